Context: an optimization exercise on an open-source flow, tuned for small area, a short achievable clock period and few clock cycles per item. The choices shown serve that exercise and are no tape-out recipe. At most, simulation tests tie the RTL to the original design; equivalence was not proved. Order is by start time. A run may have started before the one above it ended, and the first run may already hold edits. The series may have gaps, and a smaller design here may also do less where the tests do not look. For runs 3, 4, 11, 12 and 17, only the layout was checked, not whether the RTL still works. Power is estimated from default activity; no workload was simulated.

`flow/config.mk`:
```
export PLATFORM = sky130hd
export DESIGN_NAME = rsa_xcel_naive_RSAXcel
export DESIGN_NICKNAME = rsa_xcel_naive_RSAXcel
export VERILOG_FILES = /design/flow/design.v
export SDC_FILE = /design/flow/constraint.sdc
export NUM_CORES = 4
export LEC_CHECK = 0
export CAP_MARGIN = 20
export CORE_MARGIN = 2
export CORE_UTILIZATION = 40
export GPL_ROUTABILITY_DRIVEN = 0
export GPL_TIMING_DRIVEN = 0
export PLACE_DENSITY = 0.6
export SLEW_MARGIN = 20
```
`flow/constraint.sdc`:
```
create_clock -name core_clock -period 15.0 [get_ports {clk}]
set_input_delay 3.0000 -clock core_clock [delete_from_list [all_inputs] [get_ports {clk}]]
set_output_delay 3.0000 -clock core_clock [all_outputs]
set_load 0.01 [all_outputs]
```
`flow/design.v`:
```
module vc_Reg
#(
  parameter p_nbits = 1
)(
  input  logic               clk,  
  output logic [p_nbits-1:0] q,    
  input  logic [p_nbits-1:0] d     
);
  always_ff @( posedge clk )
    q <= d;
endmodule
module vc_ResetReg
#(
  parameter p_nbits       = 1,
  parameter p_reset_value = 0
)(
  input  logic               clk,    
  input  logic               reset,  
  output logic [p_nbits-1:0] q,      
  input  logic [p_nbits-1:0] d       
);
  always_ff @( posedge clk )
    q <= reset ? p_reset_value : d;
endmodule
module vc_EnReg
#(
  parameter p_nbits = 1
)(
  input  logic               clk,    
  input  logic               reset,  
  output logic [p_nbits-1:0] q,      
  input  logic [p_nbits-1:0] d,      
  input  logic               en      
);
  always_ff @( posedge clk )
    if ( en )
      q <= d;
endmodule
module vc_EnResetReg
#(
  parameter p_nbits       = 1,
  parameter p_reset_value = 0
)(
  input  logic               clk,    
  input  logic               reset,  
  output logic [p_nbits-1:0] q,      
  input  logic [p_nbits-1:0] d,      
  input  logic               en      
);
  always_ff @( posedge clk )
    if ( reset || en )
      q <= reset ? p_reset_value : d;
endmodule
module vc_Mux2
#(
  parameter p_nbits = 1
)(
  input  logic [p_nbits-1:0] in0, in1,
  input  logic               sel,
  output logic [p_nbits-1:0] out
);
  always_comb
  begin
    case ( sel )
      1'd0 : out = in0;
      1'd1 : out = in1;
      default : out = {p_nbits{1'bx}};
    endcase
  end
endmodule
module vc_QueueCtrl1
#(
  parameter p_type = 4'b0000
)(
  input  logic clk,
  input  logic reset,
  input  logic enq_val,         
  output logic enq_rdy,         
  output logic deq_val,         
  input  logic deq_rdy,         
  output logic write_en,        
  output logic bypass_mux_sel,  
  output logic num_free_entries  
);
  logic full;
  logic full_next;
  always_ff @(posedge clk) begin
    full <= reset ? 1'b0 : full_next;
  end
  assign num_free_entries = full ? 1'b0 : 1'b1;
  localparam c_pipe_en   = |( p_type & 4'b0001   );
  localparam c_bypass_en = |( p_type & 4'b0010 );
  logic  do_enq;
  assign do_enq = enq_rdy && enq_val;
  logic  do_deq;
  assign do_deq = deq_rdy && deq_val;
  logic  empty;
  assign empty = ~full;
  logic  do_pipe;
  assign do_pipe = c_pipe_en   && full  && do_enq && do_deq;
  logic  do_bypass;
  assign do_bypass = c_bypass_en && empty && do_enq && do_deq;
  assign write_en = do_enq && ~do_bypass;
  assign bypass_mux_sel = empty;
  assign enq_rdy  = ~full  || ( c_pipe_en   && full  && deq_rdy );
  assign deq_val  = ~empty || ( c_bypass_en && empty && enq_val );
  assign full_next = ( do_deq && ~do_pipe )   ? 1'b0
                   : ( do_enq && ~do_bypass ) ? 1'b1
                   :                            full;
endmodule
module vc_QueueDpath1
#(
  parameter p_type      = 4'b0000,
  parameter p_msg_nbits = 1
)(
  input  logic                   clk,
  input  logic                   reset,
  input  logic                   write_en,
  input  logic                   bypass_mux_sel,
  input  logic [p_msg_nbits-1:0] enq_msg,
  output logic [p_msg_nbits-1:0] deq_msg
);
  logic [p_msg_nbits-1:0] qstore;
  vc_EnReg#(p_msg_nbits) qstore_reg
  (
    .clk   (clk),
    .reset (reset),
    .en    (write_en),
    .d     (enq_msg),
    .q     (qstore)
  );
  generate
  if ( |(p_type & 4'b0010 ) )
    vc_Mux2#(p_msg_nbits) bypass_mux
    (
      .in0 (qstore),
      .in1 (enq_msg),
      .sel (bypass_mux_sel),
      .out (deq_msg)
    );
  else
    assign deq_msg = qstore;
  endgenerate
endmodule
module vc_Queue
#(
  parameter p_type      = 4'b0000,
  parameter p_msg_nbits = 1,
  parameter p_num_msgs  = 2,
  parameter c_addr_nbits = $clog2(p_num_msgs)
)(
  input  logic                   clk,
  input  logic                   reset,
  input  logic                   enq_val,
  output logic                   enq_rdy,
  input  logic [p_msg_nbits-1:0] enq_msg,
  output logic                   deq_val,
  input  logic                   deq_rdy,
  output logic [p_msg_nbits-1:0] deq_msg,
  output logic [c_addr_nbits:0]  num_free_entries
);
  logic write_en;
  logic bypass_mux_sel;
  vc_QueueCtrl1#(p_type) ctrl
  (
    .clk              (clk),
    .reset            (reset),
    .enq_val          (enq_val),
    .enq_rdy          (enq_rdy),
    .deq_val          (deq_val),
    .deq_rdy          (deq_rdy),
    .write_en         (write_en),
    .bypass_mux_sel   (bypass_mux_sel),
    .num_free_entries (num_free_entries)
  );
  vc_QueueDpath1#(p_type,p_msg_nbits) dpath
  (
    .clk            (clk),
    .reset          (reset),
    .write_en       (write_en),
    .bypass_mux_sel (bypass_mux_sel),
    .enq_msg        (enq_msg),
    .deq_msg        (deq_msg)
  );
endmodule
module div_ModDiv 
#(
  parameter nbits = 32
)(
    input  logic        clk,
    input  logic        reset,
    input  logic [( 2 * nbits):0]     istream_msg,  
    input  logic                      istream_val,
    output logic                      istream_rdy,
    output logic [nbits - 1:0]        ostream_msg,
    output logic                      ostream_val,
    input  logic                      ostream_rdy
);
    logic [nbits - 1:0] opa;
    logic [nbits - 1:0] opb;
    logic               msg_sel;  
    assign opa     = istream_msg[(2 * nbits) - 1:nbits];
    assign opb     = istream_msg[nbits - 1:0];
    assign msg_sel = istream_msg[(2 * nbits)];
    localparam IDLE      = 2'd0;
    localparam SHIFT_OPB = 2'd1;
    localparam CALC      = 2'd2;
    localparam DONE      = 2'd3;
    logic  [nbits - 1:0] opa_reg;
    logic  [nbits - 1:0] opb_reg;
    logic  [nbits - 1:0] opb_value;
    logic [nbits - 1:0] opb_reg_sl;
    assign opb_reg_sl = opb_reg << 1;
    logic  [1:0] state_curr;
    logic  [1:0] state_next;
    always @( posedge clk ) begin
        state_curr <= state_next;
    end
    always @( * ) begin
        if( reset )
            state_next = IDLE;
        else if( state_curr == IDLE ) begin
            if( istream_val ) begin
                if( opb > opa )  
                    state_next = DONE;
                else if( opb[nbits - 1] == 1 )  
                    state_next = CALC;
                else state_next = SHIFT_OPB;
            end
            else state_next = state_curr;
        end
        else if( state_curr == SHIFT_OPB ) begin
            if( opb_reg[nbits - 2] == 1'b1 )  
                state_next = CALC;
            else if( opb_reg_sl > opa_reg )  
                state_next = CALC;
            else state_next = state_curr;
        end
        else if( state_curr == CALC ) begin
            if( opb_reg == opb_value )
                state_next = DONE;
            else if( opb_reg == opa_reg )  
                state_next = DONE;
            else state_next = state_curr;
        end
        else if( state_curr == DONE ) begin
            if( ostream_rdy )
                state_next = IDLE;
            else state_next = state_curr;
        end
        else state_next = state_curr;
    end
    assign istream_rdy = ( state_curr == IDLE );
    assign ostream_val = ( state_curr == DONE );
    always @( posedge clk ) begin
        if( reset ) opa_reg <= 0;
        else if( state_curr == IDLE ) begin
            opa_reg <= opa;
        end
        else if( state_curr == CALC ) begin
            if( opb_reg <= opa_reg ) begin  
                opa_reg <= ( opa_reg - opb_reg );
            end
        end
    end
    always @( posedge clk ) begin
        if( reset ) opb_reg <= 0;
        else if( state_curr == IDLE ) begin
            opb_reg <= opb;
        end
        else if( state_curr == SHIFT_OPB ) begin
            opb_reg <= opb_reg_sl;  
        end
        else if( state_curr == CALC ) begin
            opb_reg <= ( opb_reg >> 1 );  
        end
    end
    always @( posedge clk ) begin
        if( reset ) opb_value <= 0;
        else if( state_curr == IDLE ) opb_value <= opb;
    end
    logic [nbits - 1:0] curr_quot;
    logic [nbits - 1:0] add_quot_val;
    always @( posedge clk ) begin
        if( reset ) add_quot_val <= 0;
        else if( state_curr == IDLE ) add_quot_val <= 1;
        else if( state_curr == SHIFT_OPB ) add_quot_val <= add_quot_val << 1;
        else if( state_curr == CALC ) add_quot_val <= add_quot_val >> 1;
    end
    always @( posedge clk ) begin
        if( reset ) curr_quot <= 0;
        else if( state_curr == IDLE ) curr_quot <= 0;
        else if( state_curr == CALC ) begin
            if( opb_reg <= opa_reg )  
                curr_quot <= curr_quot ^ add_quot_val;
        end
    end
    logic msg_sel_reg;
    always @( posedge clk ) begin
        if( reset ) msg_sel_reg <= 0;
        else if( state_curr == IDLE ) msg_sel_reg <= msg_sel;
    end
    assign ostream_msg = ( msg_sel_reg ) ? opa_reg : curr_quot;
endmodule
module mul_IntMulScycle
#(
  parameter nbits = 32
)
(
  input  logic        clk,
  input  logic        reset,
  input  logic        istream_val,
  output logic        istream_rdy,
  input  logic [( 2 * nbits) - 1:0] istream_msg,
  output logic        ostream_val,
  input  logic        ostream_rdy,
  output logic [nbits - 1:0] ostream_msg
);
  logic val_reg_out;
  vc_EnResetReg#(1) val_reg
  (
    .clk   (clk),
    .reset (reset),
    .d     (istream_val),
    .en    (ostream_rdy),
    .q     (val_reg_out)
  );
  logic [nbits-1:0] a_reg_out;
  vc_EnReg#(nbits) a_reg
  (
    .clk   (clk),
    .reset (reset),
    .d     (istream_msg[ (2 * nbits) - 1:nbits ]),
    .en    (ostream_rdy),
    .q     (a_reg_out)
  );
  logic [nbits-1:0] b_reg_out;
  vc_EnReg#(nbits) b_reg
  (
    .clk   (clk),
    .reset (reset),
    .d     (istream_msg[ nbits - 1 :0 ]),
    .en    (ostream_rdy),
    .q     (b_reg_out)
  );
  logic [nbits - 1:0] product;
  assign istream_rdy = ostream_rdy;
  assign ostream_val = val_reg_out;
  assign product     = a_reg_out * b_reg_out;
  assign ostream_msg = product & {nbits{ostream_val}};  
endmodule
module rsa_xcel_naive_MulRem
(
    input  logic clk,
    input  logic reset,
    input  logic [95:0] istream_msg,
    input  logic        istream_val,
    output logic        istream_rdy,
    output logic [31:0] ostream_msg,
    output logic        ostream_val,
    input  logic        ostream_rdy
);
    logic [31:0] mul_opa;
    logic [31:0] mul_opb;
    logic [31:0] n;
    assign n       = istream_msg[95:64];
    assign mul_opa = istream_msg[63:32];
    assign mul_opb = istream_msg[31:0];
    logic [31:0] n_reg_out;
    vc_EnResetReg#( 32, 0 ) n_reg
    (
        .clk   ( clk ),
        .reset ( reset ),
        .q     ( n_reg_out ),
        .d     ( n ),
        .en    ( istream_val & istream_rdy )
    );
    logic        mul_rem_val;
    logic        mul_rem_rdy;
    logic [63:0] mul_out;
    mul_IntMulScycle #( 64 ) imul
    (
      .clk         (clk),
      .reset       (reset),
      .istream_val (istream_val),
      .istream_rdy (istream_rdy),
      .istream_msg ({ 32'b0, mul_opa, 32'b0, mul_opb }),
      .ostream_val (mul_rem_val),
      .ostream_rdy (mul_rem_rdy),
      .ostream_msg (mul_out)
    );
    logic [63:0] div_out;
    div_ModDiv #( 64 ) div_rem
    (
      .clk         (clk),
      .reset       (reset),
      .istream_val (mul_rem_val),
      .istream_rdy (mul_rem_rdy),
      .istream_msg ({ 1'b1, mul_out, { 32'b0, n_reg_out } }),
      .ostream_val (ostream_val),
      .ostream_rdy (ostream_rdy),
      .ostream_msg (div_out)
    );
    assign ostream_msg = div_out[31:0];
endmodule
module rsa_xcel_naive_ModExpCtrl
(
    input  logic clk,
    input  logic reset,
    input  logic istream_val,
    output logic istream_rdy,
    output logic ostream_val,
    input  logic ostream_rdy,
    output logic e_mux_sel,
    output logic r_mux_sel,
    output logic b_mux_sel,
    output logic e_reg_en,
    output logic r_reg_en,
    output logic b_reg_en,
    output logic n_reg_en,
    output logic r_mulrem_i_val,
    output logic r_mulrem_o_rdy,
    output logic b_mulrem_i_val,
    output logic b_mulrem_o_rdy,
    input  logic [31:0] e_reg_out,
    input  logic        r_mulrem_i_rdy,
    input  logic        r_mulrem_o_val,
    input  logic        b_mulrem_i_rdy,
    input  logic        b_mulrem_o_val
);
    localparam IDLE            = 2'd0;
    localparam SEND_MULREM_MSG = 2'd1;
    localparam RECV_MULREM_MSG = 2'd2;
    localparam DONE            = 2'd3;
    logic [1:0] state_curr;
    logic [1:0] state_next;
    logic mulrems_i_rdy;
    logic mulrems_o_val;
    always @( posedge clk ) begin
        state_curr <= state_next;
    end
    always @( * ) begin
        state_next = state_curr;
        if( reset ) state_next = IDLE;
        else if( state_curr == IDLE ) begin
            if( istream_val ) state_next = SEND_MULREM_MSG;
        end
        else if( state_curr == SEND_MULREM_MSG ) begin
            if( mulrems_i_rdy ) begin
                state_next = RECV_MULREM_MSG;
            end
        end
        else if( state_curr == RECV_MULREM_MSG ) begin
            if( mulrems_o_val ) begin
                if( ( e_reg_out >> 1 ) == 0 ) state_next = DONE;
                else state_next = SEND_MULREM_MSG;
            end
        end
        else if( state_curr == DONE ) begin
            if( ostream_rdy ) state_next = IDLE;
        end
    end
    assign istream_rdy = ( state_curr == IDLE );
    assign ostream_val = ( state_curr == DONE );
    always @( * ) begin
        if( state_curr == IDLE ) begin
            e_mux_sel = 0;
            r_mux_sel = 0;
            b_mux_sel = 0;
            n_reg_en = 1;
        end
        else begin
            e_mux_sel = 1;
            r_mux_sel = 1;
            b_mux_sel = 1;
            n_reg_en = 0;
        end
    end
    logic e_lsb;
    assign e_lsb = e_reg_out[0];
    always @( * ) begin
        if( state_curr == IDLE ) begin
            e_reg_en = 1;
            b_reg_en = 1;
            r_reg_en = 1;
        end
        else if( ( ( state_curr == RECV_MULREM_MSG ) & mulrems_o_val ) ) begin
            e_reg_en = 1;
            b_reg_en = 1;
            if( e_lsb ) begin
                r_reg_en = 1;
            end else begin
                r_reg_en = 0;
            end
        end
        else begin
            e_reg_en = 0;
            b_reg_en = 0;
            r_reg_en = 0;
        end
    end
    always @( * ) begin
        if( e_lsb == 1 ) begin
            mulrems_i_rdy = ( b_mulrem_i_rdy & r_mulrem_i_rdy );
            mulrems_o_val = ( b_mulrem_o_val & r_mulrem_o_val );
        end
        else begin
            mulrems_i_rdy = b_mulrem_i_rdy;
            mulrems_o_val = b_mulrem_o_val;
        end
    end
    logic mulrems_i_val;
    logic mulrems_o_rdy;
    always @( * ) begin
        if( state_curr == SEND_MULREM_MSG ) begin
            mulrems_i_val = mulrems_i_rdy;
            mulrems_o_rdy = 0;
        end
        else if( state_curr == RECV_MULREM_MSG ) begin
            mulrems_i_val = 0;
            mulrems_o_rdy = mulrems_o_val;
        end
        else begin
            mulrems_i_val = 0;
            mulrems_o_rdy = 0;
        end
    end
    assign r_mulrem_i_val = ( e_lsb ) ? mulrems_i_val : 1'b0;
    assign b_mulrem_i_val = mulrems_i_val;
    assign r_mulrem_o_rdy = ( e_lsb ) ? mulrems_o_rdy : 1'b0;
    assign b_mulrem_o_rdy = mulrems_o_rdy;
endmodule
module rsa_xcel_naive_ModExpDpath
(
    input  logic clk,
    input  logic reset,
    input  logic [31:0] b,
    input  logic [31:0] e,
    input  logic [31:0] n,
    output logic [31:0] result,
    input  logic e_mux_sel,
    input  logic r_mux_sel,
    input  logic b_mux_sel,
    input  logic e_reg_en,
    input  logic r_reg_en,
    input  logic b_reg_en,
    input  logic n_reg_en,
    input  logic r_mulrem_i_val,
    input  logic r_mulrem_o_rdy,
    input  logic b_mulrem_i_val,
    input  logic b_mulrem_o_rdy,
    output logic [31:0] e_reg_out,
    output logic        r_mulrem_i_rdy,
    output logic        r_mulrem_o_val,
    output logic        b_mulrem_i_rdy,
    output logic        b_mulrem_o_val
);
    logic [31:0] e_mux_out;
    logic [31:0] r_mux_out;
    logic [31:0] b_mux_out;
    logic [31:0] e_shift_out;
    logic [31:0] r_mulrem_out;
    logic [31:0] b_mulrem_out;
    vc_Mux2 #( 32 ) e_mux
    (
        .in0 ( e ),
        .in1 ( e_shift_out ),
        .sel ( e_mux_sel ),
        .out ( e_mux_out )
    );
    vc_Mux2 #( 32 ) r_mux
    (
        .in0 ( 32'b1 ),
        .in1 ( r_mulrem_out ),
        .sel ( r_mux_sel ),
        .out ( r_mux_out )
    );
    vc_Mux2 #( 32 ) b_mux
    (
        .in0 ( b ),
        .in1 ( b_mulrem_out ),
        .sel ( b_mux_sel ),
        .out ( b_mux_out )
    );
    logic [31:0] n_reg_out;
    logic [31:0] b_reg_out;
    logic [31:0] r_reg_out;
    vc_EnResetReg#( 32, 0 ) e_reg
    (
        .clk   ( clk ),
        .reset ( reset ),
        .q     ( e_reg_out ),
        .d     ( e_mux_out ),
        .en    ( e_reg_en )
    );
    vc_EnResetReg#( 32, 0 ) r_reg
    (
        .clk   ( clk ),
        .reset ( reset ),
        .q     ( r_reg_out ),
        .d     ( r_mux_out ),
        .en    ( r_reg_en )
    );
    vc_EnResetReg#( 32, 0 ) b_reg
    (
        .clk   ( clk ),
        .reset ( reset ),
        .q     ( b_reg_out ),
        .d     ( b_mux_out ),
        .en    ( b_reg_en )
    );
    vc_EnResetReg#( 32, 0 ) n_reg
    (
        .clk   ( clk ),
        .reset ( reset ),
        .q     ( n_reg_out ),
        .d     ( n ),
        .en    ( n_reg_en )
    );
    assign e_shift_out = ( e_reg_out >> 1 );
    logic [95:0] r_mulrem_istream_msg;
    logic [95:0] b_mulrem_istream_msg;
    assign r_mulrem_istream_msg = { n_reg_out, r_reg_out, b_reg_out };
    assign b_mulrem_istream_msg = { n_reg_out, b_reg_out, b_reg_out };
    rsa_xcel_naive_MulRem r_mulrem
    (
        .clk         ( clk ),
        .reset       ( reset ),
        .istream_msg ( r_mulrem_istream_msg ),
        .istream_val ( r_mulrem_i_val ),
        .istream_rdy ( r_mulrem_i_rdy ),
        .ostream_msg ( r_mulrem_out ),
        .ostream_val ( r_mulrem_o_val ),
        .ostream_rdy ( r_mulrem_o_rdy )
    );
    rsa_xcel_naive_MulRem b_mulrem
    (
        .clk         ( clk ),
        .reset       ( reset ),
        .istream_msg ( b_mulrem_istream_msg ),
        .istream_val ( b_mulrem_i_val ),
        .istream_rdy ( b_mulrem_i_rdy ),
        .ostream_msg ( b_mulrem_out ),
        .ostream_val ( b_mulrem_o_val ),
        .ostream_rdy ( b_mulrem_o_rdy )
    );
    assign result = r_reg_out;
endmodule
module rsa_xcel_naive_ModExp
(
    input  logic clk,
    input  logic reset,
    input  logic [95:0] istream_msg,
    input  logic        istream_val,
    output logic        istream_rdy,
    output logic [31:0] ostream_msg,
    output logic        ostream_val,
    input  logic        ostream_rdy
);
    logic [31:0] b;
    logic [31:0] e;
    logic [31:0] n;
    assign b = istream_msg[31:0];
    assign e = istream_msg[63:32];
    assign n = istream_msg[95:64];
    logic [31:0] result;
    assign ostream_msg = result;
    logic e_mux_sel;
    logic r_mux_sel;
    logic b_mux_sel;
    logic e_reg_en;
    logic r_reg_en;
    logic b_reg_en;
    logic n_reg_en;
    logic r_mulrem_i_val;
    logic r_mulrem_o_rdy;
    logic b_mulrem_i_val;
    logic b_mulrem_o_rdy;
    logic [31:0] e_reg_out;
    logic        r_mulrem_i_rdy;
    logic        r_mulrem_o_val;
    logic        b_mulrem_i_rdy;
    logic        b_mulrem_o_val;
    rsa_xcel_naive_ModExpCtrl ctrl
    (
        .*
    );
    rsa_xcel_naive_ModExpDpath dpath
    (
        .*
    );
endmodule
module rsa_xcel_naive_XcelAdapter
(
    input  logic         clk,
    input  logic         reset,
    input  logic [37:0]  xcel_reqstream_msg,    
    input  logic         xcel_reqstream_val,
    output logic         xcel_reqstream_rdy,
    output logic [32:0]  xcel_respstream_msg,   
    output logic         xcel_respstream_val,
    input  logic         xcel_respstream_rdy,
    output logic [95:0]  modexp_istream_msg,
    output logic         modexp_istream_val,
    input  logic         modexp_istream_rdy,
    input  logic [31:0]  modexp_ostream_msg,
    input  logic         modexp_ostream_val,
    output logic         modexp_ostream_rdy
);
    logic [32:0] xcel_respstream_msg_raw;
    assign xcel_respstream_msg = xcel_respstream_msg_raw & {33{xcel_respstream_val}};
    logic      xcelreq_deq_val;
    logic      xcelreq_deq_rdy;
    logic [37:0] xcelreq_deq_msg;
    vc_Queue#(4'b0001,38,1) xcelreq_q
    (
      .clk     (clk),
      .reset   (reset),
      .num_free_entries(),
      .enq_val (xcel_reqstream_val),
      .enq_rdy (xcel_reqstream_rdy),
      .enq_msg (xcel_reqstream_msg),
      .deq_val (xcelreq_deq_val),
      .deq_rdy (xcelreq_deq_rdy),
      .deq_msg (xcelreq_deq_msg)
    );
    localparam IDLE = 2'd0;
    localparam SEND = 2'd1;
    localparam RECV = 2'd2;
    localparam DONE = 2'd3;
    logic is_write;
    assign is_write = ( xcelreq_deq_msg[37] == 1'd1 );
    logic [1:0] state_curr;
    logic [1:0] state_next;
    always @( posedge clk ) state_curr <= state_next;
    always @( * ) begin
        state_next = state_curr;
        if( reset ) state_next = IDLE;
        else if( state_curr == IDLE ) begin
            if( xcelreq_deq_val & xcelreq_deq_rdy & is_write & ( xcelreq_deq_msg[36:32] == 0 ) ) begin
                state_next = SEND;
            end
        end
        else if( state_curr == SEND ) begin
            if( modexp_istream_rdy ) begin
                state_next = RECV;
            end
        end
        else if( state_curr == RECV ) begin
            if( modexp_ostream_val ) begin
                state_next = DONE;
            end
        end
        else if( state_curr == DONE ) begin
            if( xcelreq_deq_val & xcel_respstream_rdy ) begin
                state_next = IDLE;
            end
        end
    end
    logic [31:0] base_reg;
    logic [31:0] exp_reg;
    logic [31:0] mod_reg;
    always @( posedge clk ) begin
        if( reset ) begin
            base_reg <= 32'b0;
            exp_reg  <= 32'b0;
            mod_reg  <= 32'b0;
        end
        else if( ( state_curr == IDLE ) & xcelreq_deq_val & xcelreq_deq_rdy & is_write ) begin
            if( xcelreq_deq_msg[36:32] == 1 )  
                base_reg <= xcelreq_deq_msg[31:0];
            else if( xcelreq_deq_msg[36:32] == 2 )  
                exp_reg <= xcelreq_deq_msg[31:0];
            else if( xcelreq_deq_msg[36:32] == 3 )  
                mod_reg <= xcelreq_deq_msg[31:0];
        end
    end
    logic [31:0] result;
    always @( posedge clk ) begin
        if( reset ) result <= 32'b0;
        else if( ( state_curr == RECV ) & modexp_ostream_val )  
            result <= modexp_ostream_msg;
    end
    assign modexp_istream_msg[31:0]  = base_reg;
    assign modexp_istream_msg[63:32] = exp_reg;
    assign modexp_istream_msg[95:64] = mod_reg;
    assign modexp_istream_val = ( state_curr == SEND );
    assign modexp_ostream_rdy = ( state_curr == RECV );
    always @( * ) begin
        if( state_curr == IDLE ) begin
            xcelreq_deq_rdy     = xcel_respstream_rdy;
            xcel_respstream_val = xcelreq_deq_val;
            xcel_respstream_msg_raw[31:0]  = 32'b0;
            xcel_respstream_msg_raw[32] = 1'd1;
        end
        else if( state_curr == DONE ) begin
            xcelreq_deq_rdy     = xcel_respstream_rdy;
            xcel_respstream_val = xcelreq_deq_val;
            xcel_respstream_msg_raw[31:0]   = result;
            xcel_respstream_msg_raw[32]  = 1'd0;
        end
        else begin
            xcelreq_deq_rdy     = 0;
            xcel_respstream_val = 0;
            xcel_respstream_msg_raw[31:0]   = 32'b0;
            xcel_respstream_msg_raw[32]  = 1'd0;
        end
    end
endmodule
module rsa_xcel_naive_RSAXcel
(
    input  logic clk,
    input  logic reset,
    input  logic [37:0]  xcel_reqstream_msg,    
    input  logic         xcel_reqstream_val,
    output logic         xcel_reqstream_rdy,
    output logic [32:0]  xcel_respstream_msg,   
    output logic         xcel_respstream_val,
    input  logic         xcel_respstream_rdy
);
    logic [95:0] modexp_istream_msg;
    logic        modexp_istream_val;
    logic        modexp_istream_rdy;
    logic [31:0] modexp_ostream_msg;
    logic        modexp_ostream_val;
    logic        modexp_ostream_rdy;
    rsa_xcel_naive_XcelAdapter adapter
    (
        .*
    );
    rsa_xcel_naive_ModExp modexp
    (
        .clk   ( clk ),
        .reset ( reset ),
        .istream_msg ( modexp_istream_msg ),
        .istream_val ( modexp_istream_val ),
        .istream_rdy ( modexp_istream_rdy ),
        .ostream_msg ( modexp_ostream_msg ),
        .ostream_val ( modexp_ostream_val ),
        .ostream_rdy ( modexp_ostream_rdy )
    );
endmodule
```
`flow/run.sh`:
```
#!/bin/bash
# synth_recipe.tcl (not shown) runs the flow's synth.tcl, then flattens the netlist and writes it again
# the make line also repeats each setting of config.mk as NAME=value (left out here)
make -C /OpenROAD-flow-scripts/flow DESIGN_CONFIG=/design/flow/config.mk WORK_HOME=/design/flow/orfs CLKGATE_MAP_FILE= SYNTH_SCRIPT=/design/flow/synth_recipe.tcl finish
```
==> results.yml, run 1 <==
status:
  outcome: "complete, no violations"
cells_and_area:
  filler_instances: 28700
  finalCoreUtilization: 0.435
  multi_input_comb_area_um2: 83000
  final_layout_size_suffix_gt1_frac: 0.0257
  design.final.nets: 15700
  sequential_cell_area_um2: 22900
  area_delta_synth_final_pct: 8.25
die:
  die_w_um: 544
  die_height_um: 544
  core_area_um2: 291000
  row_count: 198
  initial_core_util: 0.401
  floorplan.die_area_um2: 296000
  top_level_ports: 77
detailed_routing:
  finalWirelength_um: 418000
  vias_per_cell: 5.47
  final_antenna_net_count: 0
  drc_errors: 0
  detail_route.wl_per_cell_um: 24.4
  drtIter0Drc: 9161
  first_pass_iters: 6
  dr_total_vias: 93700
logic_synthesis:
  synth.net_count: 15500
  netlist_area_um2: 117000
  synthDominantCellAreaShare: 0.290
  yosys-top-cells-count: "2102 x sky130_fd_sc_hd__inv_1, 1688 x sky130_fd_sc_hd__fa_1, 1324 x sky130_fd_sc_hd__nand2_1"
  synth_edf_count: 328
  count_of_warnings_emitted_by_yosys: 9
  avgSynthCellArea_um2: 9.03
  synthDominantAreaCellType: "sky130_fd_sc_hd__fa_1"
  post_synth_top_flop: "sky130_fd_sc_hd__dfxtp_1"
  synth.lib_cells_used.distinct: 116
  synth.top_cells.by_area: "sky130_fd_sc_hd__fa_1 29%, sky130_fd_sc_hd__dfxtp_1 11%, sky130_fd_sc_hd__ha_1 9.6%"
  synthesis.instances: 12900
  synth_sequential_area_ratio: 0.196
  synth_most_common_cell: "sky130_fd_sc_hd__inv_1"
  synthArstFlopShare: 0
  post_synthesis_sequential_element_count: 979
clock_tree:
  worst_setup_hold_path_clk_slew_ps: 70
  numCtsBuffers: 101
  cts-root-to-sink-buffers: 3
  clock_tree.root_cell: "sky130_fd_sc_hd__clkbuf_16"
  cts_tree: "yes"
  cts-htree-levels: 3
  clock_sinks: 979
  number_of_buffers_inserted_to_repair_setup_after_cts: 0
  clk_latency_ps: 770
  cts.repair.resized: 0
  cts.hold.buffers_added: 0
grt:
  grt_pass1_wl_um: 621000
  gr-total-overflow: 0
  grt_antenna_before_repair: 20
  grt_usage: 0.283
  grt_start_max_net_pins: 42
  first_global_vias: 93300
sta:
  slew_headroom: 0.158
  final_min_period_over_clock_period: 0.797
  fin_crit_ps: 11950
  fmax_mhz: 83.7
  fin_tns_setup_ps: 0
  timing.final.max_slew_violations: 0
  finalSetupViolations: 0
  unrepaired_setup_endpoints_after_global_routing: "false"
  finClkSkew_ps: 55.9
  final_hold_viol_count: 0
  slew_of_the_pin_with_the_lowest_slew_margin_ps: 1260
setup_path:
  timing.critical_path.slowest_stage_cell: "sky130_fd_sc_hd__o21ai_0"
  cp-end-kind: "register"
  crit_path_frequent_cell: "sky130_fd_sc_hd__fa_1"
  arrival_ps: 12590
  critical_path_peak_fanout: 10
  timing.setup.critical_path_class: "reg -> reg"
  cp_slowest_stage_delay_ps: 790
  cp-start-kind: "register"
  required_ps: 15650
power:
  clkPwrFrac: 0.121
  static-leakage-power_uw: 0.0575
  pwr-share-seq: 0.170
  sw_frac_of_total: 0.542
  internal_power_uw: 10600
  p_comb_frac: 0.709
  max-vdd-ir-drop_v: 0.000214
  switching_power_uw: 12500
  power-per-cell-area_nw_per_um2: 183
flow_run:
  max_cap_viol_count: 0
placed_design:
  detailedPlacementHpwl_um: 343000
  buffer_ports.inserted: 75
min_path:
  worst_hold_path_type: "reg -> reg"
==> cell type report <==
type	count	share of cell area
Inverter	2104	0.0625
Buffer	738	0.0232
Antenna cell	20	0.000396
Sequential cell	979	0.181
Clock buffer	122	0.0212
Clock inverter	69	0.00783
Timing Repair Buffer	84	0.00744
Multi-Input combinational cell	9096	0.658
Tap cell	3900	0.0386
==> layer usage <==
layer / up-vias / part of all wire / GRT usage
met5: - / 0.00025 / 0
met4: 16 / 0.055 / 0.129
met3: 893 / 0.11 / 0.0751
met2: 4609 / 0.42 / 0.423
met1: 46400 / 0.41 / 0.383
li1: 41800 / - / -
==> cell families after synthesis <==
kind of cell,share of synthesized area
buf+inv,0.0926
other cells,0.0000644
xor+xnor,0.0285
fa+ha+maj,0.385
mux,0.0360
flops,0.196
compound gates,0.105
simple gates,0.157
==> path summary, 6_finish.rpt <==
kind                            slack (ps)                                           to                                    from  cells past startpoint
worst max register to register        3050  modexp.dpath.b_mulrem.div_rem.state_curr[1]  modexp.dpath.b_mulrem.imul.b_reg.q[25]                     30
worst min register to register         450                            adapter.result[1]                       adapter.result[1]                      2
worst max-delay path                  3050  modexp.dpath.b_mulrem.div_rem.state_curr[1]  modexp.dpath.b_mulrem.imul.b_reg.q[25]                     30
worst min-delay path                   450                            adapter.result[1]                       adapter.result[1]                      2
==> power by group through the flow <==
stage | logic [uW] | registers, uW | clock network [uW]
2_1_floorplan | 10600 | 3550 | 0
3_3_place_gp | 15800 | 3980 | 0
3_5_place_dp | 15700 | 3960 | 0
4_1_cts | 15900 | 3900 | 2850
5_1_grt | 22600 | 3910 | 2950
6_report | 16400 | 3930 | 2810
==> stage by stage <==
stage / power, uW / instance area, um2 / std cells / setup WS (ps) / hold WS, ps
5_1_grt: 29500 / 126000 / 17100 / 2610 / 469
6_report: 23200 / 126000 / 17100 / 3050 / 451
3_5_place_dp: 19700 / 123000 / 16900 / 3270 / 442
2_1_floorplan: 14100 / 117000 / 12900 / 6080 / 421
3_3_place_gp: 19700 / 122000 / 16900 / 2960 / 431
4_1_cts: 22700 / 126000 / 17100 / 3240 / 452
==> layout by cell type (no fill, tap or decap), types with 328 or more instances in the layout <==
cell                       instances
sky130_fd_sc_hd__a211oi_1        367
sky130_fd_sc_hd__nor2_1          970
sky130_fd_sc_hd__dfxtp_1         651
sky130_fd_sc_hd__ha_1            890
sky130_fd_sc_hd__and2_1          889
sky130_fd_sc_hd__clkbuf_1        644
sky130_fd_sc_hd__inv_1          2102
sky130_fd_sc_hd__edfxtp_1        328
sky130_fd_sc_hd__nand2_1        1322
sky130_fd_sc_hd__a21oi_1         675
sky130_fd_sc_hd__fa_1           1688
sky130_fd_sc_hd__mux2i_1         415
==> worst max-delay path: cells and delay by family, from the launching register on <==
kind            cells  cell delay, ps
buf+inv             5            1580
fa+ha+maj          10            5010
compound gates      5            2090
simple gates       10            2500
flops               1             640
Testbench counts, summed over its fixed seeds: cycles 297,518, items 192.
==> inputs of run 2 (changes only) <==
==> flow/design.v (replaced) <==
module rsa_xcel_naive_RSAXcel
(
    input  logic clk,
    input  logic reset,
    input  logic [37:0]  xcel_reqstream_msg,    
    input  logic         xcel_reqstream_val,
    output logic         xcel_reqstream_rdy,
    output logic [32:0]  xcel_respstream_msg,   
    output logic         xcel_respstream_val,
    input  logic         xcel_respstream_rdy
);
    localparam K     = 4;            
    localparam NSTEP = 36;           
    localparam NCYC  = NSTEP / K;    
    localparam ST_IDLE = 2'd0;
    localparam ST_DBL  = 2'd1;       
    localparam ST_MM   = 2'd2;       
    localparam OP_SQ  = 2'd0;        
    localparam OP_MUL = 2'd1;        
    localparam OP_FIN = 2'd2;        
    logic [31:0] b_r, e_r, n_r;      
    logic        busy;               
    logic        go_pend;            
    logic [1:0]  pend;               
    logic        t0, t1;             
    logic [1:0]  st;
    logic [1:0]  op;
    logic [3:0]  cyc;
    logic [6:0]  dcnt;
    logic [4:0]  idx;
    logic [32:0] r;                  
    logic [32:0] bt;                 
    logic [33:0] S, C;               
    assign xcel_reqstream_rdy = !busy & ( pend != 2'd2 );
    logic       acc, is_wr, deq, go_acc;
    logic [4:0] addr;
    assign acc    = xcel_reqstream_val & xcel_reqstream_rdy;
    assign is_wr  = xcel_reqstream_msg[37];
    assign addr   = xcel_reqstream_msg[36:32];
    assign go_acc = acc & is_wr & ( addr == 5'd0 );
    assign deq    = ( pend != 2'd0 ) & xcel_respstream_rdy;
    assign xcel_respstream_val = ( pend != 2'd0 );
    assign xcel_respstream_msg = { t0, r[31:0] & {32{~t0}} };
    always @( posedge clk ) begin
        if ( reset )
            pend <= 2'd0;
        else
            pend <= pend + {1'b0, acc} - {1'b0, deq};
        case ( {acc, deq} )
            2'b10: if ( pend == 2'd0 ) t0 <= is_wr; else t1 <= is_wr;
            2'b01: t0 <= t1;
            2'b11: if ( pend == 2'd1 ) t0 <= is_wr;
                   else begin t0 <= t1; t1 <= is_wr; end
            default: ;
        endcase
    end
    always @( posedge clk ) begin
        if ( acc & is_wr ) begin
            if ( addr == 5'd1 ) b_r <= xcel_reqstream_msg[31:0];
            if ( addr == 5'd2 ) e_r <= xcel_reqstream_msg[31:0];
            if ( addr == 5'd3 ) n_r <= xcel_reqstream_msg[31:0];
        end
    end
    logic rd_pend;
    assign rd_pend = ( ( pend != 2'd0 ) & ~t0 ) | ( ( pend == 2'd2 ) & ~t1 );
    logic start;
    assign start = go_pend & ~rd_pend & ( st == ST_IDLE );
    logic        dbl;
    logic        fast;
    logic        inbit;
    logic [32:0] v;
    assign dbl   = start | ( st == ST_DBL );
    assign fast  = n_r[31];
    assign inbit = ~dcnt[6] & ~dcnt[5] & b_r[~dcnt[4:0]];
    assign v     = start ? {1'b0, b_r & {32{fast}}} : {bt[31:0], inbit};
    logic [33:0] add_x, add_y;
    logic [35:0] add_s;
    assign add_x = S | ( {1'b0, v} & {34{dbl}} );
    assign add_y = C | ( ~{2'b0, n_r} & {34{dbl}} );
    assign add_s = {1'b0, add_x, dbl} + {1'b0, add_y, dbl};
    logic        ge;
    logic [32:0] red;                
    assign ge  = add_s[35];
    assign red = ge ? add_s[33:1] : v;
    logic [35:0] r_ext;
    logic [K-1:0] dig;
    logic [32:0] B;
    assign r_ext = {3'b0, r};
    assign dig   = r_ext[cyc*K +: K];
    assign B     = ( op == OP_SQ ) ? r : ( op == OP_MUL ) ? bt : 33'd1;
    logic [33:0] s_o, c_o;
    always @( * ) begin : csa
        logic [33:0] s, c, ab, s1;
        logic [34:0] c1, qn, s2, c2;
        logic        q;
        integer      j;
        s = S;
        c = C;
        for ( j = 0; j < K; j = j + 1 ) begin
            ab = dig[j] ? {1'b0, B} : 34'd0;
            s1 = s ^ c ^ ab;
            c1 = { ( s & c ) | ( s & ab ) | ( c & ab ), 1'b0 };
            q  = s1[0];
            qn = q ? {3'b0, n_r} : 35'd0;
            s2 = {1'b0, s1} ^ c1 ^ qn;
            c2 = ( {1'b0, s1} & c1 ) | ( {1'b0, s1} & qn ) | ( c1 & qn );
            s  = s2[34:1];
            c  = c2[33:0];
        end
        s_o = s;
        c_o = c;
    end
    logic compute;
    assign compute = ( st == ST_MM ) & ( cyc != NCYC[3:0] ) & ~reset;
    always @( posedge clk ) begin
        S <= compute ? s_o : 34'd0;
        C <= compute ? c_o : 34'd0;
    end
    logic ebit;
    assign ebit = e_r[idx];
    always @( posedge clk ) begin
        if ( reset ) begin
            st      <= ST_IDLE;
            busy    <= 1'b0;
            go_pend <= 1'b0;
        end
        else begin
            if ( go_acc ) begin
                busy    <= 1'b1;
                go_pend <= 1'b1;
            end
            case ( st )
                ST_IDLE: begin
                    if ( start ) begin
                        go_pend <= 1'b0;
                        st      <= ST_DBL;
                        bt      <= red;
                        dcnt    <= fast ? 7'd32 : 7'd0;
                        idx     <= 5'd31;
                    end
                end
                ST_DBL: begin
                    bt   <= red;
                    dcnt <= dcnt + 7'd1;
                    if ( ~ebit & ( idx != 5'd0 ) ) idx <= idx - 5'd1;
                    if ( dcnt == 7'd67 ) begin
                        cyc <= 4'd0;
                        if ( ~ebit ) begin
                            r    <= 33'd1;
                            st   <= ST_IDLE;
                            busy <= 1'b0;
                        end
                        else begin
                            r  <= red;
                            st <= ST_MM;
                            if ( idx == 5'd0 ) op <= OP_FIN;
                            else begin
                                op  <= OP_SQ;
                                idx <= idx - 5'd1;
                            end
                        end
                    end
                end
                ST_MM: begin
                    if ( cyc != NCYC[3:0] ) begin
                        cyc <= cyc + 4'd1;
                        if ( ( op == OP_FIN ) & ( cyc == NCYC[3:0] - 4'd1 ) )
                            busy <= 1'b0;
                    end
                    else begin
                        cyc <= 4'd0;
                        r   <= add_s[33:1];
                        case ( op )
                            OP_SQ: begin
                                if ( ebit ) op <= OP_MUL;
                                else if ( idx == 5'd0 ) op <= OP_FIN;
                                else idx <= idx - 5'd1;
                            end
                            OP_MUL: begin
                                if ( idx == 5'd0 ) op <= OP_FIN;
                                else begin
                                    op  <= OP_SQ;
                                    idx <= idx - 5'd1;
                                end
                            end
                            default: st <= ST_IDLE;
                        endcase
                    end
                end
                default: st <= ST_IDLE;
            endcase
        end
    end
endmodule
==> run 2 against run 1 <==
Effect of this change:
- non-clock buffer count down 635
- largest power group unchanged
- count of clock-buffer cells in the layout shrank 89
- routed wire length is 84% lower
- die area down 82%
- critical endpoint is now S[10]
- critical path type unchanged
- sequential cell count down 723
- maximum frequency increased by 10%
- register-to-register slack better by 1100 ps
- synthesized cell count fell by 85%
==> results.yml, run 2 <==
status:
  outcome: "complete, no violations"
logic_synthesis:
  count_of_warnings_emitted_by_yosys: 1
  synthesis.instances: 1883
  yosys-top-cells-count: "260 x sky130_fd_sc_hd__fa_1, 182 x sky130_fd_sc_hd__edfxtp_1, 173 x sky130_fd_sc_hd__inv_1"
  synth_most_common_cell: "sky130_fd_sc_hd__fa_1"
  synthDominantCellAreaShare: 0.263
  post_synth_top_flop: "sky130_fd_sc_hd__edfxtp_1"
  synth.top_cells.by_area: "sky130_fd_sc_hd__edfxtp_1 26%, sky130_fd_sc_hd__fa_1 25%, sky130_fd_sc_hd__dfxtp_1 7.1%"
  synth_sequential_area_ratio: 0.334
  synthDominantAreaCellType: "sky130_fd_sc_hd__edfxtp_1"
  synth_top_family_by_area: "adder cells"
  avgSynthCellArea_um2: 11.0
  synth_edf_count: 182
  synth.lib_cells_used.distinct: 73
  synthArstFlopShare: 0
  post_synthesis_compound_gate_area_fraction: 0.101
  yosys-mux-area-fraction: 0.0569
  netlist_area_um2: 20800
  synth_fa_ha_area_frac: 0.286
  synth.net_count: 2244
  synth_simple_gate_area_share: 0.154
  synth-xor-area-share: 0.0173
  post_synthesis_sequential_element_count: 256
detailed_routing:
  vias_per_cell: 5.57
  dr_total_vias: 15100
  finalWirelength_um: 65400
  drtIter0Drc: 1589
  detail_route.wl_per_cell_um: 24.2
  final_antenna_net_count: 0
  drc_errors: 0
  first_pass_iters: 6
die:
  initial_core_util: 0.405
  die_w_um: 232
  floorplan.die_area_um2: 53800
  die_height_um: 232
  row_count: 83
  core_area_um2: 51300
  top_level_ports: 77
sta:
  unrepaired_setup_endpoints_after_global_routing: "false"
  finalSetupViolations: 0
  slew_headroom: 0.205
  setup_slack_after_layout_ps: 4180
  final_hold_viol_count: 0
  slew_of_the_pin_with_the_lowest_slew_margin_ps: 1190
  fin_tns_setup_ps: 0
  fmax_mhz: 92.5
  finClkSkew_ps: 15.2
  fin_crit_ps: 10820
  final_min_period_over_clock_period: 0.721
  timing.final.max_slew_violations: 0
  hold-worst-slack_ps: 524
grt:
  gr-total-overflow: 0
  grt_start_max_net_pins: 21
  grt_antenna_before_repair: 2
  grt_pass1_wl_um: 99600
  grt_usage: 0.250
  first_global_vias: 15600
cells_and_area:
  antenna_cells: 0
  finalCoreUtilization: 0.460
  most-common-layout-cells: "260 x sky130_fd_sc_hd__fa_1, 182 x sky130_fd_sc_hd__edfxtp_1, 173 x sky130_fd_sc_hd__inv_1, 146 x sky130_fd_sc_hd__nand2_1, 101 x sky130_fd_sc_hd__nand2b_1"
  area_delta_synth_final_pct: 13.5
  filler_instances: 4790
  final_common_cell: "sky130_fd_sc_hd__fa_1"
  design.final.nets: 2367
  largest_registers: "C (34), S (34)"
  final_layout_size_suffix_gt1_frac: 0.0675
  postLayoutCellArea_um2: 23600
power:
  static-leakage-power_uw: 0.00880
  switching_power_uw: 1160
  sw_frac_of_total: 0.400
  max-vdd-ir-drop_v: 0.0000984
  power-per-cell-area_nw_per_um2: 123
  pwr-share-seq: 0.287
  p_comb_frac: 0.449
  clkPwrFrac: 0.264
  internal_power_uw: 1730
setup_path:
  cp-end-kind: "register"
  arrival_ps: 11290
  critical_path_peak_fanout: 10
  required_ps: 15470
  cp-start-kind: "register"
  worst_r2r_path_depth: 21
  timing.setup.critical_path_class: "reg -> reg"
clock_tree:
  cts-htree-levels: 1
  worst_setup_hold_path_clk_slew_ps: 60
  numCtsBuffers: 30
  cts.hold.buffers_added: 0
  cts-root-to-sink-buffers: 3
  cts.repair.resized: 0
  number_of_buffers_inserted_to_repair_setup_after_cts: 0
  cts_tree: "yes"
  clk_latency_ps: 580
  clock_tree.root_cell: "sky130_fd_sc_hd__clkbuf_16"
  clock_sinks: 256
flow_run:
  max_cap_viol_count: 0
min_path:
  worst_hold_path_type: "reg -> reg"
  hold_path_depth: 2
placed_design:
  post_dp_cell_area_um2: 22600
  detailedPlacementHpwl_um: 52300
  pre_cts_slack_ps: 4530
  buffer_ports.inserted: 76
## run 2: cell count changes after synthesis, moves of 605 or more
cell                      previous run  this run
sky130_fd_sc_hd__nor2_1            972        87
sky130_fd_sc_hd__ha_1              892        59
sky130_fd_sc_hd__fa_1             1688       260
sky130_fd_sc_hd__and2_1            890        72
sky130_fd_sc_hd__nand2_1          1324       146
sky130_fd_sc_hd__a21oi_1           675        70
sky130_fd_sc_hd__inv_1            2102       173
## run 2: cell families after synthesis
family | Yosys count
xor gates and xnor gates | 41
and+or+nand+nor | 614
buffers and inverters | 271
muxes | 82
AOI/OAI and AO/OA | 300
adders and majority gates | 319
DFF | 256
## run 2: routing by layer
metal	vias up	wire, um	GRT usage
met5	-	0	0
met4	0	3180	0.101
met3	127	5240	0.0320
met2	692	29100	0.384
met1	7680	27900	0.359
li1	6602	-	-
## run 2: metrics by stage
step	power [uW]	std cells
floorplan	1660	1883
global placement	2100	2639
detailed placement	2130	2654
CTS	2900	2709
global route	3080	2709
finish	2890	2709
## run 2: cell type report
| cell class | count | area [um2] | share of cell area |
|---|---|---|---|
| multi-input cells | 1356 | 12800 | 0.543 |
| repair buffers | 91 | 913 | 0.0387 |
| inverters | 175 | 657 | 0.0278 |
| clock buffers | 33 | 783 | 0.0332 |
| plain buffers | 96 | 403 | 0.0171 |
| well taps | 680 | 851 | 0.0361 |
| flip-flops and latches | 256 | 6950 | 0.294 |
| clock inverters | 22 | 223 | 0.00944 |
## run 2: final timing paths
check,start,to,slack [ps]
max,cyc[0],S[10],4180
min,busy,busy,520
max reg2reg,cyc[0],S[10],4180
min reg2reg,busy,busy,520
## run 2: critical path, stage by stage, from the launching register on
cell and delay, ps:
sky130_fd_sc_hd__edfxtp_1 420, sky130_fd_sc_hd__buf_1 630, sky130_fd_sc_hd__mux4_2 600, sky130_fd_sc_hd__a31oi_1 700, sky130_fd_sc_hd__clkbuf_1 740, sky130_fd_sc_hd__nor2_1 150
sky130_fd_sc_hd__fa_1 500, sky130_fd_sc_hd__fa_1 490, sky130_fd_sc_hd__inv_1 50, sky130_fd_sc_hd__fa_1 960, sky130_fd_sc_hd__nor2b_1 160, sky130_fd_sc_hd__fa_1 560
sky130_fd_sc_hd__inv_1 50, sky130_fd_sc_hd__fa_1 1070, sky130_fd_sc_hd__clkbuf_1 610, sky130_fd_sc_hd__nand2b_1 220, sky130_fd_sc_hd__fa_1 440, sky130_fd_sc_hd__fa_1 710
sky130_fd_sc_hd__clkbuf_1 800, sky130_fd_sc_hd__nor2b_1 190, sky130_fd_sc_hd__fa_1 520, sky130_fd_sc_hd__and2_1 150
## run 2: power groups by stage
stage / clock network (uW) / logic [uW] / registers, uW
final: 763 / 1300 / 831
after global routing: 792 / 1460 / 832
after CTS: 768 / 1300 / 829
after detailed placement: 0 / 1290 / 844
after global placement: 0 / 1250 / 847
after floorplan: 0 / 833 / 826
Testbench counts for the RTL of run 2, summed over its fixed seeds: cycles 70,710, items 192.
==> inputs of run 3 (changes only) <==
--- a/flow/design.v
+++ b/flow/design.v
@@ -10,8 +10,8 @@
     input  logic         xcel_respstream_rdy
 );
     localparam K     = 4;            
-    localparam NSTEP = 36;           
-    localparam NCYC  = NSTEP / K;    
+    localparam NSLOT = 36;           
+    localparam NCYC  = NSLOT / K;    
     localparam ST_IDLE = 2'd0;
     localparam ST_DBL  = 2'd1;       
     localparam ST_MM   = 2'd2;       
@@ -30,7 +30,8 @@
     logic [4:0]  idx;
     logic [32:0] r;                  
     logic [32:0] bt;                 
-    logic [33:0] S, C;               
+    logic [34:0] S, C;               
+    logic [K-1:0] dig_r;             
     assign xcel_reqstream_rdy = !busy & ( pend != 2'd2 );
     logic       acc, is_wr, deq, go_acc;
     logic [4:0] addr;
@@ -75,37 +76,35 @@
     assign v     = start ? {1'b0, b_r & {32{fast}}} : {bt[31:0], inbit};
     logic [33:0] add_x, add_y;
     logic [35:0] add_s;
-    assign add_x = S | ( {1'b0, v} & {34{dbl}} );
-    assign add_y = C | ( ~{2'b0, n_r} & {34{dbl}} );
+    assign add_x = S[33:0] | ( {1'b0, v} & {34{dbl}} );
+    assign add_y = C[33:0] | ( ~{2'b0, n_r} & {34{dbl}} );
     assign add_s = {1'b0, add_x, dbl} + {1'b0, add_y, dbl};
     logic        ge;
     logic [32:0] red;                
     assign ge  = add_s[35];
     assign red = ge ? add_s[33:1] : v;
-    logic [35:0] r_ext;
-    logic [K-1:0] dig;
-    logic [32:0] B;
+    logic [35:0]  r_ext;
+    logic [32:0]  B;
     assign r_ext = {3'b0, r};
-    assign dig   = r_ext[cyc*K +: K];
     assign B     = ( op == OP_SQ ) ? r : ( op == OP_MUL ) ? bt : 33'd1;
-    logic [33:0] s_o, c_o;
+    logic [34:0] s_o, c_o;
     always @( * ) begin : csa
-        logic [33:0] s, c, ab, s1;
-        logic [34:0] c1, qn, s2, c2;
+        logic [34:0] s, c, qn, s1, c1, ab, s2, c2;
         logic        q;
         integer      j;
         s = S;
         c = C;
         for ( j = 0; j < K; j = j + 1 ) begin
-            ab = dig[j] ? {1'b0, B} : 34'd0;
-            s1 = s ^ c ^ ab;
-            c1 = { ( s & c ) | ( s & ab ) | ( c & ab ), 1'b0 };
-            q  = s1[0];
+            q  = s[0];
             qn = q ? {3'b0, n_r} : 35'd0;
-            s2 = {1'b0, s1} ^ c1 ^ qn;
-            c2 = ( {1'b0, s1} & c1 ) | ( {1'b0, s1} & qn ) | ( c1 & qn );
-            s  = s2[34:1];
-            c  = c2[33:0];
+            s1 = s ^ c ^ qn;
+            c1 = ( s & c ) | ( s & qn ) | ( c & qn );
+            s1 = s1 >> 1;
+            ab = dig_r[j] ? {2'b0, B} : 35'd0;
+            s2 = s1 ^ c1 ^ ab;
+            c2 = ( s1 & c1 ) | ( s1 & ab ) | ( c1 & ab );
+            s  = s2;
+            c  = {c2[33:0], 1'b0};
         end
         s_o = s;
         c_o = c;
@@ -113,8 +112,8 @@
     logic compute;
     assign compute = ( st == ST_MM ) & ( cyc != NCYC[3:0] ) & ~reset;
     always @( posedge clk ) begin
-        S <= compute ? s_o : 34'd0;
-        C <= compute ? c_o : 34'd0;
+        S <= compute ? s_o : 35'd0;
+        C <= compute ? c_o : 35'd0;
     end
     logic ebit;
     assign ebit = e_r[idx];
@@ -143,7 +142,7 @@
                     bt   <= red;
                     dcnt <= dcnt + 7'd1;
                     if ( ~ebit & ( idx != 5'd0 ) ) idx <= idx - 5'd1;
-                    if ( dcnt == 7'd67 ) begin
+                    if ( dcnt == 7'd66 ) begin
                         cyc <= 4'd0;
                         if ( ~ebit ) begin
                             r    <= 33'd1;
@@ -151,8 +150,9 @@
                             busy <= 1'b0;
                         end
                         else begin
-                            r  <= red;
-                            st <= ST_MM;
+                            r     <= red;
+                            dig_r <= red[K-1:0];
+                            st    <= ST_MM;
                             if ( idx == 5'd0 ) op <= OP_FIN;
                             else begin
                                 op  <= OP_SQ;
@@ -163,13 +163,15 @@
                 end
                 ST_MM: begin
                     if ( cyc != NCYC[3:0] ) begin
-                        cyc <= cyc + 4'd1;
+                        cyc   <= cyc + 4'd1;
+                        dig_r <= r_ext[(cyc+4'd1)*K +: K];
                         if ( ( op == OP_FIN ) & ( cyc == NCYC[3:0] - 4'd1 ) )
                             busy <= 1'b0;
                     end
                     else begin
-                        cyc <= 4'd0;
-                        r   <= add_s[33:1];
+                        cyc   <= 4'd0;
+                        r     <= add_s[33:1];
+                        dig_r <= add_s[K:1];
                         case ( op )
                             OP_SQ: begin
                                 if ( ebit ) op <= OP_MUL;
--- a/flow/config.mk
+++ b/flow/config.mk
@@ -11,4 +11,5 @@
 export GPL_ROUTABILITY_DRIVEN = 0
 export GPL_TIMING_DRIVEN = 0
 export PLACE_DENSITY = 0.6
+export SETUP_SLACK_MARGIN = 5
 export SLEW_MARGIN = 20
==> run 3 against run 2 <==
Effect of this change:
- routed wire length increased by 0.96%
- sequential cell count increased by 5
- critical path depth decreased by 3
- worst hold slack got worse by 19 ps
- worst setup slack improved by 2300 ps
- clock power increased by 1%
- critical endpoint is now S[21]
- highest routed layer unchanged
==> results.yml, run 3 <==
sta:
  unrepaired_setup_endpoints_after_global_routing: "false"
  slew_headroom: 0.215
  final_hold_viol_count: 0
  fin_crit_ps: 8560
  final_min_period_over_clock_period: 0.571
  hold-worst-slack_ps: 506
  finClkSkew_ps: 35.4
  fmax_mhz: 117
  finalSetupViolations: 0
  timing.final.max_slew_violations: 0
  fin_tns_setup_ps: 0
  slew_of_the_pin_with_the_lowest_slew_margin_ps: 1180
logic_synthesis:
  synthDominantCellAreaShare: 0.267
  synthArstFlopShare: 0
  avgSynthCellArea_um2: 11.0
  synthDominantAreaCellType: "sky130_fd_sc_hd__edfxtp_1"
  synth_most_common_cell: "sky130_fd_sc_hd__fa_1"
  synth.top_cells.by_area: "sky130_fd_sc_hd__edfxtp_1 27%, sky130_fd_sc_hd__fa_1 25%, sky130_fd_sc_hd__dfxtp_1 7.2%"
  synth.net_count: 2265
  synth_edf_count: 186
  post_synth_top_flop: "sky130_fd_sc_hd__edfxtp_1"
  netlist_area_um2: 20900
  synthesis.instances: 1899
  yosys-top-cells-count: "260 x sky130_fd_sc_hd__fa_1, 186 x sky130_fd_sc_hd__edfxtp_1, 170 x sky130_fd_sc_hd__inv_1"
  synth_sequential_area_ratio: 0.339
  count_of_warnings_emitted_by_yosys: 1
  synth.lib_cells_used.distinct: 73
  post_synthesis_sequential_element_count: 261
detailed_routing:
  finalWirelength_um: 66100
  drtIter0Drc: 1549
  vias_per_cell: 5.61
  drc_errors: 0
  first_pass_iters: 5
  detail_route.wl_per_cell_um: 24.3
  dr_total_vias: 15300
  final_antenna_net_count: 0
die:
  core_area_um2: 51500
  row_count: 83
  initial_core_util: 0.406
  die_w_um: 233
  die_height_um: 233
  floorplan.die_area_um2: 54200
  top_level_ports: 77
setup_path:
  timing.setup.critical_path_class: "reg -> reg"
  cp-end-kind: "register"
  cp-start-kind: "register"
  arrival_ps: 9040
  critical_path_peak_fanout: 10
  required_ps: 15480
power:
  internal_power_uw: 1590
  p_comb_frac: 0.337
  power-per-cell-area_nw_per_um2: 103
  pwr-share-seq: 0.346
  clkPwrFrac: 0.317
  sw_frac_of_total: 0.351
  max-vdd-ir-drop_v: 0.0000959
  switching_power_uw: 857
  static-leakage-power_uw: 0.00899
  total_power_uw: 2440
cells_and_area:
  final_layout_size_suffix_gt1_frac: 0.0569
  design.final.nets: 2380
  final_common_cell: "sky130_fd_sc_hd__fa_1"
  postLayoutCellArea_um2: 23800
  most-common-layout-cells: "260 x sky130_fd_sc_hd__fa_1, 186 x sky130_fd_sc_hd__edfxtp_1, 170 x sky130_fd_sc_hd__inv_1, 162 x sky130_fd_sc_hd__nand2_1, 138 x sky130_fd_sc_hd__and2_1"
  largest_registers: "S (35), C (34)"
  filler_instances: 4928
  area_delta_synth_final_pct: 13.5
  largest_register_ffs: 35
  largest_reg_by_ff_count: "S"
clock_tree:
  clock_tree.root_cell: "sky130_fd_sc_hd__clkbuf_16"
  numCtsBuffers: 31
  worst_setup_hold_path_clk_slew_ps: 60
  cts_tree: "yes"
  cts-htree-levels: 1
  clock_sinks: 261
  clk_latency_ps: 620
  cts-root-to-sink-buffers: 3
  cts.repair.resized: 0
  number_of_buffers_inserted_to_repair_setup_after_cts: 0
  cts.hold.buffers_added: 0
grt:
  grt_pass1_wl_um: 99600
  gr-total-overflow: 0
  first_global_vias: 16100
  grt_usage: 0.250
  grt_antenna_before_repair: 2
  grt_start_max_net_pins: 21
placed_design:
  detailedPlacementHpwl_um: 51500
  post_dp_cell_area_um2: 22700
  buffer_ports.inserted: 76
flow_run:
  max_cap_viol_count: 0
status:
  outcome: "complete, no violations"
min_path:
  worst_hold_path_type: "reg -> reg"
run 3: final timing paths:
kind | slack, ps | end | from | cells after the start
hold / removal | 510 | go_pend | go_pend | 2
setup reg to reg | 6440 | S[21] | op[0] | 18
setup / recovery | 6440 | S[21] | op[0] | 18
hold reg to reg | 510 | go_pend | go_pend | 2
run 3: worst max-delay path: stages, from the launching register on:
cell,delay [ps]
sky130_fd_sc_hd__edfxtp_1,320
sky130_fd_sc_hd__clkbuf_1,600
sky130_fd_sc_hd__clkbuf_1,700
sky130_fd_sc_hd__a211o_1,330
sky130_fd_sc_hd__nand2_1,120
sky130_fd_sc_hd__fa_1,950
sky130_fd_sc_hd__nor2b_1,140
sky130_fd_sc_hd__fa_1,550
sky130_fd_sc_hd__inv_1,50
sky130_fd_sc_hd__fa_1,1070
sky130_fd_sc_hd__nor2b_1,160
sky130_fd_sc_hd__fa_1,570
sky130_fd_sc_hd__inv_1,50
sky130_fd_sc_hd__fa_1,660
sky130_fd_sc_hd__clkbuf_1,800
sky130_fd_sc_hd__nor2b_1,160
sky130_fd_sc_hd__fa_1,600
sky130_fd_sc_hd__fa_1,420
sky130_fd_sc_hd__and2_1,150
run 3: final cells by class:
type | instances | area (um2) | area share
tap | 680 | 851 | 0.0358
sequential | 261 | 7090 | 0.298
clock buffer | 43 | 851 | 0.0358
antenna | 2 | 5.00 | 0.000211
timing repair buffer | 82 | 906 | 0.0381
clock inverter | 15 | 171 | 0.00722
inverter | 173 | 652 | 0.0274
multi-input combinational | 1373 | 12900 | 0.541
buffer | 92 | 372 | 0.0156
run 3: through the flow:
| stage | cells | util | worst slack [ps] |
|---|---|---|---|
| global placement | 2655 | 0.438 | 5330 |
| CTS | 2719 | 0.461 | 6430 |
| detailed placement | 2661 | 0.441 | 6490 |
| floorplan | 1899 | - | 8210 |
| finish | 2721 | 0.461 | 6440 |
| global route | 2719 | 0.461 | 6150 |
run 3: kinds of logic (layout without fill, tap and decap cells):
kind of cell / Yosys count / count (layout) / share of synthesized area
other: 0 / 2 / 0
AOI/OAI and AO/OA: 314 / 314 / 0.100
adders and majority gates: 324 / 324 / 0.287
buffers and inverters: 265 / 405 / 0.0488
and+or+nand+nor: 616 / 616 / 0.156
xor gates and xnor gates: 43 / 43 / 0.0180
DFF: 261 / 261 / 0.339
muxes: 76 / 76 / 0.0513
run 3: power by group through the flow:
stage / clock, uW / sequential (uW) / combinational [uW]
CTS: 784 / 845 / 823
detailed placement: 0 / 860 / 814
global route: 808 / 847 / 916
floorplan: 0 / 843 / 522
finish: 774 / 846 / 823
global placement: 0 / 864 / 791
run 3: layer usage:
layer	GRT usage	vias to the layer above	share of wire
li1	-	6625	-
met1	0.330	7829	0.41
met5	0	-	0
met4	0.108	0	0.050
met3	0.0430	144	0.080
met2	0.407	658	0.46
==> inputs of run 4 (changes only) <==
==> flow/flow/run.sh (new file) <==
#!/bin/bash
# Standard ORFS layout, with timing repair aiming well below the clock period.
set -euo pipefail
bash standard.sh SETUP_SLACK_MARGIN=10 finish > standard_flow.log 2>&1
==> flow/standard.sh (new file) <==
#!/bin/bash
# synth_recipe.tcl (not shown) runs the flow's synth.tcl, then flattens the netlist and writes it again
# the make line also repeats each setting of config.mk as NAME=value (left out here)
make -C /OpenROAD-flow-scripts/flow DESIGN_CONFIG=/design/flow/config.mk WORK_HOME=/design/flow/orfs CLKGATE_MAP_FILE= SYNTH_SCRIPT=/design/flow/synth_recipe.tcl "${@:-finish}"
--- a/flow/config.mk
+++ b/flow/config.mk
@@ -11,5 +11,4 @@
 export GPL_ROUTABILITY_DRIVEN = 0
 export GPL_TIMING_DRIVEN = 0
 export PLACE_DENSITY = 0.6
-export SETUP_SLACK_MARGIN = 5
 export SLEW_MARGIN = 20
removed: flow/run.sh
==> run 4 against run 3 <==
Effect of this change:
- first-iteration DRC count is 6.1% lower
- area after synthesis is the same
- sequential power shrank 0.7%
- still clean
- via count is 1.5% higher
==> results.yml, run 4 <==
status:
  outcome: "complete, no violations"
grt:
  first_global_vias: 16400
  gr-total-overflow: 0
  grt_usage: 0.258
  grt_antenna_before_repair: 2
  grt_pass1_wl_um: 103000
  grt_start_max_net_pins: 21
setup_path:
  timing.critical_path.slowest_stage_cell: "sky130_fd_sc_hd__fa_2"
  cp-start-kind: "register"
  crit_path_frequent_cell: "sky130_fd_sc_hd__fa_2"
  required_ps: 15430
  path_cells: "clkbuf_16 -> and2_4 -> fa_1 -> inv_2 -> fa_2 -> nor2b_2 -> fa_1 -> inv_2 -> fa_2 -> nor2b_2 -> fa_1 -> inv_2 -> fa_2 -> buf_12 -> clkbuf_16 -> nor2b_4 -> fa_2 -> fa_2 -> and2_1"
  cp-end-kind: "register"
  path_delay_family: "adder cells"
  cp_slowest_stage_delay_ps: 620
  critical_path_peak_fanout: 5
  arrival_ps: 6250
  timing.setup.critical_path_class: "reg -> reg"
  cp_num_buf_inv: 6
cells_and_area:
  antenna_cells: 0
  finalCoreUtilization: 0.483
  largest_register_ffs: 35
  largest_registers: "S (35), C (34)"
  most-common-layout-cells: "212 x sky130_fd_sc_hd__fa_1, 186 x sky130_fd_sc_hd__edfxtp_1, 166 x sky130_fd_sc_hd__inv_1, 161 x sky130_fd_sc_hd__nand2_1, 127 x sky130_fd_sc_hd__and2_1"
  final_layout_size_suffix_gt1_frac: 0.142
  largest_reg_by_ff_count: "S"
  filler_instances: 4769
  design.final.nets: 2407
  area_delta_synth_final_pct: 18.8
  final_common_cell: "sky130_fd_sc_hd__fa_1"
logic_synthesis:
  yosys-mux-area-fraction: 0.0513
  post_synthesis_sequential_element_count: 261
  synthesis.instances: 1899
  synth_most_common_cell: "sky130_fd_sc_hd__fa_1"
  synth.lib_cells_used.distinct: 73
  synth_simple_gate_area_share: 0.156
  synthDominantAreaCellType: "sky130_fd_sc_hd__edfxtp_1"
  synth-xor-area-share: 0.0180
  synth.top_cells.by_area: "sky130_fd_sc_hd__edfxtp_1 27%, sky130_fd_sc_hd__fa_1 25%, sky130_fd_sc_hd__dfxtp_1 7.2%"
  synthArstFlopShare: 0
  synth_edf_count: 186
  synth_sequential_area_ratio: 0.339
  avgSynthCellArea_um2: 11.0
  synth.net_count: 2265
  synthDominantCellAreaShare: 0.267
  yosys-top-cells-count: "260 x sky130_fd_sc_hd__fa_1, 186 x sky130_fd_sc_hd__edfxtp_1, 170 x sky130_fd_sc_hd__inv_1"
  netlist_area_um2: 20900
  post_synth_top_flop: "sky130_fd_sc_hd__edfxtp_1"
  synth_top_family_by_area: "adder cells"
  count_of_warnings_emitted_by_yosys: 1
  synth_fa_ha_area_frac: 0.287
  post_synthesis_compound_gate_area_fraction: 0.100
sta:
  slew_headroom: 0.420
  fmax_mhz: 172
  fin_crit_ps: 5820
  final_hold_viol_count: 0
  slew_of_the_pin_with_the_lowest_slew_margin_ps: 871
  finClkSkew_ps: 24.7
  finalSetupViolations: 0
  timing.final.max_slew_violations: 0
  final_min_period_over_clock_period: 0.388
  fin_tns_setup_ps: 0
  unrepaired_setup_endpoints_after_global_routing: "true"
power:
  power-per-cell-area_nw_per_um2: 105
  static-leakage-power_uw: 0.00971
  max-vdd-ir-drop_v: 0.0000777
detailed_routing:
  dr_total_vias: 15500
  vias_per_cell: 5.64
  finalWirelength_um: 68600
  first_pass_iters: 9
  drc_errors: 0
  detail_route.wl_per_cell_um: 25.0
  drtIter0Drc: 1454
  final_antenna_net_count: 0
die:
  die_w_um: 233
  floorplan.die_area_um2: 54200
  initial_core_util: 0.406
  die_height_um: 233
  top_level_ports: 77
  row_count: 83
  core_area_um2: 51500
min_path:
  worst_hold_path_type: "reg -> reg"
flow_run:
  max_cap_viol_count: 0
clock_tree:
  cts.hold.buffers_added: 0
  cts-htree-levels: 2
  numCtsBuffers: 34
  clock_tree.root_cell: "sky130_fd_sc_hd__clkbuf_16"
  cts-root-to-sink-buffers: 3
  worst_setup_hold_path_clk_slew_ps: 60
  clk_latency_ps: 540
  cts_tree: "yes"
  clock_sinks: 261
placed_design:
  detailedPlacementHpwl_um: 52400
  buffer_ports.inserted: 76
## run 4: cell families after synthesis
| group | Yosys count |
|---|---|
| adders and majority gates | 324 |
| buffers and inverters | 265 |
| muxes | 76 |
| xor gates and xnor gates | 43 |
| DFF | 261 |
| and+or+nand+nor | 616 |
| AOI/OAI and AO/OA | 314 |
## run 4: worst register-to-register path: cells and delay by family (launching register included)
| kind | cells | cell delay [ps] |
|---|---|---|
| simple gates | 5 | 480 |
| flops | 1 | 350 |
| fa+ha+maj | 8 | 4270 |
| buf+inv | 6 | 630 |
## run 4: worst paths after layout
path	from	to	slack, ps	depth (start not counted)
max reg2reg	S[0]	S[10]	9180	19
max	S[0]	S[10]	9180	19
min reg2reg	go_pend	go_pend	510	2
min	go_pend	go_pend	510	2
## run 4: metal layers
metal,vias to the layer above,global-route usage,wire (um)
li1,6678,-,-
met1,7945,0.344,27800
met2,708,0.423,32100
met3,155,0.0379,5510
met4,0,0.106,3140
met5,-,0,0
## run 4: final cells by class
type	count	area, um2	share of cell area
buffer	92	616	0.0248
clock buffer	44	930	0.0374
clock inverter	17	160	0.00644
inverter	173	652	0.0262
multi-input combinational	1373	13300	0.536
sequential	261	7090	0.285
tap	680	851	0.0342
timing repair buffer	106	1230	0.0496
## run 4: what timing repair did
item | in CTS | in global routing
endpoints found under the setup margin | 167 | 157
resized for setup | 118 | 113
gates cloned | 1 | 3
pin swaps | 13 | 23
buffers inserted | 17 | 1
## run 4: power breakdown
group / leakage, uW / total, uW / switching [uW] / internal [uW]
combinational: 0.00689 / 957 / 558 / 399
sequential: 0.00229 / 840 / 27.7 / 812
clock: 0.000529 / 825 / 336 / 489
total: 0.00971 / 2620 / 922 / 1700
## run 4: metrics by stage
step	area, um2	worst slack (ps)	power, uW	std cells	hold slack, ps
2_1_floorplan	21100	9550	1390	1899	476
3_5_place_dp	22900	7580	1710	2663	501
5_1_grt	24900	9070	2750	2746	551
6_report	24900	9180	2620	2746	514
4_1_cts	24500	9200	2590	2742	513
3_3_place_gp	22700	7670	1680	2655	496
==> inputs of run 5 (changes only) <==
==> flow/design.v (replaced) <==
module rsa_xcel_naive_RSAXcel
(
    input  logic clk,
    input  logic reset,
    input  logic [37:0]  xcel_reqstream_msg,    
    input  logic         xcel_reqstream_val,
    output logic         xcel_reqstream_rdy,
    output logic [32:0]  xcel_respstream_msg,   
    output logic         xcel_respstream_val,
    input  logic         xcel_respstream_rdy
);
    localparam K     = 4;            
    localparam NSLOT = 36;           
    localparam NCYC  = NSLOT / K;    
    localparam ST_IDLE = 2'd0;
    localparam ST_DBL  = 2'd1;       
    localparam ST_MM   = 2'd2;       
    localparam OP_SQ  = 2'd0;        
    localparam OP_MUL = 2'd1;        
    localparam OP_FIN = 2'd2;        
    logic [31:0]  b_r, e_r, n_r;     
    logic         busy;              
    logic         go_pend;           
    logic [1:0]   pend;              
    logic         t0, t1;            
    logic [1:0]   st;
    logic [1:0]   op;
    logic [3:0]   cyc;
    logic [6:0]   dcnt;
    logic [4:0]   idx;
    logic         inbit;             
    logic [32:0]  r;                 
    logic [31:0]  bt;                
    logic [34:0]  S;                 
    logic [34:1]  C;
    logic [K-1:0] dsq, dmul, dfin;   
    logic rdy_r, val_r;              
    assign xcel_reqstream_rdy = rdy_r;
    logic       acc, is_wr, deq, go_acc;
    logic [4:0] addr;
    assign acc    = xcel_reqstream_val & xcel_reqstream_rdy;
    assign is_wr  = xcel_reqstream_msg[37];
    assign addr   = xcel_reqstream_msg[36:32];
    assign go_acc = acc & is_wr & ( addr == 5'd0 );
    assign deq    = val_r & xcel_respstream_rdy;
    assign xcel_respstream_val = val_r;
    assign xcel_respstream_msg = { t0, r[31:0] & {32{~t0}} };
    logic [1:0] pend_nxt;
    logic       busy_nxt;
    assign pend_nxt = reset ? 2'd0 : pend + {1'b0, acc} - {1'b0, deq};
    always @( posedge clk ) begin
        pend  <= pend_nxt;
        busy  <= busy_nxt;
        val_r <= ( pend_nxt != 2'd0 );
        rdy_r <= ~busy_nxt & ( pend_nxt != 2'd2 );
        case ( {acc, deq} )
            2'b10: if ( pend == 2'd0 ) t0 <= is_wr; else t1 <= is_wr;
            2'b01: t0 <= t1;
            2'b11: if ( pend == 2'd1 ) t0 <= is_wr;
                   else begin t0 <= t1; t1 <= is_wr; end
            default: ;
        endcase
    end
    always @( posedge clk ) begin
        if ( acc & is_wr ) begin
            if ( addr == 5'd1 ) b_r <= xcel_reqstream_msg[31:0];
            if ( addr == 5'd2 ) e_r <= xcel_reqstream_msg[31:0];
            if ( addr == 5'd3 ) n_r <= xcel_reqstream_msg[31:0];
        end
    end
    logic rd_pend;
    assign rd_pend = ( ( pend != 2'd0 ) & ~t0 ) | ( ( pend == 2'd2 ) & ~t1 );
    logic start;
    assign start = go_pend & ~rd_pend & ( st == ST_IDLE );
    logic        dbl;
    logic        fast;
    logic [32:0] v;
    assign dbl  = start | ( st == ST_DBL );
    assign fast = n_r[31];
    assign v    = start ? {1'b0, b_r & {32{fast}}} : {bt, inbit};
    logic [34:0] add_x, add_y;
    logic [35:0] add_s;
    assign add_x = S | ( {2'b0, v} & {35{dbl}} );
    assign add_y = {C, 1'b0} | ( ~{3'b0, n_r} & {35{dbl}} );
    always @( * ) begin : bk
        logic [35:0] g, p, G, P;
        integer      d, i;
        g = {add_x & add_y, dbl};
        p = {add_x ^ add_y, 1'b0};
        G = g;
        P = p;
        for ( d = 1; d < 36; d = d * 2 )
            for ( i = 2 * d - 1; i < 36; i = i + 2 * d ) begin
                G[i] = G[i] | ( P[i] & G[i-d] );
                P[i] = P[i] & P[i-d];
            end
        for ( d = 8; d >= 1; d = d / 2 )
            for ( i = 3 * d - 1; i < 36; i = i + 2 * d ) begin
                G[i] = G[i] | ( P[i] & G[i-d] );
                P[i] = P[i] & P[i-d];
            end
        add_s = {G[35], p[35:1] ^ G[34:0]};
    end
    logic        ge;
    logic [31:0] red;                
    logic [32:0] sum;                
    assign ge  = add_s[35];
    assign red = ge ? add_s[31:0] : v[31:0];
    assign sum = add_s[32:0];
    logic [34:0] s_o, c_o;
    always @( * ) begin : csa
        logic [34:0] s, c, qn, s1, c1, ab, s2, c2;
        logic        q, qa;
        integer      j;
        s = S;
        c = {C, 1'b0};
        q = S[0];
        for ( j = 0; j < K; j = j + 1 ) begin
            ab = {2'b0, ( r & {33{dsq[j]}} ) | ( {1'b0, bt} & {33{dmul[j]}} ) | {32'd0, dfin[j]}};
            qa = s[1] ^ c[1] ^ ab[0] ^ ( q & ~n_r[1] );
            qn = q ? {3'b0, n_r} : 35'd0;
            s1 = s ^ c ^ qn;
            c1 = ( s & c ) | ( s & qn ) | ( c & qn );
            s1 = s1 >> 1;
            s2 = s1 ^ c1 ^ ab;
            c2 = ( s1 & c1 ) | ( s1 & ab ) | ( c1 & ab );
            s  = s2;
            c  = {c2[33:0], 1'b0};
            q  = qa;
        end
        s_o = s;
        c_o = c;
    end
    logic ebit;
    assign ebit = e_r[idx];
    logic cpa;                       
    assign cpa = ( st == ST_MM ) & ( cyc == NCYC[3:0] );
    logic lead;                      
    assign lead = ( st == ST_DBL ) & ( dcnt == 7'd66 );
    logic       nxt_done;
    logic [1:0] nxt_op;
    logic       nxt_dec;
    always @( * ) begin
        nxt_done = 1'b0;
        nxt_op   = op;
        nxt_dec  = 1'b0;
        if ( lead ) begin
            if ( ~ebit ) nxt_done = 1'b1;                
            else if ( idx == 5'd0 ) nxt_op = OP_FIN;
            else begin nxt_op = OP_SQ; nxt_dec = 1'b1; end
        end
        else case ( op )
            OP_SQ: begin
                if ( ebit ) nxt_op = OP_MUL;
                else if ( idx == 5'd0 ) nxt_op = OP_FIN;
                else nxt_dec = 1'b1;
            end
            OP_MUL: begin
                if ( idx == 5'd0 ) nxt_op = OP_FIN;
                else begin nxt_op = OP_SQ; nxt_dec = 1'b1; end
            end
            default: nxt_done = 1'b1;
        endcase
    end
    always @( * ) begin
        busy_nxt = busy;
        if ( go_acc ) busy_nxt = 1'b1;
        if ( lead & nxt_done ) busy_nxt = 1'b0;
        if ( ( st == ST_MM ) & ( op == OP_FIN ) & ( cyc == NCYC[3:0] - 4'd1 ) )
            busy_nxt = 1'b0;
        if ( reset ) busy_nxt = 1'b0;
    end
    always @( posedge clk ) begin
        if ( reset ) begin
            st      <= ST_IDLE;
            go_pend <= 1'b0;
        end
        else begin
            if ( go_acc ) go_pend <= 1'b1;
            if ( start ) begin
                go_pend <= 1'b0;
                st      <= ST_DBL;
            end
            if ( lead ) st <= nxt_done ? ST_IDLE : ST_MM;
            if ( cpa & nxt_done ) st <= ST_IDLE;
        end
    end
    logic [32:0]    r_nxt;           
    logic [NSLOT+K-1:0] r_ext;
    assign r_nxt = lead ? {1'b0, red} : sum;
    assign r_ext = {{(NSLOT+K-33){1'b0}}, r};
    always @( posedge clk ) begin
        S <= ( ( st == ST_MM ) & ~cpa ) ? s_o      : 35'd0;
        C <= ( ( st == ST_MM ) & ~cpa ) ? c_o[34:1] : 34'd0;
    end
    always @( posedge clk ) begin
        if ( start ) begin
            bt   <= red;
            dcnt <= fast ? 7'd32 : 7'd0;
            idx  <= 5'd31;
        end
        if ( st == ST_DBL ) begin
            bt   <= red;
            dcnt <= dcnt + 7'd1;
            if ( ~ebit & ( idx != 5'd0 ) ) idx <= idx - 5'd1;
        end
        if ( start )
            inbit <= ~fast & b_r[31];
        else
            inbit <= ~( dcnt[6] | dcnt[5] | ( dcnt[4:0] == 5'd31 ) ) & b_r[~( dcnt[4:0] + 5'd1 )];
        if ( lead | cpa ) begin
            cyc  <= 4'd0;
            op   <= nxt_op;
            if ( nxt_dec ) idx <= idx - 5'd1;
            r    <= nxt_done & lead ? 33'd1 : r_nxt;
            dsq  <= r_nxt[K-1:0] & {K{nxt_op == OP_SQ}};
            dmul <= r_nxt[K-1:0] & {K{nxt_op == OP_MUL}};
            dfin <= r_nxt[K-1:0] & {K{nxt_op == OP_FIN}};
        end
        else if ( st == ST_MM ) begin
            cyc  <= cyc + 4'd1;
            dsq  <= r_ext[(cyc+4'd1)*K +: K] & {K{op == OP_SQ}};
            dmul <= r_ext[(cyc+4'd1)*K +: K] & {K{op == OP_MUL}};
            dfin <= r_ext[(cyc+4'd1)*K +: K] & {K{op == OP_FIN}};
        end
    end
endmodule
==> flow/flow/run.sh (replaced) <==
#!/bin/bash
# Standard ORFS layout, with timing repair aiming below the clock period.
set -euo pipefail
bash standard.sh SETUP_SLACK_MARGIN=10.8 finish > standard_flow.log 2>&1
==> run 5 against run 4 <==
Effect of this change:
- sequential share of layout area down 2.5 points
- via count up 5.6%
- clock skew down 7.0 ps
- final cell count up 0.98%
- non-clock buffer count up 142
- routed wire length up 11%
- still clean on timing, DRC and antenna
- sequential cell count up 10
- register-to-register slack better by 680 ps
- maximum frequency up 13%
- global-route usage up 2.8 points
==> results.yml, run 5 <==
status:
  outcome: "complete, no violations"
cells_and_area:
  design.final.nets: 2450
  largest_registers: "S (35), C (34), r (33)"
  postLayoutCellArea_um2: 28000
  final_common_cell: "sky130_fd_sc_hd__fa_1"
  largest_register_ffs: 35
  most-common-layout-cells: "221 x sky130_fd_sc_hd__fa_1, 184 x sky130_fd_sc_hd__edfxtp_1, 160 x sky130_fd_sc_hd__inv_1, 105 x sky130_fd_sc_hd__a22oi_1, 89 x sky130_fd_sc_hd__buf_4"
  largest_reg_by_ff_count: "S"
  final_layout_size_suffix_gt1_frac: 0.334
  area_delta_synth_final_pct: 35.2
detailed_routing:
  wl_met2_um: 35200
  final_antenna_net_count: 0
  finalWirelength_um: 76400
  drtIter0Drc: 1802
  detail_route.wl_per_cell_um: 27.5
  met3_wirelength_um: 7670
  dr_total_vias: 16400
  highest_layer: "met4"
  wirelength_met1_um: 28700
  first_pass_iters: 9
  drc_errors: 0
  vias_per_cell: 5.90
logic_synthesis:
  netlist_area_um2: 20700
  count_of_warnings_emitted_by_yosys: 1
  synthArstFlopShare: 0
  synthDominantCellAreaShare: 0.267
  post_synth_top_flop: "sky130_fd_sc_hd__edfxtp_1"
  synth.net_count: 2163
  synth.lib_cells_used.distinct: 65
  yosys-top-cells-count: "275 x sky130_fd_sc_hd__fa_1, 190 x sky130_fd_sc_hd__inv_1, 184 x sky130_fd_sc_hd__edfxtp_1"
  synth_most_common_cell: "sky130_fd_sc_hd__fa_1"
  synth.top_cells.by_area: "sky130_fd_sc_hd__edfxtp_1 27%, sky130_fd_sc_hd__fa_1 27%, sky130_fd_sc_hd__dfxtp_1 8.4%"
  synthDominantAreaCellType: "sky130_fd_sc_hd__edfxtp_1"
  synth_edf_count: 184
  post_synthesis_sequential_element_count: 271
  synthesis.instances: 1780
  avgSynthCellArea_um2: 11.6
  synth_sequential_area_ratio: 0.351
setup_path:
  worst_setup_path_startpoint: "S[0]"
  cp-start-kind: "register"
  critical_register_to_register_path_startpoint: "S[0]"
  path_cells: "clkbuf_16 -> and2_4 -> fa_1 -> inv_1 -> fa_1 -> fa_1 -> fa_2 -> inv_2 -> ha_4 -> xor2_4 -> xnor2_4 -> buf_12 -> clkbuf_16 -> nand2_4 -> fa_1 -> inv_2 -> fa_2 -> and2_1"
  cp-end-kind: "register"
  arrival_ps: 5630
  cp_slowest_stage_delay_ps: 570
  timing.critical_path.slowest_stage_cell: "sky130_fd_sc_hd__fa_2"
  required_ps: 15490
  critical_path_peak_fanout: 7
  crit_path_frequent_cell: "sky130_fd_sc_hd__fa_1"
  timing.setup.critical_path_class: "reg -> reg"
placed_design:
  post_dp_cell_area_um2: 23000
  pre_cts_slack_ps: 8350
  detailedPlacementHpwl_um: 52600
  buffer_ports.inserted: 76
clock_tree:
  cts-htree-levels: 2
  worst_setup_hold_path_clk_slew_ps: 60
  clock_tree.root_cell: "sky130_fd_sc_hd__clkbuf_16"
  cts_tree: "yes"
  cts-root-to-sink-buffers: 3
  cts.hold.buffers_added: 0
  clk_latency_ps: 550
  numCtsBuffers: 34
  clock_sinks: 271
grt:
  gr-total-overflow: 0
  grt_pass1_wl_um: 111000
  first_global_vias: 17000
  grt_antenna_before_repair: 1
  grt_start_max_net_pins: 33
  grt_usage: 0.286
sta:
  finalSetupViolations: 0
  fin_crit_ps: 5140
  fmax_mhz: 195
  finClkSkew_ps: 17.7
  slew_of_the_pin_with_the_lowest_slew_margin_ps: 1200
  unrepaired_setup_endpoints_after_global_routing: "true"
  fin_tns_setup_ps: 0
  slew_headroom: 0.198
  final_hold_viol_count: 0
  setup_slack_after_layout_ps: 9860
  final_min_period_over_clock_period: 0.343
  timing.final.max_slew_violations: 0
die:
  die_height_um: 231
  initial_core_util: 0.404
  die_w_um: 231
  floorplan.die_area_um2: 53500
  core_area_um2: 51200
  row_count: 83
  top_level_ports: 77
power:
  power-per-cell-area_nw_per_um2: 77.2
  max-vdd-ir-drop_v: 0.0000885
  static-leakage-power_uw: 0.0110
flow_run:
  max_cap_viol_count: 0
min_path:
  worst_hold_path_type: "reg -> reg"
  worst_hold_startpoint: "idx[3]"
[run 5: changes by cell type after synthesis, moves of 26 or more]
cell                       change
sky130_fd_sc_hd__nor2_1       -35
sky130_fd_sc_hd__and2_1       -33
sky130_fd_sc_hd__o21bai_1     -27
sky130_fd_sc_hd__nor2b_1      -32
sky130_fd_sc_hd__a22o_1       +26
sky130_fd_sc_hd__a22oi_1     +109
sky130_fd_sc_hd__nand2b_1     -51
[run 5: cell families (layout without fill, tap and decap cells)]
kind of cell,count (synthesis),after routing,synth area share
compound gates,354,354,0.124
xor+xnor,32,32,0.0136
fa+ha+maj,341,341,0.306
buf+inv,283,594,0.0534
flops,271,271,0.351
mux,66,66,0.0435
other cells,0,1,0
simple gates,433,434,0.107
[run 5: metal layers]
layer,global-route usage,vias to the layer above
met4,0.152,0
li1,-,6758
met2,0.455,937
met5,0,-
met1,0.365,8419
met3,0.0625,243
[run 5: repair_timing]
| item | in CTS | in global routing |
|---|---|---|
| pin swaps | 143 | 69 |
| cloned | 17 | 2 |
| buffers inserted | 110 | 42 |
| gates resized for setup | 524 | 175 |
| endpoints found under the setup margin | 277 | 183 |
[run 5: worst paths after layout]
| path | endpoint | slack [ps] | cells after the start |
|---|---|---|---|
| worst max-delay path | S[15] | 9860 | 18 |
| worst min-delay path | idx[3] | 540 | 1 |
| worst max register to register | S[15] | 9860 | 18 |
| worst min register to register | idx[3] | 540 | 1 |
[run 5: final cells by class]
cell class	count	area, um2
Clock inverter	18	168
Sequential cell	271	7270
Timing Repair inverter	2	12.5
Fill cell	4194	23200
Multi-Input combinational cell	1227	14200
Inverter	191	721
Tap cell	680	851
Buffer	92	1040
Timing Repair Buffer	248	2740
Clock buffer	43	916
Antenna cell	1	2.50
[run 5: metrics by stage]
stage | hold WS (ps) | util | total power [uW] | cells
6_report | 535 | 0.546 | 2160 | 2773
5_1_grt | 568 | 0.546 | 2220 | 2772
4_1_cts | 529 | 0.525 | 2110 | 2728
3_5_place_dp | 525 | 0.449 | 1210 | 2540
3_3_place_gp | 496 | 0.447 | 1210 | 2536
2_1_floorplan | 472 | - | 1070 | 1780
[run 5: worst max-delay path, delay by kind of cell, from the launching register on]
kind	cells	cell delay, ps
buffers and inverters	6	710
adder cells (fa/ha/maj)	7	3330
AND/OR/NAND/NOR	3	300
flip-flops	1	370
XOR/XNOR	2	360
[run 5: report_power, final]
part / switching [uW] / internal, uW
clock network: 347 / 485
registers: 23.0 / 815
logic: 252 / 238
Testbench counts for the RTL of run 5, summed over its fixed seeds: cycles 70,518, items 192.
==> inputs of run 6 (changes only) <==
==> flow/flow/run.sh (replaced) <==
#!/bin/bash
# Standard ORFS layout, with timing repair aiming below the clock period.
set -euo pipefail
bash standard.sh SETUP_SLACK_MARGIN=10 finish > standard_flow.log 2>&1
==> run 6 against run 5 <==
Effect of this change:
- worst hold slack worse by 4.1 ps
- clock power is 3.0% higher
- non-clock buffer count shrank 133
- utilization fell by 6.4 points
==> results.yml, run 6 <==
setup_path:
  timing.critical_path.slowest_stage_cell: "sky130_fd_sc_hd__fa_1"
  cp-start-kind: "register"
  required_ps: 15440
  crit_path_frequent_cell: "sky130_fd_sc_hd__fa_1"
  timing.setup.critical_path_class: "reg -> reg"
  path_cells: "clkbuf_8 -> and2_1 -> fa_1 -> inv_1 -> fa_1 -> fa_1 -> fa_1 -> fa_1 -> fa_1 -> fa_1 -> inv_1 -> fa_1 -> and2_1"
  critical_path_peak_fanout: 10
  arrival_ps: 5610
  cp-end-kind: "register"
  cp_slowest_stage_delay_ps: 550
sta:
  slew_headroom: 0.201
  setup_slack_after_layout_ps: 9830
  fin_crit_ps: 5170
  unrepaired_setup_endpoints_after_global_routing: "true"
  finClkSkew_ps: 19.9
  fin_tns_setup_ps: 0
  timing.final.max_slew_violations: 0
  slew_of_the_pin_with_the_lowest_slew_margin_ps: 1200
  fmax_mhz: 194
  final_min_period_over_clock_period: 0.345
  finalSetupViolations: 0
  final_hold_viol_count: 0
logic_synthesis:
  synth_edf_count: 184
  synthesis.instances: 1780
  post_synthesis_sequential_element_count: 271
  post_synth_top_flop: "sky130_fd_sc_hd__edfxtp_1"
  synth.lib_cells_used.distinct: 65
  synth_most_common_cell: "sky130_fd_sc_hd__fa_1"
  yosys-top-cells-count: "275 x sky130_fd_sc_hd__fa_1, 190 x sky130_fd_sc_hd__inv_1, 184 x sky130_fd_sc_hd__edfxtp_1"
  synthDominantAreaCellType: "sky130_fd_sc_hd__edfxtp_1"
  netlist_area_um2: 20700
  synth_sequential_area_ratio: 0.351
  synthDominantCellAreaShare: 0.267
  synth.net_count: 2163
  avgSynthCellArea_um2: 11.6
  synth.top_cells.by_area: "sky130_fd_sc_hd__edfxtp_1 27%, sky130_fd_sc_hd__fa_1 27%, sky130_fd_sc_hd__dfxtp_1 8.4%"
  synthArstFlopShare: 0
  count_of_warnings_emitted_by_yosys: 1
grt:
  first_global_vias: 15800
  gr-total-overflow: 0
  grt_start_max_net_pins: 26
  grt_usage: 0.263
  grt_pass1_wl_um: 102000
  grt_antenna_before_repair: 1
power:
  static-leakage-power_uw: 0.00967
  max-vdd-ir-drop_v: 0.0000587
  p_comb_frac: 0.181
  internal_power_uw: 1480
  switching_power_uw: 584
  power-per-cell-area_nw_per_um2: 83.7
  sw_frac_of_total: 0.283
  clkPwrFrac: 0.415
  pwr-share-seq: 0.404
clock_tree:
  clk_latency_ps: 560
  cts_tree: "yes"
  cts-htree-levels: 2
  cts.hold.buffers_added: 0
  worst_setup_hold_path_clk_slew_ps: 60
  clock_sinks: 271
  numCtsBuffers: 36
  cts-root-to-sink-buffers: 3
  clock_tree.root_cell: "sky130_fd_sc_hd__clkbuf_16"
die:
  top_level_ports: 77
  core_area_um2: 51200
  floorplan.die_area_um2: 53500
  die_height_um: 231
  initial_core_util: 0.404
  row_count: 83
  die_w_um: 231
detailed_routing:
  vias_per_cell: 5.76
  detail_route.wl_per_cell_um: 26.3
  first_pass_iters: 6
  drtIter0Drc: 1551
  final_antenna_net_count: 0
  finalWirelength_um: 69300
  dr_total_vias: 15200
  drc_errors: 0
cells_and_area:
  largest_register_ffs: 35
  design.final.nets: 2316
  antenna_cells: 0
  largest_registers: "S (35), C (34), r (33)"
  final_common_cell: "sky130_fd_sc_hd__fa_1"
  final_layout_size_suffix_gt1_frac: 0.153
  finish.cell_count_without_fillers: 2637
  most-common-layout-cells: "245 x sky130_fd_sc_hd__fa_1, 184 x sky130_fd_sc_hd__edfxtp_1, 179 x sky130_fd_sc_hd__inv_1, 109 x sky130_fd_sc_hd__nand2_1, 109 x sky130_fd_sc_hd__a22oi_1"
  largest_reg_by_ff_count: "S"
  area_delta_synth_final_pct: 19.4
placed_design:
  detailedPlacementHpwl_um: 52400
  pre_cts_slack_ps: 7520
  buffer_ports.inserted: 76
  post-place-cells: 2542
flow_run:
  max_cap_viol_count: 0
status:
  outcome: "complete, no violations"
min_path:
  worst_hold_path_type: "reg -> reg"
## run 6: final timing paths
path	from	to	slack [ps]	cells past startpoint
worst min-delay path	idx[2]	idx[2]	530	1
worst min register to register	idx[2]	idx[2]	530	1
worst max-delay path	n_r[31]	S[28]	9830	13
worst max register to register	n_r[31]	S[28]	9830	13
## run 6: what timing repair did
action	4_1_cts	5_1_grt
endpoints found under the hold margin	0	0
cloned	4	0
endpoints found under the setup margin	174	138
buffers inserted	22	7
pin swaps	53	39
gates resized for setup	226	66
## run 6: stage by stage
step                power [uW]   util  cell area (um2)  hold WS, ps
floorplan                 1060      -            20700          472
global placement          1190  0.436            22300          499
detailed placement        1200  0.438            22400          512
CTS                       2060  0.478            24500          517
global route              2130  0.482            24700          545
finish                    2070  0.482            24700          531
## run 6: per-layer routing
layer / vias up / wire length (um) / part of all wire / global-route usage
li1: 6459 / - / - / -
met1: 7761 / 27000 / 0.39 / 0.343
met2: 821 / 32400 / 0.47 / 0.424
met3: 153 / 6530 / 0.094 / 0.0524
met4: 2 / 3420 / 0.049 / 0.119
met5: - / 13 / 0.00019 / 0
## run 6: critical path: cells and delay by family, from the launching register on
family,cells,cell delay (ps)
AND/OR/NAND/NOR,2,320
adder cells (fa/ha/maj),8,3890
flip-flops,1,500
buffers and inverters,3,340
## run 6: cell families after synthesis
kind of cell / after synthesis / synth area share
muxes: 66 / 0.0435
buffers and inverters: 283 / 0.0534
and+or+nand+nor: 433 / 0.107
AOI/OAI and AO/OA: 354 / 0.124
adders and majority gates: 341 / 0.306
DFF: 271 / 0.351
xor gates and xnor gates: 32 / 0.0136
## run 6: final cells by class
cell class,instances,area (um2)
Buffer,92,668
Timing Repair Buffer,115,1200
Fill cell,4569,26500
Clock buffer,44,952
Sequential cell,271,7270
Tap cell,680,851
Clock inverter,18,181
Inverter,191,719
Multi-Input combinational cell,1226,12800
## run 6: power groups by stage
| stage | sequential [uW] | clock, uW | combinational (uW) |
|---|---|---|---|
| after floorplan | 845 | 0 | 216 |
| final | 835 | 857 | 375 |
| after detailed placement | 851 | 0 | 350 |
| after global routing | 836 | 889 | 407 |
| after CTS | 833 | 861 | 368 |
| after global placement | 852 | 0 | 343 |
==> inputs of run 7 (changes only) <==
==> flow/flow/run.sh (replaced) <==
#!/bin/bash
# Standard ORFS layout, with timing repair aiming below the clock period.
set -euo pipefail
bash standard.sh SETUP_SLACK_MARGIN=10 GPL_TIMING_DRIVEN=1 finish > standard_flow.log 2>&1
==> run 7 against run 6 <==
Effect of this change:
- still clean on timing, DRC and antenna
- worst hold slack worse by 4.0 ps
- critical path depth is 6 higher
- worst setup slack hardly changed
- register-to-register slack hardly changed
- synthesized cell count stayed put
- global-route usage is 2.8 points lower
- clock skew is 4.4 ps lower
- non-clock buffer count is 62 lower
- clock power is 8.5% higher
- sequential cell count stayed put
- critical path type unchanged
- largest power group unchanged
==> results.yml, run 7 <==
status:
  outcome: "complete, no violations"
sta:
  fmax_mhz: 193
  fin_tns_setup_ps: 0
  fin_crit_ps: 5170
  finalSetupViolations: 0
  final_min_period_over_clock_period: 0.345
  slew_headroom: 0.269
  unrepaired_setup_endpoints_after_global_routing: "true"
  timing.final.max_slew_violations: 0
  finClkSkew_ps: 15.4
  slew_of_the_pin_with_the_lowest_slew_margin_ps: 1090
  setup_slack_after_layout_ps: 9830
  final_hold_viol_count: 0
power:
  static-leakage-power_uw: 0.00962
  power-per-cell-area_nw_per_um2: 87.2
  max-vdd-ir-drop_v: 0.0000573
clock_tree:
  clock_sinks: 271
  clk_latency_ps: 540
  cts-htree-levels: 2
  clock_tree.root_cell: "sky130_fd_sc_hd__clkbuf_16"
  cts-root-to-sink-buffers: 3
  worst_setup_hold_path_clk_slew_ps: 60
  numCtsBuffers: 34
  cts_tree: "yes"
  cts.hold.buffers_added: 0
logic_synthesis:
  synth_sequential_area_ratio: 0.351
  synthDominantCellAreaShare: 0.267
  post_synth_top_flop: "sky130_fd_sc_hd__edfxtp_1"
  synth.net_count: 2163
  yosys-top-cells-count: "275 x sky130_fd_sc_hd__fa_1, 190 x sky130_fd_sc_hd__inv_1, 184 x sky130_fd_sc_hd__edfxtp_1"
  post_synthesis_sequential_element_count: 271
  synth.lib_cells_used.distinct: 65
  synthDominantAreaCellType: "sky130_fd_sc_hd__edfxtp_1"
  synth_most_common_cell: "sky130_fd_sc_hd__fa_1"
  avgSynthCellArea_um2: 11.6
  synth.top_cells.by_area: "sky130_fd_sc_hd__edfxtp_1 27%, sky130_fd_sc_hd__fa_1 27%, sky130_fd_sc_hd__dfxtp_1 8.4%"
  netlist_area_um2: 20700
  synthArstFlopShare: 0
  synthesis.instances: 1780
  count_of_warnings_emitted_by_yosys: 1
  synth_edf_count: 184
placed_design:
  post-place-cells: 2466
  pre_cts_slack_ps: 7720
  detailedPlacementHpwl_um: 42500
  buffer_ports.inserted: 76
cells_and_area:
  finish.cell_count_without_fillers: 2576
  largest_registers: "S (35), C (34), r (33)"
  antenna_cells: 0
  final_layout_size_suffix_gt1_frac: 0.133
  final_common_cell: "sky130_fd_sc_hd__fa_1"
  largest_reg_by_ff_count: "S"
  area_delta_synth_final_pct: 18.9
  design.final.nets: 2255
  largest_register_ffs: 35
  most-common-layout-cells: "253 x sky130_fd_sc_hd__fa_1, 184 x sky130_fd_sc_hd__edfxtp_1, 181 x sky130_fd_sc_hd__inv_1, 115 x sky130_fd_sc_hd__nand2_1, 109 x sky130_fd_sc_hd__a22oi_1"
detailed_routing:
  detail_route.wl_per_cell_um: 24.4
  vias_per_cell: 5.71
  drc_errors: 0
  finalWirelength_um: 62900
  final_antenna_net_count: 0
  first_pass_iters: 5
  dr_total_vias: 14700
  drtIter0Drc: 1293
die:
  row_count: 83
  core_area_um2: 51200
  die_height_um: 231
  floorplan.die_area_um2: 53500
  die_w_um: 231
  initial_core_util: 0.404
  top_level_ports: 77
grt:
  gr-total-overflow: 0
  grt_usage: 0.235
  grt_antenna_before_repair: 1
  grt_start_max_net_pins: 70
  grt_pass1_wl_um: 94300
  first_global_vias: 15400
setup_path:
  critical_path_peak_fanout: 6
  required_ps: 15480
  cp-end-kind: "register"
  cp-start-kind: "register"
  timing.setup.critical_path_class: "reg -> reg"
  arrival_ps: 5650
flow_run:
  max_cap_viol_count: 0
min_path:
  worst_hold_path_type: "reg -> reg"
run 7: worst paths after layout:
check | start | to | slack [ps] | cells past startpoint
max reg2reg | S[0] | S[23] | 9830 | 19
min reg2reg | idx[3] | idx[3] | 530 | 1
max | S[0] | S[23] | 9830 | 19
min | idx[3] | idx[3] | 530 | 1
run 7: critical path: stages (launching register included):
cell and delay [ps]:
sky130_fd_sc_hd__dfxtp_4 350, sky130_fd_sc_hd__buf_12 120, sky130_fd_sc_hd__and2_4 130, sky130_fd_sc_hd__fa_1 480, sky130_fd_sc_hd__inv_1 50, sky130_fd_sc_hd__fa_1 510, sky130_fd_sc_hd__fa_1 440, sky130_fd_sc_hd__fa_1 540
sky130_fd_sc_hd__inv_2 60, sky130_fd_sc_hd__ha_4 280, sky130_fd_sc_hd__xor2_4 230, sky130_fd_sc_hd__xnor2_4 160, sky130_fd_sc_hd__buf_12 150, sky130_fd_sc_hd__buf_12 130, sky130_fd_sc_hd__buf_12 140, sky130_fd_sc_hd__nand2_2 70
sky130_fd_sc_hd__fa_1 570, sky130_fd_sc_hd__inv_2 40, sky130_fd_sc_hd__fa_2 520, sky130_fd_sc_hd__and2_1 110
run 7: timing repair:
item	4_1_cts	5_1_grt
cloned	7	5
pin swaps	22	25
buffers inserted	27	11
endpoints found under the setup margin	174	120
resized for setup	86	67
run 7: kinds of logic (layout without fill, tap and decap cells):
kind of cell / Yosys count / count (layout) / synth area share
multiplexers: 66 / 66 / 0.0435
AND/OR/NAND/NOR: 433 / 435 / 0.107
flip-flops: 271 / 271 / 0.351
buffers and inverters: 283 / 396 / 0.0534
XOR/XNOR: 32 / 32 / 0.0136
adder cells (fa/ha/maj): 341 / 341 / 0.306
AO/OA/AOI/OAI: 354 / 355 / 0.124
run 7: metal layers:
metal  part of all wire  GRT usage
met1               0.42      0.314
met2               0.49      0.400
met3              0.063     0.0314
met4              0.026     0.0643
met5            0.00021          0
run 7: final cells by class:
| cell class | instances | area [um2] |
|---|---|---|
| inverters | 191 | 722 |
| fillers | 4557 | 26600 |
| clock buffers | 38 | 897 |
| multi-input cells | 1229 | 12800 |
| well taps | 680 | 851 |
| repair buffers | 145 | 1680 |
| clock inverters | 22 | 339 |
| flip-flops and latches | 271 | 7270 |
run 7: through the flow:
stage | power, uW | hold slack (ps) | instance area, um2 | util
global route | 2210 | 543 | 24600 | 0.480
detailed placement | 1180 | 509 | 22100 | 0.432
global placement | 1170 | 494 | 22100 | 0.432
finish | 2150 | 527 | 24600 | 0.480
CTS | 2130 | 522 | 24200 | 0.472
floorplan | 1060 | 472 | 20700 | -
run 7: report_power, final:
part           internal [uW]  total (uW)  leakage [uW]  switching [uW]
combinational            163         361       0.00664             197
clock                    585         930      0.000603             345
sequential               815         854       0.00237            39.7
total                   1560        2150       0.00962             582
==> inputs of run 8 (changes only) <==
==> flow/flow/run.sh (replaced) <==
#!/bin/bash
# Standard ORFS layout, with timing repair aiming below the clock period.
set -euo pipefail
bash standard.sh SETUP_SLACK_MARGIN=10 PLACE_DENSITY=0.75 finish > standard_flow.log 2>&1
==> run 8 against run 7 <==
Effect of this change:
- worst setup slack got worse by 71 ps
- sequential share of layout area fell by 0.18 points
- sequential cell count unchanged
==> results.yml, run 8 <==
status:
  outcome: "complete, no violations"
sta:
  slew_of_the_pin_with_the_lowest_slew_margin_ps: 1130
  unrepaired_setup_endpoints_after_global_routing: "true"
  finClkSkew_ps: 33.2
  fmax_mhz: 191
  finalSetupViolations: 0
  slew_headroom: 0.244
  final_min_period_over_clock_period: 0.349
  timing.final.max_slew_violations: 0
  fin_tns_setup_ps: 0
  final_hold_viol_count: 0
  fin_crit_ps: 5240
placed_design:
  buffer_ports.inserted: 76
  post-place-cells: 2542
  detailedPlacementHpwl_um: 50300
clock_tree:
  cts_tree: "yes"
  numCtsBuffers: 31
  clk_latency_ps: 600
  clock_sinks: 271
  cts-htree-levels: 1
  cts-root-to-sink-buffers: 3
  cts.hold.buffers_added: 0
  worst_setup_hold_path_clk_slew_ps: 60
  clock_tree.root_cell: "sky130_fd_sc_hd__clkbuf_16"
setup_path:
  rr_endpoint: "S[19]"
  worst_r2r_path_depth: 18
  worst_setup_path_startpoint: "S[0]"
  timing.setup.critical_path_class: "reg -> reg"
  critical_path_peak_fanout: 5
  cp-endpoint: "S[19]"
  cp-end-kind: "register"
  required_ps: 15520
  arrival_ps: 5760
  critical_register_to_register_path_startpoint: "S[0]"
  reg2reg_setup_slack_ps: 9760
  cp-start-kind: "register"
cells_and_area:
  area_delta_synth_final_pct: 19.7
  largest_reg_by_ff_count: "S"
  largest_registers: "S (35), C (34), r (33)"
  final_layout_size_suffix_gt1_frac: 0.160
  largest_register_ffs: 35
  finish.cell_count_without_fillers: 2638
  sequential_cell_area_um2: 7270
  most-common-layout-cells: "239 x sky130_fd_sc_hd__fa_1, 184 x sky130_fd_sc_hd__edfxtp_1, 178 x sky130_fd_sc_hd__inv_1, 111 x sky130_fd_sc_hd__nand2_1, 109 x sky130_fd_sc_hd__a22oi_1"
  design.final.nets: 2317
  antenna_cells: 0
  filler_instances: 4379
  final_common_cell: "sky130_fd_sc_hd__fa_1"
  multi_input_comb_area_um2: 12900
grt:
  grt_pass1_wl_um: 102000
  gr-total-overflow: 0
  grt_antenna_before_repair: 0
  grt_usage: 0.257
  grt_start_max_net_pins: 26
  first_global_vias: 16900
detailed_routing:
  first_pass_iters: 8
  vias_per_cell: 6.02
  detail_route.wl_per_cell_um: 25.9
  dr_total_vias: 15900
  final_antenna_net_count: 0
  drc_errors: 0
  finalWirelength_um: 68400
  drtIter0Drc: 2252
logic_synthesis:
  avgSynthCellArea_um2: 11.6
  synthesis.instances: 1780
  synth.top_cells.by_area: "sky130_fd_sc_hd__edfxtp_1 27%, sky130_fd_sc_hd__fa_1 27%, sky130_fd_sc_hd__dfxtp_1 8.4%"
  post_synth_top_flop: "sky130_fd_sc_hd__edfxtp_1"
  synth_most_common_cell: "sky130_fd_sc_hd__fa_1"
  synthArstFlopShare: 0
  post_synthesis_sequential_element_count: 271
  synthDominantAreaCellType: "sky130_fd_sc_hd__edfxtp_1"
  synth_sequential_area_ratio: 0.351
  netlist_area_um2: 20700
  yosys-top-cells-count: "275 x sky130_fd_sc_hd__fa_1, 190 x sky130_fd_sc_hd__inv_1, 184 x sky130_fd_sc_hd__edfxtp_1"
  count_of_warnings_emitted_by_yosys: 1
  synth.lib_cells_used.distinct: 65
  synth_edf_count: 184
  synth.net_count: 2163
  synthDominantCellAreaShare: 0.267
die:
  top_level_ports: 77
  initial_core_util: 0.404
  die_height_um: 231
  die_w_um: 231
  floorplan.die_area_um2: 53500
  core_area_um2: 51200
  row_count: 83
flow_run:
  max_cap_viol_count: 0
power:
  power-per-cell-area_nw_per_um2: 82.6
  max-vdd-ir-drop_v: 0.0000976
  static-leakage-power_uw: 0.00968
min_path:
  worst_hold_path_type: "reg -> reg"
[run 8: kinds of logic after synthesis]
kind of cell / after synthesis / synth area share
AOI/OAI and AO/OA: 354 / 0.124
xor gates and xnor gates: 32 / 0.0136
adders and majority gates: 341 / 0.306
buffers and inverters: 283 / 0.0534
DFF: 271 / 0.351
muxes: 66 / 0.0435
and+or+nand+nor: 433 / 0.107
[run 8: how the worst min path moves through the flow]
stage / startpoint / endpoint / slack, ps / depth (start not counted)
after floorplan: idx[3] / idx[3] / 470 / 1
after global placement: idx[3] / idx[3] / 500 / 1
after detailed placement: idx[3] / idx[3] / 510 / 1
after CTS: idx[3] / idx[3] / 530 / 1
after global routing: busy / busy / 550 / 2
final: busy / busy / 540 / 2
[run 8: final cells by class]
| type | instances | area share |
|---|---|---|
| repair buffers | 121 | 0.0499 |
| inverters | 191 | 0.0291 |
| well taps | 680 | 0.0344 |
| clock buffers | 36 | 0.0321 |
| plain buffers | 92 | 0.0281 |
| flip-flops and latches | 271 | 0.294 |
| clock inverters | 21 | 0.0117 |
| multi-input cells | 1226 | 0.521 |
[run 8: what timing repair did]
action	CTS	global route
resized for setup	227	88
pin swaps	46	25
cloned	6	0
buffers inserted	24	9
endpoints found under the setup margin	174	139
[run 8: worst max-delay path, cell delays in order, from the launching register on]
cell and delay, ps:
sky130_fd_sc_hd__dfxtp_4 370, sky130_fd_sc_hd__clkbuf_16 150, sky130_fd_sc_hd__and2_4 130, sky130_fd_sc_hd__fa_1 490
sky130_fd_sc_hd__inv_1 60, sky130_fd_sc_hd__fa_1 500, sky130_fd_sc_hd__inv_2 50, sky130_fd_sc_hd__ha_4 230
sky130_fd_sc_hd__xor2_4 170, sky130_fd_sc_hd__xnor2_4 430, sky130_fd_sc_hd__buf_6 200, sky130_fd_sc_hd__clkbuf_16 170
sky130_fd_sc_hd__nand2_4 50, sky130_fd_sc_hd__fa_1 530, sky130_fd_sc_hd__fa_2 460, sky130_fd_sc_hd__fa_1 500
sky130_fd_sc_hd__inv_2 40, sky130_fd_sc_hd__fa_2 510, sky130_fd_sc_hd__and2_1 110
[run 8: metrics by stage]
step | power, uW | setup WS, ps | util | hold WS (ps) | instance area [um2]
CTS | 2020 | 9760 | 0.477 | 526 | 24400
detailed placement | 1200 | 7810 | 0.438 | 515 | 22400
global placement | 1190 | 7890 | 0.436 | 496 | 22300
global route | 2100 | 9650 | 0.483 | 553 | 24700
finish | 2040 | 9760 | 0.483 | 542 | 24700
floorplan | 1060 | 10030 | - | 472 | 20700
[run 8: layer usage]
metal / share of wire / wire length [um] / track usage / up-vias
met5: 0 / 0 / 0 / -
met4: 0.074 / 5080 / 0.163 / 0
met3: 0.13 / 8970 / 0.0704 / 313
met2: 0.46 / 31200 / 0.405 / 1205
met1: 0.34 / 23100 / 0.311 / 7885
li1: - / - / - / 6470
[run 8: where the power goes]
group	total, uW	leakage [uW]	internal (uW)	switching, uW
sequential	834	0.00237	814	20.2
combinational	378	0.00679	161	217
clock	831	0.000516	486	345
total	2040	0.00968	1460	582
==> inputs of run 9 (changes only) <==
==> flow/flow/run.sh (replaced) <==
#!/bin/bash
# Standard ORFS layout, with timing repair aiming below the clock period.
set -euo pipefail
bash standard.sh SETUP_SLACK_MARGIN=10  finish > standard_flow.log 2>&1
--- a/flow/config.mk
+++ b/flow/config.mk
@@ -7,8 +7,8 @@
 export LEC_CHECK = 0
 export CAP_MARGIN = 20
 export CORE_MARGIN = 2
-export CORE_UTILIZATION = 40
+export CORE_UTILIZATION = 65
 export GPL_ROUTABILITY_DRIVEN = 0
-export GPL_TIMING_DRIVEN = 0
-export PLACE_DENSITY = 0.6
+export GPL_TIMING_DRIVEN = 1
+export PLACE_DENSITY = 0.8
 export SLEW_MARGIN = 20
==> run 9 against run 8 <==
Effect of this change:
- sequential share of layout area rose by 0.78 points
- first-iteration DRC count fell by 13%
- design area fell by 2.6%
- critical endpoint is now xcel_respstream_msg[18]
- clock power fell by 14%
- final cell count fell by 13%
- die area fell by 38%
- total power fell by 5.1%
- sequential cell count did not move
- clock skew fell by 22 ps
- via count fell by 2.1%
- critical path depth fell by 15
==> results.yml, run 9 <==
die:
  die_w_um: 182
  die_height_um: 182
  initial_core_util: 0.657
  floorplan.die_area_um2: 33200
  core_area_um2: 31500
  row_count: 65
  top_level_ports: 77
clock_tree:
  cts-htree-levels: 1
  clk_latency_ps: 570
  clock_tree.root_cell: "sky130_fd_sc_hd__clkbuf_16"
  numCtsBuffers: 29
  worst_setup_hold_path_clk_slew_ps: 60
  clock_sinks: 271
  cts_tree: "yes"
  cts.hold.buffers_added: 0
  cts-root-to-sink-buffers: 3
logic_synthesis:
  synthDominantCellAreaShare: 0.267
  synth.top_cells.by_area: "sky130_fd_sc_hd__edfxtp_1 27%, sky130_fd_sc_hd__fa_1 27%, sky130_fd_sc_hd__dfxtp_1 8.4%"
  netlist_area_um2: 20700
  synthDominantAreaCellType: "sky130_fd_sc_hd__edfxtp_1"
  post_synthesis_sequential_element_count: 271
  synthesis.instances: 1780
  synth_sequential_area_ratio: 0.351
  count_of_warnings_emitted_by_yosys: 1
  synth.net_count: 2163
  post_synth_top_flop: "sky130_fd_sc_hd__edfxtp_1"
  synthArstFlopShare: 0
  yosys-top-cells-count: "275 x sky130_fd_sc_hd__fa_1, 190 x sky130_fd_sc_hd__inv_1, 184 x sky130_fd_sc_hd__edfxtp_1"
  avgSynthCellArea_um2: 11.6
  synth_edf_count: 184
  synth_most_common_cell: "sky130_fd_sc_hd__fa_1"
  synth.lib_cells_used.distinct: 65
placed_design:
  post_dp_cell_area_um2: 21800
  buffer_ports.inserted: 76
  post-place-cells: 2190
  detailedPlacementHpwl_um: 38800
  pre_cts_slack_ps: 8860
cells_and_area:
  largest_registers: "S (35), C (34), r (33)"
  most-common-layout-cells: "228 x sky130_fd_sc_hd__fa_1, 184 x sky130_fd_sc_hd__edfxtp_1, 172 x sky130_fd_sc_hd__inv_1, 110 x sky130_fd_sc_hd__a22oi_1, 100 x sky130_fd_sc_hd__nand2_1"
  finish.cell_count_without_fillers: 2294
  filler_instances: 1943
  final_common_cell: "sky130_fd_sc_hd__fa_1"
  largest_reg_by_ff_count: "S"
  postLayoutCellArea_um2: 24100
  final_layout_size_suffix_gt1_frac: 0.163
  largest_register_ffs: 35
  design.final.nets: 2250
  area_delta_synth_final_pct: 16.6
detailed_routing:
  detail_route.wl_per_cell_um: 26.8
  finalWirelength_um: 61500
  dr_total_vias: 15500
  first_pass_iters: 6
  final_antenna_net_count: 0
  drtIter0Drc: 1966
  drc_errors: 0
  vias_per_cell: 6.78
setup_path:
  worst_r2r_path_depth: 19
  reg2reg_setup_slack_ps: 9820
  cp-start-kind: "register"
  critical_path_peak_fanout: 16
  cp-end-kind: "primary output"
  critical_register_to_register_path_startpoint: "S[0]"
  rr_endpoint: "S[21]"
  required_ps: 12000
  arrival_ps: 2190
  timing.setup.critical_path_class: "reg -> out"
grt:
  grt_usage: 0.370
  grt_antenna_before_repair: 2
  first_global_vias: 16100
  grt_start_max_net_pins: 50
  gr-total-overflow: 0
  grt_pass1_wl_um: 92300
min_path:
  worst_hold_startpoint: "busy"
  hold_path_depth: 2
  min_delay_worst_endpoint: "busy"
  worst_hold_path_type: "reg -> reg"
sta:
  slew_headroom: 0.259
  final_min_period_over_clock_period: 0.346
  fin_tns_setup_ps: 0
  setup_slack_after_layout_ps: 9810
  finClkSkew_ps: 11.4
  finalSetupViolations: 0
  fin_crit_ps: 5190
  fmax_mhz: 193
  slew_of_the_pin_with_the_lowest_slew_margin_ps: 1110
  unrepaired_setup_endpoints_after_global_routing: "true"
  timing.final.max_slew_violations: 0
  final_hold_viol_count: 0
power:
  static-leakage-power_uw: 0.00952
  power-per-cell-area_nw_per_um2: 80.5
  max-vdd-ir-drop_v: 0.0000996
  total_power_uw: 1940
flow_run:
  max_cap_viol_count: 0
status:
  outcome: "complete, no violations"
==> run 9: cell counts after synthesis <==
No cell type changed its count.
==> run 9: kinds of logic (layout without fill, tap and decap cells) <==
logic type                 Yosys count  after routing  share of synthesized area
DFF                                271            271                      0.351
other                                0              2                          0
buffers and inverters              283            391                     0.0534
AOI/OAI and AO/OA                  354            355                      0.124
and+or+nand+nor                    433            434                      0.107
muxes                               66             66                     0.0435
adders and majority gates          341            341                      0.306
xor gates and xnor gates            32             32                     0.0136
==> run 9: repair_timing <==
| action | CTS | global route |
|---|---|---|
| endpoints found under the setup margin | 157 | 128 |
| resized for setup | 110 | 130 |
| setup buffers | 23 | 13 |
| gates cloned | 8 | 3 |
| pin swaps | 49 | 33 |
==> run 9: layout make-up <==
type / count / area, um2 / share of cell area
Antenna cell: 2 / 5.00 / 0.000208
Clock buffer: 34 / 744 / 0.0309
Clock inverter: 20 / 183 / 0.00758
Inverter: 191 / 717 / 0.0297
Multi-Input combinational cell: 1228 / 13000 / 0.539
Sequential cell: 271 / 7270 / 0.302
Tap cell: 402 / 503 / 0.0209
Timing Repair Buffer: 146 / 1680 / 0.0697
==> run 9: how the worst max path moves through the flow <==
stage                              endpoint  cells past startpoint  slack (ps)    from
floorplan                             S[30]                     17       10030    S[0]
global placement                      r[20]                     17        8940      t1
detailed placement                    r[14]                     17        8860      t1
CTS                                   S[28]                     18        9870    S[0]
global route                          S[16]                     18        9750  n_r[2]
finish              xcel_respstream_msg[18]                      3        9810      t0
==> run 9: worst max-delay path: stages (launching register included) <==
cell and delay (ps):
sky130_fd_sc_hd__edfxtp_1 610, sky130_fd_sc_hd__clkbuf_16 310, sky130_fd_sc_hd__nor2b_1 140, sky130_fd_sc_hd__clkdlybuf4s50_1 560
==> run 9: stage by stage <==
| stage | hold slack, ps | utilization |
|---|---|---|
| floorplan | 472 | - |
| global placement | 491 | 0.693 |
| detailed placement | 523 | 0.693 |
| CTS | 549 | 0.749 |
| global route | 592 | 0.766 |
| finish | 551 | 0.766 |
==> run 9: report_power, final <==
group          internal [uW]  switching [uW]  leakage (uW)
Sequential               815            41.7       0.00237
Clock                    406             310      0.000456
Combinational            166             201       0.00669
Total                   1390             553       0.00952
==> run 9: routing by layer <==
metal	GRT usage	wire, um	vias up
met1	0.482	21200	7808
met5	0	0	-
met2	0.597	28700	1107
met4	0.190	4120	0
met3	0.0730	7500	283
li1	-	-	6348
==> inputs of run 10 (changes only) <==
--- a/flow/design.v
+++ b/flow/design.v
@@ -109,25 +109,42 @@
     assign sum = add_s[32:0];
     logic [34:0] s_o, c_o;
     always @( * ) begin : csa
-        logic [34:0] s, c, qn, s1, c1, ab, s2, c2;
-        logic        q, qa;
+        logic [34:0] s, c, qn, s1, c1, s2, c2;
+        logic [34:0] si [0:K];       
+        logic [34:0] ci [0:K];
+        logic [34:0] ab [0:K-1];
+        logic        q [0:K];
+        logic        x1;
         integer      j;
-        s = S;
-        c = {C, 1'b0};
-        q = S[0];
+        for ( j = 0; j < K; j = j + 1 )
+            ab[j] = {2'b0, ( r & {33{dsq[j]}} ) | ( {1'b0, bt} & {33{dmul[j]}} ) | {32'd0, dfin[j]}};
+        si[0] = S;
+        ci[0] = {C, 1'b0};
+        q[0]  = S[0];
+        q[1]  = S[1] ^ C[1] ^ ab[0][0] ^ ( q[0] & ~n_r[1] );
         for ( j = 0; j < K; j = j + 1 ) begin
-            ab = {2'b0, ( r & {33{dsq[j]}} ) | ( {1'b0, bt} & {33{dmul[j]}} ) | {32'd0, dfin[j]}};
-            qa = s[1] ^ c[1] ^ ab[0] ^ ( q & ~n_r[1] );
-            qn = q ? {3'b0, n_r} : 35'd0;
+            s  = si[j];
+            c  = ci[j];
+            if ( j + 2 <= K ) begin
+                x1 = s[1] ^ c[1] ^ ( q[j] & n_r[1] );
+                q[j+2] = ( s[2] ^ c[2] ^ ( q[j] & n_r[2] ) )
+                       ^ ( ( s[1] & c[1] ) | ( ( s[1] | c[1] ) & q[j] & n_r[1] ) )
+                       ^ ab[j][1]
+                       ^ ( ( x1 & q[j] ) | ( ( x1 | q[j] ) & ab[j][0] ) )
+                       ^ ( q[j+1] & ~n_r[1] )
+                       ^ ab[j+1 < K ? j+1 : 0][0] & ( j + 1 < K );
+            end
+            qn = q[j] ? {3'b0, n_r} : 35'd0;
             s1 = s ^ c ^ qn;
             c1 = ( s & c ) | ( s & qn ) | ( c & qn );
             s1 = s1 >> 1;
-            s2 = s1 ^ c1 ^ ab;
-            c2 = ( s1 & c1 ) | ( s1 & ab ) | ( c1 & ab );
-            s  = s2;
-            c  = {c2[33:0], 1'b0};
-            q  = qa;
-        end
+            s2 = s1 ^ c1 ^ ab[j];
+            c2 = ( s1 & c1 ) | ( s1 & ab[j] ) | ( c1 & ab[j] );
+            si[j+1] = s2;
+            ci[j+1] = {c2[33:0], 1'b0};
+        end
+        s = si[K];
+        c = ci[K];
         s_o = s;
         c_o = c;
     end
==> flow/flow/run.sh (replaced) <==
#!/bin/bash
# Standard ORFS layout, with timing repair aiming below the clock period.
set -euo pipefail
bash standard.sh SETUP_SLACK_MARGIN=10.5 GPL_TIMING_DRIVEN=1 finish > standard_flow.log 2>&1
--- a/flow/config.mk
+++ b/flow/config.mk
@@ -7,8 +7,8 @@
 export LEC_CHECK = 0
 export CAP_MARGIN = 20
 export CORE_MARGIN = 2
-export CORE_UTILIZATION = 65
+export CORE_UTILIZATION = 40
 export GPL_ROUTABILITY_DRIVEN = 0
-export GPL_TIMING_DRIVEN = 1
-export PLACE_DENSITY = 0.8
+export GPL_TIMING_DRIVEN = 0
+export PLACE_DENSITY = 0.6
 export SLEW_MARGIN = 20
==> run 10 against run 9 <==
Effect of this change:
- still clean on timing, DRC and antenna
- count of clock-buffer cells in the layout grew 7
- non-clock buffer count grew 36
- area after synthesis grew 1.2%
- maximum frequency grew 4.5%
- critical path depth grew 12
==> results.yml, run 10 <==
clock_tree:
  clk_latency_ps: 590
  cts.hold.buffers_added: 0
  numCtsBuffers: 31
  cts_tree: "yes"
  worst_setup_hold_path_clk_slew_ps: 70
  cts-root-to-sink-buffers: 3
  cts-htree-levels: 1
  clock_sinks: 271
  clock_tree.root_cell: "sky130_fd_sc_hd__clkbuf_16"
cells_and_area:
  most-common-layout-cells: "223 x sky130_fd_sc_hd__fa_1, 188 x sky130_fd_sc_hd__inv_1, 184 x sky130_fd_sc_hd__edfxtp_1, 109 x sky130_fd_sc_hd__nand2_1, 106 x sky130_fd_sc_hd__a22oi_1"
  largest_reg_by_ff_count: "S"
  final_common_cell: "sky130_fd_sc_hd__fa_1"
  finish.cell_count_without_fillers: 2644
  largest_registers: "S (35), C (34), r (33)"
  final_layout_size_suffix_gt1_frac: 0.223
  area_delta_synth_final_pct: 23.0
  largest_register_ffs: 35
  filler_instances: 4563
  antenna_cells: 0
  design.final.nets: 2323
power:
  static-leakage-power_uw: 0.0102
  internal_power_uw: 1490
  p_comb_frac: 0.209
  sw_frac_of_total: 0.290
  power-per-cell-area_nw_per_um2: 81.4
  pwr-share-seq: 0.406
  switching_power_uw: 607
  clkPwrFrac: 0.385
  max-vdd-ir-drop_v: 0.0000758
grt:
  grt_util_met3: 0.0294
  globalRouteMet2Util: 0.408
  grt_most_used_layer: "met2"
  grt_antenna_before_repair: 0
  first_global_vias: 16000
  grt_start_max_net_pins: 42
  grt_usage: 0.242
  groute.layer.met1.usage: 0.322
  grt_pass1_wl_um: 98100
  gr-total-overflow: 0
die:
  top_level_ports: 77
  initial_core_util: 0.406
  row_count: 83
  core_area_um2: 51500
  die_w_um: 233
  floorplan.die_area_um2: 54200
  die_height_um: 233
detailed_routing:
  drc_errors: 0
  vias_per_cell: 5.84
  detail_route.wl_per_cell_um: 25.8
  dr_total_vias: 15400
  first_pass_iters: 5
  drtIter0Drc: 1474
  finalWirelength_um: 68300
  final_antenna_net_count: 0
logic_synthesis:
  synthDominantAreaCellType: "sky130_fd_sc_hd__edfxtp_1"
  synthDominantCellAreaShare: 0.264
  avgSynthCellArea_um2: 11.5
  netlist_area_um2: 20900
  yosys-top-cells-count: "275 x sky130_fd_sc_hd__fa_1, 197 x sky130_fd_sc_hd__inv_1, 184 x sky130_fd_sc_hd__edfxtp_1"
  synth.net_count: 2199
  post_synth_top_flop: "sky130_fd_sc_hd__edfxtp_1"
  count_of_warnings_emitted_by_yosys: 5
  synth_sequential_area_ratio: 0.347
  synthArstFlopShare: 0
  synthesis.instances: 1815
  synth.top_cells.by_area: "sky130_fd_sc_hd__edfxtp_1 26%, sky130_fd_sc_hd__fa_1 26%, sky130_fd_sc_hd__dfxtp_1 8.3%"
  synth_most_common_cell: "sky130_fd_sc_hd__fa_1"
  synth.lib_cells_used.distinct: 61
  post_synthesis_sequential_element_count: 271
  synth_edf_count: 184
setup_path:
  required_ps: 15480
  cp-start-kind: "register"
  timing.setup.critical_path_class: "reg -> reg"
  critical_path_peak_fanout: 2
  arrival_ps: 5450
  cp-end-kind: "register"
sta:
  fin_tns_setup_ps: 0
  finClkSkew_ps: 12.7
  final_hold_viol_count: 0
  fmax_mhz: 202
  slew_of_the_pin_with_the_lowest_slew_margin_ps: 912
  timing.final.max_slew_violations: 0
  finalSetupViolations: 0
  hold-worst-slack_ps: 548
  unrepaired_setup_endpoints_after_global_routing: "true"
  final_min_period_over_clock_period: 0.331
  fin_crit_ps: 4960
  slew_headroom: 0.391
min_path:
  worst_hold_path_type: "reg -> reg"
placed_design:
  buffer_ports.inserted: 76
  post-place-cells: 2499
  detailedPlacementHpwl_um: 42100
status:
  outcome: "complete, no violations"
flow_run:
  max_cap_viol_count: 0
==> run 10: cell count changes after synthesis, sizes merged, moves of 4 or more <==
cell,delta
inv,+7
a21oi,+9
a22o,-5
a32o,-4
nor2,+7
xnor3,+4
nand4,+4
nand2,-6
==> run 10: worst paths after layout <==
path	start	endpoint	slack [ps]	cells after the start
worst min register to register	go_pend	go_pend	550	2
worst max register to register	n_r[3]	S[0]	10040	15
worst max-delay path	n_r[3]	S[0]	10040	15
worst min-delay path	go_pend	go_pend	550	2
==> run 10: cell type report <==
| cell class | instances | area [um2] | share of cell area |
|---|---|---|---|
| multi-input cells | 1256 | 13600 | 0.529 |
| flip-flops and latches | 271 | 7270 | 0.283 |
| clock inverters | 17 | 215 | 0.00836 |
| clock buffers | 41 | 833 | 0.0324 |
| inverters | 197 | 739 | 0.0287 |
| repair buffers | 182 | 2220 | 0.0861 |
| well taps | 680 | 851 | 0.0331 |
==> run 10: cells by family (layout without fill, tap and decap cells) <==
group / after synthesis / in the layout / synth area share
AND/OR/NAND/NOR: 435 / 437 / 0.107
AO/OA/AOI/OAI: 368 / 369 / 0.126
adder cells (fa/ha/maj): 344 / 344 / 0.304
buffers and inverters: 292 / 437 / 0.0544
flip-flops: 271 / 271 / 0.347
multiplexers: 68 / 68 / 0.0430
XOR/XNOR: 37 / 38 / 0.0181
==> run 10: critical path: stages, from the launching register on <==
cell and delay [ps]:
sky130_fd_sc_hd__edfxtp_1 460, sky130_fd_sc_hd__and2_4 180, sky130_fd_sc_hd__fa_1 470, sky130_fd_sc_hd__inv_1 50, sky130_fd_sc_hd__fa_1 510, sky130_fd_sc_hd__inv_2 50
sky130_fd_sc_hd__fa_2 470, sky130_fd_sc_hd__buf_4 160, sky130_fd_sc_hd__fa_2 380, sky130_fd_sc_hd__inv_1 80, sky130_fd_sc_hd__fa_1 430, sky130_fd_sc_hd__fa_1 500
sky130_fd_sc_hd__inv_1 50, sky130_fd_sc_hd__fa_2 530, sky130_fd_sc_hd__fa_2 420, sky130_fd_sc_hd__and2_1 140
==> run 10: stage by stage <==
step	instance area [um2]	setup slack [ps]	utilization	power (uW)
6_report	25700	10040	0.500	2100
5_1_grt	25700	9900	0.500	2160
4_1_cts	24500	10070	0.476	2050
3_5_place_dp	22600	9290	0.439	1190
3_3_place_gp	22600	9360	0.439	1180
2_1_floorplan	21200	10120	-	1050
==> run 10: per-layer routing <==
| metal | routed length, um | up-vias |
|---|---|---|
| met4 | 2760 | 0 |
| met1 | 27300 | 8020 |
| met2 | 33000 | 728 |
| li1 | - | 6546 |
| met3 | 5140 | 154 |
| met5 | 0 | - |
==> run 10: power groups by stage <==
stage | clock, uW | sequential [uW] | combinational, uW
floorplan | 0 | 844 | 205
CTS | 813 | 849 | 391
detailed placement | 0 | 864 | 322
global placement | 0 | 862 | 314
finish | 806 | 851 | 438
global route | 841 | 854 | 466
==> run 10: what timing repair did <==
action | CTS | global route
setup endpoints to repair | 273 | 249
buffers inserted | 31 | 37
gates resized for setup | 235 | 150
gates cloned | 10 | 9
pin swaps | 9 | 48
Testbench counts for the RTL of run 10, summed over its fixed seeds: cycles 70,518, items 192.
==> inputs of run 11 (changes only) <==
--- a/flow/design.v
+++ b/flow/design.v
@@ -73,10 +73,11 @@
     logic start;
     assign start = go_pend & ~rd_pend & ( st == ST_IDLE );
     logic        dbl;
-    logic        fast;
+    logic        fast;               
     logic [32:0] v;
     assign dbl  = start | ( st == ST_DBL );
-    assign fast = n_r[31];
+    always @( posedge clk )
+        if ( st == ST_IDLE ) fast <= n_r[31];
     assign v    = start ? {1'b0, b_r & {32{fast}}} : {bt, inbit};
     logic [34:0] add_x, add_y;
     logic [35:0] add_s;
@@ -234,7 +235,7 @@
             dmul <= r_nxt[K-1:0] & {K{nxt_op == OP_MUL}};
             dfin <= r_nxt[K-1:0] & {K{nxt_op == OP_FIN}};
         end
-        else if ( st == ST_MM ) begin
+        else begin
             cyc  <= cyc + 4'd1;
             dsq  <= r_ext[(cyc+4'd1)*K +: K] & {K{op == OP_SQ}};
             dmul <= r_ext[(cyc+4'd1)*K +: K] & {K{op == OP_MUL}};
==> flow/flow/run.sh (replaced) <==
#!/bin/bash
# Standard ORFS layout, with timing repair aiming below the clock period.
set -euo pipefail
bash standard.sh SETUP_SLACK_MARGIN=10.2 GPL_TIMING_DRIVEN=1 finish > standard_flow.log 2>&1
==> run 11 against run 10 <==
Effect of this change:
- non-clock buffer count down 17
- sequential share of layout area up 0.84 points
- largest cell class unchanged
- synthesized cell count down 0.17%
- still clean on timing, DRC and antenna
- clock power up 2.7%
- sequential power up 0.9%
- area after synthesis down 0.25%
- worst hold slack worse by 35 ps
==> results.yml, run 11 <==
status:
  outcome: "complete, no violations"
logic_synthesis:
  synth_most_common_cell: "sky130_fd_sc_hd__fa_1"
  avgSynthCellArea_um2: 11.5
  synthesis.instances: 1812
  yosys-top-cells-count: "275 x sky130_fd_sc_hd__fa_1, 194 x sky130_fd_sc_hd__inv_1, 173 x sky130_fd_sc_hd__edfxtp_1"
  post_synth_top_flop: "sky130_fd_sc_hd__edfxtp_1"
  synth_edf_count: 173
  synth_sequential_area_ratio: 0.344
  synth.top_cells.by_area: "sky130_fd_sc_hd__fa_1 26%, sky130_fd_sc_hd__edfxtp_1 25%, sky130_fd_sc_hd__dfxtp_1 9.5%"
  synthArstFlopShare: 0
  synth.net_count: 2196
  synthDominantCellAreaShare: 0.264
  count_of_warnings_emitted_by_yosys: 5
  post_synthesis_sequential_element_count: 272
  synthDominantAreaCellType: "sky130_fd_sc_hd__fa_1"
  synth.lib_cells_used.distinct: 73
  netlist_area_um2: 20900
min_path:
  worst_hold_path_type: "reg -> reg"
setup_path:
  cp-end-kind: "register"
  reg2reg_setup_slack_ps: 10010
  arrival_ps: 5450
  timing.setup.critical_path_class: "reg -> reg"
  worst_r2r_path_depth: 14
  critical_register_to_register_path_startpoint: "S[0]"
  required_ps: 15450
  cp-start-kind: "register"
  critical_path_peak_fanout: 7
  cp-endpoint: "S[0]"
  rr_endpoint: "S[0]"
  worst_setup_path_startpoint: "S[0]"
sta:
  fin_tns_setup_ps: 0
  finalSetupViolations: 0
  final_min_period_over_clock_period: 0.333
  timing.final.max_slew_violations: 0
  fin_crit_ps: 4990
  unrepaired_setup_endpoints_after_global_routing: "true"
  slew_headroom: 0.300
  setup_slack_after_layout_ps: 10010
  fmax_mhz: 200
  slew_of_the_pin_with_the_lowest_slew_margin_ps: 1050
  final_hold_viol_count: 0
  finClkSkew_ps: 25.8
  hold-worst-slack_ps: 513
detailed_routing:
  drtIter0Drc: 1386
  final_antenna_net_count: 0
  detail_route.wl_per_cell_um: 25.0
  vias_per_cell: 5.77
  drc_errors: 0
  first_pass_iters: 5
  dr_total_vias: 15200
  finalWirelength_um: 65700
clock_tree:
  clk_latency_ps: 560
  numCtsBuffers: 34
  clock_sinks: 272
  worst_setup_hold_path_clk_slew_ps: 60
  cts_tree: "yes"
  cts-htree-levels: 2
  clock_tree.root_cell: "sky130_fd_sc_hd__clkbuf_16"
  cts.hold.buffers_added: 0
  cts-root-to-sink-buffers: 3
cells_and_area:
  final_layout_size_suffix_gt1_frac: 0.126
  postLayoutCellArea_um2: 24700
  design.final.nets: 2307
  most-common-layout-cells: "260 x sky130_fd_sc_hd__fa_1, 190 x sky130_fd_sc_hd__inv_1, 173 x sky130_fd_sc_hd__edfxtp_1, 113 x sky130_fd_sc_hd__nand2_1, 112 x sky130_fd_sc_hd__a22oi_1"
  area_delta_synth_final_pct: 18.2
  final_common_cell: "sky130_fd_sc_hd__fa_1"
  largest_reg_by_ff_count: "S"
  sequential_cell_area_um2: 7180
  filler_instances: 4630
  multi_input_comb_area_um2: 12900
  largest_register_ffs: 35
  largest_registers: "S (35), C (34), r (33)"
die:
  top_level_ports: 77
  die_w_um: 232
  die_height_um: 232
  core_area_um2: 51400
  row_count: 83
  initial_core_util: 0.406
  floorplan.die_area_um2: 54000
power:
  max-vdd-ir-drop_v: 0.0000900
  static-leakage-power_uw: 0.00937
  power-per-cell-area_nw_per_um2: 112
grt:
  grt_most_used_layer: "met2"
  globalRouteMet2Util: 0.397
  grt_util_met3: 0.0368
  grt_start_max_net_pins: 70
  first_global_vias: 15900
  groute.layer.met1.usage: 0.330
  grt_pass1_wl_um: 98000
  grt_antenna_before_repair: 1
  grt_usage: 0.243
  gr-total-overflow: 0
placed_design:
  detailedPlacementHpwl_um: 43600
  pre_cts_slack_ps: 8780
  post_dp_cell_area_um2: 22500
  buffer_ports.inserted: 76
flow_run:
  max_cap_viol_count: 0
run 11: changes by cell type after synthesis, moves of 8 or more:
| cell | change |
|---|---|
| sky130_fd_sc_hd__edfxtp_1 | -11 |
| sky130_fd_sc_hd__o21ai_0 | -16 |
| sky130_fd_sc_hd__a22o_1 | +10 |
| sky130_fd_sc_hd__dfxtp_1 | +12 |
| sky130_fd_sc_hd__a31oi_1 | +8 |
| sky130_fd_sc_hd__o21ai_1 | +9 |
run 11: what timing repair did:
action / CTS / global route
setup endpoints to repair: 206 / 145
gates cloned: 7 / 6
buffers inserted: 33 / 15
resized for setup: 64 / 66
pin swaps: 7 / 8
run 11: worst max-delay path, cell delays in order (launching register included):
cell and delay (ps):
sky130_fd_sc_hd__dfxtp_4 360, sky130_fd_sc_hd__buf_12 140, sky130_fd_sc_hd__buf_16 150, sky130_fd_sc_hd__and2_4 140
sky130_fd_sc_hd__fa_1 470, sky130_fd_sc_hd__inv_1 50, sky130_fd_sc_hd__fa_1 520, sky130_fd_sc_hd__fa_2 450
sky130_fd_sc_hd__fa_2 540, sky130_fd_sc_hd__fa_1 440, sky130_fd_sc_hd__fa_1 490, sky130_fd_sc_hd__inv_1 50
sky130_fd_sc_hd__fa_2 520, sky130_fd_sc_hd__fa_2 410, sky130_fd_sc_hd__and2_1 140
run 11: cells by family after synthesis:
logic type	count (synthesis)	share of synthesized area
fa+ha+maj	344	0.305
mux	67	0.0426
simple gates	434	0.108
xor+xnor	33	0.0159
flops	272	0.344
buf+inv	287	0.0536
compound gates	375	0.131
run 11: stage by stage:
step | utilization | total power (uW) | std cells
3_3_place_gp | 0.436 | 1740 | 2504
3_5_place_dp | 0.437 | 1770 | 2506
5_1_grt | 0.480 | 2930 | 2629
2_1_floorplan | - | 1480 | 1812
4_1_cts | 0.471 | 2730 | 2608
6_report | 0.480 | 2770 | 2630
run 11: worst min path at each step:
stage	endpoint	slack, ps	cells after the start	start
2_1_floorplan	idx[2]	470	1	idx[2]
6_report	go_pend	510	2	go_pend
3_3_place_gp	idx[2]	500	1	idx[2]
5_1_grt	go_pend	550	2	go_pend
4_1_cts	go_pend	510	2	go_pend
3_5_place_dp	go_pend	500	2	go_pend
run 11: final cells by class:
type	count	share of cell area
clock inverters	17	0.00517
inverters	196	0.0298
diodes	1	0.000101
flip-flops and latches	272	0.291
repair buffers	165	0.0754
well taps	680	0.0345
clock buffers	45	0.0399
multi-input cells	1254	0.524
run 11: power by group:
group	internal (uW)	switching (uW)
combinational	467	618
clock	483	346
sequential	819	39.8
run 11: metal layers:
layer,wire length (um),vias up
li1,-,6538
met1,26700,7829
met2,30900,705
met3,5850,107
met4,2300,0
met5,0,-
==> inputs of run 12 (changes only) <==
==> flow/flow/run.sh (replaced) <==
#!/bin/bash
# Standard ORFS layout, with timing repair aiming below the clock period.
set -euo pipefail
bash standard.sh SETUP_SLACK_MARGIN=10.0 GPL_TIMING_DRIVEN=1 finish > standard_flow.log 2>&1
==> run 12 against run 11 <==
Effect of this change:
- still clean
- count of clock-buffer cells in the layout fell by 5
- synthesized cell count is the same
- clock skew grew 8.6 ps
- utilization is 0.47 points lower
- maximum frequency fell by 0.62%
- die area unchanged
- first-iteration DRC count shrank 3.5%
- global-route usage decreased by 1.1 points
- routed wire length increased by 0.63%
- total power is 0.49% lower
- sequential share of layout area up 0.31 points
- worst hold slack worse by 2.5 ps
- highest routed layer unchanged
==> results.yml, run 12 <==
setup_path:
  critical_path_peak_fanout: 15
  timing.critical_path.slowest_stage_cell: "sky130_fd_sc_hd__fa_1"
  arrival_ps: 5500
  required_ps: 15470
  cp_slowest_stage_delay_ps: 580
  path_delay_family: "adder cells"
  path_cells: "buf_12 -> a221o_1 -> inv_2 -> xnor2_4 -> xor2_4 -> buf_4 -> clkbuf_16 -> nand2_1 -> fa_1 -> fa_1 -> fa_1 -> fa_2 -> fa_1 -> inv_1 -> fa_1 -> and2_1"
  rr_endpoint: "S[22]"
  critical_register_to_register_path_startpoint: "dmul[0]"
  cp_num_buf_inv: 5
  timing.setup.critical_path_class: "reg -> reg"
  worst_r2r_path_depth: 16
  cp-end-kind: "register"
  reg2reg_setup_slack_ps: 9970
  cp-start-kind: "register"
  crit_path_frequent_cell: "sky130_fd_sc_hd__fa_1"
sta:
  finalSetupViolations: 0
  slew_headroom: 0.290
  unrepaired_setup_endpoints_after_global_routing: "true"
  fmax_mhz: 199
  final_hold_viol_count: 0
  fin_tns_setup_ps: 0
  timing.final.max_slew_violations: 0
  final_min_period_over_clock_period: 0.335
  slew_of_the_pin_with_the_lowest_slew_margin_ps: 1060
  finClkSkew_ps: 34.4
  fin_crit_ps: 5030
  setup_slack_after_layout_ps: 9970
logic_synthesis:
  synthesis.instances: 1812
  synthDominantAreaCellType: "sky130_fd_sc_hd__fa_1"
  post_synth_top_flop: "sky130_fd_sc_hd__edfxtp_1"
  yosys-mux-area-fraction: 0.0426
  synth_simple_gate_area_share: 0.108
  synth-xor-area-share: 0.0159
  synth.net_count: 2196
  yosys-top-cells-count: "275 x sky130_fd_sc_hd__fa_1, 194 x sky130_fd_sc_hd__inv_1, 173 x sky130_fd_sc_hd__edfxtp_1"
  netlist_area_um2: 20900
  synth_fa_ha_area_frac: 0.305
  avgSynthCellArea_um2: 11.5
  synthArstFlopShare: 0
  count_of_warnings_emitted_by_yosys: 5
  synthDominantCellAreaShare: 0.264
  post_synthesis_compound_gate_area_fraction: 0.131
  synth_sequential_area_ratio: 0.344
  synth_most_common_cell: "sky130_fd_sc_hd__fa_1"
  synth.top_cells.by_area: "sky130_fd_sc_hd__fa_1 26%, sky130_fd_sc_hd__edfxtp_1 25%, sky130_fd_sc_hd__dfxtp_1 9.5%"
  synth_edf_count: 173
  synth.lib_cells_used.distinct: 73
  synth_top_family_by_area: "adder cells"
  post_synthesis_sequential_element_count: 272
detailed_routing:
  first_pass_iters: 6
  drtIter0Drc: 1337
  finalWirelength_um: 66100
  vias_per_cell: 5.83
  detail_route.wl_per_cell_um: 25.4
  dr_total_vias: 15200
  final_antenna_net_count: 0
  drc_errors: 0
die:
  initial_core_util: 0.406
  top_level_ports: 77
  floorplan.die_area_um2: 54000
  core_area_um2: 51400
  die_height_um: 232
  die_w_um: 232
  row_count: 83
power:
  p_comb_frac: 0.372
  internal_power_uw: 1790
  power-per-cell-area_nw_per_um2: 113
  sw_frac_of_total: 0.352
  clkPwrFrac: 0.316
  pwr-share-seq: 0.312
  static-leakage-power_uw: 0.00905
  max-vdd-ir-drop_v: 0.000113
  switching_power_uw: 971
cells_and_area:
  antenna_cells: 0
  largest_register_ffs: 35
  most-common-layout-cells: "262 x sky130_fd_sc_hd__fa_1, 192 x sky130_fd_sc_hd__inv_1, 173 x sky130_fd_sc_hd__edfxtp_1, 129 x sky130_fd_sc_hd__nand2_1, 112 x sky130_fd_sc_hd__a22oi_1"
  area_delta_synth_final_pct: 17.1
  design.final.nets: 2284
  final_layout_size_suffix_gt1_frac: 0.104
  final_common_cell: "sky130_fd_sc_hd__fa_1"
  largest_registers: "S (35), C (34), r (33)"
  largest_reg_by_ff_count: "S"
grt:
  grt_usage: 0.232
  grt_pass1_wl_um: 95000
  grt_antenna_before_repair: 1
  gr-total-overflow: 0
  grt_start_max_net_pins: 66
  first_global_vias: 16000
min_path:
  min_delay_worst_endpoint: "go_pend"
  worst_hold_path_type: "reg -> reg"
  hold_path_depth: 2
  worst_hold_startpoint: "go_pend"
clock_tree:
  numCtsBuffers: 31
  cts.hold.buffers_added: 0
  worst_setup_hold_path_clk_slew_ps: 60
  cts-htree-levels: 1
  clk_latency_ps: 610
  cts_tree: "yes"
  clock_tree.root_cell: "sky130_fd_sc_hd__clkbuf_16"
  clock_sinks: 272
  cts-root-to-sink-buffers: 3
placed_design:
  buffer_ports.inserted: 76
  pre_cts_slack_ps: 9180
  detailedPlacementHpwl_um: 43800
flow_run:
  max_cap_viol_count: 0
status:
  outcome: "complete, no violations"
## run 12: cell type report
| cell class | instances | area [um2] |
|---|---|---|
| Multi-Input combinational cell | 1253 | 12800 |
| Inverter | 196 | 736 |
| Sequential cell | 272 | 7180 |
| Tap cell | 680 | 851 |
| Clock inverter | 18 | 288 |
| Fill cell | 4632 | 27000 |
| Timing Repair Buffer | 146 | 1680 |
| Clock buffer | 40 | 882 |
## run 12: worst max path at each step
| stage | startpoint | end | slack [ps] | cells past startpoint |
|---|---|---|---|---|
| detailed placement | dmul[0] | S[24] | 9180 | 18 |
| finish | dmul[0] | S[22] | 9970 | 16 |
| global placement | dmul[0] | S[22] | 8960 | 17 |
| floorplan | xcel_reqstream_val | e_r[0] | 10030 | 3 |
| CTS | n_r[3] | S[24] | 10000 | 16 |
| global route | S[0] | S[25] | 9860 | 17 |
## run 12: what timing repair did
item / 4_1_cts / 5_1_grt
endpoints found under the setup margin: 174 / 129
gates resized for setup: 30 / 48
setup buffers: 12 / 17
cloned: 0 / 13
hold endpoints to repair: 0 / 0
pin swaps: 2 / 6
## run 12: power by group through the flow
stage | sequential [uW] | combinational (uW) | clock (uW)
finish | 861 | 1030 | 873
global route | 865 | 1140 | 912
CTS | 859 | 924 | 885
detailed placement | 874 | 892 | 0
global placement | 873 | 848 | 0
floorplan | 853 | 623 | 0
## run 12: worst reg2reg max path, cell delays in order (launching register included)
cell and delay [ps]:
sky130_fd_sc_hd__dfxtp_4 380, sky130_fd_sc_hd__buf_12 130, sky130_fd_sc_hd__a221o_1 330, sky130_fd_sc_hd__inv_2 130, sky130_fd_sc_hd__xnor2_4 160, sky130_fd_sc_hd__xor2_4 170, sky130_fd_sc_hd__buf_4 160, sky130_fd_sc_hd__clkbuf_16 220
sky130_fd_sc_hd__nand2_1 110, sky130_fd_sc_hd__fa_1 580, sky130_fd_sc_hd__fa_1 460, sky130_fd_sc_hd__fa_1 540, sky130_fd_sc_hd__fa_2 450, sky130_fd_sc_hd__fa_1 480, sky130_fd_sc_hd__inv_1 50, sky130_fd_sc_hd__fa_1 420
sky130_fd_sc_hd__and2_1 140
## run 12: through the flow
step / hold slack [ps] / area (um2) / std cells / util / power [uW]
detailed placement: 498 / 22500 / 2505 / 0.437 / 1770
global placement: 494 / 22400 / 2503 / 0.436 / 1720
CTS: 510 / 23800 / 2575 / 0.463 / 2670
finish: 510 / 24400 / 2605 / 0.475 / 2760
global route: 568 / 24400 / 2605 / 0.475 / 2920
floorplan: 471 / 20900 / 1812 / - / 1480
## run 12: kinds of logic after synthesis
kind of cell    after synthesis
compound gates              375
fa+ha+maj                   344
buf+inv                     287
simple gates                434
flops                       272
xor+xnor                     33
mux                          67
## run 12: routing by layer
layer  vias to the layer above  global-route usage  share of wire
met5                         -                   0              0
met4                         0              0.0803          0.039
met3                       136              0.0250          0.082
met2                       760               0.392           0.48
met1                      7798               0.310           0.40
li1                       6489                   -              -
==> inputs of run 13 (changes only) <==
--- a/flow/design.v
+++ b/flow/design.v
@@ -73,11 +73,10 @@
     logic start;
     assign start = go_pend & ~rd_pend & ( st == ST_IDLE );
     logic        dbl;
-    logic        fast;               
+    logic        fast;
     logic [32:0] v;
     assign dbl  = start | ( st == ST_DBL );
-    always @( posedge clk )
-        if ( st == ST_IDLE ) fast <= n_r[31];
+    assign fast = n_r[31];
     assign v    = start ? {1'b0, b_r & {32{fast}}} : {bt, inbit};
     logic [34:0] add_x, add_y;
     logic [35:0] add_s;
@@ -235,7 +234,7 @@
             dmul <= r_nxt[K-1:0] & {K{nxt_op == OP_MUL}};
             dfin <= r_nxt[K-1:0] & {K{nxt_op == OP_FIN}};
         end
-        else begin
+        else if ( st == ST_MM ) begin
             cyc  <= cyc + 4'd1;
             dsq  <= r_ext[(cyc+4'd1)*K +: K] & {K{op == OP_SQ}};
             dmul <= r_ext[(cyc+4'd1)*K +: K] & {K{op == OP_MUL}};
==> flow/flow/run.sh (replaced) <==
#!/bin/bash
# Standard ORFS layout, with timing repair aiming below the clock period.
set -euo pipefail
bash standard.sh SETUP_SLACK_MARGIN=10.2 GPL_TIMING_DRIVEN=1 finish > standard_flow.log 2>&1
==> run 13 against run 12 <==
Effect of this change:
- clock power down 2.6%
- die area increased by 0.24%
- final cell count fell by 0.35%
- non-clock buffer count is 13 lower
- sequential cell count fell by 1
- combinational power is 67% lower
- total power decreased by 26%
- register-to-register slack improved by 90 ps
- largest cell class unchanged
==> results.yml, run 13 <==
die:
  core_area_um2: 51500
  row_count: 83
  initial_core_util: 0.406
  die_height_um: 233
  die_w_um: 233
  top_level_ports: 77
  floorplan.die_area_um2: 54200
cells_and_area:
  largest_register_ffs: 35
  largest_reg_by_ff_count: "S"
  final_layout_size_suffix_gt1_frac: 0.109
  most-common-layout-cells: "261 x sky130_fd_sc_hd__fa_1, 196 x sky130_fd_sc_hd__inv_1, 184 x sky130_fd_sc_hd__edfxtp_1, 119 x sky130_fd_sc_hd__nand2_1, 106 x sky130_fd_sc_hd__a22oi_1"
  antenna_cells: 0
  multi_input_comb_area_um2: 12900
  area_delta_synth_final_pct: 16.7
  design.final.nets: 2275
  filler_instances: 4704
  finish.cell_count_without_fillers: 2596
  final_common_cell: "sky130_fd_sc_hd__fa_1"
  largest_registers: "S (35), C (34), r (33)"
  finalCoreUtilization: 0.474
  sequential_cell_area_um2: 7270
clock_tree:
  cts.hold.buffers_added: 0
  cts_tree: "yes"
  clock_sinks: 271
  cts-htree-levels: 2
  worst_setup_hold_path_clk_slew_ps: 60
  numCtsBuffers: 34
  cts-root-to-sink-buffers: 3
  clk_latency_ps: 550
  clock_tree.root_cell: "sky130_fd_sc_hd__clkbuf_16"
logic_synthesis:
  post_synthesis_sequential_element_count: 271
  post_synthesis_compound_gate_area_fraction: 0.126
  synth_sequential_area_ratio: 0.347
  synthArstFlopShare: 0
  synth-xor-area-share: 0.0181
  netlist_area_um2: 20900
  yosys-top-cells-count: "275 x sky130_fd_sc_hd__fa_1, 197 x sky130_fd_sc_hd__inv_1, 184 x sky130_fd_sc_hd__edfxtp_1"
  yosys-mux-area-fraction: 0.0430
  count_of_warnings_emitted_by_yosys: 5
  synth.top_cells.by_area: "sky130_fd_sc_hd__edfxtp_1 26%, sky130_fd_sc_hd__fa_1 26%, sky130_fd_sc_hd__dfxtp_1 8.3%"
  synthesis.instances: 1815
  avgSynthCellArea_um2: 11.5
  synthDominantAreaCellType: "sky130_fd_sc_hd__edfxtp_1"
  synth_most_common_cell: "sky130_fd_sc_hd__fa_1"
  synth_simple_gate_area_share: 0.107
  synthDominantCellAreaShare: 0.264
  synth_fa_ha_area_frac: 0.304
  synth.net_count: 2199
  synth_top_family_by_area: "adder cells"
  synth.lib_cells_used.distinct: 61
  post_synth_top_flop: "sky130_fd_sc_hd__edfxtp_1"
  synth_edf_count: 184
detailed_routing:
  finalWirelength_um: 62800
  drc_errors: 0
  dr_total_vias: 14900
  vias_per_cell: 5.73
  detail_route.wl_per_cell_um: 24.2
  drtIter0Drc: 1241
  first_pass_iters: 7
  final_antenna_net_count: 0
sta:
  fin_tns_setup_ps: 0
  timing.final.max_slew_violations: 0
  unrepaired_setup_endpoints_after_global_routing: "true"
  finalSetupViolations: 0
  finClkSkew_ps: 15.6
  fmax_mhz: 203
  final_min_period_over_clock_period: 0.329
  setup_slack_after_layout_ps: 10070
  slew_headroom: 0.452
  hold-worst-slack_ps: 526
  final_hold_viol_count: 0
  slew_of_the_pin_with_the_lowest_slew_margin_ps: 822
  fin_crit_ps: 4930
placed_design:
  buffer_ports.inserted: 76
  detailedPlacementHpwl_um: 42400
  pre_cts_slack_ps: 8980
  post-place-cells: 2500
setup_path:
  arrival_ps: 5370
  cp-start-kind: "register"
  cp-end-kind: "register"
  cp_slowest_stage_delay_ps: 570
  required_ps: 15430
  crit_path_frequent_cell: "sky130_fd_sc_hd__fa_1"
  path_cells: "buf_12 -> and2_1 -> fa_1 -> inv_1 -> fa_1 -> inv_1 -> fa_2 -> xor2_2 -> xnor3_1 -> xor2_2 -> xor2_4 -> buf_4 -> buf_12 -> nand2_1 -> fa_1 -> inv_1 -> fa_1 -> and2_1"
  timing.critical_path.slowest_stage_cell: "sky130_fd_sc_hd__fa_2"
  critical_register_to_register_path_startpoint: "S[0]"
  worst_setup_path_startpoint: "S[0]"
  timing.setup.critical_path_class: "reg -> reg"
  reg2reg_setup_slack_ps: 10070
  critical_path_peak_fanout: 34
power:
  internal_power_uw: 1480
  switching_power_uw: 564
  pwr-share-seq: 0.415
  sw_frac_of_total: 0.276
  max-vdd-ir-drop_v: 0.0000689
  clkPwrFrac: 0.416
  static-leakage-power_uw: 0.0101
  power-per-cell-area_nw_per_um2: 83.8
  p_comb_frac: 0.169
grt:
  grt_start_max_net_pins: 49
  first_global_vias: 15600
  grt_antenna_before_repair: 1
  gr-total-overflow: 0
  grt_usage: 0.235
  grt_pass1_wl_um: 94900
status:
  outcome: "complete, no violations"
min_path:
  worst_hold_startpoint: "go_pend"
  worst_hold_path_type: "reg -> reg"
flow_run:
  max_cap_viol_count: 0
-- run 13: area by class of cell --
cell class / instances / area share
repair buffers: 133 / 0.0604
clock inverters: 16 / 0.00635
clock buffers: 45 / 0.0404
multi-input cells: 1254 / 0.530
inverters: 197 / 0.0303
flip-flops and latches: 271 / 0.298
well taps: 680 / 0.0348
-- run 13: timing repair --
item | 4_1_cts | 5_1_grt
gates cloned | 3 | 3
endpoints found under the setup margin | 208 | 182
buffers inserted | 16 | 13
gates resized for setup | 80 | 61
pin swaps | 30 | 2
-- run 13: routing by layer --
layer | GRT usage | share of wire | wire length, um
met1 | 0.315 | 0.41 | 25900
met2 | 0.387 | 0.48 | 30100
met3 | 0.0395 | 0.076 | 4800
met4 | 0.0770 | 0.031 | 1950
met5 | 0 | 0 | 0
-- run 13: cell families (layout without fill, tap and decap cells) --
family                     count (synthesis)  count (layout)
and+or+nand+nor                          435             436
muxes                                     68              68
buffers and inverters                    292             391
adders and majority gates                344             344
AOI/OAI and AO/OA                        368             369
DFF                                      271             271
xor gates and xnor gates                  37              37
-- run 13: final timing paths --
| kind | cells after the start | endpoint |
|---|---|---|
| min | 2 | go_pend |
| max | 18 | S[20] |
| min reg2reg | 2 | go_pend |
| max reg2reg | 18 | S[20] |
-- run 13: worst max-delay path, delay by kind of cell (launching register included) --
family | cells | cell delay, ps
flops | 1 | 320
fa+ha+maj | 5 | 2510
simple gates | 3 | 410
buf+inv | 6 | 660
xor+xnor | 4 | 900
-- run 13: stage by stage --
| step | total power, uW | area, um2 |
|---|---|---|
| 4_1_cts | 2040 | 24100 |
| 5_1_grt | 2130 | 24400 |
| 2_1_floorplan | 1050 | 21000 |
| 6_report | 2050 | 24400 |
| 3_5_place_dp | 1180 | 22400 |
| 3_3_place_gp | 1170 | 22400 |
-- run 13: power by group through the flow --
stage | Sequential (uW) | Combinational [uW] | Clock (uW)
final | 850 | 345 | 850
after global routing | 853 | 381 | 892
after CTS | 850 | 326 | 860
after detailed placement | 865 | 311 | 0
after global placement | 864 | 304 | 0
after floorplan | 844 | 203 | 0
Testbench counts for the RTL of run 13, summed over its fixed seeds: cycles 70,518, items 192.
==> inputs of run 14 (changes only) <==
==> flow/flow/run.sh (replaced) <==
#!/bin/bash
# Standard ORFS layout, with timing repair aiming below the clock period.
set -euo pipefail
bash standard.sh SETUP_SLACK_MARGIN=10.2 GPL_TIMING_DRIVEN=1 CTS_BUF_LIST=sky130_fd_sc_hd__clkbuf_8 finish > standard_flow.log 2>&1
==> run 14 against run 13 <==
Effect of this change:
- largest cell class unchanged
- global-route usage rose by 0.45 points
- still clean on timing, DRC and antenna
- count of clock-buffer cells in the layout increased by 13
- maximum frequency fell by 2.1%
- total power is 6.4% lower
- critical path depth decreased by 4
- clock power decreased by 18%
- sequential cell count is the same
- clock skew is 9.6 ps higher
- via count up 1.6%
- critical endpoint is now S[19]
==> results.yml, run 14 <==
clock_tree:
  cts_tree: "yes"
  clk_latency_ps: 630
  cts.hold.buffers_added: 0
  numCtsBuffers: 50
  cts-root-to-sink-buffers: 3
  cts-htree-levels: 2
  clock_sinks: 271
  worst_setup_hold_path_clk_slew_ps: 60
  clock_tree.root_cell: "sky130_fd_sc_hd__clkbuf_8"
grt:
  gr-total-overflow: 0
  grt_start_max_net_pins: 49
  grt_pass1_wl_um: 96400
  first_global_vias: 15800
  grt_antenna_before_repair: 1
  grt_usage: 0.239
setup_path:
  timing.critical_path.slowest_stage_cell: "sky130_fd_sc_hd__fa_2"
  cp_slowest_stage_delay_ps: 550
  path_delay_family: "adder cells"
  cp.depth: 14
  rr_endpoint: "S[19]"
  path_cells: "buf_12 -> clkbuf_16 -> and2_1 -> fa_1 -> inv_1 -> fa_2 -> fa_2 -> fa_2 -> fa_2 -> fa_2 -> fa_1 -> inv_1 -> fa_1 -> and2_1"
  cp-start-kind: "register"
  worst_r2r_path_depth: 14
  reg2reg_setup_slack_ps: 9960
  required_ps: 15500
  cp_num_buf_inv: 4
  critical_path_peak_fanout: 8
  timing.setup.critical_path_class: "reg -> reg"
  crit_path_frequent_cell: "sky130_fd_sc_hd__fa_2"
  cp-end-kind: "register"
  critical_register_to_register_path_startpoint: "S[0]"
  arrival_ps: 5540
detailed_routing:
  finalWirelength_um: 64400
  detail_route.wl_per_cell_um: 24.4
  first_pass_iters: 5
  drc_errors: 0
  vias_per_cell: 5.71
  final_antenna_net_count: 0
  drtIter0Drc: 1221
  dr_total_vias: 15100
flow_run:
  max_cap_viol_count: 0
logic_synthesis:
  synth_most_common_cell: "sky130_fd_sc_hd__fa_1"
  synthDominantAreaCellType: "sky130_fd_sc_hd__edfxtp_1"
  post_synth_top_flop: "sky130_fd_sc_hd__edfxtp_1"
  count_of_warnings_emitted_by_yosys: 5
  avgSynthCellArea_um2: 11.5
  synthDominantCellAreaShare: 0.264
  synth_sequential_area_ratio: 0.347
  post_synthesis_sequential_element_count: 271
  synthesis.instances: 1815
  synth.net_count: 2199
  synth_edf_count: 184
  synth.top_cells.by_area: "sky130_fd_sc_hd__edfxtp_1 26%, sky130_fd_sc_hd__fa_1 26%, sky130_fd_sc_hd__dfxtp_1 8.3%"
  yosys-top-cells-count: "275 x sky130_fd_sc_hd__fa_1, 197 x sky130_fd_sc_hd__inv_1, 184 x sky130_fd_sc_hd__edfxtp_1"
  synthArstFlopShare: 0
  netlist_area_um2: 20900
  synth.lib_cells_used.distinct: 61
die:
  row_count: 83
  die_height_um: 233
  top_level_ports: 77
  die_w_um: 233
  core_area_um2: 51500
  floorplan.die_area_um2: 54200
  initial_core_util: 0.406
sta:
  fmax_mhz: 198
  fin_crit_ps: 5040
  finalSetupViolations: 0
  fin_tns_setup_ps: 0
  timing.final.max_slew_violations: 0
  final_hold_viol_count: 0
  slew_of_the_pin_with_the_lowest_slew_margin_ps: 845
  final_min_period_over_clock_period: 0.336
  finClkSkew_ps: 25.2
  unrepaired_setup_endpoints_after_global_routing: "true"
  slew_headroom: 0.437
min_path:
  hold_path_depth: 2
  worst_hold_startpoint: "go_pend"
  worst_hold_path_type: "reg -> reg"
  min_delay_worst_endpoint: "go_pend"
placed_design:
  buffer_ports.inserted: 76
  detailedPlacementHpwl_um: 42400
  post_dp_cell_area_um2: 22400
cells_and_area:
  design.final.nets: 2311
  area_delta_synth_final_pct: 18.9
  final_layout_size_suffix_gt1_frac: 0.176
  largest_register_ffs: 35
  largest_reg_by_ff_count: "S"
  final_common_cell: "sky130_fd_sc_hd__fa_1"
  most-common-layout-cells: "219 x sky130_fd_sc_hd__fa_1, 194 x sky130_fd_sc_hd__inv_1, 184 x sky130_fd_sc_hd__edfxtp_1, 106 x sky130_fd_sc_hd__a22oi_1, 103 x sky130_fd_sc_hd__nand2_1"
  largest_registers: "S (35), C (34), r (33)"
  postLayoutCellArea_um2: 24900
power:
  power-per-cell-area_nw_per_um2: 77.0
  static-leakage-power_uw: 0.0103
  max-vdd-ir-drop_v: 0.0000576
status:
  outcome: "complete, no violations"
run 14: cell count changes in the layout (fill, tap and decap cells not counted), sizes merged, moves of 2 or more:
cell,change
buf,+19
inv,+18
clkbuf,+15
clkdlybuf4s50,+4
dlymetal6s2s,-4
bufinv,-2
run 14: cells by family after synthesis:
group,Yosys count,share of synthesized area
adder cells (fa/ha/maj),344,0.304
multiplexers,68,0.0430
AO/OA/AOI/OAI,368,0.126
XOR/XNOR,37,0.0181
flip-flops,271,0.347
AND/OR/NAND/NOR,435,0.107
buffers and inverters,292,0.0544
run 14: worst min-delay path: stages, from the launching register on:
cell,delay [ps]
sky130_fd_sc_hd__dfxtp_1,330
sky130_fd_sc_hd__nor2_1,100
sky130_fd_sc_hd__nor3_1,50
run 14: timing repair:
| action | CTS | global route |
|---|---|---|
| cloned | 4 | 5 |
| gates resized for setup | 164 | 105 |
| endpoints found under the setup margin | 176 | 183 |
| pin swaps | 48 | 23 |
| setup buffers | 33 | 12 |
run 14: cell type report:
| class | count | area (um2) |
|---|---|---|
| Antenna cell | 1 | 2.50 |
| Clock buffer | 58 | 798 |
| Clock inverter | 32 | 155 |
| Fill cell | 4674 | 26600 |
| Inverter | 197 | 739 |
| Multi-Input combinational cell | 1253 | 13200 |
| Sequential cell | 271 | 7270 |
| Tap cell | 680 | 851 |
| Timing Repair Buffer | 154 | 1840 |
run 14: stage by stage:
stage	cells	total power [uW]	hold WS [ps]	utilization	setup slack [ps]
after detailed placement	2500	1180	513	0.436	8980
final	2646	1910	522	0.483	9960
after floorplan	1815	1050	481	-	10120
after CTS	2627	1890	525	0.473	9950
after global placement	2500	1170	505	0.436	8940
after global routing	2645	2000	552	0.483	9860
run 14: worst max path at each step:
stage / from / endpoint / slack [ps]
3_3_place_gp: t1 / r[14] / 8940
2_1_floorplan: xcel_reqstream_val / e_r[0] / 10120
4_1_cts: t0 / xcel_respstream_msg[28] / 9950
5_1_grt: n_r[3] / S[12] / 9860
3_5_place_dp: r[0] / S[30] / 8980
6_report: S[0] / S[19] / 9960
run 14: report_power, final:
group / total (uW) / leakage, uW / switching, uW / internal, uW
logic: 369 / 0.00733 / 203 / 166
clock network: 696 / 0.000555 / 329 / 367
registers: 850 / 0.00237 / 35.4 / 815
run 14: per-layer routing:
metal,track usage,share of wire,routed length [um],vias to the layer above
met2,0.393,0.48,30700,628
met4,0.0864,0.036,2320,0
met1,0.317,0.41,26100,7811
met5,0,0,0,-
met3,0.0439,0.083,5320,140
li1,-,-,-,6526
==> inputs of run 15 (changes only) <==
==> flow/flow/run.sh (replaced) <==
#!/bin/bash
# Standard ORFS layout, with timing repair aiming below the clock period.
set -euo pipefail
bash standard.sh SETUP_SLACK_MARGIN=10.2  finish > standard_flow.log 2>&1
--- a/flow/config.mk
+++ b/flow/config.mk
@@ -7,8 +7,8 @@
 export LEC_CHECK = 0
 export CAP_MARGIN = 20
 export CORE_MARGIN = 2
-export CORE_UTILIZATION = 40
+export CORE_UTILIZATION = 75
 export GPL_ROUTABILITY_DRIVEN = 0
-export GPL_TIMING_DRIVEN = 0
-export PLACE_DENSITY = 0.6
+export GPL_TIMING_DRIVEN = 1
+export PLACE_DENSITY = 0.85
 export SLEW_MARGIN = 20
==> run 15 against run 14 <==
Effect of this change:
- still clean
- routed wire length is 11% higher
- non-clock buffer count is 6 lower
- global-route usage is 25 points higher
- total power is 3.8% higher
- combinational power is 2% higher
- design area is 1.0% lower
- largest cell class unchanged
==> results.yml, run 15 <==
status:
  outcome: "complete, no violations"
sta:
  unrepaired_setup_endpoints_after_global_routing: "true"
  finClkSkew_ps: 15.8
  finalSetupViolations: 0
  timing.final.max_slew_violations: 0
  fin_crit_ps: 5190
  final_hold_viol_count: 0
  slew_headroom: 0.256
  final_min_period_over_clock_period: 0.346
  setup_slack_after_layout_ps: 9810
  fin_tns_setup_ps: 0
  fmax_mhz: 193
  slew_of_the_pin_with_the_lowest_slew_margin_ps: 1110
logic_synthesis:
  synthDominantCellAreaShare: 0.264
  post_synthesis_sequential_element_count: 271
  synth_sequential_area_ratio: 0.347
  synth.top_cells.by_area: "sky130_fd_sc_hd__edfxtp_1 26%, sky130_fd_sc_hd__fa_1 26%, sky130_fd_sc_hd__dfxtp_1 8.3%"
  synthDominantAreaCellType: "sky130_fd_sc_hd__edfxtp_1"
  synth_edf_count: 184
  avgSynthCellArea_um2: 11.5
  synth_most_common_cell: "sky130_fd_sc_hd__fa_1"
  synth.lib_cells_used.distinct: 61
  post_synth_top_flop: "sky130_fd_sc_hd__edfxtp_1"
  synthesis.instances: 1815
  count_of_warnings_emitted_by_yosys: 5
  yosys-top-cells-count: "275 x sky130_fd_sc_hd__fa_1, 197 x sky130_fd_sc_hd__inv_1, 184 x sky130_fd_sc_hd__edfxtp_1"
  synthArstFlopShare: 0
  netlist_area_um2: 20900
  synth.net_count: 2199
clock_tree:
  clock_tree.root_cell: "sky130_fd_sc_hd__clkbuf_16"
  cts.hold.buffers_added: 0
  clock_sinks: 271
  worst_setup_hold_path_clk_slew_ps: 70
  cts-root-to-sink-buffers: 3
  clk_latency_ps: 560
  numCtsBuffers: 29
  cts_tree: "yes"
  cts-htree-levels: 1
cells_and_area:
  multi_input_comb_area_um2: 13400
  design.final.nets: 2288
  final_common_cell: "sky130_fd_sc_hd__fa_1"
  largest_registers: "S (35), C (34), r (33)"
  final_layout_size_suffix_gt1_frac: 0.209
  largest_register_ffs: 35
  sequential_cell_area_um2: 7270
  filler_instances: 1191
  area_delta_synth_final_pct: 17.7
  finish.cell_count_without_fillers: 2306
  largest_reg_by_ff_count: "S"
  most-common-layout-cells: "198 x sky130_fd_sc_hd__fa_1, 184 x sky130_fd_sc_hd__edfxtp_1, 167 x sky130_fd_sc_hd__inv_1, 102 x sky130_fd_sc_hd__a22oi_1, 97 x sky130_fd_sc_hd__nand2_1"
placed_design:
  detailedPlacementHpwl_um: 40500
  buffer_ports.inserted: 76
  post-place-cells: 2198
  pre_cts_slack_ps: 8670
setup_path:
  reg2reg_setup_slack_ps: 9810
  cp_slowest_stage_delay_ps: 560
  timing.critical_path.slowest_stage_cell: "sky130_fd_sc_hd__fa_2"
  path_cells: "buf_12 -> buf_16 -> and2_4 -> fa_1 -> inv_2 -> fa_2 -> fa_1 -> fa_2 -> fa_2 -> fa_2 -> fa_1 -> inv_2 -> fa_2 -> and2_1"
  crit_path_frequent_cell: "sky130_fd_sc_hd__fa_2"
  required_ps: 15450
  critical_register_to_register_path_startpoint: "S[0]"
  arrival_ps: 5640
  rr_endpoint: "S[6]"
  worst_r2r_path_depth: 14
  timing.setup.critical_path_class: "reg -> reg"
  cp-end-kind: "register"
  cp-start-kind: "register"
  critical_path_peak_fanout: 8
grt:
  first_global_vias: 17600
  grt_pass1_wl_um: 103000
  gr-total-overflow: 0
  grt_start_max_net_pins: 42
  grt_usage: 0.485
  grt_antenna_before_repair: 3
flow_run:
  max_cap_viol_count: 0
detailed_routing:
  final_antenna_net_count: 0
  dr_total_vias: 16900
  vias_per_cell: 7.34
  finalWirelength_um: 71300
  drtIter0Drc: 2834
  detail_route.wl_per_cell_um: 30.9
  first_pass_iters: 7
  drc_errors: 0
die:
  floorplan.die_area_um2: 29300
  die_height_um: 171
  initial_core_util: 0.757
  top_level_ports: 77
  core_area_um2: 27600
  die_w_um: 171
  row_count: 61
min_path:
  hold_path_depth: 2
  worst_hold_startpoint: "go_pend"
  worst_hold_path_type: "reg -> reg"
  min_delay_worst_endpoint: "go_pend"
power:
  max-vdd-ir-drop_v: 0.0000945
  static-leakage-power_uw: 0.00993
  power-per-cell-area_nw_per_um2: 80.7
  total_power_uw: 1990
==> run 15: changes by cell type in the layout (fill, tap and decap cells not counted), sizes merged, moves of 3 or more <==
cell / delta
inv: -19
clkbuf: -23
nor2: +3
clkdlybuf4s50: -5
buf: -6
dlygate4sd2: +32
dlymetal6s2s: -27
==> run 15: metrics by stage <==
stage	cell area [um2]	hold slack [ps]	util
after global placement	22000	503	0.798
final	24600	540	0.891
after CTS	24100	519	0.872
after detailed placement	22100	507	0.798
after floorplan	21000	481	-
after global routing	24600	538	0.891
==> run 15: cell type report <==
| class | count | share of cell area |
|---|---|---|
| diodes | 2 | 0.000203 |
| clock buffers | 37 | 0.0336 |
| clock inverters | 16 | 0.00635 |
| inverters | 197 | 0.0300 |
| multi-input cells | 1257 | 0.545 |
| flip-flops and latches | 271 | 0.295 |
| well taps | 378 | 0.0192 |
| repair buffers | 148 | 0.0702 |
==> run 15: timing repair <==
action / 4_1_cts / 5_1_grt
endpoints found under the setup margin: 176 / 159
gates cloned: 13 / 2
buffers inserted: 26 / 12
resized for setup: 227 / 125
pin swaps: 21 / 31
==> run 15: cell families (layout without fill, tap and decap cells) <==
| group | count (synthesis) | in the layout | synth area share |
|---|---|---|---|
| simple gates | 435 | 438 | 0.107 |
| compound gates | 368 | 370 | 0.126 |
| fa+ha+maj | 344 | 344 | 0.304 |
| buf+inv | 292 | 398 | 0.0544 |
| flops | 271 | 271 | 0.347 |
| mux | 68 | 68 | 0.0430 |
| xor+xnor | 37 | 37 | 0.0181 |
| other cells | 0 | 2 | 0 |
==> run 15: critical path, delay by kind of cell (launching register included) <==
| kind | cells | cell delay [ps] |
|---|---|---|
| adder cells (fa/ha/maj) | 8 | 3940 |
| buffers and inverters | 4 | 460 |
| flip-flops | 1 | 360 |
| AND/OR/NAND/NOR | 2 | 310 |
==> run 15: layer usage <==
layer / vias up / share of wire / GRT usage
met5: - / 0.00032 / 0
met4: 2 / 0.093 / 0.342
met3: 580 / 0.16 / 0.157
met2: 1706 / 0.44 / 0.728
met1: 8151 / 0.30 / 0.600
li1: 6485 / - / -
==> run 15: worst max-delay path by stage <==
stage	start	end	slack (ps)	depth (start not counted)
2_1_floorplan	xcel_reqstream_val	e_r[0]	10120	3
3_3_place_gp	t1	r[14]	8920	14
3_5_place_dp	t1	r[30]	8670	14
4_1_cts	S[0]	S[22]	9990	14
5_1_grt	S[0]	S[6]	9810	14
6_report	S[0]	S[6]	9810	14
==> run 15: report_power, final <==
group	switching (uW)	internal (uW)	leakage, uW
combinational	227	150	0.00707
sequential	38.9	814	0.00237
clock	318	439	0.000487
==> inputs of run 16 (changes only) <==
--- a/flow/config.mk
+++ b/flow/config.mk
@@ -7,8 +7,8 @@
 export LEC_CHECK = 0
 export CAP_MARGIN = 20
 export CORE_MARGIN = 2
-export CORE_UTILIZATION = 75
+export CORE_UTILIZATION = 55
 export GPL_ROUTABILITY_DRIVEN = 0
 export GPL_TIMING_DRIVEN = 1
-export PLACE_DENSITY = 0.85
+export PLACE_DENSITY = 0.7
 export SLEW_MARGIN = 20
==> run 16 against run 15 <==
Effect of this change:
- total power is 0.27% lower
- clock power is 2% higher
- register-to-register slack better by 130 ps
- final cell count is 5.4% higher
- first-iteration DRC count is 40% lower
- critical path depth is 4 higher
- critical endpoint unchanged
- highest routed layer is now met4
==> results.yml, run 16 <==
logic_synthesis:
  netlist_area_um2: 20900
  avgSynthCellArea_um2: 11.5
  synth_sequential_area_ratio: 0.347
  post_synthesis_sequential_element_count: 271
  synthArstFlopShare: 0
  count_of_warnings_emitted_by_yosys: 5
  synth.net_count: 2199
  synth_most_common_cell: "sky130_fd_sc_hd__fa_1"
  post_synth_top_flop: "sky130_fd_sc_hd__edfxtp_1"
  synth.top_cells.by_area: "sky130_fd_sc_hd__edfxtp_1 26%, sky130_fd_sc_hd__fa_1 26%, sky130_fd_sc_hd__dfxtp_1 8.3%"
  synth_edf_count: 184
  synthesis.instances: 1815
  synthDominantAreaCellType: "sky130_fd_sc_hd__edfxtp_1"
  synthDominantCellAreaShare: 0.264
  synth.lib_cells_used.distinct: 61
  yosys-top-cells-count: "275 x sky130_fd_sc_hd__fa_1, 197 x sky130_fd_sc_hd__inv_1, 184 x sky130_fd_sc_hd__edfxtp_1"
min_path:
  worst_hold_path_type: "reg -> reg"
  hold_path_depth: 2
cells_and_area:
  design.final.nets: 2278
  most-common-layout-cells: "245 x sky130_fd_sc_hd__fa_1, 188 x sky130_fd_sc_hd__inv_1, 184 x sky130_fd_sc_hd__edfxtp_1, 119 x sky130_fd_sc_hd__nand2_1, 102 x sky130_fd_sc_hd__a22oi_1"
  final_common_cell: "sky130_fd_sc_hd__fa_1"
  antenna_cells: 0
  area_delta_synth_final_pct: 16.4
  largest_reg_by_ff_count: "S"
  largest_registers: "S (35), C (34), r (33)"
  largest_register_ffs: 35
  final_layout_size_suffix_gt1_frac: 0.138
detailed_routing:
  dr_total_vias: 15200
  detail_route.wl_per_cell_um: 25.0
  wl_met2_um: 29200
  drtIter0Drc: 1704
  final_antenna_net_count: 0
  vias_per_cell: 6.24
  finalWirelength_um: 60700
  met3_wirelength_um: 5640
  drc_errors: 0
  wirelength_met1_um: 23700
  first_pass_iters: 6
  highest_layer: "met4"
clock_tree:
  numCtsBuffers: 31
  clock_sinks: 271
  clock_tree.root_cell: "sky130_fd_sc_hd__clkbuf_16"
  clk_latency_ps: 590
  cts_tree: "yes"
  cts-htree-levels: 1
  worst_setup_hold_path_clk_slew_ps: 70
  cts-root-to-sink-buffers: 3
  cts.hold.buffers_added: 0
setup_path:
  arrival_ps: 5580
  timing.setup.critical_path_class: "reg -> reg"
  critical_path_peak_fanout: 8
  cp-end-kind: "register"
  cp_slowest_stage_delay_ps: 550
  worst_r2r_path_depth: 18
  cp-endpoint: "S[6]"
  rr_endpoint: "S[6]"
  required_ps: 15530
  reg2reg_setup_slack_ps: 9950
  cp-start-kind: "register"
  worst_setup_path_startpoint: "n_r[3]"
  critical_register_to_register_path_startpoint: "n_r[3]"
  path_cells: "and2_4 -> fa_1 -> inv_1 -> fa_1 -> inv_1 -> fa_2 -> xor2_1 -> xnor3_1 -> xor2_2 -> xor2_4 -> buf_12 -> buf_12 -> buf_16 -> nand2_4 -> fa_1 -> inv_1 -> fa_2 -> and2_1"
  timing.critical_path.slowest_stage_cell: "sky130_fd_sc_hd__fa_2"
grt:
  first_global_vias: 15800
  gr-total-overflow: 0
  grt_pass1_wl_um: 92200
  grt_usage: 0.313
  grt_antenna_before_repair: 1
  grt_start_max_net_pins: 42
sta:
  final_hold_viol_count: 0
  finalSetupViolations: 0
  fin_crit_ps: 5050
  slew_of_the_pin_with_the_lowest_slew_margin_ps: 1050
  fin_tns_setup_ps: 0
  timing.final.max_slew_violations: 0
  final_min_period_over_clock_period: 0.337
  hold-worst-slack_ps: 530
  slew_headroom: 0.299
  finClkSkew_ps: 16.0
  unrepaired_setup_endpoints_after_global_routing: "true"
  fmax_mhz: 198
die:
  top_level_ports: 77
  core_area_um2: 37600
  initial_core_util: 0.557
  die_height_um: 199
  row_count: 71
  die_w_um: 199
  floorplan.die_area_um2: 39600
power:
  static-leakage-power_uw: 0.0100
  pwr-share-seq: 0.431
  internal_power_uw: 1420
  clkPwrFrac: 0.391
  switching_power_uw: 558
  p_comb_frac: 0.178
  power-per-cell-area_nw_per_um2: 81.3
  sw_frac_of_total: 0.282
  max-vdd-ir-drop_v: 0.0000905
status:
  outcome: "complete, no violations"
flow_run:
  max_cap_viol_count: 0
placed_design:
  detailedPlacementHpwl_um: 40800
  buffer_ports.inserted: 76
[run 16: cell types whose count changed in the layout (fill, tap and decap cells not counted), sizes merged, moves of 2 or more]
cell | previous run | this run
dlymetal6s2s | 1 | 25
nor2 | 64 | 61
dlygate4sd2 | 32 | 8
diode | 2 | 0
clkinv | 12 | 5
bufinv | 3 | 0
buf | 68 | 61
clkinvlp | 2 | 0
inv | 196 | 198
clkbuf | 39 | 55
[run 16: kinds of logic after synthesis]
kind of cell	count (synthesis)	synth area share
DFF	271	0.347
adders and majority gates	344	0.304
AOI/OAI and AO/OA	368	0.126
muxes	68	0.0430
xor gates and xnor gates	37	0.0181
buffers and inverters	292	0.0544
and+or+nand+nor	435	0.107
[run 16: critical path, delay by kind of cell, from the launching register on]
| kind | cells | cell delay, ps |
|---|---|---|
| adders and majority gates | 5 | 2570 |
| and+or+nand+nor | 3 | 370 |
| DFF | 1 | 460 |
| xor gates and xnor gates | 4 | 1010 |
| buffers and inverters | 6 | 570 |
[run 16: worst min-delay path by stage]
stage	start	end	slack, ps
global route	go_pend	go_pend	580
CTS	go_pend	go_pend	530
global placement	go_pend	go_pend	500
floorplan	go_pend	go_pend	480
finish	go_pend	go_pend	530
detailed placement	go_pend	go_pend	520
[run 16: per-stage QoR]
step                power, uW  area [um2]   util  std cells  worst slack [ps]
finish                   1980       24400  0.648       2430              9950
global route             2040       24400  0.648       2430              9850
CTS                      1950       23900  0.636       2419             10040
detailed placement       1180       22200  0.591       2333              8880
global placement         1170       22200  0.591       2333              9060
floorplan                1050       21000      -       1815             10120
[run 16: per-layer routing]
metal | global-route usage | vias up
li1 | - | 6459
met1 | 0.422 | 7783
met2 | 0.508 | 780
met3 | 0.0577 | 137
met4 | 0.118 | 0
met5 | 0 | -
[run 16: cell type report]
cell class                 instances  area, um2
inverter                         197        739
multi-input combinational       1252      13000
sequential                       271       7270
fill                            2863      13200
clock buffer                      52       1010
clock inverter                     6       32.5
timing repair buffer             141       1660
tap                              511        639
[run 16: timing repair]
| item | in CTS | in global routing |
|---|---|---|
| setup endpoints to repair | 176 | 182 |
| pin swaps | 10 | 17 |
| buffers inserted | 23 | 8 |
| resized for setup | 98 | 96 |
| cloned | 5 | 3 |
[run 16: power groups by stage]
stage / registers [uW] / logic, uW / clock network (uW)
floorplan: 844 / 203 / 0
global placement: 864 / 304 / 0
detailed placement: 866 / 312 / 0
CTS: 851 / 323 / 775
global route: 855 / 380 / 809
finish: 854 / 353 / 774
==> inputs of run 17 (changes only) <==
--- a/flow/design.v
+++ b/flow/design.v
@@ -29,6 +29,7 @@
     logic [6:0]   dcnt;
     logic [4:0]   idx;
     logic         inbit;             
+    logic         q0r;               
     logic [32:0]  r;                 
     logic [31:0]  bt;                
     logic [34:0]  S;                 
@@ -108,6 +109,7 @@
     assign red = ge ? add_s[31:0] : v[31:0];
     assign sum = add_s[32:0];
     logic [34:0] s_o, c_o;
+    logic        q_o;
     always @( * ) begin : csa
         logic [34:0] s, c, qn, s1, c1, s2, c2;
         logic [34:0] si [0:K];       
@@ -120,7 +122,7 @@
             ab[j] = {2'b0, ( r & {33{dsq[j]}} ) | ( {1'b0, bt} & {33{dmul[j]}} ) | {32'd0, dfin[j]}};
         si[0] = S;
         ci[0] = {C, 1'b0};
-        q[0]  = S[0];
+        q[0]  = q0r;
         q[1]  = S[1] ^ C[1] ^ ab[0][0] ^ ( q[0] & ~n_r[1] );
         for ( j = 0; j < K; j = j + 1 ) begin
             s  = si[j];
@@ -145,6 +147,7 @@
         end
         s = si[K];
         c = ci[K];
+        q_o = q[K];
         s_o = s;
         c_o = c;
     end
@@ -209,6 +212,7 @@
     always @( posedge clk ) begin
         S <= ( ( st == ST_MM ) & ~cpa ) ? s_o      : 35'd0;
         C <= ( ( st == ST_MM ) & ~cpa ) ? c_o[34:1] : 34'd0;
+        q0r <= ( st == ST_MM ) & ~cpa & q_o;
     end
     always @( posedge clk ) begin
         if ( start ) begin
==> flow/flow/run.sh (replaced) <==
#!/bin/bash
# Standard ORFS layout, with timing repair aiming below the clock period.
set -euo pipefail
bash standard.sh SETUP_SLACK_MARGIN=10.2 GPL_TIMING_DRIVEN=1 finish > standard_flow.log 2>&1
--- a/flow/config.mk
+++ b/flow/config.mk
@@ -7,8 +7,8 @@
 export LEC_CHECK = 0
 export CAP_MARGIN = 20
 export CORE_MARGIN = 2
-export CORE_UTILIZATION = 55
+export CORE_UTILIZATION = 40
 export GPL_ROUTABILITY_DRIVEN = 0
-export GPL_TIMING_DRIVEN = 1
-export PLACE_DENSITY = 0.7
+export GPL_TIMING_DRIVEN = 0
+export PLACE_DENSITY = 0.6
 export SLEW_MARGIN = 20
==> run 17 against run 16 <==
Effect of this change:
- final cell count increased by 8.9%
- total power increased by 3.1%
- sequential power about the same
- largest cell class unchanged
- critical path depth decreased by 14
- count of clock-buffer cells in the layout decreased by 12
- area after synthesis increased by 0.16%
- first-iteration DRC count increased by 4.8%
- via count increased by 2.2%
- sequential share of layout area decreased by 1.4 points
- routed wire length increased by 12%
- critical endpoint is now xcel_respstream_msg[27]
- still clean
==> results.yml, run 17 <==
power:
  pwr-share-seq: 0.416
  sw_frac_of_total: 0.283
  internal_power_uw: 1460
  clkPwrFrac: 0.406
  p_comb_frac: 0.178
  switching_power_uw: 578
  static-leakage-power_uw: 0.0101
  power-per-cell-area_nw_per_um2: 79.9
  max-vdd-ir-drop_v: 0.0000733
cells_and_area:
  final_common_cell: "sky130_fd_sc_hd__fa_1"
  largest_registers: "S (35), C (34), r (33)"
  largest_reg_by_ff_count: "S"
  design.final.nets: 2327
  final_layout_size_suffix_gt1_frac: 0.207
  largest_register_ffs: 35
  area_delta_synth_final_pct: 22.1
  postLayoutCellArea_um2: 25600
  finish.cell_count_without_fillers: 2646
  most-common-layout-cells: "219 x sky130_fd_sc_hd__fa_1, 184 x sky130_fd_sc_hd__edfxtp_1, 176 x sky130_fd_sc_hd__inv_1, 105 x sky130_fd_sc_hd__a22oi_1, 93 x sky130_fd_sc_hd__nand2_1"
  antenna_cells: 0
logic_synthesis:
  synth.lib_cells_used.distinct: 65
  synth_most_common_cell: "sky130_fd_sc_hd__fa_1"
  post_synth_top_flop: "sky130_fd_sc_hd__edfxtp_1"
  netlist_area_um2: 21000
  avgSynthCellArea_um2: 11.6
  synth.net_count: 2195
  synthArstFlopShare: 0
  synthesis.instances: 1809
  synthDominantAreaCellType: "sky130_fd_sc_hd__edfxtp_1"
  yosys-top-cells-count: "275 x sky130_fd_sc_hd__fa_1, 202 x sky130_fd_sc_hd__inv_1, 184 x sky130_fd_sc_hd__edfxtp_1"
  count_of_warnings_emitted_by_yosys: 5
  synth_edf_count: 184
  synth_sequential_area_ratio: 0.348
  post_synthesis_sequential_element_count: 272
  synthDominantCellAreaShare: 0.264
  synth.top_cells.by_area: "sky130_fd_sc_hd__edfxtp_1 26%, sky130_fd_sc_hd__fa_1 26%, sky130_fd_sc_hd__dfxtp_1 8.4%"
setup_path:
  worst_setup_path_startpoint: "t0"
  cp-end-kind: "primary output"
  arrival_ps: 2100
  critical_path_peak_fanout: 16
  cp-start-kind: "register"
  cp-endpoint: "xcel_respstream_msg[27]"
  worst_r2r_path_depth: 13
  critical_register_to_register_path_startpoint: "n_r[31]"
  required_ps: 12000
  rr_endpoint: "S[27]"
  timing.setup.critical_path_class: "reg -> out"
  reg2reg_setup_slack_ps: 9920
detailed_routing:
  final_antenna_net_count: 0
  drc_errors: 0
  dr_total_vias: 15500
  vias_per_cell: 5.86
  finalWirelength_um: 68200
  first_pass_iters: 5
  drtIter0Drc: 1786
  detail_route.wl_per_cell_um: 25.8
sta:
  fin_crit_ps: 5100
  finClkSkew_ps: 28.6
  slew_of_the_pin_with_the_lowest_slew_margin_ps: 1190
  final_hold_viol_count: 0
  unrepaired_setup_endpoints_after_global_routing: "true"
  timing.final.max_slew_violations: 0
  final_min_period_over_clock_period: 0.340
  fin_tns_setup_ps: 0
  slew_headroom: 0.204
  finalSetupViolations: 0
  fmax_mhz: 196
min_path:
  worst_hold_path_type: "reg -> reg"
die:
  core_area_um2: 51500
  row_count: 83
  die_height_um: 233
  floorplan.die_area_um2: 54200
  initial_core_util: 0.407
  top_level_ports: 77
  die_w_um: 233
grt:
  grt_pass1_wl_um: 99300
  grt_usage: 0.249
  grt_antenna_before_repair: 3
  gr-total-overflow: 0
  grt_start_max_net_pins: 50
  first_global_vias: 16100
clock_tree:
  clock_sinks: 272
  cts.hold.buffers_added: 0
  cts-root-to-sink-buffers: 3
  clock_tree.root_cell: "sky130_fd_sc_hd__clkbuf_16"
  cts_tree: "yes"
  numCtsBuffers: 34
  worst_setup_hold_path_clk_slew_ps: 60
  cts-htree-levels: 2
  clk_latency_ps: 560
flow_run:
  max_cap_viol_count: 0
placed_design:
  post-place-cells: 2495
  buffer_ports.inserted: 76
  post_dp_cell_area_um2: 22500
  detailedPlacementHpwl_um: 43400
status:
  outcome: "complete, no violations"
-- run 17: cell types whose count changed after synthesis, sizes merged, moves of 8 or more --
cell,before,now
o21ai,32,44
mux4,17,25
xnor2,16,26
mux2i,46,37
a211oi,8,0
nor2,61,49
a21o,7,21
-- run 17: area by class of cell --
cell class / instances / area, um2
clock inverter: 21 / 198
fill: 4549 / 25900
sequential: 272 / 7290
inverter: 202 / 758
multi-input combinational: 1240 / 13400
tap: 680 / 851
timing repair buffer: 191 / 2220
clock buffer: 40 / 895
-- run 17: power by group through the flow --
stage / registers (uW) / clock network, uW / logic, uW
floorplan: 848 / 0 / 184
global placement: 863 / 0 / 304
detailed placement: 864 / 0 / 307
CTS: 849 / 843 / 327
global route: 852 / 870 / 390
finish: 851 / 829 / 363
-- run 17: repair_timing --
item	CTS	global route
gates cloned	10	6
setup buffers	37	37
pin swaps	30	65
setup endpoints to repair	231	181
gates resized for setup	160	136
-- run 17: logic make-up (layout without fill, tap and decap cells) --
logic type / after synthesis / in the layout / synth area share
multiplexers: 64 / 64 / 0.0462
adder cells (fa/ha/maj): 346 / 346 / 0.305
AND/OR/NAND/NOR: 417 / 418 / 0.103
flip-flops: 272 / 272 / 0.348
buffers and inverters: 299 / 454 / 0.0545
XOR/XNOR: 41 / 41 / 0.0182
AO/OA/AOI/OAI: 370 / 371 / 0.126
-- run 17: per-layer routing --
| layer | part of all wire | GRT usage | vias up |
|---|---|---|---|
| li1 | - | - | 6496 |
| met1 | 0.39 | 0.323 | 8027 |
| met2 | 0.47 | 0.400 | 798 |
| met3 | 0.096 | 0.0647 | 177 |
| met4 | 0.044 | 0.0973 | 0 |
| met5 | 0 | 0 | - |
-- run 17: critical path, stage by stage (launching register included) --
cell                              delay [ps]
sky130_fd_sc_hd__edfxtp_1                460
sky130_fd_sc_hd__buf_4                   200
sky130_fd_sc_hd__clkbuf_16               200
sky130_fd_sc_hd__nor2b_1                 130
sky130_fd_sc_hd__clkdlybuf4s50_1         540
-- run 17: worst min-delay path by stage --
stage,depth (start not counted),end,slack (ps),from
floorplan,2,go_pend,460,go_pend
finish,2,go_pend,500,go_pend
CTS,2,go_pend,500,go_pend
global placement,2,go_pend,500,go_pend
global route,2,go_pend,550,go_pend
detailed placement,2,go_pend,490,go_pend
-- run 17: per-stage QoR --
step | hold slack, ps | worst slack (ps) | util | total power [uW]
floorplan | 464 | 10170 | - | 1030
global placement | 496 | 8510 | 0.436 | 1170
detailed placement | 491 | 8530 | 0.436 | 1170
CTS | 500 | 10000 | 0.479 | 2020
global route | 552 | 9840 | 0.497 | 2110
finish | 499 | 9900 | 0.497 | 2040
==> inputs of run 18 (changes only) <==
--- a/flow/design.v
+++ b/flow/design.v
@@ -29,7 +29,6 @@
     logic [6:0]   dcnt;
     logic [4:0]   idx;
     logic         inbit;             
-    logic         q0r;               
     logic [32:0]  r;                 
     logic [31:0]  bt;                
     logic [34:0]  S;                 
@@ -109,7 +108,6 @@
     assign red = ge ? add_s[31:0] : v[31:0];
     assign sum = add_s[32:0];
     logic [34:0] s_o, c_o;
-    logic        q_o;
     always @( * ) begin : csa
         logic [34:0] s, c, qn, s1, c1, s2, c2;
         logic [34:0] si [0:K];       
@@ -122,7 +120,7 @@
             ab[j] = {2'b0, ( r & {33{dsq[j]}} ) | ( {1'b0, bt} & {33{dmul[j]}} ) | {32'd0, dfin[j]}};
         si[0] = S;
         ci[0] = {C, 1'b0};
-        q[0]  = q0r;
+        q[0]  = S[0];
         q[1]  = S[1] ^ C[1] ^ ab[0][0] ^ ( q[0] & ~n_r[1] );
         for ( j = 0; j < K; j = j + 1 ) begin
             s  = si[j];
@@ -147,7 +145,6 @@
         end
         s = si[K];
         c = ci[K];
-        q_o = q[K];
         s_o = s;
         c_o = c;
     end
@@ -212,7 +209,6 @@
     always @( posedge clk ) begin
         S <= ( ( st == ST_MM ) & ~cpa ) ? s_o      : 35'd0;
         C <= ( ( st == ST_MM ) & ~cpa ) ? c_o[34:1] : 34'd0;
-        q0r <= ( st == ST_MM ) & ~cpa & q_o;
     end
     always @( posedge clk ) begin
         if ( start ) begin
==> flow/flow/run.sh (replaced) <==
#!/bin/bash
# Standard ORFS layout, with timing repair aiming below the clock period and
# plain buffers on the ports.
set -euo pipefail
bash standard.sh SETUP_SLACK_MARGIN=10.2 GPL_TIMING_DRIVEN=1 \
    "BUFFER_PORTS_ARGS=-buffer_cell sky130_fd_sc_hd__buf_2" finish > standard_flow.log 2>&1
==> run 18 against run 17 <==
Effect of this change:
- critical endpoint is now S[18]
- die area fell by 0.16%
- clock skew fell by 13 ps
- utilization fell by 3.5 points
- global-route usage fell by 1.6 points
- clock power rose by 2%
- critical path depth rose by 10
- sequential power fell by 0.5%
- area after synthesis fell by 0.16%
- routed wire length fell by 9.1%
- first-iteration DRC count fell by 27%
==> results.yml, run 18 <==
status:
  outcome: "complete, no violations"
sta:
  final_min_period_over_clock_period: 0.331
  unrepaired_setup_endpoints_after_global_routing: "true"
  timing.final.max_slew_violations: 0
  fin_crit_ps: 4960
  finalSetupViolations: 0
  slew_headroom: 0.283
  finClkSkew_ps: 15.1
  fin_tns_setup_ps: 0
  final_hold_viol_count: 0
  fmax_mhz: 201
  slew_of_the_pin_with_the_lowest_slew_margin_ps: 1080
cells_and_area:
  largest_registers: "S (35), C (34), r (33)"
  most-common-layout-cells: "270 x sky130_fd_sc_hd__fa_1, 196 x sky130_fd_sc_hd__inv_1, 184 x sky130_fd_sc_hd__edfxtp_1, 131 x sky130_fd_sc_hd__nand2_1, 106 x sky130_fd_sc_hd__a22oi_1"
  final_layout_size_suffix_gt1_frac: 0.138
  filler_instances: 4731
  antenna_cells: 0
  area_delta_synth_final_pct: 13.7
  largest_reg_by_ff_count: "S"
  final_common_cell: "sky130_fd_sc_hd__fa_1"
  largest_register_ffs: 35
  design.final.nets: 2271
  finalCoreUtilization: 0.462
die:
  core_area_um2: 51500
  initial_core_util: 0.406
  die_height_um: 233
  floorplan.die_area_um2: 54200
  die_w_um: 233
  row_count: 83
  top_level_ports: 77
logic_synthesis:
  synth.net_count: 2199
  synthesis.instances: 1815
  synth.top_cells.by_area: "sky130_fd_sc_hd__edfxtp_1 26%, sky130_fd_sc_hd__fa_1 26%, sky130_fd_sc_hd__dfxtp_1 8.3%"
  count_of_warnings_emitted_by_yosys: 5
  synth_most_common_cell: "sky130_fd_sc_hd__fa_1"
  post_synth_top_flop: "sky130_fd_sc_hd__edfxtp_1"
  synth.lib_cells_used.distinct: 61
  synth_edf_count: 184
  avgSynthCellArea_um2: 11.5
  synthArstFlopShare: 0
  synthDominantCellAreaShare: 0.264
  post_synthesis_sequential_element_count: 271
  synth_sequential_area_ratio: 0.347
  synthDominantAreaCellType: "sky130_fd_sc_hd__edfxtp_1"
  netlist_area_um2: 20900
  yosys-top-cells-count: "275 x sky130_fd_sc_hd__fa_1, 197 x sky130_fd_sc_hd__inv_1, 184 x sky130_fd_sc_hd__edfxtp_1"
detailed_routing:
  detail_route.wl_per_cell_um: 23.9
  drtIter0Drc: 1301
  finalWirelength_um: 62000
  final_antenna_net_count: 0
  drc_errors: 0
  vias_per_cell: 5.72
  first_pass_iters: 7
  dr_total_vias: 14800
clock_tree:
  cts-htree-levels: 2
  clk_latency_ps: 550
  cts_tree: "yes"
  cts-root-to-sink-buffers: 3
  numCtsBuffers: 35
  clock_tree.root_cell: "sky130_fd_sc_hd__clkbuf_16"
  worst_setup_hold_path_clk_slew_ps: 60
  clock_sinks: 271
  cts.hold.buffers_added: 0
setup_path:
  required_ps: 15450
  arrival_ps: 5410
  timing.setup.critical_path_class: "reg -> reg"
  cp-start-kind: "register"
  critical_path_peak_fanout: 11
  cp-end-kind: "register"
grt:
  grt_antenna_before_repair: 1
  grt_start_max_net_pins: 49
  grt_usage: 0.233
  grt_pass1_wl_um: 93700
  gr-total-overflow: 0
  first_global_vias: 15400
power:
  pwr-share-seq: 0.424
  static-leakage-power_uw: 0.00958
  p_comb_frac: 0.153
  max-vdd-ir-drop_v: 0.0000700
  power-per-cell-area_nw_per_um2: 83.9
  internal_power_uw: 1430
  clkPwrFrac: 0.423
  sw_frac_of_total: 0.283
  switching_power_uw: 565
placed_design:
  buffer_ports.inserted: 76
  detailedPlacementHpwl_um: 42900
min_path:
  worst_hold_path_type: "reg -> reg"
flow_run:
  max_cap_viol_count: 0
## run 18: cell types whose count changed in the layout (fill, tap and decap cells not counted), sizes merged, moves of 6 or more
cell           previous run  this run
mux4                     25        17
clkdlybuf4s50            66         0
dlymetal6s2s              7         0
nand2                   141       135
a21oi                    49        56
buf                     107       127
mux2i                    37        46
xnor2                    26        16
a211oi                    0         8
a21o                     21         7
o21ai                    45        32
nor2                     49        61
nand2b                   14         8
## run 18: cell type report
cell class / count / area [um2] / share of cell area
Multi-Input combinational cell: 1252 / 12800 / 0.538
Sequential cell: 271 / 7270 / 0.306
Timing Repair Buffer: 130 / 1000 / 0.0422
Clock buffer: 47 / 993 / 0.0418
Tap cell: 680 / 851 / 0.0358
Inverter: 197 / 739 / 0.0311
Clock inverter: 15 / 133 / 0.00557
## run 18: power by group through the flow
stage               registers, uW  clock network, uW  logic (uW)
finish                        847                845         305
global route                  851                888         336
CTS                           845                856         302
detailed placement            861                  0         293
global placement              860                  0         286
floorplan                     844                  0         203
## run 18: worst max-delay path, cell delays in order (launching register included)
cell and delay (ps):
sky130_fd_sc_hd__dfxtp_4 370, sky130_fd_sc_hd__buf_4 160, sky130_fd_sc_hd__clkbuf_16 170, sky130_fd_sc_hd__and2_1 150, sky130_fd_sc_hd__fa_1 490, sky130_fd_sc_hd__inv_1 50, sky130_fd_sc_hd__fa_1 460, sky130_fd_sc_hd__fa_1 520
sky130_fd_sc_hd__fa_1 450, sky130_fd_sc_hd__fa_1 530, sky130_fd_sc_hd__fa_1 430, sky130_fd_sc_hd__fa_1 490, sky130_fd_sc_hd__inv_1 50, sky130_fd_sc_hd__fa_1 410, sky130_fd_sc_hd__and2_1 140
## run 18: routing by layer
layer | up-vias | wire (um) | share of wire | GRT usage
met1 | 7624 | 25400 | 0.41 | 0.307
met4 | 0 | 2000 | 0.032 | 0.0748
li1 | 6437 | - | - | -
met3 | 119 | 5230 | 0.084 | 0.0533
met5 | - | 0 | 0 | 0
met2 | 641 | 29400 | 0.47 | 0.382
## run 18: what timing repair did
action	CTS	global route
pin swaps	5	7
buffers inserted	15	8
gates cloned	2	3
setup endpoints to repair	138	118
gates resized for setup	32	39
## run 18: cells by family after synthesis
logic type | synth area share
compound gates | 0.126
xor+xnor | 0.0181
fa+ha+maj | 0.304
buf+inv | 0.0544
flops | 0.347
mux | 0.0430
simple gates | 0.107
## run 18: final timing paths
path	from	to	slack [ps]	cells past startpoint
hold / removal	go_pend	go_pend	540	2
hold reg to reg	go_pend	go_pend	540	2
setup reg to reg	S[0]	S[18]	10040	14
setup / recovery	S[0]	S[18]	10040	14
## run 18: per-stage QoR
stage,total power [uW],cells,setup slack (ps),hold slack [ps],area (um2)
final,2000,2592,10040,539,23800
after global routing,2080,2592,9940,572,23800
after CTS,2000,2581,10090,534,23500
after detailed placement,1150,2502,9190,522,22100
after global placement,1150,2502,9310,511,22100
after floorplan,1050,1815,10120,481,21000
Testbench counts for the RTL of run 18, summed over its fixed seeds: cycles 70,518, items 192.
==> inputs of run 19 (changes only) <==
==> flow/flow/run.sh (replaced) <==
#!/bin/bash
# Standard ORFS layout, with timing repair aiming below the clock period,
# plain buffers on the ports and no dummy loads in the clock tree.
set -euo pipefail
bash standard.sh SETUP_SLACK_MARGIN=10.2 GPL_TIMING_DRIVEN=1 \
    "BUFFER_PORTS_ARGS=-buffer_cell sky130_fd_sc_hd__buf_2" \
    "CTS_ARGS=-sink_clustering_enable -repair_clock_nets -dont_use_dummy_load" \
    finish > standard_flow.log 2>&1
==> run 19 against run 18 <==
Effect of this change:
- worst hold slack better by 3.4 ps
- clock power shrank 15%
- routed wire length increased by 1.4%
- sequential power about the same
- die area is the same
- highest routed layer unchanged
==> results.yml, run 19 <==
sta:
  fin_crit_ps: 4940
  finalSetupViolations: 0
  unrepaired_setup_endpoints_after_global_routing: "true"
  timing.final.max_slew_violations: 0
  slew_of_the_pin_with_the_lowest_slew_margin_ps: 1090
  final_min_period_over_clock_period: 0.329
  fin_tns_setup_ps: 0
  fmax_mhz: 202
  slew_headroom: 0.274
  final_hold_viol_count: 0
  hold-worst-slack_ps: 542
  finClkSkew_ps: 24.7
min_path:
  worst_hold_path_type: "reg -> reg"
  hold_path_depth: 2
status:
  outcome: "complete, no violations"
clock_tree:
  clock_tree.root_cell: "sky130_fd_sc_hd__clkbuf_16"
  cts.hold.buffers_added: 0
  worst_setup_hold_path_clk_slew_ps: 50
  numCtsBuffers: 35
  clock_sinks: 271
  cts_tree: "yes"
  cts-htree-levels: 2
  cts-root-to-sink-buffers: 3
  clk_latency_ps: 540
logic_synthesis:
  post_synth_top_flop: "sky130_fd_sc_hd__edfxtp_1"
  synth.net_count: 2199
  post_synthesis_sequential_element_count: 271
  synthDominantCellAreaShare: 0.264
  synth_edf_count: 184
  synthArstFlopShare: 0
  count_of_warnings_emitted_by_yosys: 5
  synthesis.instances: 1815
  synth.lib_cells_used.distinct: 61
  avgSynthCellArea_um2: 11.5
  synth.top_cells.by_area: "sky130_fd_sc_hd__edfxtp_1 26%, sky130_fd_sc_hd__fa_1 26%, sky130_fd_sc_hd__dfxtp_1 8.3%"
  yosys-top-cells-count: "275 x sky130_fd_sc_hd__fa_1, 197 x sky130_fd_sc_hd__inv_1, 184 x sky130_fd_sc_hd__edfxtp_1"
  synth_most_common_cell: "sky130_fd_sc_hd__fa_1"
  synthDominantAreaCellType: "sky130_fd_sc_hd__edfxtp_1"
  synth_sequential_area_ratio: 0.347
  netlist_area_um2: 20900
detailed_routing:
  detail_route.wl_per_cell_um: 24.5
  final_antenna_net_count: 0
  drtIter0Drc: 1252
  first_pass_iters: 5
  finalWirelength_um: 62900
  drc_errors: 0
  dr_total_vias: 14900
  vias_per_cell: 5.78
die:
  core_area_um2: 51500
  initial_core_util: 0.406
  die_height_um: 233
  die_w_um: 233
  floorplan.die_area_um2: 54200
  top_level_ports: 77
  row_count: 83
setup_path:
  required_ps: 15470
  cp-end-kind: "register"
  cp-start-kind: "register"
  arrival_ps: 5410
  critical_path_peak_fanout: 10
  timing.setup.critical_path_class: "reg -> reg"
  worst_r2r_path_depth: 14
power:
  max-vdd-ir-drop_v: 0.0000664
  internal_power_uw: 1340
  clkPwrFrac: 0.383
  pwr-share-seq: 0.452
  sw_frac_of_total: 0.283
  power-per-cell-area_nw_per_um2: 78.4
  p_comb_frac: 0.165
  switching_power_uw: 529
  static-leakage-power_uw: 0.00961
grt:
  first_global_vias: 15500
  grt_usage: 0.232
  gr-total-overflow: 0
  grt_pass1_wl_um: 93400
  grt_antenna_before_repair: 0
  grt_start_max_net_pins: 49
cells_and_area:
  most-common-layout-cells: "249 x sky130_fd_sc_hd__fa_1, 189 x sky130_fd_sc_hd__inv_1, 184 x sky130_fd_sc_hd__edfxtp_1, 106 x sky130_fd_sc_hd__a22oi_1, 103 x sky130_fd_sc_hd__nand2_1"
  design.final.nets: 2275
  filler_instances: 4706
  largest_register_ffs: 35
  largest_reg_by_ff_count: "S"
  largest_registers: "S (35), C (34), r (33)"
  final_common_cell: "sky130_fd_sc_hd__fa_1"
  finalCoreUtilization: 0.463
  area_delta_synth_final_pct: 14.1
  final_layout_size_suffix_gt1_frac: 0.172
placed_design:
  buffer_ports.inserted: 76
  detailedPlacementHpwl_um: 42900
flow_run:
  max_cap_viol_count: 0
==> run 19: layer usage <==
metal / share of wire / up-vias / track usage / wire length (um)
met5: 0 / - / 0 / 0
met4: 0.033 / 0 / 0.0776 / 2060
met3: 0.090 / 108 / 0.0520 / 5630
met2: 0.48 / 676 / 0.381 / 30100
met1: 0.40 / 7662 / 0.305 / 25100
li1: - / 6408 / - / -
==> run 19: path summary, 6_finish.rpt <==
| check | from | to | slack, ps |
|---|---|---|---|
| worst min-delay path | go_pend | go_pend | 540 |
| worst min register to register | go_pend | go_pend | 540 |
| worst max register to register | S[0] | S[9] | 10060 |
| worst max-delay path | S[0] | S[9] | 10060 |
==> run 19: layout make-up <==
type	instances	area, um2	share of cell area
multi-input cells	1252	13100	0.547
flip-flops and latches	271	7270	0.305
repair buffers	134	1060	0.0444
clock buffers	35	876	0.0367
well taps	680	851	0.0356
inverters	197	739	0.0310
diodes	1	2.50	0.000105
==> run 19: power groups by stage <==
| stage | registers [uW] | clock network (uW) | logic (uW) |
|---|---|---|---|
| global placement | 860 | 0 | 286 |
| finish | 847 | 716 | 309 |
| detailed placement | 861 | 0 | 293 |
| CTS | 846 | 730 | 302 |
| floorplan | 844 | 0 | 203 |
| global route | 850 | 760 | 339 |
==> run 19: cells by family after synthesis <==
logic type | count (synthesis) | synth area share
and+or+nand+nor | 435 | 0.107
AOI/OAI and AO/OA | 368 | 0.126
xor gates and xnor gates | 37 | 0.0181
muxes | 68 | 0.0430
buffers and inverters | 292 | 0.0544
adders and majority gates | 344 | 0.304
DFF | 271 | 0.347
==> run 19: per-stage QoR <==
stage	cells	total power [uW]	setup slack [ps]	cell area, um2
after floorplan	1815	1050	10120	21000
after global placement	2502	1150	9310	22100
after detailed placement	2502	1150	9190	22100
after CTS	2553	1880	10080	23300
after global routing	2569	1950	9940	23900
final	2570	1870	10060	23900
==> run 19: what timing repair did <==
item	in CTS	in global routing
setup endpoints to repair	138	121
gates resized for setup	49	119
cloned	2	4
pin swaps	7	31
buffers inserted	14	12
==> run 19: worst max-delay path, cell delays in order (launching register included) <==
cell and delay, ps:
sky130_fd_sc_hd__dfxtp_4 390, sky130_fd_sc_hd__buf_12 140, sky130_fd_sc_hd__buf_12 140, sky130_fd_sc_hd__and2_4 140, sky130_fd_sc_hd__fa_1 480, sky130_fd_sc_hd__inv_1 60
sky130_fd_sc_hd__fa_1 460, sky130_fd_sc_hd__fa_1 540, sky130_fd_sc_hd__fa_1 440, sky130_fd_sc_hd__fa_1 520, sky130_fd_sc_hd__fa_1 440, sky130_fd_sc_hd__fa_1 490
sky130_fd_sc_hd__inv_1 50, sky130_fd_sc_hd__fa_2 500, sky130_fd_sc_hd__and2_1 110
==> inputs of run 20 (changes only) <==
==> flow/run.sh (new file) <==
#!/bin/bash
# synth_recipe.tcl (not shown) runs the flow's synth.tcl, then flattens the netlist and writes it again
# the make line also repeats each setting of config.mk as NAME=value (left out here)
make -C /OpenROAD-flow-scripts/flow DESIGN_CONFIG=/design/flow/config.mk WORK_HOME=/design/flow/orfs CLKGATE_MAP_FILE= SYNTH_SCRIPT=/design/flow/synth_recipe.tcl finish
--- a/flow/config.mk
+++ b/flow/config.mk
@@ -9,6 +9,7 @@
 export CORE_MARGIN = 2
 export CORE_UTILIZATION = 40
 export GPL_ROUTABILITY_DRIVEN = 0
-export GPL_TIMING_DRIVEN = 0
+export GPL_TIMING_DRIVEN = 1
 export PLACE_DENSITY = 0.6
+export SETUP_SLACK_MARGIN = 5
 export SLEW_MARGIN = 20
removed: flow/flow/run.sh
removed: flow/standard.sh
==> run 20 against run 19 <==
Effect of this change:
- still clean on timing, DRC and antenna
- count of clock-buffer cells in the layout is 17 higher
- final cell count decreased by 0.27%
- die area is the same
- combinational power is 4% higher
- clock power increased by about 10%
==> results.yml, run 20 <==
setup_path:
  cp-start-kind: "register"
  arrival_ps: 6580
  worst_r2r_path_depth: 17
  cp-end-kind: "register"
  critical_register_to_register_path_startpoint: "t1"
  rr_endpoint: "r[10]"
  critical_path_peak_fanout: 48
  reg2reg_setup_slack_ps: 8800
  timing.setup.critical_path_class: "reg -> reg"
  required_ps: 15380
sta:
  unrepaired_setup_endpoints_after_global_routing: "false"
  final_hold_viol_count: 0
  fmax_mhz: 161
  timing.final.max_slew_violations: 0
  slew_of_the_pin_with_the_lowest_slew_margin_ps: 1060
  fin_tns_setup_ps: 0
  final_min_period_over_clock_period: 0.414
  fin_crit_ps: 6200
  finalSetupViolations: 0
  finClkSkew_ps: 28.0
  slew_headroom: 0.286
logic_synthesis:
  synthDominantCellAreaShare: 0.264
  synth_sequential_area_ratio: 0.347
  synthesis.instances: 1815
  yosys-top-cells-count: "275 x sky130_fd_sc_hd__fa_1, 197 x sky130_fd_sc_hd__inv_1, 184 x sky130_fd_sc_hd__edfxtp_1"
  synth.net_count: 2199
  synth.top_cells.by_area: "sky130_fd_sc_hd__edfxtp_1 26%, sky130_fd_sc_hd__fa_1 26%, sky130_fd_sc_hd__dfxtp_1 8.3%"
  post_synthesis_sequential_element_count: 271
  post_synth_top_flop: "sky130_fd_sc_hd__edfxtp_1"
  avgSynthCellArea_um2: 11.5
  synthDominantAreaCellType: "sky130_fd_sc_hd__edfxtp_1"
  synth_most_common_cell: "sky130_fd_sc_hd__fa_1"
  netlist_area_um2: 20900
  synth.lib_cells_used.distinct: 61
  synthArstFlopShare: 0
  count_of_warnings_emitted_by_yosys: 5
  synth_edf_count: 184
power:
  total_power_uw: 1960
  static-leakage-power_uw: 0.00925
  max-vdd-ir-drop_v: 0.0000698
  power-per-cell-area_nw_per_um2: 83.4
cells_and_area:
  final_layout_size_suffix_gt1_frac: 0.0627
  finish.cell_count_without_fillers: 2563
  final_common_cell: "sky130_fd_sc_hd__fa_1"
  largest_reg_by_ff_count: "S"
  design.final.nets: 2241
  most-common-layout-cells: "275 x sky130_fd_sc_hd__fa_1, 196 x sky130_fd_sc_hd__inv_1, 184 x sky130_fd_sc_hd__edfxtp_1, 134 x sky130_fd_sc_hd__nand2_1, 107 x sky130_fd_sc_hd__a22oi_1"
  area_delta_synth_final_pct: 12.1
  largest_registers: "S (35), C (34), r (33)"
  antenna_cells: 0
  filler_instances: 4761
  largest_register_ffs: 35
clock_tree:
  cts.hold.buffers_added: 0
  number_of_buffers_inserted_to_repair_setup_after_cts: 0
  cts-htree-levels: 2
  clock_sinks: 271
  worst_setup_hold_path_clk_slew_ps: 60
  cts.repair.resized: 0
  cts_tree: "yes"
  numCtsBuffers: 34
  clk_latency_ps: 560
  cts-root-to-sink-buffers: 3
  clock_tree.root_cell: "sky130_fd_sc_hd__clkbuf_16"
die:
  floorplan.die_area_um2: 54200
  die_height_um: 233
  die_w_um: 233
  row_count: 83
  top_level_ports: 77
  core_area_um2: 51500
  initial_core_util: 0.406
detailed_routing:
  dr_total_vias: 14700
  vias_per_cell: 5.73
  drc_errors: 0
  final_antenna_net_count: 0
  first_pass_iters: 5
  finalWirelength_um: 60300
  detail_route.wl_per_cell_um: 23.5
  drtIter0Drc: 1202
placed_design:
  buffer_ports.inserted: 76
  post-place-cells: 2501
  detailedPlacementHpwl_um: 42800
grt:
  grt_usage: 0.231
  grt_antenna_before_repair: 3
  grt_start_max_net_pins: 49
  gr-total-overflow: 0
  grt_pass1_wl_um: 94200
  first_global_vias: 15600
flow_run:
  max_cap_viol_count: 0
min_path:
  min_delay_worst_endpoint: "go_pend"
  worst_hold_path_type: "reg -> reg"
  worst_hold_startpoint: "go_pend"
  hold_path_depth: 2
status:
  outcome: "complete, no violations"
## run 20: cell families after synthesis
| logic type | after synthesis | share of synthesized area |
|---|---|---|
| buf+inv | 292 | 0.0544 |
| simple gates | 435 | 0.107 |
| flops | 271 | 0.347 |
| mux | 68 | 0.0430 |
| fa+ha+maj | 344 | 0.304 |
| compound gates | 368 | 0.126 |
| xor+xnor | 37 | 0.0181 |
## run 20: cell type report
cell class / instances / area (um2) / area share
clock buffers: 52 / 982 / 0.0419
well taps: 680 / 851 / 0.0363
flip-flops and latches: 271 / 7270 / 0.310
clock inverters: 10 / 58.8 / 0.00251
repair buffers: 101 / 948 / 0.0404
inverters: 197 / 739 / 0.0315
multi-input cells: 1252 / 12600 / 0.538
## run 20: worst max-delay path, cell delays in order, from the launching register on
cell and delay (ps):
sky130_fd_sc_hd__edfxtp_1 380, sky130_fd_sc_hd__o21ai_0 580, sky130_fd_sc_hd__a211oi_4 120, sky130_fd_sc_hd__buf_4 290, sky130_fd_sc_hd__nor2_4 110, sky130_fd_sc_hd__buf_4 540, sky130_fd_sc_hd__nor2_1 80, sky130_fd_sc_hd__or2_2 310
sky130_fd_sc_hd__ha_1 320, sky130_fd_sc_hd__nand4_1 200, sky130_fd_sc_hd__inv_1 90, sky130_fd_sc_hd__a22oi_1 470, sky130_fd_sc_hd__o2bb2ai_1 270, sky130_fd_sc_hd__o21ai_4 180, sky130_fd_sc_hd__buf_4 600, sky130_fd_sc_hd__nand3_1 770
sky130_fd_sc_hd__buf_4 470, sky130_fd_sc_hd__o22ai_1 200
## run 20: how the worst max path moves through the flow
stage                            start  endpoint  depth (start not counted)
finish                              t1     r[10]                         17
floorplan           xcel_reqstream_val    e_r[0]                          3
CTS                                 t1     r[10]                         17
global placement                    t1     r[18]                         16
detailed placement                  t1     r[10]                         17
global route                        t1     r[10]                         16
## run 20: stage by stage
stage | util | cell area [um2] | worst slack [ps] | hold slack [ps]
2_1_floorplan | - | 20900 | 8510 | 481
3_3_place_gp | 0.435 | 22400 | 8780 | 519
3_5_place_dp | 0.435 | 22400 | 8880 | 539
4_1_cts | 0.455 | 23500 | 8860 | 546
5_1_grt | 0.455 | 23500 | 8530 | 583
6_report | 0.455 | 23500 | 8800 | 550
## run 20: metal layers
metal	part of all wire	global-route usage	vias to the layer above
li1	-	-	6373
met1	0.42	0.307	7554
met2	0.48	0.386	638
met3	0.072	0.0387	114
met4	0.030	0.0727	4
met5	0.00045	0	-
## run 20: where the power goes
group	leakage (uW)	internal, uW	switching, uW	total [uW]
Sequential	0.00237	815	32.6	847
Clock	0.000503	454	336	790
Combinational	0.00637	137	183	321
==> inputs of run 21 (changes only) <==
==> flow/flow/run.sh (new file) <==
#!/bin/bash
# Standard ORFS layout, with timing repair aiming below the clock period and
# plain buffers on the ports; the generic gate mapping before the full-adder
# extraction is skipped, which leaves the adder rows without inverters.
set -euo pipefail
bash standard.sh SETUP_SLACK_MARGIN=10.2 GPL_TIMING_DRIVEN=1 SYNTH_ARGS=-noabc \
    "BUFFER_PORTS_ARGS=-buffer_cell sky130_fd_sc_hd__buf_2" finish > standard_flow.log 2>&1
==> flow/standard.sh (new file) <==
#!/bin/bash
# synth_recipe.tcl (not shown) runs the flow's synth.tcl, then flattens the netlist and writes it again
# the make line also repeats each setting of config.mk as NAME=value (left out here)
make -C /OpenROAD-flow-scripts/flow DESIGN_CONFIG=/design/flow/config.mk WORK_HOME=/design/flow/orfs CLKGATE_MAP_FILE= SYNTH_SCRIPT=/design/flow/synth_recipe.tcl "${@:-finish}"
--- a/flow/config.mk
+++ b/flow/config.mk
@@ -9,7 +9,6 @@
 export CORE_MARGIN = 2
 export CORE_UTILIZATION = 40
 export GPL_ROUTABILITY_DRIVEN = 0
-export GPL_TIMING_DRIVEN = 1
+export GPL_TIMING_DRIVEN = 0
 export PLACE_DENSITY = 0.6
-export SETUP_SLACK_MARGIN = 5
 export SLEW_MARGIN = 20
removed: flow/run.sh
==> run 21 against run 20 <==
Effect of this change:
- critical path type unchanged
- via count is 3.2% lower
- still clean
- final cell count decreased by 5.4%
- clock skew is 6.8 ps lower
- critical path depth down 6
- sequential power up 1%
- sequential cell count stayed put
==> results.yml, run 21 <==
status:
  outcome: "complete, no violations"
placed_design:
  post-place-cells: 2341
  pre_cts_slack_ps: 9300
  detailedPlacementHpwl_um: 42900
  post_dp_cell_area_um2: 21900
  buffer_ports.inserted: 76
detailed_routing:
  first_pass_iters: 5
  drtIter0Drc: 1145
  detail_route.wl_per_cell_um: 25.5
  finalWirelength_um: 61800
  final_antenna_net_count: 0
  vias_per_cell: 5.86
  dr_total_vias: 14200
  drc_errors: 0
sta:
  fmax_mhz: 198
  fin_crit_ps: 5050
  unrepaired_setup_endpoints_after_global_routing: "true"
  finClkSkew_ps: 21.3
  slew_of_the_pin_with_the_lowest_slew_margin_ps: 1120
  final_hold_viol_count: 0
  slew_headroom: 0.254
  setup_slack_after_layout_ps: 9950
  finalSetupViolations: 0
  fin_tns_setup_ps: 0
  final_min_period_over_clock_period: 0.337
  timing.final.max_slew_violations: 0
  hold-worst-slack_ps: 527
logic_synthesis:
  yosys-top-cells-count: "276 x sky130_fd_sc_hd__fa_1, 205 x sky130_fd_sc_hd__and2_1, 184 x sky130_fd_sc_hd__edfxtp_1"
  synthDominantAreaCellType: "sky130_fd_sc_hd__edfxtp_1"
  count_of_warnings_emitted_by_yosys: 5
  post_synthesis_sequential_element_count: 271
  netlist_area_um2: 20800
  synth_most_common_cell: "sky130_fd_sc_hd__fa_1"
  synth_sequential_area_ratio: 0.350
  avgSynthCellArea_um2: 12.6
  synth_edf_count: 184
  synthDominantCellAreaShare: 0.266
  synthesis.instances: 1655
  synthArstFlopShare: 0
  synth.lib_cells_used.distinct: 68
  synth.top_cells.by_area: "sky130_fd_sc_hd__edfxtp_1 27%, sky130_fd_sc_hd__fa_1 27%, sky130_fd_sc_hd__dfxtp_1 8.4%"
  synth.net_count: 2041
  post_synth_top_flop: "sky130_fd_sc_hd__edfxtp_1"
grt:
  grt_usage: 0.230
  gr-total-overflow: 0
  grt_pass1_wl_um: 92700
  grt_util_met3: 0.0410
  grt_antenna_before_repair: 5
  globalRouteMet2Util: 0.377
  grt_most_used_layer: "met2"
  grt_start_max_net_pins: 51
  first_global_vias: 15100
  groute.layer.met1.usage: 0.309
setup_path:
  cp-end-kind: "register"
  reg2reg_setup_slack_ps: 9950
  critical_register_to_register_path_startpoint: "S[0]"
  worst_setup_path_startpoint: "S[0]"
  required_ps: 15450
  rr_endpoint: "S[25]"
  worst_r2r_path_depth: 11
  timing.setup.critical_path_class: "reg -> reg"
  critical_path_peak_fanout: 8
  cp-start-kind: "register"
  cp-endpoint: "S[25]"
  arrival_ps: 5500
cells_and_area:
  design.final.nets: 2107
  sequential_cell_area_um2: 7270
  area_delta_synth_final_pct: 14.4
  largest_register_ffs: 35
  most-common-layout-cells: "200 x sky130_fd_sc_hd__fa_1, 184 x sky130_fd_sc_hd__edfxtp_1, 183 x sky130_fd_sc_hd__and2_1, 133 x sky130_fd_sc_hd__a22o_1, 86 x sky130_fd_sc_hd__dfxtp_1"
  final_layout_size_suffix_gt1_frac: 0.194
  largest_reg_by_ff_count: "S"
  final_common_cell: "sky130_fd_sc_hd__fa_1"
  postLayoutCellArea_um2: 23800
  largest_registers: "S (35), C (34), r (33)"
  multi_input_comb_area_um2: 13500
  filler_instances: 4647
  finish.cell_count_without_fillers: 2425
die:
  floorplan.die_area_um2: 53800
  initial_core_util: 0.405
  die_height_um: 232
  core_area_um2: 51300
  die_w_um: 232
  top_level_ports: 77
  row_count: 83
flow_run:
  max_cap_viol_count: 0
clock_tree:
  cts_tree: "yes"
  clock_tree.root_cell: "sky130_fd_sc_hd__clkbuf_16"
  worst_setup_hold_path_clk_slew_ps: 60
  clock_sinks: 271
  cts-root-to-sink-buffers: 3
  numCtsBuffers: 35
  clk_latency_ps: 550
  cts-htree-levels: 2
power:
  max-vdd-ir-drop_v: 0.0000963
  switching_power_uw: 557
  static-leakage-power_uw: 0.00978
  pwr-share-seq: 0.434
  p_comb_frac: 0.150
  sw_frac_of_total: 0.282
  internal_power_uw: 1420
  clkPwrFrac: 0.416
  power-per-cell-area_nw_per_um2: 83.0
min_path:
  worst_hold_path_type: "reg -> reg"
==> run 21: cell count changes after synthesis, sizes merged, moves of 15 or more <==
cell / previous run / this run
a21oi: 56 / 74
a22o: 39 / 133
a22oi: 107 / 15
and2: 105 / 205
inv: 197 / 21
mux2i: 46 / 31
nand2: 135 / 37
==> run 21: cell type report <==
class	instances	share of cell area
Antenna cell	1	0.000105
Clock buffer	44	0.0409
Clock inverter	16	0.00490
Inverter	21	0.00347
Multi-Input combinational cell	1265	0.568
Sequential cell	271	0.306
Tap cell	680	0.0358
Timing Repair Buffer	125	0.0399
Timing Repair inverter	2	0.000526
==> run 21: power groups by stage <==
stage          clock, uW  sequential (uW)  combinational (uW)
2_1_floorplan          0              843                 213
3_3_place_gp           0              870                 283
3_5_place_dp           0              871                 288
4_1_cts              831              855                 292
5_1_grt              856              860                 326
6_report             822              856                 295
==> run 21: kinds of logic after synthesis <==
family                     after synthesis  synth area share
and+or+nand+nor                        436             0.121
AOI/OAI and AO/OA                      396             0.145
adders and majority gates              344             0.307
DFF                                    271             0.350
buffers and inverters                  119            0.0230
muxes                                   53            0.0366
xor gates and xnor gates                36            0.0176
==> run 21: repair_timing <==
action	4_1_cts	5_1_grt
buffers inserted	8	8
hold buffers	0	0
pin swaps	52	93
gates cloned	3	4
gates resized for setup	51	96
setup endpoints to repair	138	117
==> run 21: metrics by stage <==
stage / utilization / total power (uW)
2_1_floorplan: - / 1060
6_report: 0.463 / 1970
3_3_place_gp: 0.427 / 1150
5_1_grt: 0.463 / 2040
3_5_place_dp: 0.427 / 1160
4_1_cts: 0.454 / 1980
==> run 21: critical path: stages, from the launching register on <==
cell and delay (ps):
sky130_fd_sc_hd__dfxtp_4 390, sky130_fd_sc_hd__clkbuf_16 200, sky130_fd_sc_hd__and2_4 170, sky130_fd_sc_hd__fa_2 570, sky130_fd_sc_hd__fa_1 460, sky130_fd_sc_hd__fa_2 570
sky130_fd_sc_hd__fa_1 450, sky130_fd_sc_hd__fa_2 550, sky130_fd_sc_hd__fa_1 450, sky130_fd_sc_hd__fa_1 520, sky130_fd_sc_hd__fa_1 470, sky130_fd_sc_hd__and2_1 140
==> run 21: per-layer routing <==
metal  vias to the layer above  share of wire  wire length (um)
met5                         -              0                 0
met3                       112          0.071              4380
met1                      7437           0.42             26100
met4                         0          0.031              1940
li1                       6132              -                 -
met2                       536           0.48             29400
==> run 21: how the worst min path moves through the flow <==
stage | start | end | slack, ps | cells after the start
final | go_pend | go_pend | 530 | 2
after global routing | go_pend | go_pend | 540 | 2
after CTS | go_pend | go_pend | 530 | 2
after detailed placement | go_pend | go_pend | 520 | 2
after global placement | st[1] | st[1] | 510 | 2
after floorplan | st[1] | st[1] | 470 | 2

-- static timing again, ports no longer ideal --
In the flow no input, the clock included, has a driving cell. The finished layouts below were timed again as built, in two steps.
Step 1, drivers: a clkbuf_16 drives clk and a buf_2 each remaining input, both assumed.
Step 2, shift: input delay + t, output delay - t, t = (earliest + latest rising clock arrival at the registers) / 2. This alone moves slack from input paths to output paths.
Three values: ideal ports, drivers, drivers and shift; two values: the first two.
run	t, ns	setup slack, ns	latest minus earliest clock arrival (ns)	slew at the worst register clock pin (ns)	worst data-port slew with drivers (ns)
run 1	0.821	3.051 / 3.051 / 3.051	0.063 / 0.063	0.07 / 0.07	0.07
run 2	0.625	4.184 / 4.184 / 4.184	0.015 / 0.015	0.07 / 0.07	0.05
run 3	0.651	6.441 / 6.441 / 6.441	0.035 / 0.035	0.07 / 0.07	0.04
run 4	0.579	9.182 / 9.182 / 9.182	0.025 / 0.025	0.07 / 0.07	0.04
run 5	0.601	9.859 / 9.859 / 9.859	0.018 / 0.018	0.07 / 0.07	0.04
run 6	0.598	9.832 / 9.832 / 9.681	0.020 / 0.020	0.06 / 0.06	0.04
run 7	0.591	9.832 / 9.832 / 9.690	0.015 / 0.016	0.06 / 0.06	0.04
run 8	0.643	9.761 / 9.761 / 9.706	0.033 / 0.033	0.07 / 0.07	0.04
run 9	0.613	9.815 / 9.764 / 9.610	0.011 / 0.012	0.07 / 0.07	0.04
run 10	0.635	10.038 / 10.038 / 9.940	0.013 / 0.013	0.07 / 0.07	0.04
run 11	0.598	10.005 / 10.005 / 9.688	0.025 / 0.026	0.07 / 0.07	0.04
run 12	0.648	9.974 / 9.955 / 9.706	0.035 / 0.034	0.07 / 0.07	0.04
run 13	0.591	10.065 / 10.065 / 9.740	0.016 / 0.016	0.07 / 0.07	0.05
run 14	0.669	9.958 / 9.935 / 9.774	0.025 / 0.025	0.07 / 0.07	0.05
run 15	0.611	9.814 / 9.814 / 9.669	0.016 / 0.015	0.07 / 0.07	0.06
run 16	0.633	9.947 / 9.947 / 9.760	0.016 / 0.017	0.07 / 0.07	0.04
run 17	0.603	9.900 / 9.845 / 9.798	0.030 / 0.029	0.07 / 0.07	0.04
run 18	0.595	10.037 / 10.037 / 10.037	0.015 / 0.015	0.06 / 0.06	0.05
run 19	0.584	10.060 / 10.060 / 10.060	0.024 / 0.024	0.06 / 0.06	0.05
run 20	0.603	8.797 / 8.797 / 8.797	0.028 / 0.029	0.06 / 0.06	0.04
run 21	0.597	9.950 / 9.950 / 9.950	0.022 / 0.022	0.06 / 0.06	0.03
After both steps setup and hold are still met in every run listed. The setup slack of run 13, which loses most, moves by 0.000 ns with the drivers and by -0.325 ns with both steps.
